Context: an optimization exercise on an open-source flow, tuned for small area. The choices shown serve that exercise and are no tape-out recipe. Where RTL was checked, it was by simulation tests only, not by an equivalence proof against the original. Order is by start time. A run may have started before the one above it ended, and the first run may already hold edits. Not every run is shown, and edits may drop behaviour that the tests do not exercise. For run 2, only the layout was checked, not whether the RTL still works. The clock port is modelled as an ideal driver, which makes a skipped or thinned clock tree look cheaper than it is; a real chip needs a root buffer or a tree.

==> flow/design.v <==
module mux    #(
		parameter IN1 = 14'h800
	      )
	      (
		  input sel,  
                  output [13:0] out   
               );
assign out = (sel) ? IN1 : sel;
endmodule
module mult #(parameter weight = 0)
	      (
                  input [13:0] input2,
                  output [13:0] out   
               );
wire [27:0] temp_mult;
assign temp_mult = weight * input2;
assign out = temp_mult[21:8];
endmodule
module spike_sum (
                 input reset,
                 input clk,
                 input [111:0] i_weighted_spikes,
                 input [13:0] i_cond_decay,
                 output reg [13:0] o_sum_voltage_ff,
                 output reg [13:0] o_sum_voltage
                 );
genvar i;
assign o_sum_voltage = i_weighted_spikes[111:98] +  i_weighted_spikes[97:84] + i_weighted_spikes[83:70] 
                       +  i_weighted_spikes[69:56] +  i_weighted_spikes[55:42] +  i_weighted_spikes[41:28] 
                       +  i_weighted_spikes[27:14] +  i_weighted_spikes[13:0] + i_cond_decay;
always @(posedge clk or negedge reset) begin
    if (!reset) begin
        o_sum_voltage_ff <= 0;
    end
    else begin
        o_sum_voltage_ff <= o_sum_voltage;
    end
end
endmodule
module spike_sum3 (
                 input reset,
                 input clk,
                 input [13:0] i_sum_excit,
                 input [13:0] i_sum_inhibit,
                 input [13:0] i_cond_decay,
                 output reg [13:0] o_final_voltage,
                 output reg o_spike
                 );
wire [13:0] sum;
wire [13:0] sum_excit_decay;
genvar i;
reg spike_f;
reg spike_ff;
wire comp;
parameter threshold = 14'h1300;
assign sum = i_sum_excit - i_sum_inhibit + i_cond_decay;  
assign sum_excit_decay = i_sum_excit + i_cond_decay;
always_ff @(posedge clk or negedge reset) begin
    if (!reset) begin
        o_final_voltage <= 0;
    end
    else begin
       if (o_spike == 1) begin
          o_final_voltage <= 0;
       end
       else begin
	  if (sum_excit_decay > i_sum_inhibit) begin
	      o_final_voltage <= sum;
	  end
	  else begin
              o_final_voltage <= 0;
	  end
       end
    end
end
assign comp = (o_final_voltage >= threshold);
always_ff @(posedge clk or negedge reset) begin
    if (!reset) begin
        spike_f <= 1'b0;
    end
    else begin
        if (comp) begin
           spike_f <= 1'b1;
        end
        else
           spike_f <= 1'b0;
        end
    end
always_ff @(posedge clk or negedge reset) begin
    if (!reset) begin
        spike_ff <= 1'b0;
    end
    else begin
        spike_ff <= spike_f;
    end
end
assign o_spike = spike_f && ~spike_ff;
endmodule
module neuron (
              input reset,
              input clk,
              input [7:0] i_excitatory,
              input [7:0] i_inhibitory,
	      output o_spike 
              );
localparam weight = 14'h800;  
localparam weight1 = 14'h9A;  
localparam weight2 = 14'hCD;  
localparam weight3 = 14'hE6;  
genvar i;
wire [111:0] excit_weighted;
wire [111:0] inhibit_weighted;
wire [13:0] excit_weight;
wire [13:0] inhibit_weight;
wire [13:0] final_decay;
wire [13:0] final_vt;
wire [13:0] vt_e;
wire [13:0] sum_vt_e;
wire [13:0] vt_i;
wire [13:0] sum_vt_i;
spike_sum element1 (
                   .reset (reset),
		   .clk (clk),
                   .i_weighted_spikes (excit_weighted),
                   .i_cond_decay (excit_weight),
                   .o_sum_voltage(sum_vt_e),
                   .o_sum_voltage_ff(vt_e)
                   );
spike_sum element2 (
                   .reset (reset),
                   .clk (clk),
                   .i_weighted_spikes (inhibit_weighted),
                   .i_cond_decay (inhibit_weight),
		   .o_sum_voltage(sum_vt_i),
                   .o_sum_voltage_ff(vt_i)
                   );
generate 
   for (i = 0; i < 8; i = i+1) begin
       mux #(.IN1(weight)) mux_e (
                 .sel (i_excitatory[i]),
                 .out (excit_weighted[14*i +: 14])
                  );
       mux #(.IN1(weight)) mux_i (
                 .sel (i_inhibitory[i]),
                 .out (inhibit_weighted[14*i +: 14])
                  );
   end
endgenerate         
mult #(weight1) mul3 (
          .input2 (vt_e),
          .out (excit_weight)
          );
mult #(weight2) mul4 (
          .input2 (vt_i),
          .out (inhibit_weight)
          );
mult #(weight3) mul5 (
          .input2 (final_vt),
          .out (final_decay)
          );
spike_sum3 element3 (
                    .reset (reset),
                    .clk (clk),
                    .i_sum_excit (sum_vt_e),
                    .i_sum_inhibit (sum_vt_i),
                    .i_cond_decay (final_decay),
                    .o_final_voltage (final_vt),
                    .o_spike (o_spike)
                    );
endmodule
==> flow/run.sh <==
#!/bin/bash
# synth_recipe.tcl (not shown) runs the flow's synth.tcl, then flattens the netlist and writes it again
# the make line also repeats each setting of config.mk as NAME=value (left out here)
make -C /OpenROAD-flow-scripts/flow DESIGN_CONFIG=/design/flow/config.mk WORK_HOME=/design/flow/orfs CLKGATE_MAP_FILE= SYNTH_SCRIPT=/design/flow/synth_recipe.tcl finish
==> flow/config.mk <==
export PLATFORM = sky130hd
export DESIGN_NAME = neuron
export DESIGN_NICKNAME = neuron
export VERILOG_FILES = /design/flow/design.v
export SDC_FILE = /design/flow/constraint.sdc
export NUM_CORES = 4
export LEC_CHECK = 0
export CAP_MARGIN = 20
export CORE_MARGIN = 2
export CORE_UTILIZATION = 40
export SLEW_MARGIN = 20
==> flow/constraint.sdc <==
create_clock -name core_clock -period 12.0 [get_ports {clk}]
set_input_delay 2.4000 -clock core_clock [delete_from_list [all_inputs] [get_ports {clk}]]
set_output_delay 2.4000 -clock core_clock [all_outputs]
set_load 0.01 [all_outputs]
==> notes.md, run 1 <==
----------------------------------------------------
[Outcome]
  Run status ... timing/DRC/antenna clean

[Route]
  Via count of the routed design ... 6,126
  Post-DRT Antenna Nets ... 0
  DR iter-0 viols ... 184
  DRT Pass-1 Iters ... 4
  Average routed wire per standard cell ... 13.29 um
  Detailed-route vias per instance ... 4.775
  Total detailed-routing wirelength ... 17.05 mm
  Remaining design rule violation count ... 0

[Global route]
  Global-route wire length before repair ... 30.25 mm
  Initial antenna violation count ... 0
  Total routing usage reported by global routing ... 15.52%
  Pin count of the biggest net entering global routing ... 45
  Vias in the first global route ... 6,283
  Overflow left after global routing ... 0

[Clock tree]
  Number of buffers on the longest clock path ... 2
  Worst skew pair latency ... 0.29 ns
  Post-CTS sizing ... 0
  Sink Count ... 44
  Buffer count from post-CTS setup fixing ... 0
  Post-cts hold buffer count ... 0
  Number of buffers created by CTS ... 5
  TritonCTS clock tree ... built
  CTS Root Buffer Type ... sky130_fd_sc_hd__clkbuf_16
  Clock transition at the registers of the reported paths ... 0.07 ns
  H-tree depth ... 2

[Setup path]
  Worst Setup End Kind ... register
  Max stage delay on crit path ... 0.56 ns
  Highest-delay cell along the critical path ... sky130_fd_sc_hd__fa_1
  Length in cells of the worst reg-to-reg path ... 34
  Reg2Reg Setup Slack ... 3.85 ns
  Endpoint of the most critical register-to-register path ... element3.o_final_voltage[11]
  Data required time at the worst endpoint ... 12.21 ns
  Kind of start point of the critical path ... register
  Reg-to-Reg Start ... element2.o_sum_voltage_ff[5]
  Data arrival time of the worst path ... 8.36 ns
  Start-to-end type of the worst setup path ... register to register
  Launching instance or port of the critical path ... element2.o_sum_voltage_ff[5]
  Maximum fanout encountered on the critical timing path ... 11

[Cells and area]
  Post-route cell area ... 9732 um2
  Commonest cells after routing, fill and taps aside ... sky130_fd_sc_hd__inv_1 (272), sky130_fd_sc_hd__ha_1 (219), sky130_fd_sc_hd__fa_1 (100), sky130_fd_sc_hd__dfrtp_1 (44), sky130_fd_sc_hd__nor2_1 (43)
  Fin nets ... 1,334
  Commonest non-fill, non-tap cell in the layout ... sky130_fd_sc_hd__inv_1
  Share of cells above drive strength 1 ... 2.505%
  Util after Layout ... 43.38%
  Synthesis-to-finish area growth ... 7.475%
  Count of inserted antenna diode cells ... 0

[Synth]
  Post-synthesis async set-or-reset flop share ... 100.0%
  Number of distinct library cell variants in the gate-level netlist after synthesis ... 51
  Number of warnings printed during yosys synthesis ... 4
  Syn avg cell area ... 9.297 um2
  Net Count, Synth ... 1,311
  Number of synthesized register bits ... 44
  Number of cells produced by synthesis ... 974
  Syn Std Cell Area ... 9055 um2
  Number of flops mapped to enable cells by yosys ... 0
  Synth Flop Type ... sky130_fd_sc_hd__dfrtp_1
  Sequential cell area fraction in the yosys report ... 12.16%

[Floorplanning]
  Area enclosed by the die boundary ... 23,860 um2
  Placement Rows ... 55
  Initial core utilization ... 40.36%
  I/O pins ... 19
  Die Y ... 154.5 um
  Area of the core region ... 22,430 um2
  Width of the die ... 154.5 um

[Place]
  Dpl cell area ... 9579 um2
  DPL Wire Length ... 15.27 mm
  Last weighted congestion value of the routability-driven placer ... 0.8347
  Port Buffers ... 18

[STA]
  Sum of negative setup slack ... 0 ns
  Worst-margin pin slew ... 0.7700 ns
  Final worst clock skew ... 0.005601 ns
  Max-slew violation count ... 0
  Peak Freq ... 122.7 MHz
  Worst-case headroom to the max-slew limit ... 48.35%
  RSZ-0062 raised after global routing ... false
  Ratio of final minimum period to clock period ... 67.92%
  Shortest period the worst path allows ... 8.151 ns
  Worst Hold Slack ... 0.3943 ns
  Final Hold Vio Count ... 0
  Final setup viols ... 0

[Hold path]
  Min-Delay Path Class ... register to register
  Worst hold endpoint ... element3.spike_ff
  Number of stages on the worst hold path ... 0
  Hold path startpoint ... element3.spike_f

[Flow run]
  Number of max-capacitance violations reported ... 0

----------------------------------------------------
## worst max path at each step
stage	end	slack [ns]	cells past startpoint
detailed placement	element3.o_final_voltage[12]	3.92	34
finish	element3.o_final_voltage[11]	3.85	34
CTS	element3.o_final_voltage[12]	3.89	34
floorplan	element3.o_final_voltage[12]	4.24	35
global placement	element3.o_final_voltage[11]	4.01	34
global route	element3.o_final_voltage[11]	3.29	34
## registers in the layout (all words and copies together), names as in the netlist
| register | count |
|---|---|
| element1.o_sum_voltage_ff | 14 |
| element2.o_sum_voltage_ff | 14 |
| element3.o_final_voltage | 14 |
| element3.spike_f | 1 |
| element3.spike_ff | 1 |
## per-stage QoR
| stage | setup WS, ns | instances |
|---|---|---|
| finish | 3.849 | 1283 |
| global route | 3.292 | 1283 |
| CTS | 3.887 | 1283 |
| detailed placement | 3.921 | 1275 |
| global placement | 4.006 | 1275 |
| floorplan | 4.244 | 974 |
## cell type report
cell class,instances,area (um2)
sequential,44,1101
timing repair buffer,18,177.7
fill,2201,12700
tap,285,356.6
clock buffer,7,142.6
multi-input combinational,655,6917
clock inverter,1,7.507
inverter,273,1030
## synthesized netlist by cell type (3+ instances only)
cell                       count  area [um2]
sky130_fd_sc_hd__a211oi_1      8       60.06
sky130_fd_sc_hd__a21o_1       13       97.59
sky130_fd_sc_hd__a21oi_1      31       155.2
sky130_fd_sc_hd__a31o_2        4       35.03
sky130_fd_sc_hd__a31oi_1       3       18.77
sky130_fd_sc_hd__and2_1        7       43.79
sky130_fd_sc_hd__and3_1        7       43.79
sky130_fd_sc_hd__dfrtp_1      44        1101
sky130_fd_sc_hd__fa_1        100        2002
sky130_fd_sc_hd__ha_1        219        2740
sky130_fd_sc_hd__inv_1       272        1021
sky130_fd_sc_hd__nand2_1      21       78.83
sky130_fd_sc_hd__nand2b_1      5       31.28
sky130_fd_sc_hd__nand3_1      14       70.07
sky130_fd_sc_hd__nand4_1       5       31.28
sky130_fd_sc_hd__nor2_1       43       161.4
sky130_fd_sc_hd__nor2b_1      12       75.07
sky130_fd_sc_hd__nor3_1       15       75.07
sky130_fd_sc_hd__o211ai_1      4       30.03
sky130_fd_sc_hd__o21a_1       11       82.58
sky130_fd_sc_hd__o21ai_0      19       95.09
sky130_fd_sc_hd__o21ba_2       3       30.03
sky130_fd_sc_hd__o21bai_1      6       45.04
sky130_fd_sc_hd__or2_2         4       25.02
sky130_fd_sc_hd__or3_1         3       18.77
sky130_fd_sc_hd__xnor2_1      42       367.9
sky130_fd_sc_hd__xor2_1       25       219.0
## kinds of logic (layout without fill, tap and decap cells)
logic type                 Yosys count  count (layout)  synth area share, %
buffers and inverters              275             299                11.46
adders and majority gates          319             319                52.37
and+or+nand+nor                    141             141                7.614
DFF                                 44              44                12.16
muxes                                1               1               0.1105
xor gates and xnor gates            68              68                6.729
AOI/OAI and AO/OA                  126             126                9.562
## critical path, delay by kind of cell, from the launching register on
| family | cells | cell delay (ns) |
|---|---|---|
| AO/OA/AOI/OAI | 8 | 1.79 |
| XOR/XNOR | 4 | 0.58 |
| adder cells (fa/ha/maj) | 10 | 3.91 |
| buffers and inverters | 4 | 0.18 |
| flip-flops | 1 | 0.42 |
| AND/OR/NAND/NOR | 8 | 1.18 |
## routing by layer
layer / GRT usage [%] / up-vias / wire [um]
met4: 2.646 / 0 / 167
li1: - / 3156 / -
met1: 22.32 / 2898 / 8627
met5: 0 / - / 0
met3: 1.289 / 9 / 389
met2: 25.91 / 63 / 7865
Power of run 1 is not shown: default switching activity piles up to over one toggle a cycle in this logic, so the estimate is an artifact.
==> run 2, diff against run 1 <==
==> flow/design.v (replaced) <==
module fa (
    input  a,
    input  b,
    input  c,
    output s,
    output co
);
assign s  = a ^ b ^ c;
assign co = (a & b) | (a & c) | (b & c);
endmodule
module ha (
    input  a,
    input  b,
    output s,
    output co
);
assign s  = a ^ b;
assign co = a & b;
endmodule
module x2 (
    input  a,
    input  b,
    output y
);
assign y = a ^ b;
endmodule
module neuron (
    input        reset,
    input        clk,
    input  [7:0] i_excitatory,
    input  [7:0] i_inhibitory,
    output       o_spike
);
reg  [13:0] vte;    
reg  [13:0] vti;    
reg  [13:0] v;      
reg         f;      
reg         g;      
wire [13:0] se;     
wire [13:0] si;     
wire [13:0] d;      
wire        ge;     
assign o_spike = f & ~g;
wire g1;
wire s2;
wire c3;
wire g4;
wire s5;
wire c6;
wire m7;
wire s8;
wire c9;
wire m10;
wire s11;
wire c12;
wire s13;
wire c14;
wire g15;
wire s16;
wire c17;
wire s18;
wire c19;
wire s20;
wire c21;
wire s22;
wire c23;
wire s24;
wire c25;
wire s26;
wire c27;
wire s28;
wire c29;
wire s30;
wire c31;
wire s32;
wire c33;
wire s34;
wire c35;
wire s36;
wire c37;
wire s38;
wire c39;
wire s40;
wire c41;
wire s42;
wire c43;
wire s44;
wire c45;
wire s46;
wire c47;
wire s48;
wire c49;
wire s50;
wire c51;
wire s52;
wire c53;
wire s54;
wire c55;
wire s56;
wire c57;
wire s58;
wire c59;
wire s60;
wire c61;
wire s62;
wire c63;
wire s64;
wire c65;
wire s66;
wire c67;
wire s68;
wire c69;
wire s70;
wire c71;
wire s72;
wire c73;
wire s74;
wire c75;
wire s76;
wire c77;
wire s78;
wire c79;
wire s80;
wire c81;
wire s82;
wire c83;
wire s84;
wire c85;
wire s86;
wire c87;
wire s88;
wire c89;
wire s90;
wire c91;
wire x92;
wire x93;
wire s94;
wire c95;
wire s96;
wire c97;
wire s98;
wire c99;
wire s100;
wire c101;
wire s102;
wire c103;
wire s104;
wire c105;
wire s106;
wire c107;
wire s108;
wire c109;
wire s110;
wire c111;
wire s112;
wire c113;
wire s114;
wire c115;
wire s116;
wire c117;
wire s118;
wire c119;
wire s120;
wire c121;
wire g122;
wire m123;
wire s124;
wire c125;
wire g126;
wire s127;
wire c128;
wire m129;
wire s130;
wire c131;
wire m132;
wire s133;
wire c134;
wire s135;
wire c136;
wire s137;
wire c138;
wire s139;
wire c140;
wire s141;
wire c142;
wire s143;
wire c144;
wire s145;
wire c146;
wire s147;
wire c148;
wire s149;
wire c150;
wire s151;
wire c152;
wire s153;
wire c154;
wire s155;
wire c156;
wire s157;
wire c158;
wire s159;
wire c160;
wire s161;
wire c162;
wire s163;
wire c164;
wire s165;
wire c166;
wire s167;
wire c168;
wire s169;
wire c170;
wire s171;
wire c172;
wire s173;
wire c174;
wire s175;
wire c176;
wire s177;
wire c178;
wire s179;
wire c180;
wire s181;
wire c182;
wire s183;
wire c184;
wire s185;
wire c186;
wire s187;
wire c188;
wire s189;
wire c190;
wire s191;
wire c192;
wire s193;
wire c194;
wire x195;
wire x196;
wire x197;
wire g198;
wire m199;
wire m200;
wire x201;
wire g202;
wire m203;
wire s204;
wire c205;
wire ni206;
wire m207;
wire s208;
wire c209;
wire ni210;
wire m211;
wire s212;
wire c213;
wire ni214;
wire s215;
wire c216;
wire s217;
wire c218;
wire s219;
wire c220;
wire ni221;
wire s222;
wire c223;
wire s224;
wire c225;
wire s226;
wire c227;
wire s228;
wire c229;
wire ni230;
wire s231;
wire c232;
wire s233;
wire c234;
wire s235;
wire c236;
wire s237;
wire c238;
wire ni239;
wire s240;
wire c241;
wire s242;
wire c243;
wire s244;
wire c245;
wire s246;
wire c247;
wire ni248;
wire s249;
wire c250;
wire s251;
wire c252;
wire s253;
wire c254;
wire s255;
wire c256;
wire ni257;
wire s258;
wire c259;
wire s260;
wire c261;
wire s262;
wire c263;
wire s264;
wire c265;
wire ni266;
wire s267;
wire c268;
wire s269;
wire c270;
wire s271;
wire c272;
wire s273;
wire c274;
wire ni275;
wire s276;
wire c277;
wire s278;
wire c279;
wire s280;
wire c281;
wire s282;
wire c283;
wire ni284;
wire s285;
wire c286;
wire s287;
wire c288;
wire s289;
wire c290;
wire ni291;
wire s292;
wire c293;
wire s294;
wire c295;
wire s296;
wire c297;
wire ni298;
wire s299;
wire c300;
wire s301;
wire c302;
wire x303;
wire g304;
wire s305;
wire c306;
wire ni307;
wire s308;
wire c309;
wire x310;
wire g311;
wire s312;
wire c313;
wire ni314;
wire s315;
wire c316;
wire x317;
wire x318;
wire x319;
wire x320;
wire x321;
wire g322;
wire s323;
wire c324;
wire ni325;
wire s326;
wire c327;
wire ni328;
wire s329;
wire c330;
wire ni331;
wire s332;
wire c333;
wire ni334;
wire s335;
wire c336;
wire ni337;
wire s338;
wire c339;
wire ni340;
wire s341;
wire c342;
wire ni343;
wire s344;
wire c345;
wire ni346;
wire s347;
wire c348;
wire ni349;
wire s350;
wire c351;
wire ni352;
wire s353;
wire c354;
wire ni355;
wire s356;
wire c357;
wire ni358;
wire s359;
wire c360;
wire ni361;
assign g1 = vte[2] & vte[0];
fa u_s2 (.a(vte[3]), .b(vte[1]), .c(vte[0]), .s(s2), .co(c3));
assign g4 = g1 & s2;
fa u_s5 (.a(vte[4]), .b(vte[2]), .c(vte[1]), .s(s5), .co(c6));
assign m7 = (c3 & s5) | (c3 & g4) | (s5 & g4);
fa u_s8 (.a(vte[5]), .b(vte[3]), .c(vte[2]), .s(s8), .co(c9));
assign m10 = (c6 & s8) | (c6 & m7) | (s8 & m7);
fa u_s11 (.a(vte[6]), .b(vte[4]), .c(vte[3]), .s(s11), .co(c12));
fa u_s13 (.a(vte[0]), .b(c9), .c(s11), .s(s13), .co(c14));
assign g15 = s13 & m10;
fa u_s16 (.a(vte[7]), .b(vte[5]), .c(vte[4]), .s(s16), .co(c17));
fa u_s18 (.a(vte[1]), .b(c12), .c(s16), .s(s18), .co(c19));
fa u_s20 (.a(c14), .b(s18), .c(g15), .s(s20), .co(c21));
fa u_s22 (.a(vte[8]), .b(vte[6]), .c(vte[5]), .s(s22), .co(c23));
fa u_s24 (.a(vte[2]), .b(c17), .c(s22), .s(s24), .co(c25));
fa u_s26 (.a(c19), .b(s24), .c(c21), .s(s26), .co(c27));
fa u_s28 (.a(vte[9]), .b(vte[7]), .c(vte[6]), .s(s28), .co(c29));
fa u_s30 (.a(vte[3]), .b(c23), .c(s28), .s(s30), .co(c31));
fa u_s32 (.a(c25), .b(s30), .c(c27), .s(s32), .co(c33));
fa u_s34 (.a(vte[10]), .b(vte[8]), .c(vte[7]), .s(s34), .co(c35));
fa u_s36 (.a(vte[4]), .b(c29), .c(s34), .s(s36), .co(c37));
fa u_s38 (.a(c31), .b(s36), .c(c33), .s(s38), .co(c39));
fa u_s40 (.a(vte[11]), .b(vte[9]), .c(vte[8]), .s(s40), .co(c41));
fa u_s42 (.a(vte[5]), .b(c35), .c(s40), .s(s42), .co(c43));
fa u_s44 (.a(c37), .b(s42), .c(c39), .s(s44), .co(c45));
fa u_s46 (.a(vte[12]), .b(vte[10]), .c(vte[9]), .s(s46), .co(c47));
fa u_s48 (.a(vte[6]), .b(c41), .c(s46), .s(s48), .co(c49));
fa u_s50 (.a(c43), .b(s48), .c(c45), .s(s50), .co(c51));
fa u_s52 (.a(vte[13]), .b(vte[11]), .c(vte[10]), .s(s52), .co(c53));
fa u_s54 (.a(vte[7]), .b(c47), .c(s52), .s(s54), .co(c55));
fa u_s56 (.a(c49), .b(s54), .c(c51), .s(s56), .co(c57));
fa u_s58 (.a(vte[12]), .b(vte[11]), .c(vte[8]), .s(s58), .co(c59));
fa u_s60 (.a(c53), .b(s58), .c(c55), .s(s60), .co(c61));
ha u_s62 (.a(s60), .b(c57), .s(s62), .co(c63));
fa u_s64 (.a(vte[13]), .b(vte[12]), .c(vte[9]), .s(s64), .co(c65));
fa u_s66 (.a(c59), .b(s64), .c(c61), .s(s66), .co(c67));
ha u_s68 (.a(s66), .b(c63), .s(s68), .co(c69));
fa u_s70 (.a(vte[13]), .b(vte[10]), .c(c65), .s(s70), .co(c71));
fa u_s72 (.a(s70), .b(c67), .c(c69), .s(s72), .co(c73));
fa u_s74 (.a(vte[11]), .b(c71), .c(c73), .s(s74), .co(c75));
fa u_s76 (.a(vte[12]), .b(i_excitatory[0]), .c(i_excitatory[1]), .s(s76), .co(c77));
fa u_s78 (.a(i_excitatory[2]), .b(i_excitatory[3]), .c(i_excitatory[4]), .s(s78), .co(c79));
fa u_s80 (.a(i_excitatory[5]), .b(i_excitatory[6]), .c(i_excitatory[7]), .s(s80), .co(c81));
fa u_s82 (.a(s76), .b(s78), .c(s80), .s(s82), .co(c83));
ha u_s84 (.a(s82), .b(c75), .s(s84), .co(c85));
fa u_s86 (.a(vte[13]), .b(c77), .c(c79), .s(s86), .co(c87));
fa u_s88 (.a(c81), .b(c83), .c(s86), .s(s88), .co(c89));
ha u_s90 (.a(s88), .b(c85), .s(s90), .co(c91));
x2 u_x92 (.a(c87), .b(c89), .y(x92));
x2 u_x93 (.a(x92), .b(c91), .y(x93));
ha u_s94 (.a(vti[2]), .b(vti[0]), .s(s94), .co(c95));
fa u_s96 (.a(vti[3]), .b(vti[1]), .c(c95), .s(s96), .co(c97));
fa u_s98 (.a(vti[4]), .b(vti[2]), .c(c97), .s(s98), .co(c99));
fa u_s100 (.a(vti[5]), .b(vti[3]), .c(c99), .s(s100), .co(c101));
fa u_s102 (.a(vti[6]), .b(vti[4]), .c(c101), .s(s102), .co(c103));
fa u_s104 (.a(vti[7]), .b(vti[5]), .c(c103), .s(s104), .co(c105));
fa u_s106 (.a(vti[8]), .b(vti[6]), .c(c105), .s(s106), .co(c107));
fa u_s108 (.a(vti[9]), .b(vti[7]), .c(c107), .s(s108), .co(c109));
fa u_s110 (.a(vti[10]), .b(vti[8]), .c(c109), .s(s110), .co(c111));
fa u_s112 (.a(vti[11]), .b(vti[9]), .c(c111), .s(s112), .co(c113));
fa u_s114 (.a(vti[12]), .b(vti[10]), .c(c113), .s(s114), .co(c115));
fa u_s116 (.a(vti[13]), .b(vti[11]), .c(c115), .s(s116), .co(c117));
ha u_s118 (.a(vti[12]), .b(c117), .s(s118), .co(c119));
ha u_s120 (.a(vti[13]), .b(c119), .s(s120), .co(c121));
assign g122 = vti[0] & s96;
assign m123 = (vti[1] & g122) | (vti[1] & s98) | (g122 & s98);
fa u_s124 (.a(vti[0]), .b(s94), .c(s100), .s(s124), .co(c125));
assign g126 = m123 & s124;
fa u_s127 (.a(vti[1]), .b(s96), .c(s102), .s(s127), .co(c128));
assign m129 = (c125 & g126) | (c125 & s127) | (g126 & s127);
fa u_s130 (.a(s94), .b(s98), .c(s104), .s(s130), .co(c131));
assign m132 = (c128 & m129) | (c128 & s130) | (m129 & s130);
fa u_s133 (.a(s96), .b(s100), .c(s106), .s(s133), .co(c134));
fa u_s135 (.a(c131), .b(m132), .c(s133), .s(s135), .co(c136));
fa u_s137 (.a(s98), .b(s102), .c(s108), .s(s137), .co(c138));
fa u_s139 (.a(c134), .b(c136), .c(s137), .s(s139), .co(c140));
fa u_s141 (.a(s100), .b(s104), .c(s110), .s(s141), .co(c142));
fa u_s143 (.a(c138), .b(c140), .c(s141), .s(s143), .co(c144));
fa u_s145 (.a(s102), .b(s106), .c(s112), .s(s145), .co(c146));
fa u_s147 (.a(c142), .b(c144), .c(s145), .s(s147), .co(c148));
fa u_s149 (.a(s104), .b(s108), .c(s114), .s(s149), .co(c150));
fa u_s151 (.a(c146), .b(c148), .c(s149), .s(s151), .co(c152));
fa u_s153 (.a(s106), .b(s110), .c(s116), .s(s153), .co(c154));
fa u_s155 (.a(c150), .b(c152), .c(s153), .s(s155), .co(c156));
fa u_s157 (.a(s108), .b(s112), .c(s118), .s(s157), .co(c158));
fa u_s159 (.a(c154), .b(s157), .c(c156), .s(s159), .co(c160));
fa u_s161 (.a(s110), .b(s114), .c(s120), .s(s161), .co(c162));
fa u_s163 (.a(c158), .b(s161), .c(c160), .s(s163), .co(c164));
fa u_s165 (.a(s112), .b(s116), .c(c121), .s(s165), .co(c166));
fa u_s167 (.a(c162), .b(s165), .c(c164), .s(s167), .co(c168));
fa u_s169 (.a(s114), .b(s118), .c(c166), .s(s169), .co(c170));
ha u_s171 (.a(s169), .b(c168), .s(s171), .co(c172));
fa u_s173 (.a(s116), .b(s120), .c(c170), .s(s173), .co(c174));
ha u_s175 (.a(s173), .b(c172), .s(s175), .co(c176));
fa u_s177 (.a(i_inhibitory[0]), .b(i_inhibitory[1]), .c(i_inhibitory[2]), .s(s177), .co(c178));
fa u_s179 (.a(i_inhibitory[3]), .b(i_inhibitory[4]), .c(i_inhibitory[5]), .s(s179), .co(c180));
fa u_s181 (.a(i_inhibitory[6]), .b(i_inhibitory[7]), .c(s177), .s(s181), .co(c182));
fa u_s183 (.a(s179), .b(s181), .c(s118), .s(s183), .co(c184));
fa u_s185 (.a(c121), .b(s183), .c(c174), .s(s185), .co(c186));
ha u_s187 (.a(s185), .b(c176), .s(s187), .co(c188));
fa u_s189 (.a(c178), .b(c180), .c(c182), .s(s189), .co(c190));
fa u_s191 (.a(s189), .b(s120), .c(c184), .s(s191), .co(c192));
fa u_s193 (.a(s191), .b(c186), .c(c188), .s(s193), .co(c194));
x2 u_x195 (.a(c190), .b(c121), .y(x195));
x2 u_x196 (.a(x195), .b(c192), .y(x196));
x2 u_x197 (.a(x196), .b(c194), .y(x197));
assign g198 = v[1] & v[0];
assign m199 = (v[2] & v[1]) | (v[2] & g198) | (v[1] & g198);
assign m200 = (v[3] & v[2]) | (v[3] & m199) | (v[2] & m199);
x2 u_x201 (.a(v[4]), .b(v[3]), .y(x201));
assign g202 = v[4] | v[3];
assign m203 = (v[0] & x201) | (v[0] & ~m200) | (x201 & ~m200);
assign ni206 = ~v[1];
fa u_s204 (.a(v[5]), .b(v[4]), .c(ni206), .s(s204), .co(c205));
assign m207 = (g202 & s204) | (g202 & ~m203) | (s204 & ~m203);
assign ni210 = ~v[2];
fa u_s208 (.a(v[6]), .b(v[5]), .c(ni210), .s(s208), .co(c209));
assign m211 = (c205 & s208) | (c205 & m207) | (s208 & m207);
assign ni214 = ~v[3];
fa u_s212 (.a(v[7]), .b(v[6]), .c(ni214), .s(s212), .co(c213));
fa u_s215 (.a(v[0]), .b(c209), .c(s212), .s(s215), .co(c216));
fa u_s217 (.a(s215), .b(s20), .c(m211), .s(s217), .co(c218));
assign ni221 = ~v[4];
fa u_s219 (.a(v[8]), .b(v[7]), .c(ni221), .s(s219), .co(c220));
fa u_s222 (.a(v[1]), .b(c213), .c(s219), .s(s222), .co(c223));
fa u_s224 (.a(c216), .b(s222), .c(s26), .s(s224), .co(c225));
ha u_s226 (.a(c218), .b(s224), .s(s226), .co(c227));
assign ni230 = ~v[5];
fa u_s228 (.a(v[9]), .b(v[8]), .c(ni230), .s(s228), .co(c229));
fa u_s231 (.a(v[2]), .b(c220), .c(s228), .s(s231), .co(c232));
fa u_s233 (.a(c223), .b(s231), .c(s32), .s(s233), .co(c234));
fa u_s235 (.a(c225), .b(c227), .c(s233), .s(s235), .co(c236));
assign ni239 = ~v[6];
fa u_s237 (.a(v[10]), .b(v[9]), .c(ni239), .s(s237), .co(c238));
fa u_s240 (.a(v[3]), .b(c229), .c(s237), .s(s240), .co(c241));
fa u_s242 (.a(c232), .b(s240), .c(s38), .s(s242), .co(c243));
fa u_s244 (.a(c234), .b(c236), .c(s242), .s(s244), .co(c245));
assign ni248 = ~v[7];
fa u_s246 (.a(v[11]), .b(v[10]), .c(ni248), .s(s246), .co(c247));
fa u_s249 (.a(v[4]), .b(c238), .c(s246), .s(s249), .co(c250));
fa u_s251 (.a(c241), .b(s249), .c(s44), .s(s251), .co(c252));
fa u_s253 (.a(c243), .b(c245), .c(s251), .s(s253), .co(c254));
assign ni257 = ~v[8];
fa u_s255 (.a(v[12]), .b(v[11]), .c(ni257), .s(s255), .co(c256));
fa u_s258 (.a(v[5]), .b(c247), .c(s255), .s(s258), .co(c259));
fa u_s260 (.a(c250), .b(s258), .c(s50), .s(s260), .co(c261));
fa u_s262 (.a(c252), .b(c254), .c(s260), .s(s262), .co(c263));
assign ni266 = ~v[9];
fa u_s264 (.a(v[13]), .b(v[12]), .c(ni266), .s(s264), .co(c265));
fa u_s267 (.a(v[6]), .b(c256), .c(s264), .s(s267), .co(c268));
fa u_s269 (.a(c259), .b(s267), .c(s56), .s(s269), .co(c270));
fa u_s271 (.a(c261), .b(c263), .c(s269), .s(s271), .co(c272));
assign ni275 = ~v[10];
fa u_s273 (.a(v[13]), .b(ni275), .c(v[7]), .s(s273), .co(c274));
fa u_s276 (.a(c265), .b(s273), .c(c268), .s(s276), .co(c277));
fa u_s278 (.a(s276), .b(s62), .c(c270), .s(s278), .co(c279));
ha u_s280 (.a(c272), .b(s278), .s(s280), .co(c281));
assign ni284 = ~v[11];
fa u_s282 (.a(ni284), .b(v[8]), .c(c274), .s(s282), .co(c283));
fa u_s285 (.a(s282), .b(c277), .c(s68), .s(s285), .co(c286));
fa u_s287 (.a(c279), .b(s285), .c(c281), .s(s287), .co(c288));
assign ni291 = ~v[12];
fa u_s289 (.a(ni291), .b(v[9]), .c(c283), .s(s289), .co(c290));
fa u_s292 (.a(s289), .b(s72), .c(c286), .s(s292), .co(c293));
ha u_s294 (.a(s292), .b(c288), .s(s294), .co(c295));
assign ni298 = ~v[13];
fa u_s296 (.a(ni298), .b(v[10]), .c(c290), .s(s296), .co(c297));
fa u_s299 (.a(s296), .b(s74), .c(c293), .s(s299), .co(c300));
ha u_s301 (.a(c295), .b(s299), .s(s301), .co(c302));
x2 u_x303 (.a(v[11]), .b(c297), .y(x303));
assign g304 = v[11] | c297;
assign ni307 = ~x303;
fa u_s305 (.a(ni307), .b(s84), .c(c300), .s(s305), .co(c306));
ha u_s308 (.a(c302), .b(s305), .s(s308), .co(c309));
x2 u_x310 (.a(v[12]), .b(g304), .y(x310));
assign g311 = v[12] | g304;
assign ni314 = ~x310;
fa u_s312 (.a(ni314), .b(s90), .c(c306), .s(s312), .co(c313));
ha u_s315 (.a(c309), .b(s312), .s(s315), .co(c316));
x2 u_x317 (.a(v[13]), .b(g311), .y(x317));
x2 u_x318 (.a(x317), .b(x93), .y(x318));
x2 u_x319 (.a(x318), .b(c313), .y(x319));
x2 u_x320 (.a(c316), .b(x319), .y(x320));
x2 u_x321 (.a(s217), .b(s135), .y(x321));
assign g322 = s217 | ~s135;
assign ni325 = ~s139;
fa u_s323 (.a(s226), .b(g322), .c(ni325), .s(s323), .co(c324));
assign ni328 = ~s143;
fa u_s326 (.a(s235), .b(ni328), .c(c324), .s(s326), .co(c327));
assign ni331 = ~s147;
fa u_s329 (.a(s244), .b(ni331), .c(c327), .s(s329), .co(c330));
assign ni334 = ~s151;
fa u_s332 (.a(s253), .b(ni334), .c(c330), .s(s332), .co(c333));
assign ni337 = ~s155;
fa u_s335 (.a(s262), .b(ni337), .c(c333), .s(s335), .co(c336));
assign ni340 = ~s159;
fa u_s338 (.a(s271), .b(ni340), .c(c336), .s(s338), .co(c339));
assign ni343 = ~s163;
fa u_s341 (.a(s280), .b(ni343), .c(c339), .s(s341), .co(c342));
assign ni346 = ~s167;
fa u_s344 (.a(s287), .b(ni346), .c(c342), .s(s344), .co(c345));
assign ni349 = ~s171;
fa u_s347 (.a(s294), .b(ni349), .c(c345), .s(s347), .co(c348));
assign ni352 = ~s175;
fa u_s350 (.a(s301), .b(ni352), .c(c348), .s(s350), .co(c351));
assign ni355 = ~s187;
fa u_s353 (.a(s308), .b(ni355), .c(c351), .s(s353), .co(c354));
assign ni358 = ~s193;
fa u_s356 (.a(s315), .b(ni358), .c(c354), .s(s356), .co(c357));
assign ni361 = ~c357;
fa u_s359 (.a(x320), .b(x197), .c(ni361), .s(s359), .co(c360));
assign se[0] = s20;
assign si[0] = s135;
assign d[0] = x321;
assign se[1] = s26;
assign si[1] = s139;
assign d[1] = s323;
assign se[2] = s32;
assign si[2] = s143;
assign d[2] = s326;
assign se[3] = s38;
assign si[3] = s147;
assign d[3] = s329;
assign se[4] = s44;
assign si[4] = s151;
assign d[4] = s332;
assign se[5] = s50;
assign si[5] = s155;
assign d[5] = s335;
assign se[6] = s56;
assign si[6] = s159;
assign d[6] = s338;
assign se[7] = s62;
assign si[7] = s163;
assign d[7] = s341;
assign se[8] = s68;
assign si[8] = s167;
assign d[8] = s344;
assign se[9] = s72;
assign si[9] = s171;
assign d[9] = s347;
assign se[10] = s74;
assign si[10] = s175;
assign d[10] = s350;
assign se[11] = s84;
assign si[11] = s187;
assign d[11] = s353;
assign se[12] = s90;
assign si[12] = s193;
assign d[12] = s356;
assign se[13] = x93;
assign si[13] = x197;
assign d[13] = ~s359;
assign ge = ~c360;
always @(posedge clk or negedge reset) begin
    if (!reset) begin
        vte <= 14'd0;
        vti <= 14'd0;
        v   <= 14'd0;
        f   <= 1'b0;
        g   <= 1'b0;
    end else begin
        vte <= se;
        vti <= si;
        v   <= (ge & ~o_spike) ? d : 14'd0;
        f   <= (v >= 14'h1300);
        g   <= f;
    end
end
endmodule
--- a/flow/config.mk
+++ b/flow/config.mk
@@ -8,4 +8,7 @@
 export CAP_MARGIN = 20
 export CORE_MARGIN = 2
 export CORE_UTILIZATION = 40
+export CTS_BUF_LIST = sky130_fd_sc_hd__clkbuf_4 sky130_fd_sc_hd__clkbuf_8
 export SLEW_MARGIN = 20
+export SYNTH_HIERARCHICAL = 1
+export SYNTH_MINIMUM_KEEP_SIZE = 0
==> run 2 against run 1 <==
Effect of this change: maximum frequency down 20%; sequential share of layout area up 11 points; non-clock buffer count unchanged; clock-buffer cell count down 1; utilization up 2.0 points; worst hold slack worse by 0.0012 ns; die area down 50%.
==> notes.md, run 2 <==
----------------------------------------------------
[Outcome]
  Run status ... timing/DRC/antenna clean

[STA]
  Worst-case headroom to the max-slew limit ... 58.46% (+10 points)
  Sum of negative setup slack ... 0 ns (unchanged)
  Worst path setup slack after routing ... 1.806 ns (-2.043 ns)
  Final setup viols ... 0 (unchanged)
  Shortest period the worst path allows ... 10.19 ns (+2.043 ns)
  Peak Freq ... 98.10 MHz (-20%)
  Ratio of final minimum period to clock period ... 84.95% (+17 points)
  Final Hold Vio Count ... 0 (unchanged)
  Worst Hold Slack ... 0.3931 ns (-0.001176 ns)
  RSZ-0062 raised after global routing ... false
  Max-slew violation count ... 0 (unchanged)
  Worst-margin pin slew ... 0.6208 ns (-0.1493 ns)
  Final worst clock skew ... 0.005491 ns (-0.0001097 ns)

[Flow run]
  Number of max-capacitance violations reported ... 0 (unchanged)

[Floorplanning]
  I/O pins ... 19 (unchanged)
  Initial core utilization ... 41.16% (+0.80 points)
  Area enclosed by the die boundary ... 12,020 um2 (-50%)
  Placement Rows ... 38 (-31%)
  Die Y ... 109.6 um (-29%)
  Width of the die ... 109.6 um (-29%)
  Area of the core region ... 10,840 um2 (-52%)

[Synth]
  Syn avg cell area ... 16.17 um2 (+74%)
  Cell with the most instances after synthesis ... sky130_fd_sc_hd__fa_1
  Number of synthesized register bits ... 44 (unchanged)
  Synth Flop Type ... sky130_fd_sc_hd__dfrtp_1
  Dominant cell type by area after synthesis ... sky130_fd_sc_hd__fa_1
  Number of cells produced by synthesis ... 276 (-72%)
  Sequential cell area fraction in the yosys report ... 24.68% (+13 points)
  Syn Std Cell Area ... 4462 um2 (-51%)
  Number of flops mapped to enable cells by yosys ... 0 (unchanged)
  Number of distinct library cell variants in the gate-level netlist after synthesis ... 24 (-53%)
  Number of warnings printed during yosys synthesis ... 7 (+3)
  Top cells by count, synth ... sky130_fd_sc_hd__fa_1 (134), sky130_fd_sc_hd__dfrtp_1 (44), sky130_fd_sc_hd__inv_1 (28)
  Net Count, Synth ... 444 (-66%)
  Ranking of synthesized cells by area ... sky130_fd_sc_hd__fa_1 (60%), sky130_fd_sc_hd__dfrtp_1 (25%), sky130_fd_sc_hd__ha_1 (4.5%), sky130_fd_sc_hd__xor2_1 (2.6%), sky130_fd_sc_hd__inv_1 (2.4%)
  Post-synthesis async set-or-reset flop share ... 100.0% (unchanged)
  Portion of synthesized cell area occupied by the leading cell type ... 60.12% (+30 points)

[Clock tree]
  Post-CTS sizing ... 0 (unchanged)
  Number of buffers on the longest clock path ... 2 (unchanged)
  Number of buffers created by CTS ... 5 (unchanged)
  Sink Count ... 44 (unchanged)
  TritonCTS clock tree ... built
  Post-cts hold buffer count ... 0 (unchanged)
  Clock transition at the registers of the reported paths ... 0.09 ns (+0.02 ns)
  CTS Root Buffer Type ... sky130_fd_sc_hd__clkbuf_8
  Buffer count from post-CTS setup fixing ... 0 (unchanged)
  Worst skew pair latency ... 0.30 ns (about the same)
  H-tree depth ... 2 (unchanged)

[Setup path]
  Cell class contributing the biggest share of worst-path delay ... adder cells
  Reg2Reg Setup Slack ... 1.81 ns (-2.04 ns)
  Reg-to-Reg Start ... vti[0]
  Worst Path Buf+Inv ... 2 (-2)
  Endpoint of the most critical register-to-register path ... v[4]
  Cell type with the highest occurrence count on the critical path ... sky130_fd_sc_hd__fa_1
  Data arrival time of the worst path ... 10.39 ns (+2.03 ns)
  Max stage delay on crit path ... 0.62 ns (+0.06 ns)
  Length in cells of the worst reg-to-reg path ... 27 (-21%)
  Highest-delay cell along the critical path ... sky130_fd_sc_hd__fa_1
  Kind of start point of the critical path ... register
  Data required time at the worst endpoint ... 12.19 ns (-0.02 ns)
  Maximum fanout encountered on the critical timing path ... 13 (+2)
  Start-to-end type of the worst setup path ... register to register
  Worst Setup End Kind ... register

[Global route]
  Pin count of the biggest net entering global routing ... 45 (unchanged)
  Vias in the first global route ... 2,636 (-58%)
  Global-route wire length before repair ... 12.61 mm (-58%)
  Total routing usage reported by global routing ... 13.94% (-1.6 points)
  Overflow left after global routing ... 0 (unchanged)
  Initial antenna violation count ... 0 (unchanged)

[Cells and area]
  Area of the multi-input gates ... 3252 um2 (-53%)
  Area of all sequential standard cells ... 1101 um2 (unchanged)
  Post-route cell area ... 4922 um2 (-49%)
  Layout filler cell count ... 992 (-55%)
  Count of inserted antenna diode cells ... 0 (unchanged)
  Largest regs ... v: 14 flops, vte: 14 flops, vti: 14 flops
  Synthesis-to-finish area growth ... 10.32%
  Share of cells above drive strength 1 ... 4.319% (+1.8 points)
  Fin nets ... 468 (-65%)
  Commonest non-fill, non-tap cell in the layout ... sky130_fd_sc_hd__fa_1
  Commonest cells after routing, fill and taps aside ... sky130_fd_sc_hd__fa_1 (134), sky130_fd_sc_hd__dfrtp_1 (44), sky130_fd_sc_hd__inv_1 (28), sky130_fd_sc_hd__clkdlybuf4s50_1 (17), sky130_fd_sc_hd__ha_1 (16)

[Route]
  Average routed wire per standard cell ... 14.89 um (+12%)
  Remaining design rule violation count ... 0 (unchanged)
  Via count of the routed design ... 2,101 (-66%)
  Detailed-route vias per instance ... 4.764 (-0.22%)
  Total detailed-routing wirelength ... 6.568 mm (-61%)
  DRT Pass-1 Iters ... 4 (unchanged)
  Post-DRT Antenna Nets ... 0 (unchanged)
  DR iter-0 viols ... 86 (-53%)

[Place]
  Last weighted congestion value of the routability-driven placer ... 0.7342 (-12%)
  Dpl cell area ... 4808 um2 (-50%)
  Port Buffers ... 18 (unchanged)
  Worst slack at placement ... 1.748 ns (-2.173 ns)
  DPL Wire Length ... 6.030 mm (-61%)

[Hold path]
  Number of stages on the worst hold path ... 0 (unchanged)
  Hold path startpoint ... f
  Worst hold endpoint ... g
  Min-Delay Path Class ... register to register

----------------------------------------------------
## run 2: cell families after synthesis
| family | share of synthesized area (%) |
|---|---|
| AOI/OAI and AO/OA | 1.963 |
| xor gates and xnor gates | 2.552 |
| and+or+nand+nor | 3.253 |
| DFF | 24.68 |
| adders and majority gates | 65.11 |
| buffers and inverters | 2.440 |
## run 2: through the flow
stage / instances / util, %
after floorplan: 276 / -
after global placement: 433 / 44.36
after detailed placement: 433 / 44.36
after CTS: 441 / 45.38
after global routing: 441 / 45.41
final: 441 / 45.41
## run 2: Yosys stat by module, one instance, submodules excluded
module,flip-flops and latches,times used,cells
fa,0,134,1
ha,0,16,1
neuron,44,1,113
x2,0,13,1
## run 2: how the worst max path moves through the flow
stage,depth (start not counted),to,startpoint
2_1_floorplan,28,v[10],vti[0]
3_3_place_gp,26,v[13],vti[0]
3_5_place_dp,26,v[13],vti[0]
4_1_cts,27,v[4],vti[0]
5_1_grt,27,v[5],vti[0]
6_report,27,v[4],vti[0]
## run 2: per-layer routing
layer	vias to the layer above	GRT usage, %	share of wire (%)
li1	897	-	-
met1	1171	19.77	44
met2	23	22.75	52
met3	10	2.134	1.9
met4	0	3.617	1.4
met5	-	0	0
## run 2: cell type report
class / instances / share of cell area, %
flip-flops and latches: 44 / 22.37
repair buffers: 18 / 3.610
clock inverters: 2 / 0.7117
clock buffers: 6 / 1.551
well taps: 140 / 3.559
inverters: 28 / 2.135
multi-input cells: 203 / 66.07
Power of run 2 is left out for the same reason.
==> run 3, diff against run 2 <==
--- a/flow/design.v
+++ b/flow/design.v
@@ -354,54 +354,53 @@
 wire g311;
 wire s312;
 wire c313;
-wire ni314;
-wire s315;
-wire c316;
+wire s314;
+wire c315;
+wire x316;
 wire x317;
 wire x318;
 wire x319;
 wire x320;
-wire x321;
-wire g322;
-wire s323;
-wire c324;
-wire ni325;
-wire s326;
-wire c327;
-wire ni328;
-wire s329;
-wire c330;
-wire ni331;
-wire s332;
-wire c333;
-wire ni334;
-wire s335;
-wire c336;
-wire ni337;
-wire s338;
-wire c339;
-wire ni340;
-wire s341;
-wire c342;
-wire ni343;
-wire s344;
-wire c345;
-wire ni346;
-wire s347;
-wire c348;
-wire ni349;
-wire s350;
-wire c351;
-wire ni352;
-wire s353;
-wire c354;
-wire ni355;
-wire s356;
-wire c357;
-wire ni358;
-wire s359;
-wire c360;
-wire ni361;
+wire g321;
+wire s322;
+wire c323;
+wire ni324;
+wire s325;
+wire c326;
+wire ni327;
+wire s328;
+wire c329;
+wire ni330;
+wire s331;
+wire c332;
+wire ni333;
+wire s334;
+wire c335;
+wire ni336;
+wire s337;
+wire c338;
+wire ni339;
+wire s340;
+wire c341;
+wire ni342;
+wire s343;
+wire c344;
+wire ni345;
+wire s346;
+wire c347;
+wire ni348;
+wire s349;
+wire c350;
+wire ni351;
+wire s352;
+wire c353;
+wire ni354;
+wire s355;
+wire c356;
+wire ni357;
+wire s358;
+wire c359;
+wire ni360;
 assign g1 = vte[2] & vte[0];
 fa u_s2 (.a(vte[3]), .b(vte[1]), .c(vte[0]), .s(s2), .co(c3));
 assign g4 = g1 & s2;
@@ -512,14 +511,14 @@
 assign m199 = (v[2] & v[1]) | (v[2] & g198) | (v[1] & g198);
 assign m200 = (v[3] & v[2]) | (v[3] & m199) | (v[2] & m199);
 x2 u_x201 (.a(v[4]), .b(v[3]), .y(x201));
-assign g202 = v[4] | v[3];
+assign g202 = ~(v[4] | v[3]);
 assign m203 = (v[0] & x201) | (v[0] & ~m200) | (x201 & ~m200);
 assign ni206 = ~v[1];
 fa u_s204 (.a(v[5]), .b(v[4]), .c(ni206), .s(s204), .co(c205));
-assign m207 = (g202 & s204) | (g202 & ~m203) | (s204 & ~m203);
+assign m207 = (g202 & ~s204) | (g202 & m203) | (~s204 & m203);
 assign ni210 = ~v[2];
 fa u_s208 (.a(v[6]), .b(v[5]), .c(ni210), .s(s208), .co(c209));
-assign m211 = (c205 & s208) | (c205 & m207) | (s208 & m207);
+assign m211 = (c205 & s208) | (c205 & ~m207) | (s208 & ~m207);
 assign ni214 = ~v[3];
 fa u_s212 (.a(v[7]), .b(v[6]), .c(ni214), .s(s212), .co(c213));
 fa u_s215 (.a(v[0]), .b(c209), .c(s212), .s(s215), .co(c216));
@@ -572,90 +571,89 @@
 fa u_s299 (.a(s296), .b(s74), .c(c293), .s(s299), .co(c300));
 ha u_s301 (.a(c295), .b(s299), .s(s301), .co(c302));
 x2 u_x303 (.a(v[11]), .b(c297), .y(x303));
-assign g304 = v[11] | c297;
+assign g304 = ~(v[11] | c297);
 assign ni307 = ~x303;
 fa u_s305 (.a(ni307), .b(s84), .c(c300), .s(s305), .co(c306));
 ha u_s308 (.a(c302), .b(s305), .s(s308), .co(c309));
 x2 u_x310 (.a(v[12]), .b(g304), .y(x310));
-assign g311 = v[12] | g304;
-assign ni314 = ~x310;
-fa u_s312 (.a(ni314), .b(s90), .c(c306), .s(s312), .co(c313));
-ha u_s315 (.a(c309), .b(s312), .s(s315), .co(c316));
-x2 u_x317 (.a(v[13]), .b(g311), .y(x317));
-x2 u_x318 (.a(x317), .b(x93), .y(x318));
-x2 u_x319 (.a(x318), .b(c313), .y(x319));
-x2 u_x320 (.a(c316), .b(x319), .y(x320));
-x2 u_x321 (.a(s217), .b(s135), .y(x321));
-assign g322 = s217 | ~s135;
-assign ni325 = ~s139;
-fa u_s323 (.a(s226), .b(g322), .c(ni325), .s(s323), .co(c324));
-assign ni328 = ~s143;
-fa u_s326 (.a(s235), .b(ni328), .c(c324), .s(s326), .co(c327));
-assign ni331 = ~s147;
-fa u_s329 (.a(s244), .b(ni331), .c(c327), .s(s329), .co(c330));
-assign ni334 = ~s151;
-fa u_s332 (.a(s253), .b(ni334), .c(c330), .s(s332), .co(c333));
-assign ni337 = ~s155;
-fa u_s335 (.a(s262), .b(ni337), .c(c333), .s(s335), .co(c336));
-assign ni340 = ~s159;
-fa u_s338 (.a(s271), .b(ni340), .c(c336), .s(s338), .co(c339));
-assign ni343 = ~s163;
-fa u_s341 (.a(s280), .b(ni343), .c(c339), .s(s341), .co(c342));
-assign ni346 = ~s167;
-fa u_s344 (.a(s287), .b(ni346), .c(c342), .s(s344), .co(c345));
-assign ni349 = ~s171;
-fa u_s347 (.a(s294), .b(ni349), .c(c345), .s(s347), .co(c348));
-assign ni352 = ~s175;
-fa u_s350 (.a(s301), .b(ni352), .c(c348), .s(s350), .co(c351));
-assign ni355 = ~s187;
-fa u_s353 (.a(s308), .b(ni355), .c(c351), .s(s353), .co(c354));
-assign ni358 = ~s193;
-fa u_s356 (.a(s315), .b(ni358), .c(c354), .s(s356), .co(c357));
-assign ni361 = ~c357;
-fa u_s359 (.a(x320), .b(x197), .c(ni361), .s(s359), .co(c360));
+assign g311 = ~(v[12] | ~g304);
+fa u_s312 (.a(x310), .b(s90), .c(c306), .s(s312), .co(c313));
+ha u_s314 (.a(c309), .b(s312), .s(s314), .co(c315));
+x2 u_x316 (.a(v[13]), .b(g311), .y(x316));
+x2 u_x317 (.a(x316), .b(x93), .y(x317));
+x2 u_x318 (.a(x317), .b(c313), .y(x318));
+x2 u_x319 (.a(c315), .b(x318), .y(x319));
+x2 u_x320 (.a(s217), .b(s135), .y(x320));
+assign g321 = ~(s217 | ~s135);
+assign ni324 = ~s226;
+fa u_s322 (.a(ni324), .b(g321), .c(s139), .s(s322), .co(c323));
+assign ni327 = ~s235;
+fa u_s325 (.a(ni327), .b(s143), .c(c323), .s(s325), .co(c326));
+assign ni330 = ~s244;
+fa u_s328 (.a(ni330), .b(s147), .c(c326), .s(s328), .co(c329));
+assign ni333 = ~s253;
+fa u_s331 (.a(ni333), .b(s151), .c(c329), .s(s331), .co(c332));
+assign ni336 = ~s262;
+fa u_s334 (.a(ni336), .b(s155), .c(c332), .s(s334), .co(c335));
+assign ni339 = ~s271;
+fa u_s337 (.a(ni339), .b(s159), .c(c335), .s(s337), .co(c338));
+assign ni342 = ~s280;
+fa u_s340 (.a(ni342), .b(s163), .c(c338), .s(s340), .co(c341));
+assign ni345 = ~s287;
+fa u_s343 (.a(ni345), .b(s167), .c(c341), .s(s343), .co(c344));
+assign ni348 = ~s294;
+fa u_s346 (.a(ni348), .b(s171), .c(c344), .s(s346), .co(c347));
+assign ni351 = ~s301;
+fa u_s349 (.a(ni351), .b(s175), .c(c347), .s(s349), .co(c350));
+assign ni354 = ~s308;
+fa u_s352 (.a(ni354), .b(s187), .c(c350), .s(s352), .co(c353));
+assign ni357 = ~s314;
+fa u_s355 (.a(ni357), .b(s193), .c(c353), .s(s355), .co(c356));
+assign ni360 = ~x319;
+fa u_s358 (.a(ni360), .b(x197), .c(c356), .s(s358), .co(c359));
 assign se[0] = s20;
 assign si[0] = s135;
-assign d[0] = x321;
+assign d[0] = x320;
 assign se[1] = s26;
 assign si[1] = s139;
-assign d[1] = s323;
+assign d[1] = ~s322;
 assign se[2] = s32;
 assign si[2] = s143;
-assign d[2] = s326;
+assign d[2] = ~s325;
 assign se[3] = s38;
 assign si[3] = s147;
-assign d[3] = s329;
+assign d[3] = ~s328;
 assign se[4] = s44;
 assign si[4] = s151;
-assign d[4] = s332;
+assign d[4] = ~s331;
 assign se[5] = s50;
 assign si[5] = s155;
-assign d[5] = s335;
+assign d[5] = ~s334;
 assign se[6] = s56;
 assign si[6] = s159;
-assign d[6] = s338;
+assign d[6] = ~s337;
 assign se[7] = s62;
 assign si[7] = s163;
-assign d[7] = s341;
+assign d[7] = ~s340;
 assign se[8] = s68;
 assign si[8] = s167;
-assign d[8] = s344;
+assign d[8] = ~s343;
 assign se[9] = s72;
 assign si[9] = s171;
-assign d[9] = s347;
+assign d[9] = ~s346;
 assign se[10] = s74;
 assign si[10] = s175;
-assign d[10] = s350;
+assign d[10] = ~s349;
 assign se[11] = s84;
 assign si[11] = s187;
-assign d[11] = s353;
+assign d[11] = ~s352;
 assign se[12] = s90;
 assign si[12] = s193;
-assign d[12] = s356;
+assign d[12] = ~s355;
 assign se[13] = x93;
 assign si[13] = x197;
-assign d[13] = ~s359;
-assign ge = ~c360;
+assign d[13] = ~s358;
+assign ge = ~c359;
 always @(posedge clk or negedge reset) begin
     if (!reset) begin
         vte <= 14'd0;
--- a/flow/config.mk
+++ b/flow/config.mk
@@ -8,7 +8,9 @@
 export CAP_MARGIN = 20
 export CORE_MARGIN = 2
 export CORE_UTILIZATION = 40
-export CTS_BUF_LIST = sky130_fd_sc_hd__clkbuf_4 sky130_fd_sc_hd__clkbuf_8
+export CTS_BUF_LIST = sky130_fd_sc_hd__clkbuf_8 sky130_fd_sc_hd__clkbuf_16
+export CTS_CLUSTER_DIAMETER = 500
+export CTS_CLUSTER_SIZE = 50
 export SLEW_MARGIN = 20
 export SYNTH_HIERARCHICAL = 1
 export SYNTH_MINIMUM_KEEP_SIZE = 0
==> run 3 against run 2 <==
Effect of this change: highest routed layer unchanged; still clean on timing, DRC and antenna; critical path type unchanged; routed wire length down 0.21%; critical endpoint is now v[5]; sequential cell count unchanged; maximum frequency down 2.6%; utilization down 0.16 points.
==> notes.md, run 3 <==
----------------------------------------------------
[Global route]
  Overflow left after global routing ... 0 (unchanged)
  Global-route wire length before repair ... 12.68 mm (+0.60%)
  Total routing usage reported by global routing ... 13.92% (-0.021 points)
  Initial antenna violation count ... 0 (unchanged)
  Pin count of the biggest net entering global routing ... 45 (unchanged)
  Vias in the first global route ... 2,694 (+2.2%)

[Synth]
  Syn avg cell area ... 16.00 um2 (-1.0%)
  Number of flops mapped to enable cells by yosys ... 0 (unchanged)
  Number of cells produced by synthesis ... 277 (+0.36%)
  Dominant cell type by area after synthesis ... sky130_fd_sc_hd__fa_1
  Ranking of synthesized cells by area ... sky130_fd_sc_hd__fa_1 (61%), sky130_fd_sc_hd__dfrtp_1 (25%), sky130_fd_sc_hd__ha_1 (4.5%), sky130_fd_sc_hd__xor2_1 (2.6%), sky130_fd_sc_hd__inv_1 (2.4%)
  Portion of synthesized cell area occupied by the leading cell type ... 60.53% (+0.41 points)
  Top cells by count, synth ... sky130_fd_sc_hd__fa_1 (134), sky130_fd_sc_hd__dfrtp_1 (44), sky130_fd_sc_hd__inv_1 (28)
  Number of warnings printed during yosys synthesis ... 7 (unchanged)
  Number of synthesized register bits ... 44 (unchanged)
  Number of distinct library cell variants in the gate-level netlist after synthesis ... 23 (-4.2%)
  Synth Flop Type ... sky130_fd_sc_hd__dfrtp_1
  Post-synthesis async set-or-reset flop share ... 100.0% (unchanged)
  Sequential cell area fraction in the yosys report ... 24.84% (+0.17 points)
  Cell with the most instances after synthesis ... sky130_fd_sc_hd__fa_1
  Syn Std Cell Area ... 4432 um2 (-0.67%)
  Net Count, Synth ... 445 (+0.23%)

[Clock tree]
  CTS Root Buffer Type ... sky130_fd_sc_hd__clkbuf_8
  Number of buffers created by CTS ... 5 (unchanged)
  Post-CTS sizing ... 0 (unchanged)
  Number of buffers on the longest clock path ... 2 (unchanged)
  Sink Count ... 44 (unchanged)
  H-tree depth ... 2 (unchanged)
  Buffer count from post-CTS setup fixing ... 0 (unchanged)
  Post-cts hold buffer count ... 0 (unchanged)
  Clock transition at the registers of the reported paths ... 0.09 ns (about the same)
  TritonCTS clock tree ... built
  Worst skew pair latency ... 0.30 ns (about the same)

[Route]
  DR iter-0 viols ... 54 (-37%)
  Post-DRT Antenna Nets ... 0 (unchanged)
  Average routed wire per standard cell ... 14.90 um (about the same)
  Via count of the routed design ... 2,107 (+0.29%)
  Detailed-route vias per instance ... 4.789 (+0.51%)
  Remaining design rule violation count ... 0 (unchanged)
  Total detailed-routing wirelength ... 6.554 mm (-0.21%)
  DRT Pass-1 Iters ... 4 (unchanged)

[Cells and area]
  Area of all sequential standard cells ... 1101 um2 (unchanged)
  Commonest non-fill, non-tap cell in the layout ... sky130_fd_sc_hd__fa_1
  Share of cells above drive strength 1 ... 4.000% (-0.32 points)
  Fin nets ... 468 (unchanged)
  Area of the multi-input gates ... 3217 um2 (-1.1%)
  Filler-free cell count of the finished design ... 440 (-0.23%)
  Layout filler cell count ... 984 (-0.81%)
  Largest regs ... v: 14 flops, vte: 14 flops, vti: 14 flops
  Commonest cells after routing, fill and taps aside ... sky130_fd_sc_hd__fa_1 (134), sky130_fd_sc_hd__dfrtp_1 (44), sky130_fd_sc_hd__inv_1 (28), sky130_fd_sc_hd__nor2_1 (17), sky130_fd_sc_hd__clkdlybuf4s50_1 (17)
  Synthesis-to-finish area growth ... 10.67%
  Post-route cell area ... 4905 um2 (-0.36%)
  Count of inserted antenna diode cells ... 0 (unchanged)

[Setup path]
  Kind of start point of the critical path ... register
  Highest-delay cell along the critical path ... sky130_fd_sc_hd__fa_1
  Cell type with the highest occurrence count on the critical path ... sky130_fd_sc_hd__fa_1
  Max stage delay on crit path ... 0.64 ns (+0.02 ns)
  Maximum fanout encountered on the critical timing path ... 14 (+1)
  Start-to-end type of the worst setup path ... register to register
  Worst Setup End Kind ... register
  Data arrival time of the worst path ... 10.69 ns (+0.30 ns)
  Data required time at the worst endpoint ... 12.22 ns (+0.03 ns)

[STA]
  Shortest period the worst path allows ... 10.46 ns (+0.2688 ns)
  Max-slew violation count ... 0 (unchanged)
  Worst Hold Slack ... 0.3885 ns (-0.004622 ns)
  Final setup viols ... 0 (unchanged)
  Worst-case headroom to the max-slew limit ... 63.51% (+5.0 points)
  Peak Freq ... 95.58 MHz (-2.6%)
  Final Hold Vio Count ... 0 (unchanged)
  Worst-margin pin slew ... 0.5474 ns (-0.07340 ns)
  Final worst clock skew ... 0.009319 ns (+0.003828 ns)
  Ratio of final minimum period to clock period ... 87.19% (+2.2 points)
  Sum of negative setup slack ... 0 ns (unchanged)
  RSZ-0062 raised after global routing ... false

[Floorplanning]
  Die Y ... 109.3 um (-0.32%)
  Area enclosed by the die boundary ... 11,940 um2 (-0.65%)
  Initial core utilization ... 40.88% (-0.28 points)
  Width of the die ... 109.3 um (-0.32%)
  Area of the core region ... 10,840 um2 (unchanged)
  I/O pins ... 19 (unchanged)
  Placement Rows ... 38 (unchanged)

[Place]
  DPL Wire Length ... 6.097 mm (+1.1%)
  Placed cell count ... 433 (unchanged)
  Port Buffers ... 18 (unchanged)
  Last weighted congestion value of the routability-driven placer ... 0.7570 (+3.1%)
  Dpl cell area ... 4773 um2 (-0.73%)

[Flow run]
  Number of max-capacitance violations reported ... 0 (unchanged)

[Hold path]
  Min-Delay Path Class ... register to register

[Outcome]
  Run status ... timing/DRC/antenna clean

----------------------------------------------------
==> run 3: cells by family (layout without fill, tap and decap cells) <==
logic type,count (synthesis),in the layout,synth area share (%)
xor gates and xnor gates,13,13,2.569
adders and majority gates,152,152,65.56
AOI/OAI and AO/OA,12,12,1.976
and+or+nand+nor,26,26,2.485
DFF,44,44,24.84
buffers and inverters,30,53,2.569
==> run 3: area by class of cell <==
class                      instances  share of cell area (%)
multi-input combinational        203                   65.59
sequential                        44                   22.45
timing repair buffer              18                   3.622
tap                              140                   3.571
inverter                          28                   2.143
clock buffer                       5                   1.403
clock inverter                     2                   1.224
==> run 3: path summary, 6_finish.rpt <==
kind | start | endpoint | slack [ns] | depth (start not counted)
max in group asynchronous | reset | v[3] | 9.54 | 1
hold reg to reg | f | g | 0.39 | 0
setup reg to reg | vti[0] | v[5] | 1.54 | 25
setup / recovery | vti[0] | v[5] | 1.54 | 25
min in group asynchronous | reset | vti[13] | 2.09 | 1
hold / removal | f | g | 0.39 | 0
==> run 3: critical path, delay by kind of cell, from the launching register on <==
family | cells | cell delay (ns)
adders and majority gates | 23 | 9.41
DFF | 1 | 0.43
and+or+nand+nor | 2 | 0.55
==> run 3: Yosys stat by module, one instance, submodules excluded <==
module,times used,cell area (um2),cells inside,flip-flops and latches
neuron,1,1435,114,44
x2,13,8.758,1,0
fa,134,20.02,1,0
ha,16,12.51,1,0
==> run 3: metal layers <==
layer / global-route usage, % / wire, um / vias up
met2: 24.13 / 3636 / 15
met1: 19.01 / 2742 / 1192
met3: 2.391 / 125 / 5
met4: 2.080 / 49 / 0
met5: 0 / 0 / -
li1: - / - / 895
==> run 3: stage by stage <==
step / worst slack, ns / utilization (%)
floorplan: 1.754 / -
global placement: 1.711 / 44.03
detailed placement: 1.437 / 44.03
CTS: 1.418 / 45.22
global route: 1.040 / 45.24
finish: 1.537 / 45.24
Power of run 3 is left out for the same reason.
==> run 4, diff against run 3 <==
==> flow/flow/run.sh (new file) <==
#!/bin/bash
# Layout: the standard flow, with the port buffers made of the smallest buffer cell.
bash standard.sh "BUFFER_PORTS_ARGS=-buffer_cell sky130_fd_sc_hd__buf_1" finish > standard.log 2>&1
==> flow/standard.sh (new file) <==
#!/bin/bash
# synth_recipe.tcl (not shown) runs the flow's synth.tcl, then flattens the netlist and writes it again
# the make line also repeats each setting of config.mk as NAME=value (left out here)
make -C /OpenROAD-flow-scripts/flow DESIGN_CONFIG=/design/flow/config.mk WORK_HOME=/design/flow/orfs CLKGATE_MAP_FILE= SYNTH_SCRIPT=/design/flow/synth_recipe.tcl "${@:-finish}"
--- a/flow/config.mk
+++ b/flow/config.mk
@@ -8,9 +8,7 @@
 export CAP_MARGIN = 20
 export CORE_MARGIN = 2
 export CORE_UTILIZATION = 40
-export CTS_BUF_LIST = sky130_fd_sc_hd__clkbuf_8 sky130_fd_sc_hd__clkbuf_16
-export CTS_CLUSTER_DIAMETER = 500
-export CTS_CLUSTER_SIZE = 50
+export CTS_BUF_LIST = sky130_fd_sc_hd__clkbuf_4 sky130_fd_sc_hd__clkbuf_8
 export SLEW_MARGIN = 20
 export SYNTH_HIERARCHICAL = 1
 export SYNTH_MINIMUM_KEEP_SIZE = 0
removed: flow/run.sh
==> run 4 against run 3 <==
Effect of this change: still clean; clock skew shrank 0.0022 ns; cell count grew 0.23%; register-to-register slack gained 0.12 ns; sequential cell count is the same; critical path depth is the same; global-route usage shrank 0.60 points; die area is the same; utilization shrank 1.1 points.
==> notes.md, run 4 <==
----------------------------------------------------
[Global route]
  Initial antenna violation count ... 0 (unchanged)
  Vias in the first global route ... 2,623 (-2.6%)
  Global-route wire length before repair ... 12.21 mm (-3.7%)
  Overflow left after global routing ... 0 (unchanged)
  Pin count of the biggest net entering global routing ... 45 (unchanged)
  Total routing usage reported by global routing ... 13.32% (-0.60 points)

[Setup path]
  Cell type with the highest occurrence count on the critical path ... sky130_fd_sc_hd__fa_1
  Highest-delay cell along the critical path ... sky130_fd_sc_hd__fa_1
  Worst Setup End Kind ... register
  Maximum fanout encountered on the critical timing path ... 14 (unchanged)
  Reg2Reg Setup Slack ... 1.65 ns (+0.12 ns)
  Start-to-end type of the worst setup path ... register to register
  Max stage delay on crit path ... 0.63 ns (about the same)
  Kind of start point of the critical path ... register
  Data required time at the worst endpoint ... 12.22 ns (about the same)
  Launching instance or port of the critical path ... vti[0]
  Reg-to-Reg Start ... vti[0]
  Data arrival time of the worst path ... 10.57 ns (-0.12 ns)

[STA]
  Final worst clock skew ... 0.007124 ns (-0.002196 ns)
  Shortest period the worst path allows ... 10.35 ns (-0.1155 ns)
  RSZ-0062 raised after global routing ... false
  Worst Hold Slack ... 0.3885 ns (+0.00002300 ns)
  Ratio of final minimum period to clock period ... 86.23% (-0.96 points)
  Worst-case headroom to the max-slew limit ... 62.98% (-0.53 points)
  Max-slew violation count ... 0 (unchanged)
  Sum of negative setup slack ... 0 ns (unchanged)
  Final setup viols ... 0 (unchanged)
  Final Hold Vio Count ... 0 (unchanged)
  Peak Freq ... 96.65 MHz (+1.1%)
  Worst-margin pin slew ... 0.5553 ns (+0.007907 ns)
  Worst path setup slack after routing ... 1.653 ns (+0.1155 ns)

[Synth]
  Dominant cell type by area after synthesis ... sky130_fd_sc_hd__fa_1
  Syn Std Cell Area ... 4432 um2 (unchanged)
  Portion of synthesized cell area occupied by the leading cell type ... 60.53% (unchanged)
  Sequential cell area fraction in the yosys report ... 24.84% (unchanged)
  Number of synthesized register bits ... 44 (unchanged)
  Number of cells produced by synthesis ... 277 (unchanged)
  Net Count, Synth ... 445 (unchanged)
  Post-synthesis async set-or-reset flop share ... 100.0% (unchanged)
  Top cells by count, synth ... sky130_fd_sc_hd__fa_1 (134), sky130_fd_sc_hd__dfrtp_1 (44), sky130_fd_sc_hd__inv_1 (28)
  Synth Flop Type ... sky130_fd_sc_hd__dfrtp_1
  Ranking of synthesized cells by area ... sky130_fd_sc_hd__fa_1 (61%), sky130_fd_sc_hd__dfrtp_1 (25%), sky130_fd_sc_hd__ha_1 (4.5%), sky130_fd_sc_hd__xor2_1 (2.6%), sky130_fd_sc_hd__inv_1 (2.4%)
  Number of warnings printed during yosys synthesis ... 7 (unchanged)
  Number of distinct library cell variants in the gate-level netlist after synthesis ... 23 (unchanged)
  Syn avg cell area ... 16.00 um2 (unchanged)
  Cell with the most instances after synthesis ... sky130_fd_sc_hd__fa_1
  Number of flops mapped to enable cells by yosys ... 0 (unchanged)

[Cells and area]
  Fin nets ... 468 (unchanged)
  Count of inserted antenna diode cells ... 0 (unchanged)
  Area of all sequential standard cells ... 1101 um2 (unchanged)
  Share of cells above drive strength 1 ... 4.319% (+0.32 points)
  Commonest cells after routing, fill and taps aside ... sky130_fd_sc_hd__fa_1 (134), sky130_fd_sc_hd__dfrtp_1 (44), sky130_fd_sc_hd__inv_1 (28), sky130_fd_sc_hd__nor2_1 (17), sky130_fd_sc_hd__buf_1 (17)
  Commonest non-fill, non-tap cell in the layout ... sky130_fd_sc_hd__fa_1
  Area of the multi-input gates ... 3217 um2 (unchanged)
  Layout filler cell count ... 994 (+1.0%)
  Post-route cell area ... 4781 um2 (-2.5%)
  Synthesis-to-finish area growth ... 7.877%
  Largest regs ... v: 14 flops, vte: 14 flops, vti: 14 flops

[Hold path]
  Hold path startpoint ... f
  Min-Delay Path Class ... register to register

[Floorplanning]
  Placement Rows ... 38 (unchanged)
  Width of the die ... 109.3 um (unchanged)
  I/O pins ... 19 (unchanged)
  Initial core utilization ... 40.88% (unchanged)
  Area enclosed by the die boundary ... 11,940 um2 (unchanged)
  Area of the core region ... 10,840 um2 (unchanged)
  Die Y ... 109.3 um (unchanged)

[Route]
  Metal-1 WL ... 2.679 mm (-2.3%)
  Amount of wire on met2 after detailed routing ... 3.446 mm (-5.2%)
  Total detailed-routing wirelength ... 6.291 mm (-4.0%)
  Top routing layer in use ... met4
  DRT Pass-1 Iters ... 4 (unchanged)
  DR iter-0 viols ... 45 (-17%)
  Via count of the routed design ... 2,087 (-0.95%)
  Total length of routed met3 wires ... 125 um (unchanged)
  Average routed wire per standard cell ... 14.27 um (-4.2%)
  Detailed-route vias per instance ... 4.732 (-1.2%)
  Post-DRT Antenna Nets ... 0 (unchanged)
  Remaining design rule violation count ... 0 (unchanged)

[Flow run]
  Number of max-capacitance violations reported ... 0 (unchanged)

[Place]
  Dpl cell area ... 4667 um2 (-2.2%)
  Last weighted congestion value of the routability-driven placer ... 0.7476 (-1.2%)
  DPL Wire Length ... 5.805 mm (-4.8%)
  Worst slack at placement ... 1.589 ns (+0.1519 ns)
  Port Buffers ... 18 (unchanged)

[Clock tree]
  Number of buffers created by CTS ... 5 (unchanged)
  H-tree depth ... 2 (unchanged)
  CTS Root Buffer Type ... sky130_fd_sc_hd__clkbuf_8
  Number of buffers on the longest clock path ... 2 (unchanged)
  TritonCTS clock tree ... built
  Sink Count ... 44 (unchanged)
  Buffer count from post-CTS setup fixing ... 0 (unchanged)
  Post-cts hold buffer count ... 0 (unchanged)
  Clock transition at the registers of the reported paths ... 0.09 ns (about the same)
  Worst skew pair latency ... 0.29 ns (about the same)
  Post-CTS sizing ... 0 (unchanged)

[Outcome]
  Run status ... timing/DRC/antenna clean

----------------------------------------------------
run 4: cell counts after synthesis:
No cell type changed its count.
run 4: through the flow:
stage / util (%) / std cells
after floorplan: - / 277
after global placement: 43.05 / 433
after detailed placement: 43.05 / 433
after CTS: 44.08 / 441
after global routing: 44.10 / 441
final: 44.10 / 441
run 4: final timing paths:
check,endpoint,cells after the start
setup / recovery,v[8],25
max in group asynchronous,v[10],1
setup reg to reg,v[8],25
hold reg to reg,g,0
hold / removal,g,0
min in group asynchronous,vti[13],1
run 4: layout make-up:
class,count,share of cell area (%)
repair buffers,18,1.492
clock inverters,2,0.7328
clock buffers,6,1.596
inverters,28,2.198
multi-input cells,203,67.29
well taps,140,3.664
flip-flops and latches,44,23.03
run 4: critical path: cells and delay by family (launching register included):
family / cells / cell delay, ns
adder cells (fa/ha/maj): 23 / 9.29
AND/OR/NAND/NOR: 2 / 0.55
flip-flops: 1 / 0.43
run 4: routing by layer:
metal / GRT usage (%) / vias up
li1: - / 896
met1: 18.87 / 1165
met2: 22.36 / 20
met3: 1.973 / 6
met4: 2.441 / 0
met5: 0 / -
run 4: Yosys stat by module, one instance, submodules excluded:
module | flip-flops and latches | cells inside
neuron | 44 | 114
x2 | 0 | 1
ha | 0 | 1
fa | 0 | 1
run 4: logic make-up (layout without fill, tap and decap cells):
group,after synthesis,count (layout),synth area share (%)
AOI/OAI and AO/OA,12,12,1.976
xor gates and xnor gates,13,13,2.569
adders and majority gates,152,152,65.56
buffers and inverters,30,54,2.569
DFF,44,44,24.84
and+or+nand+nor,26,26,2.485
Power of run 4 is left out for the same reason.
==> run 5, diff against run 4 <==
==> flow/flow/run.sh (replaced) <==
#!/bin/bash
# Layout: the standard flow, with the port buffers made of the smallest
# buffer cell and a clock tree without dummy loads.
bash standard.sh "BUFFER_PORTS_ARGS=-buffer_cell sky130_fd_sc_hd__buf_1" \
  "CTS_ARGS=-sink_clustering_enable -repair_clock_nets -dont_use_dummy_load -buf_list sky130_fd_sc_hd__clkbuf_16 -root_buf sky130_fd_sc_hd__clkbuf_16 -sink_clustering_size 50 -sink_clustering_max_diameter 500" \
  finish > standard.log 2>&1
--- a/flow/config.mk
+++ b/flow/config.mk
@@ -8,7 +8,6 @@
 export CAP_MARGIN = 20
 export CORE_MARGIN = 2
 export CORE_UTILIZATION = 40
-export CTS_BUF_LIST = sky130_fd_sc_hd__clkbuf_4 sky130_fd_sc_hd__clkbuf_8
 export SLEW_MARGIN = 20
 export SYNTH_HIERARCHICAL = 1
 export SYNTH_MINIMUM_KEEP_SIZE = 0
==> run 5 against run 4 <==
Effect of this change: sequential cell count did not move; utilization rose by 0.13 points; synthesized cell count did not move; first-iteration DRC count fell by 53%; via count fell by 0.62%; die area did not move; critical path depth did not move; worst setup slack barely moved; synthesized area did not move; global-route usage barely moved; register-to-register slack barely moved; maximum frequency barely moved.
==> notes.md, run 5 <==
----------------------------------------------------
[Floorplanning]
  Die Y ... 109.3 um (unchanged)
  Area enclosed by the die boundary ... 11,940 um2 (unchanged)
  I/O pins ... 19 (unchanged)
  Width of the die ... 109.3 um (unchanged)
  Area of the core region ... 10,840 um2 (unchanged)
  Placement Rows ... 38 (unchanged)
  Initial core utilization ... 40.88% (unchanged)

[Synth]
  Number of cells produced by synthesis ... 277 (unchanged)
  Number of synthesized register bits ... 44 (unchanged)
  Post-synthesis async set-or-reset flop share ... 100.0% (unchanged)
  Sequential cell area fraction in the yosys report ... 24.84% (unchanged)
  Portion of synthesized cell area occupied by the leading cell type ... 60.53% (unchanged)
  Syn avg cell area ... 16.00 um2 (unchanged)
  Number of flops mapped to enable cells by yosys ... 0 (unchanged)
  Net Count, Synth ... 445 (unchanged)
  Dominant cell type by area after synthesis ... sky130_fd_sc_hd__fa_1
  Number of distinct library cell variants in the gate-level netlist after synthesis ... 23 (unchanged)
  Top cells by count, synth ... sky130_fd_sc_hd__fa_1 (134), sky130_fd_sc_hd__dfrtp_1 (44), sky130_fd_sc_hd__inv_1 (28)
  Number of warnings printed during yosys synthesis ... 7 (unchanged)
  Syn Std Cell Area ... 4432 um2 (unchanged)
  Cell with the most instances after synthesis ... sky130_fd_sc_hd__fa_1
  Synth Flop Type ... sky130_fd_sc_hd__dfrtp_1
  Ranking of synthesized cells by area ... sky130_fd_sc_hd__fa_1 (61%), sky130_fd_sc_hd__dfrtp_1 (25%), sky130_fd_sc_hd__ha_1 (4.5%), sky130_fd_sc_hd__xor2_1 (2.6%), sky130_fd_sc_hd__inv_1 (2.4%)

[Cells and area]
  Commonest cells after routing, fill and taps aside ... sky130_fd_sc_hd__fa_1 (134), sky130_fd_sc_hd__dfrtp_1 (44), sky130_fd_sc_hd__inv_1 (28), sky130_fd_sc_hd__nor2_1 (17), sky130_fd_sc_hd__buf_1 (17)
  Largest regs ... v: 14 flops, vte: 14 flops, vti: 14 flops
  Post-route cell area ... 4795 um2 (+0.29%)
  Commonest non-fill, non-tap cell in the layout ... sky130_fd_sc_hd__fa_1
  Synthesis-to-finish area growth ... 8.188%
  Share of cells above drive strength 1 ... 3.356% (-0.96 points)
  Count of inserted antenna diode cells ... 0 (unchanged)
  Fin nets ... 468 (unchanged)

[STA]
  Ratio of final minimum period to clock period ... 86.22% (about the same)
  Final worst clock skew ... 0.01051 ns (+0.003388 ns)
  Final setup viols ... 0 (unchanged)
  Max-slew violation count ... 0 (unchanged)
  Worst-margin pin slew ... 0.5577 ns (+0.002458 ns)
  Worst-case headroom to the max-slew limit ... 62.82% (-0.16 points)
  RSZ-0062 raised after global routing ... false
  Final Hold Vio Count ... 0 (unchanged)
  Sum of negative setup slack ... 0 ns (unchanged)
  Shortest period the worst path allows ... 10.35 ns (-0.0002900 ns)
  Peak Freq ... 96.65 MHz (about the same)

[Setup path]
  Cell class contributing the biggest share of worst-path delay ... adder cells
  Max stage delay on crit path ... 0.63 ns (about the same)
  Worst Setup End Kind ... register
  Maximum fanout encountered on the critical timing path ... 14 (unchanged)
  Data arrival time of the worst path ... 10.54 ns (-0.03 ns)
  Start-to-end type of the worst setup path ... register to register
  Kind of start point of the critical path ... register
  Highest-delay cell along the critical path ... sky130_fd_sc_hd__fa_1
  Cell type with the highest occurrence count on the critical path ... sky130_fd_sc_hd__fa_1
  Worst Path Buf+Inv ... 0 (unchanged)
  Data required time at the worst endpoint ... 12.20 ns (-0.02 ns)

[Clock tree]
  Number of buffers created by CTS ... 5 (unchanged)
  Worst skew pair latency ... 0.28 ns (about the same)
  Post-CTS sizing ... 0 (unchanged)
  Post-cts hold buffer count ... 0 (unchanged)
  TritonCTS clock tree ... built
  Sink Count ... 44 (unchanged)
  H-tree depth ... 2 (unchanged)
  Number of buffers on the longest clock path ... 2 (unchanged)
  Buffer count from post-CTS setup fixing ... 0 (unchanged)
  CTS Root Buffer Type ... sky130_fd_sc_hd__clkbuf_16
  Clock transition at the registers of the reported paths ... 0.06 ns (-0.03 ns)

[Global route]
  Vias in the first global route ... 2,608 (-0.57%)
  Busiest layer in global routing ... met2
  Global-route track usage on met1 ... 18.88% (about the same)
  Met3 capacity usage during global routing ... 1.973% (unchanged)
  Total routing usage reported by global routing ... 13.34% (+0.015 points)
  Initial antenna violation count ... 0 (unchanged)
  Pin count of the biggest net entering global routing ... 45 (unchanged)
  Global-route wire length before repair ... 12.19 mm (-0.23%)
  Met2 GRT Util ... 22.67% (+0.31 points)
  Overflow left after global routing ... 0 (unchanged)

[Route]
  Detailed-route vias per instance ... 4.735 (about the same)
  Total detailed-routing wirelength ... 6.258 mm (-0.52%)
  Remaining design rule violation count ... 0 (unchanged)
  Via count of the routed design ... 2,074 (-0.62%)
  DR iter-0 viols ... 21 (-53%)
  DRT Pass-1 Iters ... 4 (unchanged)
  Post-DRT Antenna Nets ... 0 (unchanged)
  Average routed wire per standard cell ... 14.29 um (+0.16%)

[Place]
  Last weighted congestion value of the routability-driven placer ... 0.7476 (unchanged)
  Port Buffers ... 18 (unchanged)
  Dpl cell area ... 4667 um2 (unchanged)
  DPL Wire Length ... 5.805 mm (unchanged)

[Hold path]
  Min-Delay Path Class ... register to register

[Outcome]
  Run status ... timing/DRC/antenna clean

[Flow run]
  Number of max-capacitance violations reported ... 0 (unchanged)

----------------------------------------------------
-- run 5: cell count changes in the layout (fill, tap and decap cells not counted), sizes merged --
cell	previous run	this run
clkinv	1	0
bufinv	1	0
clkbuf	6	5
-- run 5: Yosys stat by module (local to each module, per instance) --
| module | cell area [um2] | times used | flip-flops and latches | cells |
|---|---|---|---|---|
| neuron | 1435 | 1 | 44 | 114 |
| fa | 20.02 | 134 | 0 | 1 |
| ha | 12.51 | 16 | 0 | 1 |
| x2 | 8.758 | 13 | 0 | 1 |
-- run 5: metal layers --
| layer | up-vias | part of all wire [%] |
|---|---|---|
| li1 | 894 | - |
| met1 | 1161 | 42 |
| met2 | 17 | 56 |
| met3 | 2 | 1.9 |
| met4 | 0 | 0.34 |
| met5 | - | 0 |
-- run 5: cell families after synthesis --
| family | count (synthesis) | synth area share (%) |
|---|---|---|
| AO/OA/AOI/OAI | 12 | 1.976 |
| XOR/XNOR | 13 | 2.569 |
| adder cells (fa/ha/maj) | 152 | 65.56 |
| buffers and inverters | 30 | 2.569 |
| flip-flops | 44 | 24.84 |
| AND/OR/NAND/NOR | 26 | 2.485 |
-- run 5: metrics by stage --
| step | setup WS, ns | hold slack, ns | util [%] | cells |
|---|---|---|---|---|
| 5_1_grt | 1.224 | 0.4138 | 44.23 | 438 |
| 3_5_place_dp | 1.589 | 0.3680 | 43.05 | 433 |
| 4_1_cts | 1.563 | 0.3926 | 44.21 | 438 |
| 2_1_floorplan | 1.754 | 0.3465 | - | 277 |
| 6_report | 1.653 | 0.3884 | 44.23 | 438 |
| 3_3_place_gp | 1.713 | 0.3718 | 43.05 | 433 |
-- run 5: final timing paths --
kind	slack, ns	end	startpoint	cells past startpoint
max reg2reg	1.65	v[8]	vti[0]	25
min reg2reg	0.39	g	f	0
min	0.39	g	f	0
min in group asynchronous	2.12	vti[7]	reset	1
max	1.65	v[8]	vti[0]	25
max in group asynchronous	9.50	v[8]	reset	1
-- run 5: area by class of cell --
| class | instances | area [um2] |
|---|---|---|
| clock buffers | 5 | 125.1 |
| fillers | 991 | 6046 |
| inverters | 28 | 105.1 |
| multi-input cells | 203 | 3217 |
| flip-flops and latches | 44 | 1101 |
| well taps | 140 | 175.2 |
| repair buffers | 18 | 71.32 |
Power of run 5 is left out for the same reason.
==> run 6, diff against run 5 <==
==> flow/flow/run.sh (replaced) <==
#!/bin/bash
# Layout: the standard flow, with the port buffers made of the smallest
# buffer cell and a clock tree without dummy loads.
bash standard.sh "BUFFER_PORTS_ARGS=-buffer_cell sky130_fd_sc_hd__buf_1" \
  "CTS_ARGS=-sink_clustering_enable -repair_clock_nets -dont_use_dummy_load -buf_list sky130_fd_sc_hd__clkbuf_8" \
  finish > standard.log 2>&1
==> run 6 against run 5 <==
Effect of this change: still clean; synthesized area unchanged; first-iteration DRC count up 110%; die area stayed put; final area shrank 1.2%; clock-buffer cell count unchanged; synthesized cell count did not move; register-to-register slack hardly changed; utilization is 0.52 points lower; critical path type unchanged.
==> notes.md, run 6 <==
----------------------------------------------------
[Outcome]
  Run status ... timing/DRC/antenna clean

[Floorplanning]
  Initial core utilization ... 40.88% (unchanged)
  Die Y ... 109.3 um (unchanged)
  I/O pins ... 19 (unchanged)
  Placement Rows ... 38 (unchanged)
  Area of the core region ... 10,840 um2 (unchanged)
  Area enclosed by the die boundary ... 11,940 um2 (unchanged)
  Width of the die ... 109.3 um (unchanged)

[Synth]
  Ranking of synthesized cells by area ... sky130_fd_sc_hd__fa_1 (61%), sky130_fd_sc_hd__dfrtp_1 (25%), sky130_fd_sc_hd__ha_1 (4.5%), sky130_fd_sc_hd__xor2_1 (2.6%), sky130_fd_sc_hd__inv_1 (2.4%)
  Syn avg cell area ... 16.00 um2 (unchanged)
  Cell with the most instances after synthesis ... sky130_fd_sc_hd__fa_1
  Net Count, Synth ... 445 (unchanged)
  Portion of synthesized cell area occupied by the leading cell type ... 60.53% (unchanged)
  Top cells by count, synth ... sky130_fd_sc_hd__fa_1 (134), sky130_fd_sc_hd__dfrtp_1 (44), sky130_fd_sc_hd__inv_1 (28)
  Number of warnings printed during yosys synthesis ... 7 (unchanged)
  Post-synthesis async set-or-reset flop share ... 100.0% (unchanged)
  Number of distinct library cell variants in the gate-level netlist after synthesis ... 23 (unchanged)
  Number of cells produced by synthesis ... 277 (unchanged)
  Dominant cell type by area after synthesis ... sky130_fd_sc_hd__fa_1
  Synth Flop Type ... sky130_fd_sc_hd__dfrtp_1
  Sequential cell area fraction in the yosys report ... 24.84% (unchanged)
  Number of flops mapped to enable cells by yosys ... 0 (unchanged)
  Syn Std Cell Area ... 4432 um2 (unchanged)
  Number of synthesized register bits ... 44 (unchanged)

[Hold path]
  Worst hold endpoint ... g
  Number of stages on the worst hold path ... 0 (unchanged)
  Min-Delay Path Class ... register to register
  Hold path startpoint ... f

[Route]
  Remaining design rule violation count ... 0 (unchanged)
  DR iter-0 viols ... 45 (+110%)
  Total detailed-routing wirelength ... 6.207 mm (-0.81%)
  DRT Pass-1 Iters ... 4 (unchanged)
  Post-DRT Antenna Nets ... 0 (unchanged)
  Average routed wire per standard cell ... 14.17 um (-0.81%)
  Detailed-route vias per instance ... 4.721 (-0.29%)
  Via count of the routed design ... 2,068 (-0.29%)

[STA]
  Worst-case headroom to the max-slew limit ... 63.04% (+0.22 points)
  Peak Freq ... 96.58 MHz (about the same)
  Max-slew violation count ... 0 (unchanged)
  Sum of negative setup slack ... 0 ns (unchanged)
  RSZ-0062 raised after global routing ... false
  Shortest period the worst path allows ... 10.35 ns (+0.007760 ns)
  Final worst clock skew ... 0.01477 ns (+0.004262 ns)
  Final setup viols ... 0 (unchanged)
  Worst-margin pin slew ... 0.5544 ns (-0.003351 ns)
  Ratio of final minimum period to clock period ... 86.29% (about the same)
  Final Hold Vio Count ... 0 (unchanged)

[Cells and area]
  Commonest cells after routing, fill and taps aside ... sky130_fd_sc_hd__fa_1 (134), sky130_fd_sc_hd__dfrtp_1 (44), sky130_fd_sc_hd__inv_1 (28), sky130_fd_sc_hd__nor2_1 (17), sky130_fd_sc_hd__buf_1 (17)
  Largest regs ... v: 14 flops, vte: 14 flops, vti: 14 flops
  Fin nets ... 468 (unchanged)
  Commonest non-fill, non-tap cell in the layout ... sky130_fd_sc_hd__fa_1
  Layout filler cell count ... 998 (+0.71%)
  Area of the multi-input gates ... 3217 um2 (unchanged)
  Area of all sequential standard cells ... 1101 um2 (unchanged)
  Synthesis-to-finish area growth ... 6.917%
  Share of cells above drive strength 1 ... 3.356% (unchanged)
  Count of inserted antenna diode cells ... 0 (unchanged)

[Clock tree]
  Number of buffers created by CTS ... 5 (unchanged)
  Buffer count from post-CTS setup fixing ... 0 (unchanged)
  Post-CTS sizing ... 0 (unchanged)
  Sink Count ... 44 (unchanged)
  TritonCTS clock tree ... built
  CTS Root Buffer Type ... sky130_fd_sc_hd__clkbuf_8
  Post-cts hold buffer count ... 0 (unchanged)
  Clock transition at the registers of the reported paths ... 0.08 ns (+0.02 ns)
  Worst skew pair latency ... 0.29 ns (about the same)
  Number of buffers on the longest clock path ... 2 (unchanged)
  H-tree depth ... 2 (unchanged)

[Setup path]
  Endpoint of the most critical register-to-register path ... v[8]
  Length in cells of the worst reg-to-reg path ... 25 (unchanged)
  Maximum fanout encountered on the critical timing path ... 14 (unchanged)
  Worst Setup End Kind ... register
  Kind of start point of the critical path ... register
  Reg2Reg Setup Slack ... 1.65 ns (about the same)
  Data arrival time of the worst path ... 10.56 ns (+0.02 ns)
  Reg-to-Reg Start ... vti[0]
  Data required time at the worst endpoint ... 12.20 ns (about the same)
  Start-to-end type of the worst setup path ... register to register

[Global route]
  Pin count of the biggest net entering global routing ... 45 (unchanged)
  Overflow left after global routing ... 0 (unchanged)
  Initial antenna violation count ... 0 (unchanged)
  Global-route wire length before repair ... 12.08 mm (-0.90%)
  Vias in the first global route ... 2,604 (-0.15%)
  Total routing usage reported by global routing ... 13.13% (-0.21 points)

[Place]
  DPL Wire Length ... 5.805 mm (unchanged)
  Port Buffers ... 18 (unchanged)
  Last weighted congestion value of the routability-driven placer ... 0.7476 (unchanged)

[Flow run]
  Number of max-capacitance violations reported ... 0 (unchanged)

----------------------------------------------------
-- run 6: changes by cell type in the layout (fill, tap and decap cells not counted) --
cell / delta
sky130_fd_sc_hd__clkbuf_8: +5
sky130_fd_sc_hd__clkbuf_16: -5
-- run 6: worst max-delay path by stage --
stage	start	end	slack, ns	cells past startpoint
floorplan	vti[0]	v[10]	1.75	27
global placement	vti[0]	v[0]	1.71	25
detailed placement	vti[0]	v[8]	1.59	25
CTS	vti[0]	v[8]	1.55	25
global route	vti[0]	v[10]	1.22	25
finish	vti[0]	v[8]	1.65	25
-- run 6: logic make-up (layout without fill, tap and decap cells) --
kind of cell | Yosys count | after routing | share of synthesized area [%]
xor+xnor | 13 | 13 | 2.569
simple gates | 26 | 26 | 2.485
buf+inv | 30 | 51 | 2.569
flops | 44 | 44 | 24.84
fa+ha+maj | 152 | 152 | 65.56
compound gates | 12 | 12 | 1.976
-- run 6: final cells by class --
cell class	instances	share of cell area (%)
flip-flops and latches	44	23.24
multi-input cells	203	67.89
well taps	140	3.697
clock buffers	5	1.452
repair buffers	18	1.505
inverters	28	2.218
-- run 6: stage by stage --
stage / util (%) / area (um2) / cells / hold WS (ns) / setup slack, ns
2_1_floorplan: - / 4432 / 277 / 0.3465 / 1.754
6_report: 43.71 / 4738 / 438 / 0.3943 / 1.645
5_1_grt: 43.71 / 4738 / 438 / 0.4208 / 1.219
3_3_place_gp: 43.05 / 4667 / 433 / 0.3718 / 1.713
4_1_cts: 43.69 / 4736 / 438 / 0.3979 / 1.548
3_5_place_dp: 43.05 / 4667 / 433 / 0.3680 / 1.589
-- run 6: Yosys stat by module, one instance, submodules excluded --
module	area (um2)	copies in the design
fa	20.02	134
x2	8.758	13
ha	12.51	16
neuron	1435	1
-- run 6: routing by layer --
layer	GRT usage (%)	routed length, um
met1	18.76	2623
met3	1.973	135
met2	22.09	3430
met4	1.899	19
met5	0	0
-- run 6: worst max-delay path, stage by stage, from the launching register on --
cell	delay [ns]
sky130_fd_sc_hd__dfrtp_1	0.43
sky130_fd_sc_hd__ha_1	0.21
sky130_fd_sc_hd__fa_1	0.37
sky130_fd_sc_hd__fa_1	0.38
sky130_fd_sc_hd__fa_1	0.38
sky130_fd_sc_hd__fa_1	0.38
sky130_fd_sc_hd__fa_1	0.38
sky130_fd_sc_hd__fa_1	0.63
sky130_fd_sc_hd__fa_1	0.48
sky130_fd_sc_hd__fa_1	0.40
sky130_fd_sc_hd__fa_1	0.42
sky130_fd_sc_hd__fa_1	0.42
sky130_fd_sc_hd__fa_1	0.42
sky130_fd_sc_hd__fa_1	0.43
sky130_fd_sc_hd__fa_1	0.42
sky130_fd_sc_hd__fa_1	0.38
sky130_fd_sc_hd__fa_1	0.49
sky130_fd_sc_hd__fa_1	0.42
sky130_fd_sc_hd__fa_1	0.38
sky130_fd_sc_hd__fa_1	0.38
sky130_fd_sc_hd__fa_1	0.38
sky130_fd_sc_hd__fa_1	0.39
sky130_fd_sc_hd__fa_1	0.39
sky130_fd_sc_hd__fa_1	0.36
sky130_fd_sc_hd__or2_2	0.42
sky130_fd_sc_hd__nor2_1	0.13
Power of run 6 is left out for the same reason.
==> run 7, diff against run 6 <==
==> flow/flow/run.sh (replaced) <==
#!/bin/bash
bash standard.sh "BUFFER_PORTS_ARGS=-buffer_cell sky130_fd_sc_hd__buf_1" \
  "CTS_ARGS=-sink_clustering_enable -repair_clock_nets -dont_use_dummy_load -buf_list sky130_fd_sc_hd__clkbuf_4" \
  finish > standard.log 2>&1
--- a/flow/config.mk
+++ b/flow/config.mk
@@ -7,7 +7,7 @@
 export LEC_CHECK = 0
 export CAP_MARGIN = 20
 export CORE_MARGIN = 2
-export CORE_UTILIZATION = 40
+export CORE_UTILIZATION = 60
 export SLEW_MARGIN = 20
 export SYNTH_HIERARCHICAL = 1
 export SYNTH_MINIMUM_KEEP_SIZE = 0
==> run 7 against run 6 <==
Effect of this change: non-clock buffer count is the same; register-to-register slack worse by 0.11 ns; first-iteration DRC count up 33%; maximum frequency shrank 1.1%; clock skew increased by 0.0070 ns; utilization up 21 points; routed wire length is 0.29% lower; sequential cell count unchanged; sequential share of layout area increased by 0.41 points; global-route usage rose by 5.6 points; die area decreased by 32%; clock-buffer cell count unchanged; critical endpoint unchanged; largest cell class unchanged; highest routed layer unchanged.
==> notes.md, run 7 <==
----------------------------------------------------
[Outcome]
  Run status ... timing/DRC/antenna clean

[Cells and area]
  Commonest non-fill, non-tap cell in the layout ... sky130_fd_sc_hd__fa_1
  Fin nets ... 468 (unchanged)
  Synthesis-to-finish area growth ... 5.054%
  Count of inserted antenna diode cells ... 0 (unchanged)
  Share of cells above drive strength 1 ... 3.356% (unchanged)
  Commonest cells after routing, fill and taps aside ... sky130_fd_sc_hd__fa_1 (134), sky130_fd_sc_hd__dfrtp_1 (44), sky130_fd_sc_hd__inv_1 (28), sky130_fd_sc_hd__nor2_1 (17), sky130_fd_sc_hd__buf_1 (17)
  Largest regs ... v: 14 flops, vte: 14 flops, vti: 14 flops

[Synth]
  Top cells by count, synth ... sky130_fd_sc_hd__fa_1 (134), sky130_fd_sc_hd__dfrtp_1 (44), sky130_fd_sc_hd__inv_1 (28)
  Syn Std Cell Area ... 4432 um2 (unchanged)
  Net Count, Synth ... 445 (unchanged)
  Cell with the most instances after synthesis ... sky130_fd_sc_hd__fa_1
  Syn avg cell area ... 16.00 um2 (unchanged)
  Number of cells produced by synthesis ... 277 (unchanged)
  Number of flops mapped to enable cells by yosys ... 0 (unchanged)
  Number of distinct library cell variants in the gate-level netlist after synthesis ... 23 (unchanged)
  Sequential cell area fraction in the yosys report ... 24.84% (unchanged)
  Ranking of synthesized cells by area ... sky130_fd_sc_hd__fa_1 (61%), sky130_fd_sc_hd__dfrtp_1 (25%), sky130_fd_sc_hd__ha_1 (4.5%), sky130_fd_sc_hd__xor2_1 (2.6%), sky130_fd_sc_hd__inv_1 (2.4%)
  Dominant cell type by area after synthesis ... sky130_fd_sc_hd__fa_1
  Synth Flop Type ... sky130_fd_sc_hd__dfrtp_1
  Number of warnings printed during yosys synthesis ... 7 (unchanged)
  Post-synthesis async set-or-reset flop share ... 100.0% (unchanged)
  Portion of synthesized cell area occupied by the leading cell type ... 60.53% (unchanged)
  Number of synthesized register bits ... 44 (unchanged)

[Floorplanning]
  Area enclosed by the die boundary ... 8090 um2 (-32%)
  Initial core utilization ... 61.43% (+21 points)
  Placement Rows ... 31 (-18%)
  Width of the die ... 89.95 um (-18%)
  Area of the core region ... 7214 um2 (-33%)
  Die Y ... 89.95 um (-18%)
  I/O pins ... 19 (unchanged)

[Setup path]
  Endpoint of the most critical register-to-register path ... v[8]
  Data arrival time of the worst path ... 10.72 ns (+0.16 ns)
  Reg2Reg Setup Slack ... 1.53 ns (-0.11 ns)
  Reg-to-Reg Start ... vti[0]
  Maximum fanout encountered on the critical timing path ... 14 (unchanged)
  Kind of start point of the critical path ... register
  Worst Setup End Kind ... register
  Length in cells of the worst reg-to-reg path ... 25 (unchanged)
  Data required time at the worst endpoint ... 12.25 ns (+0.05 ns)
  Start-to-end type of the worst setup path ... register to register

[Place]
  Last weighted congestion value of the routability-driven placer ... 0.7578 (+1.4%)
  DPL Wire Length ... 5.776 mm (-0.52%)
  Port Buffers ... 18 (unchanged)

[Clock tree]
  CTS Root Buffer Type ... sky130_fd_sc_hd__clkbuf_4
  Post-cts hold buffer count ... 0 (unchanged)
  Buffer count from post-CTS setup fixing ... 0 (unchanged)
  Post-CTS sizing ... 0 (unchanged)
  Sink Count ... 44 (unchanged)
  Number of buffers on the longest clock path ... 2 (unchanged)
  Number of buffers created by CTS ... 5 (unchanged)
  Worst skew pair latency ... 0.33 ns (+0.04 ns)
  H-tree depth ... 2 (unchanged)
  Clock transition at the registers of the reported paths ... 0.12 ns (+0.04 ns)
  TritonCTS clock tree ... built

[Route]
  Detailed-route vias per instance ... 5.252 (+11%)
  Average routed wire per standard cell ... 15.59 um (+10%)
  Total length of routed met3 wires ... 87 um (-36%)
  Remaining design rule violation count ... 0 (unchanged)
  Metal-1 WL ... 2.533 mm (-3.4%)
  DR iter-0 viols ... 60 (+33%)
  Post-DRT Antenna Nets ... 0 (unchanged)
  Via count of the routed design ... 2,085 (+0.82%)
  Total detailed-routing wirelength ... 6.189 mm (-0.29%)
  Top routing layer in use ... met4
  Amount of wire on met2 after detailed routing ... 3.529 mm (+2.9%)
  DRT Pass-1 Iters ... 4 (unchanged)

[Hold path]
  Worst hold endpoint ... g
  Min-Delay Path Class ... register to register
  Hold path startpoint ... f
  Number of stages on the worst hold path ... 0 (unchanged)

[Global route]
  Initial antenna violation count ... 0 (unchanged)
  Total routing usage reported by global routing ... 18.76% (+5.6 points)
  Overflow left after global routing ... 0 (unchanged)
  Vias in the first global route ... 2,621 (+0.65%)
  Pin count of the biggest net entering global routing ... 45 (unchanged)
  Global-route wire length before repair ... 11.99 mm (-0.69%)

[Flow run]
  Number of max-capacitance violations reported ... 0 (unchanged)

[STA]
  Ratio of final minimum period to clock period ... 87.24% (+0.95 points)
  Sum of negative setup slack ... 0 ns (unchanged)
  Peak Freq ... 95.53 MHz (-1.1%)
  RSZ-0062 raised after global routing ... false
  Worst-case headroom to the max-slew limit ... 63.40% (+0.36 points)
  Worst-margin pin slew ... 0.5490 ns (-0.005363 ns)
  Shortest period the worst path allows ... 10.47 ns (+0.1137 ns)
  Final worst clock skew ... 0.02173 ns (+0.006953 ns)
  Final Hold Vio Count ... 0 (unchanged)
  Final setup viols ... 0 (unchanged)
  Max-slew violation count ... 0 (unchanged)

----------------------------------------------------
[run 7: cell counts after synthesis]
Identical to the previous run, type by type.
[run 7: per-module statistics from Yosys (local to each module, per instance)]
module / flip-flops and latches / area, um2 / times used
ha: 0 / 12.51 / 16
fa: 0 / 20.02 / 134
x2: 0 / 8.758 / 13
neuron: 44 / 1435 / 1
[run 7: layer usage]
metal / GRT usage [%] / vias up
met5: 0 / -
met4: 2.949 / 0
met3: 2.682 / 4
met2: 32.77 / 13
met1: 26.33 / 1177
li1: - / 891
[run 7: cell type report]
| cell class | instances | area, um2 |
|---|---|---|
| multi-input cells | 203 | 3217 |
| flip-flops and latches | 44 | 1101 |
| repair buffers | 18 | 71.32 |
| well taps | 99 | 123.9 |
| inverters | 28 | 105.1 |
| clock buffers | 5 | 37.54 |
| fillers | 563 | 2559 |
[run 7: worst max path at each step]
stage	startpoint	to	cells after the start
2_1_floorplan	vti[0]	v[10]	27
4_1_cts	vti[0]	v[8]	25
6_report	vti[0]	v[8]	25
3_5_place_dp	vti[0]	v[3]	25
5_1_grt	vti[0]	v[8]	25
3_3_place_gp	vti[0]	v[13]	25
[run 7: critical path, stage by stage, from the launching register on]
cell	delay, ns
sky130_fd_sc_hd__dfrtp_1	0.44
sky130_fd_sc_hd__ha_1	0.21
sky130_fd_sc_hd__fa_1	0.38
sky130_fd_sc_hd__fa_1	0.40
sky130_fd_sc_hd__fa_1	0.39
sky130_fd_sc_hd__fa_1	0.39
sky130_fd_sc_hd__fa_1	0.39
sky130_fd_sc_hd__fa_1	0.63
sky130_fd_sc_hd__fa_1	0.48
sky130_fd_sc_hd__fa_1	0.41
sky130_fd_sc_hd__fa_1	0.43
sky130_fd_sc_hd__fa_1	0.44
sky130_fd_sc_hd__fa_1	0.43
sky130_fd_sc_hd__fa_1	0.43
sky130_fd_sc_hd__fa_1	0.41
sky130_fd_sc_hd__fa_1	0.49
sky130_fd_sc_hd__fa_1	0.42
sky130_fd_sc_hd__fa_1	0.38
sky130_fd_sc_hd__fa_1	0.38
sky130_fd_sc_hd__fa_1	0.39
sky130_fd_sc_hd__fa_1	0.39
sky130_fd_sc_hd__fa_1	0.39
sky130_fd_sc_hd__fa_1	0.38
sky130_fd_sc_hd__fa_1	0.35
sky130_fd_sc_hd__or2_2	0.43
sky130_fd_sc_hd__nor2_1	0.13
[run 7: metrics by stage]
step / utilization [%] / instances / setup WS, ns / hold slack, ns / area, um2
floorplan: - / 277 / 1.754 / 0.3465 / 4432
global placement: 63.98 / 392 / 1.732 / 0.3728 / 4616
detailed placement: 63.98 / 392 / 1.488 / 0.3633 / 4616
global route: 64.53 / 397 / 1.102 / 0.4091 / 4656
finish: 64.53 / 397 / 1.532 / 0.3959 / 4656
CTS: 64.50 / 397 / 1.440 / 0.4022 / 4653
[run 7: kinds of logic after synthesis]
logic type      count (synthesis)  synth area share [%]
simple gates                   26                 2.485
xor+xnor                       13                 2.569
buf+inv                        30                 2.569
compound gates                 12                 1.976
fa+ha+maj                     152                 65.56
flops                          44                 24.84
Power of run 7 is left out for the same reason.
==> run 8, diff against run 7 <==
==> flow/flow/run.sh (replaced) <==
#!/bin/bash
# Layout: the standard flow, with the port buffers made of the smallest
# buffer cell and a clock tree without dummy loads.
bash standard.sh "BUFFER_PORTS_ARGS=-buffer_cell sky130_fd_sc_hd__buf_1" \
  "CTS_ARGS=-sink_clustering_enable -repair_clock_nets -dont_use_dummy_load -buf_list sky130_fd_sc_hd__clkbuf_8" \
  finish > standard.log 2>&1
--- a/flow/config.mk
+++ b/flow/config.mk
@@ -5,6 +5,7 @@
 export SDC_FILE = /design/flow/constraint.sdc
 export NUM_CORES = 4
 export LEC_CHECK = 0
+export ABC_AREA = 1
 export CAP_MARGIN = 20
 export CORE_MARGIN = 2
 export CORE_UTILIZATION = 60
==> run 8 against run 7 <==
Effect of this change: still clean on timing, DRC and antenna; critical path depth stayed put; final area up 5.7%; clock-buffer cell count stayed put; sequential cell count did not move; utilization is 0.20 points lower; non-clock buffer count is the same; via count increased by 12%; critical path type unchanged; critical endpoint is now v[2]; largest cell class unchanged.
==> notes.md, run 8 <==
----------------------------------------------------
[Outcome]
  Run status ... timing/DRC/antenna clean

[Synth]
  Ranking of synthesized cells by area ... sky130_fd_sc_hd__fa_1 (57%), sky130_fd_sc_hd__dfrtp_1 (24%), sky130_fd_sc_hd__nand2_1 (4.9%), sky130_fd_sc_hd__inv_1 (4.6%), sky130_fd_sc_hd__ha_1 (4.3%)
  Post-synthesis async set-or-reset flop share ... 100.0% (unchanged)
  Syn avg cell area ... 13.54 um2 (-15%)
  Number of synthesized register bits ... 44 (unchanged)
  Portion of synthesized cell area occupied by the leading cell type ... 57.28% (-3.3 points)
  Main combinational cell family by area after synthesis ... adder cells
  Net Count, Synth ... 514 (+16%)
  Dominant cell type by area after synthesis ... sky130_fd_sc_hd__fa_1
  Number of warnings printed during yosys synthesis ... 7 (unchanged)
  Synth Area in XOR/XNOR ... 0% (-2.6 points)
  Number of flops mapped to enable cells by yosys ... 0 (unchanged)
  Complex-gate fraction of the synthesized area ... 0.9351% (-1.0 points)
  Synthesized-area fraction occupied by and/or/nand/nor cells ... 8.763% (+6.3 points)
  Number of cells produced by synthesis ... 346 (+25%)
  Arithmetic-cell share of the synthesized area counting full adders, half adders and majority gates ... 61.55% (-4.0 points)
  Cell with the most instances after synthesis ... sky130_fd_sc_hd__fa_1
  Top cells by count, synth ... sky130_fd_sc_hd__fa_1 (134), sky130_fd_sc_hd__nand2_1 (61), sky130_fd_sc_hd__inv_1 (57)
  Multiplexer share of the synthesized area ... 0% (unchanged)
  Syn Std Cell Area ... 4683 um2 (+5.7%)
  Synth Flop Type ... sky130_fd_sc_hd__dfrtp_1
  Sequential cell area fraction in the yosys report ... 23.51% (-1.3 points)
  Number of distinct library cell variants in the gate-level netlist after synthesis ... 18 (-22%)

[Place]
  Worst slack at placement ... 1.206 ns (-0.2825 ns)
  Port Buffers ... 18 (unchanged)
  DPL Wire Length ... 6.166 mm (+6.8%)
  Placed cell count ... 464 (+18%)
  Last weighted congestion value of the routability-driven placer ... 0.7365 (-2.8%)

[Route]
  Via count of the routed design ... 2,338 (+12%)
  DR iter-0 viols ... 67 (+12%)
  DRT Pass-1 Iters ... 6 (+2)
  Remaining design rule violation count ... 0 (unchanged)
  Total detailed-routing wirelength ... 6.686 mm (+8.0%)
  Average routed wire per standard cell ... 14.26 um (-8.6%)
  Detailed-route vias per instance ... 4.985 (-5.1%)
  Post-DRT Antenna Nets ... 0 (unchanged)

[Clock tree]
  Sink Count ... 44 (unchanged)
  Number of buffers created by CTS ... 5 (unchanged)
  Number of buffers on the longest clock path ... 2 (unchanged)
  H-tree depth ... 2 (unchanged)
  Post-CTS sizing ... 0 (unchanged)
  TritonCTS clock tree ... built
  Clock transition at the registers of the reported paths ... 0.09 ns (-0.03 ns)
  Post-cts hold buffer count ... 0 (unchanged)
  Buffer count from post-CTS setup fixing ... 0 (unchanged)
  CTS Root Buffer Type ... sky130_fd_sc_hd__clkbuf_8
  Worst skew pair latency ... 0.30 ns (-0.03 ns)

[Hold path]
  Min-Delay Path Class ... register to register

[Setup path]
  Worst Path Buf+Inv ... 0 (unchanged)
  Highest-delay cell along the critical path ... sky130_fd_sc_hd__fa_1
  Worst Setup End Kind ... register
  Data required time at the worst endpoint ... 12.21 ns (-0.04 ns)
  Max stage delay on crit path ... 0.62 ns (about the same)
  Data arrival time of the worst path ... 10.91 ns (+0.19 ns)
  Cell type with the highest occurrence count on the critical path ... sky130_fd_sc_hd__fa_1
  Start-to-end type of the worst setup path ... register to register
  Kind of start point of the critical path ... register
  Cell class contributing the biggest share of worst-path delay ... adder cells
  Maximum fanout encountered on the critical timing path ... 14 (unchanged)

[STA]
  RSZ-0062 raised after global routing ... false
  Max-slew violation count ... 0 (unchanged)
  Sum of negative setup slack ... 0 ns (unchanged)
  Final Hold Vio Count ... 0 (unchanged)
  Worst-case headroom to the max-slew limit ... 30.39% (-33 points)
  Worst-margin pin slew ... 1.044 ns (+0.4951 ns)
  Shortest period the worst path allows ... 10.70 ns (+0.2296 ns)
  Final worst clock skew ... 0.02373 ns (+0.002004 ns)
  Ratio of final minimum period to clock period ... 89.15% (+1.9 points)
  Worst path setup slack after routing ... 1.302 ns (-0.2296 ns)
  Final setup viols ... 0 (unchanged)
  Peak Freq ... 93.48 MHz (-2.1%)

[Cells and area]
  Share of cells above drive strength 1 ... 4.632% (+1.3 points)
  Area of all sequential standard cells ... 1101 um2 (unchanged)
  Synthesis-to-finish area growth ... 5.049% (about the same)
  Filler-free cell count of the finished design ... 469 (+18%)
  Fin nets ... 537 (+15%)
  Commonest cells after routing, fill and taps aside ... sky130_fd_sc_hd__fa_1 (134), sky130_fd_sc_hd__nand2_1 (61), sky130_fd_sc_hd__inv_1 (57), sky130_fd_sc_hd__dfrtp_1 (44), sky130_fd_sc_hd__buf_1 (17)
  Count of inserted antenna diode cells ... 0 (unchanged)
  Largest regs ... v: 14 flops, vte: 14 flops, vti: 14 flops
  Layout filler cell count ... 606 (+7.6%)
  Area of the multi-input gates ... 3337 um2 (+3.7%)
  Commonest non-fill, non-tap cell in the layout ... sky130_fd_sc_hd__fa_1
  Util after Layout ... 64.33% (-0.20 points)

[Floorplanning]
  Initial core utilization ... 61.24% (-0.19 points)
  Width of the die ... 92.35 um (+2.7%)
  Area of the core region ... 7647 um2 (+6.0%)
  Area enclosed by the die boundary ... 8529 um2 (+5.4%)
  Placement Rows ... 32 (+3.2%)
  I/O pins ... 19 (unchanged)
  Die Y ... 92.35 um (+2.7%)

[Global route]
  Total routing usage reported by global routing ... 19.60% (+0.84 points)
  Global-route wire length before repair ... 12.83 mm (+7.0%)
  Pin count of the biggest net entering global routing ... 45 (unchanged)
  Initial antenna violation count ... 0 (unchanged)
  Vias in the first global route ... 2,763 (+5.4%)
  Overflow left after global routing ... 0 (unchanged)

[Flow run]
  Number of max-capacitance violations reported ... 0 (unchanged)

----------------------------------------------------
## run 8: cell count changes in the layout (fill, tap and decap cells not counted), sizes merged, moves of 2 or more
cell    before  now
nand3        0    2
maj3         2    0
a211oi       2    0
o21ai        3    0
nand2        3   61
nor2b        2    0
xor2        13    0
inv         28   57
nor2        17   21
## run 8: logic make-up (layout without fill, tap and decap cells)
group / after synthesis / count (layout)
adders and majority gates: 150 / 150
DFF: 44 / 44
AOI/OAI and AO/OA: 6 / 6
and+or+nand+nor: 87 / 87
buffers and inverters: 59 / 80
## run 8: area by class of cell
cell class | instances | share of cell area, %
timing repair buffer | 18 | 1.450
multi-input combinational | 243 | 67.83
clock buffer | 5 | 1.399
sequential | 44 | 22.38
tap | 102 | 2.594
inverter | 57 | 4.349
## run 8: through the flow
step | instance area [um2] | hold slack [ns]
2_1_floorplan | 4683 | 0.3537
3_3_place_gp | 4848 | 0.3750
3_5_place_dp | 4848 | 0.3713
4_1_cts | 4917 | 0.4028
5_1_grt | 4920 | 0.4130
6_report | 4920 | 0.4016
## run 8: per-layer routing
layer	share of wire (%)	GRT usage [%]
met5	0	0
met3	1.6	2.441
met2	55	33.15
met1	43	28.35
met4	0.78	3.731
## run 8: final timing paths
path,startpoint,to,slack (ns),depth (start not counted)
worst max-delay path,vti[0],v[2],1.30,25
worst min-delay path,f,g,0.40,0
worst max register to register,vti[0],v[2],1.30,25
worst min register to register,f,g,0.40,0
max in group asynchronous,reset,v[12],9.50,1
min in group asynchronous,reset,v[3],2.09,1
## run 8: worst reg2reg max path, stage by stage (launching register included)
cell,delay (ns)
sky130_fd_sc_hd__dfrtp_1,0.43
sky130_fd_sc_hd__ha_1,0.20
sky130_fd_sc_hd__fa_1,0.37
sky130_fd_sc_hd__fa_1,0.39
sky130_fd_sc_hd__fa_1,0.38
sky130_fd_sc_hd__fa_1,0.40
sky130_fd_sc_hd__fa_1,0.41
sky130_fd_sc_hd__fa_1,0.62
sky130_fd_sc_hd__fa_1,0.47
sky130_fd_sc_hd__fa_1,0.40
sky130_fd_sc_hd__fa_1,0.42
sky130_fd_sc_hd__fa_1,0.42
sky130_fd_sc_hd__fa_1,0.42
sky130_fd_sc_hd__fa_1,0.43
sky130_fd_sc_hd__fa_1,0.42
sky130_fd_sc_hd__fa_1,0.49
sky130_fd_sc_hd__fa_1,0.43
sky130_fd_sc_hd__fa_1,0.39
sky130_fd_sc_hd__fa_1,0.39
sky130_fd_sc_hd__fa_1,0.39
sky130_fd_sc_hd__fa_1,0.39
sky130_fd_sc_hd__fa_1,0.40
sky130_fd_sc_hd__fa_1,0.40
sky130_fd_sc_hd__fa_1,0.36
sky130_fd_sc_hd__or2_1,0.59
sky130_fd_sc_hd__nor2_1,0.22
## run 8: Yosys stat by module, one instance, submodules excluded
module / area [um2] / copies in the design
ha: 12.51 / 16
x2: 18.77 / 13
neuron: 1556 / 1
fa: 20.02 / 134
Power of run 8 is left out for the same reason.
==> run 9, diff against run 8 <==
==> flow/flow/run.sh (replaced) <==
#!/bin/bash
bash standard.sh "BUFFER_PORTS_ARGS=-buffer_cell sky130_fd_sc_hd__buf_1" \
  "CTS_ARGS=-sink_clustering_enable -repair_clock_nets -dont_use_dummy_load -buf_list sky130_fd_sc_hd__clkbuf_4 -sink_clustering_size 10" \
  finish > standard.log 2>&1
--- a/flow/config.mk
+++ b/flow/config.mk
@@ -5,7 +5,6 @@
 export SDC_FILE = /design/flow/constraint.sdc
 export NUM_CORES = 4
 export LEC_CHECK = 0
-export ABC_AREA = 1
 export CAP_MARGIN = 20
 export CORE_MARGIN = 2
 export CORE_UTILIZATION = 60
==> run 9 against run 8 <==
Effect of this change: sequential share of layout area up 1.3 points; worst hold slack worse by 0.0058 ns; maximum frequency up 2.2%; via count down 11%; highest routed layer unchanged; largest cell class unchanged; global-route usage down 0.84 points; still clean on timing, DRC and antenna.
==> notes.md, run 9 <==
----------------------------------------------------
[Outcome]
  Run status ... timing/DRC/antenna clean

[Setup path]
  Reg-to-Reg Start ... vti[0]
  Kind of start point of the critical path ... register
  Maximum fanout encountered on the critical timing path ... 14 (unchanged)
  Start-to-end type of the worst setup path ... register to register
  Data arrival time of the worst path ... 10.72 ns (-0.19 ns)
  Worst Setup End Kind ... register
  Launching instance or port of the critical path ... vti[0]
  Data required time at the worst endpoint ... 12.25 ns (+0.04 ns)

[Synth]
  Dominant cell type by area after synthesis ... sky130_fd_sc_hd__fa_1
  Cell with the most instances after synthesis ... sky130_fd_sc_hd__fa_1
  Number of cells produced by synthesis ... 277 (-20%)
  Syn Std Cell Area ... 4432 um2 (-5.4%)
  Net Count, Synth ... 445 (-13%)
  Portion of synthesized cell area occupied by the leading cell type ... 60.53% (+3.3 points)
  Number of warnings printed during yosys synthesis ... 7 (unchanged)
  Synth Flop Type ... sky130_fd_sc_hd__dfrtp_1
  Post-synthesis async set-or-reset flop share ... 100.0% (unchanged)
  Ranking of synthesized cells by area ... sky130_fd_sc_hd__fa_1 (61%), sky130_fd_sc_hd__dfrtp_1 (25%), sky130_fd_sc_hd__ha_1 (4.5%), sky130_fd_sc_hd__xor2_1 (2.6%), sky130_fd_sc_hd__inv_1 (2.4%)
  Number of distinct library cell variants in the gate-level netlist after synthesis ... 23 (+5)
  Top cells by count, synth ... sky130_fd_sc_hd__fa_1 (134), sky130_fd_sc_hd__dfrtp_1 (44), sky130_fd_sc_hd__inv_1 (28)
  Sequential cell area fraction in the yosys report ... 24.84% (+1.3 points)
  Number of flops mapped to enable cells by yosys ... 0 (unchanged)
  Number of synthesized register bits ... 44 (unchanged)
  Syn avg cell area ... 16.00 um2 (+18%)

[Cells and area]
  Largest regs ... v: 14 flops, vte: 14 flops, vti: 14 flops
  Commonest non-fill, non-tap cell in the layout ... sky130_fd_sc_hd__fa_1
  Commonest cells after routing, fill and taps aside ... sky130_fd_sc_hd__fa_1 (134), sky130_fd_sc_hd__dfrtp_1 (44), sky130_fd_sc_hd__inv_1 (28), sky130_fd_sc_hd__nor2_1 (17), sky130_fd_sc_hd__buf_1 (17)
  Share of cells above drive strength 1 ... 3.356% (-1.3 points)
  Synthesis-to-finish area growth ... 5.054% (about the same)
  Fin nets ... 468 (-13%)
  Count of inserted antenna diode cells ... 0 (unchanged)

[Clock tree]
  Buffer count from post-CTS setup fixing ... 0 (unchanged)
  CTS Root Buffer Type ... sky130_fd_sc_hd__clkbuf_4
  Clock transition at the registers of the reported paths ... 0.12 ns (+0.03 ns)
  TritonCTS clock tree ... built
  Post-cts hold buffer count ... 0 (unchanged)
  Number of buffers created by CTS ... 5 (unchanged)
  Sink Count ... 44 (unchanged)
  Number of buffers on the longest clock path ... 2 (unchanged)
  Worst skew pair latency ... 0.33 ns (+0.03 ns)
  H-tree depth ... 2 (unchanged)
  Post-CTS sizing ... 0 (unchanged)

[Place]
  Last weighted congestion value of the routability-driven placer ... 0.7578 (+2.9%)
  Port Buffers ... 18 (unchanged)
  DPL Wire Length ... 5.776 mm (-6.3%)

[Global route]
  Vias in the first global route ... 2,621 (-5.1%)
  Global-route wire length before repair ... 11.99 mm (-6.6%)
  Total routing usage reported by global routing ... 18.76% (-0.84 points)
  Overflow left after global routing ... 0 (unchanged)
  Initial antenna violation count ... 0 (unchanged)
  Pin count of the biggest net entering global routing ... 45 (unchanged)

[Floorplanning]
  Area enclosed by the die boundary ... 8090 um2 (-5.1%)
  Width of the die ... 89.95 um (-2.6%)
  Die Y ... 89.95 um (-2.6%)
  Initial core utilization ... 61.43% (+0.19 points)
  Placement Rows ... 31 (-3.1%)
  I/O pins ... 19 (unchanged)
  Area of the core region ... 7214 um2 (-5.7%)

[Route]
  Via count of the routed design ... 2,085 (-11%)
  Post-DRT Antenna Nets ... 0 (unchanged)
  Detailed-route vias per instance ... 5.252 (+5.4%)
  DR iter-0 viols ... 60 (-10%)
  Average routed wire per standard cell ... 15.59 um (+9.4%)
  Total detailed-routing wirelength ... 6.189 mm (-7.4%)
  DRT Pass-1 Iters ... 4 (-2)
  Remaining design rule violation count ... 0 (unchanged)

[STA]
  Worst-margin pin slew ... 0.5490 ns (-0.4951 ns)
  RSZ-0062 raised after global routing ... false
  Final setup viols ... 0 (unchanged)
  Ratio of final minimum period to clock period ... 87.24% (-1.9 points)
  Peak Freq ... 95.53 MHz (+2.2%)
  Final Hold Vio Count ... 0 (unchanged)
  Shortest period the worst path allows ... 10.47 ns (-0.2296 ns)
  Worst-case headroom to the max-slew limit ... 63.40% (+33 points)
  Final worst clock skew ... 0.02173 ns (-0.002004 ns)
  Max-slew violation count ... 0 (unchanged)
  Sum of negative setup slack ... 0 ns (unchanged)

[Hold path]
  Min-Delay Path Class ... register to register
  Hold path startpoint ... f

[Flow run]
  Number of max-capacitance violations reported ... 0 (unchanged)

----------------------------------------------------
-- run 9: cell types whose count changed after synthesis, sizes merged, moves of 3 or more --
| cell | delta |
|---|---|
| nand2 | -58 |
| inv | -29 |
| xor2 | +13 |
| nor2 | -4 |
| o21ai | +3 |
-- run 9: final cells by class --
type / instances / area (um2)
Sequential cell: 44 / 1101
Multi-Input combinational cell: 203 / 3217
Fill cell: 563 / 2559
Tap cell: 99 / 123.9
Timing Repair Buffer: 18 / 71.32
Inverter: 28 / 105.1
Clock buffer: 5 / 37.54
-- run 9: critical path, stage by stage (launching register included) --
cell and delay [ns]:
sky130_fd_sc_hd__dfrtp_1 0.44, sky130_fd_sc_hd__ha_1 0.21, sky130_fd_sc_hd__fa_1 0.38, sky130_fd_sc_hd__fa_1 0.40, sky130_fd_sc_hd__fa_1 0.39, sky130_fd_sc_hd__fa_1 0.39, sky130_fd_sc_hd__fa_1 0.39, sky130_fd_sc_hd__fa_1 0.63
sky130_fd_sc_hd__fa_1 0.48, sky130_fd_sc_hd__fa_1 0.41, sky130_fd_sc_hd__fa_1 0.43, sky130_fd_sc_hd__fa_1 0.44, sky130_fd_sc_hd__fa_1 0.43, sky130_fd_sc_hd__fa_1 0.43, sky130_fd_sc_hd__fa_1 0.41, sky130_fd_sc_hd__fa_1 0.49
sky130_fd_sc_hd__fa_1 0.42, sky130_fd_sc_hd__fa_1 0.38, sky130_fd_sc_hd__fa_1 0.38, sky130_fd_sc_hd__fa_1 0.39, sky130_fd_sc_hd__fa_1 0.39, sky130_fd_sc_hd__fa_1 0.39, sky130_fd_sc_hd__fa_1 0.38, sky130_fd_sc_hd__fa_1 0.35
sky130_fd_sc_hd__or2_2 0.43, sky130_fd_sc_hd__nor2_1 0.13
-- run 9: stage by stage --
stage | utilization [%] | cells | hold slack, ns | setup WS, ns | cell area, um2
global placement | 63.98 | 392 | 0.3728 | 1.732 | 4616
floorplan | - | 277 | 0.3465 | 1.754 | 4432
detailed placement | 63.98 | 392 | 0.3633 | 1.488 | 4616
CTS | 64.50 | 397 | 0.4022 | 1.440 | 4653
finish | 64.53 | 397 | 0.3959 | 1.532 | 4656
global route | 64.53 | 397 | 0.4091 | 1.102 | 4656
-- run 9: path summary, 6_finish.rpt --
kind                        end  slack [ns]  cells after the start
max                        v[8]        1.53                     25
min                           g        0.40                      0
max reg2reg                v[8]        1.53                     25
min reg2reg                   g        0.40                      0
max in group asynchronous  v[8]        9.57                      1
min in group asynchronous  v[1]        2.05                      1
-- run 9: cell families (layout without fill, tap and decap cells) --
family | after synthesis | in the layout | share of synthesized area (%)
fa+ha+maj | 152 | 152 | 65.56
flops | 44 | 44 | 24.84
xor+xnor | 13 | 13 | 2.569
compound gates | 12 | 12 | 1.976
simple gates | 26 | 26 | 2.485
buf+inv | 30 | 51 | 2.569
-- run 9: layer usage --
metal / part of all wire (%) / up-vias / wire (um) / global-route usage (%)
met2: 57 / 13 / 3529 / 32.77
met1: 41 / 1177 / 2533 / 26.33
met4: 0.61 / 0 / 38 / 2.949
li1: - / 891 / - / -
met5: 0 / - / 0 / 0
met3: 1.4 / 4 / 87 / 2.682
-- run 9: modules after synthesis (local to each module, per instance) --
module	area, um2	times used	cells	flops+latches
ha	12.51	16	1	0
neuron	1435	1	114	44
fa	20.02	134	1	0
x2	8.758	13	1	0
Power of run 9 is left out for the same reason.
==> run 10, diff against run 9 <==
--- a/flow/design.v
+++ b/flow/design.v
@@ -254,61 +254,61 @@
 wire m211;
 wire s212;
 wire c213;
-wire ni214;
-wire s215;
-wire c216;
+wire s214;
+wire c215;
+wire ni216;
 wire s217;
 wire c218;
 wire s219;
 wire c220;
-wire ni221;
-wire s222;
-wire c223;
+wire s221;
+wire c222;
+wire ni223;
 wire s224;
 wire c225;
 wire s226;
 wire c227;
 wire s228;
 wire c229;
-wire ni230;
-wire s231;
-wire c232;
+wire s230;
+wire c231;
+wire ni232;
 wire s233;
 wire c234;
 wire s235;
 wire c236;
 wire s237;
 wire c238;
-wire ni239;
-wire s240;
-wire c241;
+wire s239;
+wire c240;
+wire ni241;
 wire s242;
 wire c243;
 wire s244;
 wire c245;
 wire s246;
 wire c247;
-wire ni248;
-wire s249;
-wire c250;
+wire s248;
+wire c249;
+wire ni250;
 wire s251;
 wire c252;
 wire s253;
 wire c254;
 wire s255;
 wire c256;
-wire ni257;
-wire s258;
-wire c259;
+wire s257;
+wire c258;
+wire ni259;
 wire s260;
 wire c261;
 wire s262;
 wire c263;
 wire s264;
 wire c265;
-wire ni266;
-wire s267;
-wire c268;
+wire s266;
+wire c267;
+wire ni268;
 wire s269;
 wire c270;
 wire s271;
@@ -347,60 +347,58 @@
 wire g304;
 wire s305;
 wire c306;
-wire ni307;
-wire s308;
-wire c309;
-wire x310;
-wire g311;
-wire s312;
-wire c313;
-wire s314;
-wire c315;
+wire x307;
+wire g308;
+wire x309;
+wire g310;
+wire s311;
+wire c312;
+wire s313;
+wire c314;
+wire x315;
 wire x316;
 wire x317;
 wire x318;
 wire x319;
-wire x320;
-wire g321;
-wire s322;
-wire c323;
-wire ni324;
-wire s325;
-wire c326;
-wire ni327;
-wire s328;
-wire c329;
-wire ni330;
-wire s331;
-wire c332;
-wire ni333;
-wire s334;
-wire c335;
-wire ni336;
-wire s337;
-wire c338;
-wire ni339;
-wire s340;
-wire c341;
-wire ni342;
-wire s343;
-wire c344;
-wire ni345;
-wire s346;
-wire c347;
-wire ni348;
-wire s349;
-wire c350;
-wire ni351;
-wire s352;
-wire c353;
-wire ni354;
-wire s355;
-wire c356;
-wire ni357;
-wire s358;
-wire c359;
-wire ni360;
+wire g320;
+wire s321;
+wire c322;
+wire ni323;
+wire s324;
+wire c325;
+wire ni326;
+wire s327;
+wire c328;
+wire ni329;
+wire s330;
+wire c331;
+wire ni332;
+wire s333;
+wire c334;
+wire ni335;
+wire s336;
+wire c337;
+wire ni338;
+wire s339;
+wire c340;
+wire ni341;
+wire s342;
+wire c343;
+wire ni344;
+wire s345;
+wire c346;
+wire ni347;
+wire s348;
+wire c349;
+wire ni350;
+wire s351;
+wire c352;
+wire s353;
+wire c354;
+wire ni355;
+wire s356;
+wire c357;
+wire ni358;
 assign g1 = vte[2] & vte[0];
 fa u_s2 (.a(vte[3]), .b(vte[1]), .c(vte[0]), .s(s2), .co(c3));
 assign g4 = g1 & s2;
@@ -519,43 +517,43 @@
 assign ni210 = ~v[2];
 fa u_s208 (.a(v[6]), .b(v[5]), .c(ni210), .s(s208), .co(c209));
 assign m211 = (c205 & s208) | (c205 & ~m207) | (s208 & ~m207);
-assign ni214 = ~v[3];
-fa u_s212 (.a(v[7]), .b(v[6]), .c(ni214), .s(s212), .co(c213));
-fa u_s215 (.a(v[0]), .b(c209), .c(s212), .s(s215), .co(c216));
-fa u_s217 (.a(s215), .b(s20), .c(m211), .s(s217), .co(c218));
-assign ni221 = ~v[4];
-fa u_s219 (.a(v[8]), .b(v[7]), .c(ni221), .s(s219), .co(c220));
-fa u_s222 (.a(v[1]), .b(c213), .c(s219), .s(s222), .co(c223));
-fa u_s224 (.a(c216), .b(s222), .c(s26), .s(s224), .co(c225));
+fa u_s212 (.a(v[7]), .b(v[6]), .c(v[0]), .s(s212), .co(c213));
+assign ni216 = ~v[3];
+fa u_s214 (.a(ni216), .b(c209), .c(s212), .s(s214), .co(c215));
+fa u_s217 (.a(s214), .b(s20), .c(m211), .s(s217), .co(c218));
+fa u_s219 (.a(v[8]), .b(v[7]), .c(v[1]), .s(s219), .co(c220));
+assign ni223 = ~v[4];
+fa u_s221 (.a(ni223), .b(c213), .c(s219), .s(s221), .co(c222));
+fa u_s224 (.a(c215), .b(s221), .c(s26), .s(s224), .co(c225));
 ha u_s226 (.a(c218), .b(s224), .s(s226), .co(c227));
-assign ni230 = ~v[5];
-fa u_s228 (.a(v[9]), .b(v[8]), .c(ni230), .s(s228), .co(c229));
-fa u_s231 (.a(v[2]), .b(c220), .c(s228), .s(s231), .co(c232));
-fa u_s233 (.a(c223), .b(s231), .c(s32), .s(s233), .co(c234));
+fa u_s228 (.a(v[9]), .b(v[8]), .c(v[2]), .s(s228), .co(c229));
+assign ni232 = ~v[5];
+fa u_s230 (.a(ni232), .b(c220), .c(s228), .s(s230), .co(c231));
+fa u_s233 (.a(c222), .b(s230), .c(s32), .s(s233), .co(c234));
 fa u_s235 (.a(c225), .b(c227), .c(s233), .s(s235), .co(c236));
-assign ni239 = ~v[6];
-fa u_s237 (.a(v[10]), .b(v[9]), .c(ni239), .s(s237), .co(c238));
-fa u_s240 (.a(v[3]), .b(c229), .c(s237), .s(s240), .co(c241));
-fa u_s242 (.a(c232), .b(s240), .c(s38), .s(s242), .co(c243));
+fa u_s237 (.a(v[10]), .b(v[9]), .c(v[3]), .s(s237), .co(c238));
+assign ni241 = ~v[6];
+fa u_s239 (.a(ni241), .b(c229), .c(s237), .s(s239), .co(c240));
+fa u_s242 (.a(c231), .b(s239), .c(s38), .s(s242), .co(c243));
 fa u_s244 (.a(c234), .b(c236), .c(s242), .s(s244), .co(c245));
-assign ni248 = ~v[7];
-fa u_s246 (.a(v[11]), .b(v[10]), .c(ni248), .s(s246), .co(c247));
-fa u_s249 (.a(v[4]), .b(c238), .c(s246), .s(s249), .co(c250));
-fa u_s251 (.a(c241), .b(s249), .c(s44), .s(s251), .co(c252));
+fa u_s246 (.a(v[11]), .b(v[10]), .c(v[4]), .s(s246), .co(c247));
+assign ni250 = ~v[7];
+fa u_s248 (.a(ni250), .b(c238), .c(s246), .s(s248), .co(c249));
+fa u_s251 (.a(c240), .b(s248), .c(s44), .s(s251), .co(c252));
 fa u_s253 (.a(c243), .b(c245), .c(s251), .s(s253), .co(c254));
-assign ni257 = ~v[8];
-fa u_s255 (.a(v[12]), .b(v[11]), .c(ni257), .s(s255), .co(c256));
-fa u_s258 (.a(v[5]), .b(c247), .c(s255), .s(s258), .co(c259));
-fa u_s260 (.a(c250), .b(s258), .c(s50), .s(s260), .co(c261));
+fa u_s255 (.a(v[12]), .b(v[11]), .c(v[5]), .s(s255), .co(c256));
+assign ni259 = ~v[8];
+fa u_s257 (.a(ni259), .b(c247), .c(s255), .s(s257), .co(c258));
+fa u_s260 (.a(c249), .b(s257), .c(s50), .s(s260), .co(c261));
 fa u_s262 (.a(c252), .b(c254), .c(s260), .s(s262), .co(c263));
-assign ni266 = ~v[9];
-fa u_s264 (.a(v[13]), .b(v[12]), .c(ni266), .s(s264), .co(c265));
-fa u_s267 (.a(v[6]), .b(c256), .c(s264), .s(s267), .co(c268));
-fa u_s269 (.a(c259), .b(s267), .c(s56), .s(s269), .co(c270));
+fa u_s264 (.a(v[13]), .b(v[12]), .c(v[6]), .s(s264), .co(c265));
+assign ni268 = ~v[9];
+fa u_s266 (.a(ni268), .b(c256), .c(s264), .s(s266), .co(c267));
+fa u_s269 (.a(c258), .b(s266), .c(s56), .s(s269), .co(c270));
 fa u_s271 (.a(c261), .b(c263), .c(s269), .s(s271), .co(c272));
 assign ni275 = ~v[10];
 fa u_s273 (.a(v[13]), .b(ni275), .c(v[7]), .s(s273), .co(c274));
-fa u_s276 (.a(c265), .b(s273), .c(c268), .s(s276), .co(c277));
+fa u_s276 (.a(c265), .b(s273), .c(c267), .s(s276), .co(c277));
 fa u_s278 (.a(s276), .b(s62), .c(c270), .s(s278), .co(c279));
 ha u_s280 (.a(c272), .b(s278), .s(s280), .co(c281));
 assign ni284 = ~v[11];
@@ -572,88 +570,87 @@
 ha u_s301 (.a(c295), .b(s299), .s(s301), .co(c302));
 x2 u_x303 (.a(v[11]), .b(c297), .y(x303));
 assign g304 = ~(v[11] | c297);
-assign ni307 = ~x303;
-fa u_s305 (.a(ni307), .b(s84), .c(c300), .s(s305), .co(c306));
-ha u_s308 (.a(c302), .b(s305), .s(s308), .co(c309));
-x2 u_x310 (.a(v[12]), .b(g304), .y(x310));
-assign g311 = ~(v[12] | ~g304);
-fa u_s312 (.a(x310), .b(s90), .c(c306), .s(s312), .co(c313));
-ha u_s314 (.a(c309), .b(s312), .s(s314), .co(c315));
-x2 u_x316 (.a(v[13]), .b(g311), .y(x316));
-x2 u_x317 (.a(x316), .b(x93), .y(x317));
-x2 u_x318 (.a(x317), .b(c313), .y(x318));
-x2 u_x319 (.a(c315), .b(x318), .y(x319));
-x2 u_x320 (.a(s217), .b(s135), .y(x320));
-assign g321 = ~(s217 | ~s135);
-assign ni324 = ~s226;
-fa u_s322 (.a(ni324), .b(g321), .c(s139), .s(s322), .co(c323));
-assign ni327 = ~s235;
-fa u_s325 (.a(ni327), .b(s143), .c(c323), .s(s325), .co(c326));
-assign ni330 = ~s244;
-fa u_s328 (.a(ni330), .b(s147), .c(c326), .s(s328), .co(c329));
-assign ni333 = ~s253;
-fa u_s331 (.a(ni333), .b(s151), .c(c329), .s(s331), .co(c332));
-assign ni336 = ~s262;
-fa u_s334 (.a(ni336), .b(s155), .c(c332), .s(s334), .co(c335));
-assign ni339 = ~s271;
-fa u_s337 (.a(ni339), .b(s159), .c(c335), .s(s337), .co(c338));
-assign ni342 = ~s280;
-fa u_s340 (.a(ni342), .b(s163), .c(c338), .s(s340), .co(c341));
-assign ni345 = ~s287;
-fa u_s343 (.a(ni345), .b(s167), .c(c341), .s(s343), .co(c344));
-assign ni348 = ~s294;
-fa u_s346 (.a(ni348), .b(s171), .c(c344), .s(s346), .co(c347));
-assign ni351 = ~s301;
-fa u_s349 (.a(ni351), .b(s175), .c(c347), .s(s349), .co(c350));
-assign ni354 = ~s308;
-fa u_s352 (.a(ni354), .b(s187), .c(c350), .s(s352), .co(c353));
-assign ni357 = ~s314;
-fa u_s355 (.a(ni357), .b(s193), .c(c353), .s(s355), .co(c356));
-assign ni360 = ~x319;
-fa u_s358 (.a(ni360), .b(x197), .c(c356), .s(s358), .co(c359));
+fa u_s305 (.a(s84), .b(c300), .c(c302), .s(s305), .co(c306));
+x2 u_x307 (.a(x303), .b(s305), .y(x307));
+assign g308 = ~x303 & s305;
+x2 u_x309 (.a(v[12]), .b(g304), .y(x309));
+assign g310 = ~(v[12] | ~g304);
+fa u_s311 (.a(x309), .b(s90), .c(c306), .s(s311), .co(c312));
+ha u_s313 (.a(g308), .b(s311), .s(s313), .co(c314));
+x2 u_x315 (.a(v[13]), .b(g310), .y(x315));
+x2 u_x316 (.a(x315), .b(x93), .y(x316));
+x2 u_x317 (.a(x316), .b(c312), .y(x317));
+x2 u_x318 (.a(c314), .b(x317), .y(x318));
+x2 u_x319 (.a(s217), .b(s135), .y(x319));
+assign g320 = ~(s217 | ~s135);
+assign ni323 = ~s226;
+fa u_s321 (.a(ni323), .b(g320), .c(s139), .s(s321), .co(c322));
+assign ni326 = ~s235;
+fa u_s324 (.a(ni326), .b(s143), .c(c322), .s(s324), .co(c325));
+assign ni329 = ~s244;
+fa u_s327 (.a(ni329), .b(s147), .c(c325), .s(s327), .co(c328));
+assign ni332 = ~s253;
+fa u_s330 (.a(ni332), .b(s151), .c(c328), .s(s330), .co(c331));
+assign ni335 = ~s262;
+fa u_s333 (.a(ni335), .b(s155), .c(c331), .s(s333), .co(c334));
+assign ni338 = ~s271;
+fa u_s336 (.a(ni338), .b(s159), .c(c334), .s(s336), .co(c337));
+assign ni341 = ~s280;
+fa u_s339 (.a(ni341), .b(s163), .c(c337), .s(s339), .co(c340));
+assign ni344 = ~s287;
+fa u_s342 (.a(ni344), .b(s167), .c(c340), .s(s342), .co(c343));
+assign ni347 = ~s294;
+fa u_s345 (.a(ni347), .b(s171), .c(c343), .s(s345), .co(c346));
+assign ni350 = ~s301;
+fa u_s348 (.a(ni350), .b(s175), .c(c346), .s(s348), .co(c349));
+fa u_s351 (.a(x307), .b(s187), .c(c349), .s(s351), .co(c352));
+assign ni355 = ~s313;
+fa u_s353 (.a(ni355), .b(s193), .c(c352), .s(s353), .co(c354));
+assign ni358 = ~x318;
+fa u_s356 (.a(ni358), .b(x197), .c(c354), .s(s356), .co(c357));
 assign se[0] = s20;
 assign si[0] = s135;
-assign d[0] = x320;
+assign d[0] = x319;
 assign se[1] = s26;
 assign si[1] = s139;
-assign d[1] = ~s322;
+assign d[1] = ~s321;
 assign se[2] = s32;
 assign si[2] = s143;
-assign d[2] = ~s325;
+assign d[2] = ~s324;
 assign se[3] = s38;
 assign si[3] = s147;
-assign d[3] = ~s328;
+assign d[3] = ~s327;
 assign se[4] = s44;
 assign si[4] = s151;
-assign d[4] = ~s331;
+assign d[4] = ~s330;
 assign se[5] = s50;
 assign si[5] = s155;
-assign d[5] = ~s334;
+assign d[5] = ~s333;
 assign se[6] = s56;
 assign si[6] = s159;
-assign d[6] = ~s337;
+assign d[6] = ~s336;
 assign se[7] = s62;
 assign si[7] = s163;
-assign d[7] = ~s340;
+assign d[7] = ~s339;
 assign se[8] = s68;
 assign si[8] = s167;
-assign d[8] = ~s343;
+assign d[8] = ~s342;
 assign se[9] = s72;
 assign si[9] = s171;
-assign d[9] = ~s346;
+assign d[9] = ~s345;
 assign se[10] = s74;
 assign si[10] = s175;
-assign d[10] = ~s349;
+assign d[10] = ~s348;
 assign se[11] = s84;
 assign si[11] = s187;
-assign d[11] = ~s352;
+assign d[11] = ~s351;
 assign se[12] = s90;
 assign si[12] = s193;
-assign d[12] = ~s355;
+assign d[12] = ~s353;
 assign se[13] = x93;
 assign si[13] = x197;
-assign d[13] = ~s358;
-assign ge = ~c359;
+assign d[13] = ~s356;
+assign ge = ~c357;
 always @(posedge clk or negedge reset) begin
     if (!reset) begin
         vte <= 14'd0;
==> flow/flow/run.sh (replaced) <==
#!/bin/bash
# Layout: the standard flow, with the port buffers made of the smallest
# buffer cell and a clock tree without dummy loads.
bash standard.sh "BUFFER_PORTS_ARGS=-buffer_cell sky130_fd_sc_hd__buf_1" \
  "CTS_ARGS=-sink_clustering_enable -repair_clock_nets -dont_use_dummy_load -buf_list sky130_fd_sc_hd__clkbuf_8" \
  finish > standard.log 2>&1
==> run 10 against run 9 <==
Effect of this change: still clean; clock skew down 0.0079 ns; routed wire length decreased by 0.65%; final area up 0.56%; cell count is 0.25% lower; utilization grew 0.36 points; critical path depth is the same; sequential cell count stayed put; synthesized cell count fell by 0.36%; global-route usage hardly changed; worst hold slack got worse by 0.0072 ns; via count fell by 0.82%; critical endpoint is now v[5]; largest cell class unchanged.
==> notes.md, run 10 <==
----------------------------------------------------
[Synth]
  Ranking of synthesized cells by area ... sky130_fd_sc_hd__fa_1 (61%), sky130_fd_sc_hd__dfrtp_1 (25%), sky130_fd_sc_hd__ha_1 (4.2%), sky130_fd_sc_hd__xor2_1 (2.8%), sky130_fd_sc_hd__inv_1 (2.2%)
  Main combinational cell family by area after synthesis ... adder cells
  Arithmetic-cell share of the synthesized area counting full adders, half adders and majority gates ... 65.35% (-0.21 points)
  Syn avg cell area ... 16.04 um2 (+0.25%)
  Sequential cell area fraction in the yosys report ... 24.87% (+0.028 points)
  Net Count, Synth ... 443 (-0.45%)
  Synthesized-area fraction occupied by and/or/nand/nor cells ... 2.629% (+0.14 points)
  Number of flops mapped to enable cells by yosys ... 0 (unchanged)
  Syn Std Cell Area ... 4427 um2 (-0.11%)
  Synth Flop Type ... sky130_fd_sc_hd__dfrtp_1
  Top cells by count, synth ... sky130_fd_sc_hd__fa_1 (134), sky130_fd_sc_hd__dfrtp_1 (44), sky130_fd_sc_hd__inv_1 (26)
  Complex-gate fraction of the synthesized area ... 1.979% (+0.0022 points)
  Cell with the most instances after synthesis ... sky130_fd_sc_hd__fa_1
  Number of cells produced by synthesis ... 276 (-0.36%)
  Dominant cell type by area after synthesis ... sky130_fd_sc_hd__fa_1
  Portion of synthesized cell area occupied by the leading cell type ... 60.60% (+0.068 points)
  Synth Area in XOR/XNOR ... 2.770% (+0.20 points)
  Post-synthesis async set-or-reset flop share ... 100.0% (unchanged)
  Multiplexer share of the synthesized area ... 0% (unchanged)
  Number of warnings printed during yosys synthesis ... 7 (unchanged)
  Number of synthesized register bits ... 44 (unchanged)
  Number of distinct library cell variants in the gate-level netlist after synthesis ... 23 (unchanged)

[Route]
  Average routed wire per standard cell ... 15.53 um (-0.40%)
  DR iter-0 viols ... 78 (+30%)
  Detailed-route vias per instance ... 5.222 (-0.56%)
  Post-DRT Antenna Nets ... 0 (unchanged)
  DRT Pass-1 Iters ... 4 (unchanged)
  Total detailed-routing wirelength ... 6.149 mm (-0.65%)
  Remaining design rule violation count ... 0 (unchanged)
  Via count of the routed design ... 2,068 (-0.82%)

[Cells and area]
  Commonest non-fill, non-tap cell in the layout ... sky130_fd_sc_hd__fa_1
  Commonest cells after routing, fill and taps aside ... sky130_fd_sc_hd__fa_1 (134), sky130_fd_sc_hd__dfrtp_1 (44), sky130_fd_sc_hd__inv_1 (26), sky130_fd_sc_hd__nor2_1 (17), sky130_fd_sc_hd__buf_1 (17)
  Post-route cell area ... 4682 um2 (+0.56%)
  Count of inserted antenna diode cells ... 0 (unchanged)
  Fin nets ... 466 (-0.43%)
  Share of cells above drive strength 1 ... 3.367% (+0.011 points)
  Layout filler cell count ... 560 (-0.53%)
  Synthesis-to-finish area growth ... 5.766%
  Largest regs ... v: 14 flops, vte: 14 flops, vti: 14 flops

[Setup path]
  Start-to-end type of the worst setup path ... register to register
  Kind of start point of the critical path ... register
  Data required time at the worst endpoint ... 12.21 ns (-0.04 ns)
  Maximum fanout encountered on the critical timing path ... 14 (unchanged)
  Data arrival time of the worst path ... 10.57 ns (-0.15 ns)
  Endpoint of the most critical register-to-register path ... v[5]
  Length in cells of the worst reg-to-reg path ... 25 (unchanged)
  Reg2Reg Setup Slack ... 1.64 ns (+0.11 ns)
  Worst Setup End Kind ... register
  Reg-to-Reg Start ... vti[0]

[Clock tree]
  Post-CTS sizing ... 0 (unchanged)
  Worst skew pair latency ... 0.30 ns (-0.03 ns)
  H-tree depth ... 2 (unchanged)
  CTS Root Buffer Type ... sky130_fd_sc_hd__clkbuf_8
  Clock transition at the registers of the reported paths ... 0.08 ns (-0.04 ns)
  Post-cts hold buffer count ... 0 (unchanged)
  Number of buffers on the longest clock path ... 2 (unchanged)
  Buffer count from post-CTS setup fixing ... 0 (unchanged)
  TritonCTS clock tree ... built
  Sink Count ... 44 (unchanged)
  Number of buffers created by CTS ... 5 (unchanged)

[Floorplanning]
  I/O pins ... 19 (unchanged)
  Initial core utilization ... 61.36% (-0.069 points)
  Width of the die ... 89.90 um (about the same)
  Placement Rows ... 31 (unchanged)
  Area of the core region ... 7214 um2 (unchanged)
  Area enclosed by the die boundary ... 8081 um2 (-0.11%)
  Die Y ... 89.90 um (about the same)

[STA]
  Final Hold Vio Count ... 0 (unchanged)
  Max-slew violation count ... 0 (unchanged)
  Worst Hold Slack ... 0.3887 ns (-0.007156 ns)
  Sum of negative setup slack ... 0 ns (unchanged)
  Worst-margin pin slew ... 0.5538 ns (+0.004778 ns)
  Worst-case headroom to the max-slew limit ... 63.08% (-0.32 points)
  Final setup viols ... 0 (unchanged)
  Final worst clock skew ... 0.01381 ns (-0.007915 ns)
  Shortest period the worst path allows ... 10.36 ns (-0.1111 ns)
  RSZ-0062 raised after global routing ... false
  Peak Freq ... 96.55 MHz (+1.1%)
  Ratio of final minimum period to clock period ... 86.31% (-0.93 points)

[Global route]
  Total routing usage reported by global routing ... 18.78% (about the same)
  Pin count of the biggest net entering global routing ... 45 (unchanged)
  Initial antenna violation count ... 0 (unchanged)
  Vias in the first global route ... 2,503 (-4.5%)
  Global-route wire length before repair ... 11.85 mm (-1.2%)
  Overflow left after global routing ... 0 (unchanged)

[Hold path]
  Number of stages on the worst hold path ... 0 (unchanged)
  Worst hold endpoint ... g
  Min-Delay Path Class ... register to register
  Hold path startpoint ... f

[Flow run]
  Number of max-capacitance violations reported ... 0 (unchanged)

[Place]
  Dpl cell area ... 4611 um2 (-0.11%)
  Last weighted congestion value of the routability-driven placer ... 0.7619 (+0.54%)
  Port Buffers ... 18 (unchanged)
  DPL Wire Length ... 5.694 mm (-1.4%)

[Outcome]
  Run status ... timing/DRC/antenna clean

----------------------------------------------------
[run 10: cell count changes after synthesis]
| cell | before | now |
|---|---|---|
| sky130_fd_sc_hd__inv_1 | 28 | 26 |
| sky130_fd_sc_hd__xor2_1 | 13 | 14 |
| sky130_fd_sc_hd__ha_1 | 16 | 15 |
| sky130_fd_sc_hd__nor2b_1 | 2 | 3 |
[run 10: cell families (layout without fill, tap and decap cells)]
logic type | after synthesis | count (layout)
xor+xnor | 14 | 14
fa+ha+maj | 151 | 151
simple gates | 27 | 27
buf+inv | 28 | 49
compound gates | 12 | 12
flops | 44 | 44
[run 10: per-stage QoR]
step	setup WS, ns	utilization [%]	std cells
after global routing	1.221	64.90	396
after CTS	1.580	64.86	396
after detailed placement	1.611	63.91	391
final	1.643	64.90	396
after global placement	1.747	63.91	391
after floorplan	1.754	-	276
[run 10: layout make-up]
cell class	instances	area (um2)	share of cell area, %
Multi-Input combinational cell	204	3219	68.76
Sequential cell	44	1101	23.52
Tap cell	99	123.9	2.646
Inverter	26	97.59	2.084
Timing Repair Buffer	18	71.32	1.523
Clock buffer	5	68.82	1.470
[run 10: modules after synthesis (local to each module, per instance)]
module  copies in the design  cells  flops+latches
fa                       134      1              0
neuron                     1    113             44
ha                        15      1              0
x2                        14      1              0
[run 10: worst max path at each step]
stage,end,from,cells past startpoint
4_1_cts,v[5],vti[0],25
5_1_grt,v[7],vti[2],25
6_report,v[5],vti[0],25
2_1_floorplan,v[10],vti[0],27
3_3_place_gp,v[0],vti[0],25
3_5_place_dp,v[5],vti[0],25
[run 10: critical path: stages, from the launching register on]
cell,delay (ns)
sky130_fd_sc_hd__dfrtp_1,0.43
sky130_fd_sc_hd__ha_1,0.21
sky130_fd_sc_hd__fa_1,0.38
sky130_fd_sc_hd__fa_1,0.39
sky130_fd_sc_hd__fa_1,0.38
sky130_fd_sc_hd__fa_1,0.38
sky130_fd_sc_hd__fa_1,0.39
sky130_fd_sc_hd__fa_1,0.62
sky130_fd_sc_hd__fa_1,0.47
sky130_fd_sc_hd__fa_1,0.40
sky130_fd_sc_hd__fa_1,0.42
sky130_fd_sc_hd__fa_1,0.42
sky130_fd_sc_hd__fa_1,0.42
sky130_fd_sc_hd__fa_1,0.42
sky130_fd_sc_hd__fa_1,0.42
sky130_fd_sc_hd__fa_1,0.39
sky130_fd_sc_hd__fa_1,0.49
sky130_fd_sc_hd__fa_1,0.42
sky130_fd_sc_hd__fa_1,0.38
sky130_fd_sc_hd__fa_1,0.38
sky130_fd_sc_hd__fa_1,0.38
sky130_fd_sc_hd__fa_1,0.38
sky130_fd_sc_hd__fa_1,0.39
sky130_fd_sc_hd__fa_1,0.35
sky130_fd_sc_hd__or2_2,0.42
sky130_fd_sc_hd__nor2_1,0.13
[run 10: metal layers]
layer	up-vias	wire length, um	track usage [%]
met3	6	135	3.604
met5	-	0	0
met2	16	3406	31.57
met1	1157	2539	26.59
li1	889	-	-
met4	0	68	3.590
Power of run 10 is left out for the same reason.
==> run 11, diff against run 10 <==
==> flow/flow/run.sh (replaced) <==
#!/bin/bash
# Layout: the standard flow, with the port buffers made of the smallest
# buffer cell, a clock tree without dummy loads and without a root buffer
# (the clock port drives the four leaf buffers).
bash standard.sh "BUFFER_PORTS_ARGS=-buffer_cell sky130_fd_sc_hd__buf_1" \
  "CTS_ARGS=-sink_clustering_enable -repair_clock_nets -dont_use_dummy_load -buf_list sky130_fd_sc_hd__clkbuf_8" \
  "POST_CTS_TCL=$(pwd)/flow/post_cts.tcl" \
  finish > standard.log 2>&1
==> flow/flow/post_cts.tcl (new file) <==
set block [ord::get_db_block]
set root [$block findInst clkbuf_0_clk]
if { $root != "NULL" } {
  set clk_net [[$root findITerm A] getNet]
  set mid_net [[$root findITerm X] getNet]
  set loads {}
  foreach it [$mid_net getITerms] {
    if { [$it getInst] != $root } { lappend loads $it }
  }
  if { [llength $loads] <= 4 } {
    foreach it $loads {
      $it disconnect
      $it connect $clk_net
    }
    odb::dbInst_destroy $root
    odb::dbNet_destroy $mid_net
    puts "post_cts: removed root buffer, clock port drives [llength $loads] buffers"
  }
}
==> run 11 against run 10 <==
Effect of this change: synthesized cell count did not move; sequential share of layout area rose by 0.069 points; routed wire length fell by 0.88%; critical endpoint unchanged; clock skew fell by 0.00090 ns; first-iteration DRC count fell by 22%; critical path type unchanged; via count fell by 0.34%.
==> notes.md, run 11 <==
----------------------------------------------------
[Synth]
  Number of synthesized register bits ... 44 (unchanged)
  Sequential cell area fraction in the yosys report ... 24.87% (unchanged)
  Dominant cell type by area after synthesis ... sky130_fd_sc_hd__fa_1
  Ranking of synthesized cells by area ... sky130_fd_sc_hd__fa_1 (61%), sky130_fd_sc_hd__dfrtp_1 (25%), sky130_fd_sc_hd__ha_1 (4.2%), sky130_fd_sc_hd__xor2_1 (2.8%), sky130_fd_sc_hd__inv_1 (2.2%)
  Top cells by count, synth ... sky130_fd_sc_hd__fa_1 (134), sky130_fd_sc_hd__dfrtp_1 (44), sky130_fd_sc_hd__inv_1 (26)
  Syn avg cell area ... 16.04 um2 (unchanged)
  Post-synthesis async set-or-reset flop share ... 100.0% (unchanged)
  Cell with the most instances after synthesis ... sky130_fd_sc_hd__fa_1
  Net Count, Synth ... 443 (unchanged)
  Number of flops mapped to enable cells by yosys ... 0 (unchanged)
  Number of warnings printed during yosys synthesis ... 7 (unchanged)
  Portion of synthesized cell area occupied by the leading cell type ... 60.60% (unchanged)
  Syn Std Cell Area ... 4427 um2 (unchanged)
  Number of cells produced by synthesis ... 276 (unchanged)
  Synth Flop Type ... sky130_fd_sc_hd__dfrtp_1
  Number of distinct library cell variants in the gate-level netlist after synthesis ... 23 (unchanged)

[STA]
  Peak Freq ... 96.55 MHz (about the same)
  Final setup viols ... 0 (unchanged)
  Shortest period the worst path allows ... 10.36 ns (+0.0006900 ns)
  Ratio of final minimum period to clock period ... 86.32% (about the same)
  Final Hold Vio Count ... 0 (unchanged)
  Sum of negative setup slack ... 0 ns (unchanged)
  RSZ-0062 raised after global routing ... false
  Worst path setup slack after routing ... 1.642 ns (-0.0006900 ns)
  Max-slew violation count ... 0 (unchanged)
  Final worst clock skew ... 0.01291 ns (-0.0009001 ns)
  Worst-margin pin slew ... 0.5584 ns (+0.004564 ns)
  Worst-case headroom to the max-slew limit ... 62.78% (-0.30 points)

[Outcome]
  Run status ... timing/DRC/antenna clean

[Cells and area]
  Count of inserted antenna diode cells ... 0 (unchanged)
  Commonest non-fill, non-tap cell in the layout ... sky130_fd_sc_hd__fa_1
  Synthesis-to-finish area growth ... 5.455%
  Largest regs ... v: 14 flops, vte: 14 flops, vti: 14 flops
  Share of cells above drive strength 1 ... 3.041% (-0.33 points)
  Fin nets ... 465 (-0.21%)
  Commonest cells after routing, fill and taps aside ... sky130_fd_sc_hd__fa_1 (134), sky130_fd_sc_hd__dfrtp_1 (44), sky130_fd_sc_hd__inv_1 (26), sky130_fd_sc_hd__nor2_1 (17), sky130_fd_sc_hd__buf_1 (17)

[Setup path]
  Endpoint of the most critical register-to-register path ... v[5]
  Worst Setup End Kind ... register
  Worst Path Buf+Inv ... 0 (unchanged)
  Max stage delay on crit path ... 0.62 ns (about the same)
  Maximum fanout encountered on the critical timing path ... 14 (unchanged)
  Cell class contributing the biggest share of worst-path delay ... adder cells
  Reg-to-Reg Start ... vti[0]
  Kind of start point of the critical path ... register
  Data arrival time of the worst path ... 10.42 ns (-0.15 ns)
  Start-to-end type of the worst setup path ... register to register
  Reg2Reg Setup Slack ... 1.64 ns (about the same)
  Count of cell instances traversed by the critical path ... 25 (unchanged)
  Highest-delay cell along the critical path ... sky130_fd_sc_hd__fa_1
  Cell type with the highest occurrence count on the critical path ... sky130_fd_sc_hd__fa_1
  Length in cells of the worst reg-to-reg path ... 25 (unchanged)
  Data required time at the worst endpoint ... 12.06 ns (-0.15 ns)

[Clock tree]
  Clock transition at the registers of the reported paths ... 0.08 ns (about the same)
  Worst skew pair latency ... 0.14 ns (-0.16 ns)
  Sink Count ... 44 (unchanged)

[Route]
  DRT Pass-1 Iters ... 4 (unchanged)
  Detailed-route vias per instance ... 5.218 (about the same)
  Post-DRT Antenna Nets ... 0 (unchanged)
  DR iter-0 viols ... 61 (-22%)
  Remaining design rule violation count ... 0 (unchanged)
  Top routing layer in use ... met4
  Amount of wire on met2 after detailed routing ... 3.424 mm (+0.53%)
  Total length of routed met3 wires ... 85 um (-37%)
  Total detailed-routing wirelength ... 6.095 mm (-0.88%)
  Metal-1 WL ... 2.541 mm (about the same)
  Average routed wire per standard cell ... 15.43 um (-0.63%)
  Via count of the routed design ... 2,061 (-0.34%)

[Global route]
  Overflow left after global routing ... 0 (unchanged)
  Global-route wire length before repair ... 11.80 mm (-0.46%)
  Total routing usage reported by global routing ... 18.50% (-0.28 points)
  Vias in the first global route ... 2,493 (-0.40%)
  Initial antenna violation count ... 0 (unchanged)
  Pin count of the biggest net entering global routing ... 45 (unchanged)

[Place]
  DPL Wire Length ... 5.694 mm (unchanged)
  Port Buffers ... 18 (unchanged)
  Worst slack at placement ... 1.611 ns (unchanged)
  Last weighted congestion value of the routability-driven placer ... 0.7619 (unchanged)

[Hold path]
  Min-Delay Path Class ... register to register
  Number of stages on the worst hold path ... 0 (unchanged)
  Worst hold endpoint ... g
  Hold path startpoint ... f

[Floorplanning]
  Area enclosed by the die boundary ... 8081 um2 (unchanged)
  I/O pins ... 19 (unchanged)
  Area of the core region ... 7214 um2 (unchanged)
  Die Y ... 89.90 um (unchanged)
  Placement Rows ... 31 (unchanged)
  Initial core utilization ... 61.36% (unchanged)
  Width of the die ... 89.90 um (unchanged)

[Flow run]
  Number of max-capacitance violations reported ... 0 (unchanged)

----------------------------------------------------
[run 11: cell counts after synthesis]
Identical to the previous run, type by type.
[run 11: layout make-up]
| class | instances | area (um2) |
|---|---|---|
| inverter | 26 | 97.59 |
| fill | 559 | 2546 |
| timing repair buffer | 18 | 71.32 |
| multi-input combinational | 204 | 3219 |
| tap | 99 | 123.9 |
| sequential | 44 | 1101 |
| clock buffer | 4 | 55.05 |
[run 11: Yosys stat by module, one instance, submodules excluded]
module	flops+latches	cells inside
fa	0	1
x2	0	1
ha	0	1
neuron	44	113
[run 11: metrics by stage]
step                cell area (um2)  util [%]  hold slack, ns  std cells
floorplan                      4427         -          0.3465        276
global placement               4611     63.91          0.3685        391
detailed placement             4611     63.91          0.3619        391
global route                   4668     64.71          0.4020        395
finish                         4668     64.71          0.3887        395
[run 11: metal layers]
| layer | vias to the layer above | global-route usage, % |
|---|---|---|
| met5 | - | 0 |
| met4 | 0 | 2.436 |
| met3 | 4 | 3.101 |
| met2 | 13 | 31.57 |
| met1 | 1156 | 26.59 |
| li1 | 888 | - |
[run 11: how the worst max path moves through the flow]
stage / startpoint / to / slack (ns)
floorplan: vti[0] / v[10] / 1.75
global placement: vti[0] / v[0] / 1.75
detailed placement: vti[0] / v[5] / 1.61
global route: vti[2] / v[7] / 1.22
finish: vti[0] / v[5] / 1.64
[run 11: kinds of logic (layout without fill, tap and decap cells)]
group	count (synthesis)	after routing	share of synthesized area (%)
DFF	44	44	24.87
xor gates and xnor gates	14	14	2.770
and+or+nand+nor	27	27	2.629
AOI/OAI and AO/OA	12	12	1.978
adders and majority gates	151	151	65.35
buffers and inverters	28	48	2.402
Power of run 11 is left out for the same reason.
==> run 12, diff against run 11 <==
--- a/flow/design.v
+++ b/flow/design.v
@@ -246,12 +246,12 @@
 wire m203;
 wire s204;
 wire c205;
-wire ni206;
-wire m207;
-wire s208;
-wire c209;
-wire ni210;
-wire m211;
+wire m206;
+wire s207;
+wire c208;
+wire m209;
+wire s210;
+wire c211;
 wire s212;
 wire c213;
 wire s214;
@@ -264,97 +264,97 @@
 wire s221;
 wire c222;
 wire ni223;
-wire s224;
-wire c225;
+wire x224;
+wire g225;
 wire s226;
 wire c227;
 wire s228;
 wire c229;
 wire s230;
 wire c231;
-wire ni232;
-wire s233;
-wire c234;
+wire s232;
+wire c233;
+wire ni234;
 wire s235;
 wire c236;
 wire s237;
 wire c238;
 wire s239;
 wire c240;
-wire ni241;
-wire s242;
-wire c243;
+wire s241;
+wire c242;
+wire ni243;
 wire s244;
 wire c245;
 wire s246;
 wire c247;
 wire s248;
 wire c249;
-wire ni250;
-wire s251;
-wire c252;
+wire s250;
+wire c251;
+wire ni252;
 wire s253;
 wire c254;
 wire s255;
 wire c256;
 wire s257;
 wire c258;
-wire ni259;
-wire s260;
-wire c261;
+wire s259;
+wire c260;
+wire ni261;
 wire s262;
 wire c263;
 wire s264;
 wire c265;
 wire s266;
 wire c267;
-wire ni268;
-wire s269;
-wire c270;
+wire s268;
+wire c269;
+wire ni270;
 wire s271;
 wire c272;
 wire s273;
 wire c274;
-wire ni275;
-wire s276;
-wire c277;
-wire s278;
-wire c279;
+wire s275;
+wire c276;
+wire ni277;
+wire x278;
+wire g279;
 wire s280;
 wire c281;
 wire s282;
 wire c283;
-wire ni284;
-wire s285;
-wire c286;
+wire s284;
+wire c285;
+wire ni286;
 wire s287;
 wire c288;
 wire s289;
 wire c290;
 wire ni291;
-wire s292;
-wire c293;
+wire x292;
+wire g293;
 wire s294;
 wire c295;
 wire s296;
 wire c297;
 wire ni298;
-wire s299;
-wire c300;
-wire s301;
-wire c302;
-wire x303;
-wire g304;
-wire s305;
-wire c306;
-wire x307;
-wire g308;
-wire x309;
-wire g310;
-wire s311;
-wire c312;
-wire s313;
-wire c314;
+wire x299;
+wire g300;
+wire x301;
+wire g302;
+wire s303;
+wire c304;
+wire ni305;
+wire x306;
+wire g307;
+wire x308;
+wire g309;
+wire s310;
+wire c311;
+wire ni312;
+wire x313;
+wire g314;
 wire x315;
 wire x316;
 wire x317;
@@ -366,39 +366,29 @@
 wire ni323;
 wire s324;
 wire c325;
-wire ni326;
-wire s327;
-wire c328;
-wire ni329;
+wire s326;
+wire c327;
+wire s328;
+wire c329;
 wire s330;
 wire c331;
-wire ni332;
-wire s333;
-wire c334;
-wire ni335;
+wire s332;
+wire c333;
+wire s334;
+wire c335;
 wire s336;
 wire c337;
-wire ni338;
-wire s339;
-wire c340;
-wire ni341;
+wire s338;
+wire c339;
+wire s340;
+wire c341;
 wire s342;
 wire c343;
-wire ni344;
-wire s345;
-wire c346;
-wire ni347;
-wire s348;
-wire c349;
-wire ni350;
-wire s351;
-wire c352;
-wire s353;
-wire c354;
-wire ni355;
-wire s356;
-wire c357;
-wire ni358;
+wire s344;
+wire c345;
+wire s346;
+wire c347;
+wire ni348;
 assign g1 = vte[2] & vte[0];
 fa u_s2 (.a(vte[3]), .b(vte[1]), .c(vte[0]), .s(s2), .co(c3));
 assign g4 = g1 & s2;
@@ -509,108 +499,103 @@
 assign m199 = (v[2] & v[1]) | (v[2] & g198) | (v[1] & g198);
 assign m200 = (v[3] & v[2]) | (v[3] & m199) | (v[2] & m199);
 x2 u_x201 (.a(v[4]), .b(v[3]), .y(x201));
-assign g202 = ~(v[4] | v[3]);
+assign g202 = v[4] | v[3];
 assign m203 = (v[0] & x201) | (v[0] & ~m200) | (x201 & ~m200);
-assign ni206 = ~v[1];
-fa u_s204 (.a(v[5]), .b(v[4]), .c(ni206), .s(s204), .co(c205));
-assign m207 = (g202 & ~s204) | (g202 & m203) | (~s204 & m203);
-assign ni210 = ~v[2];
-fa u_s208 (.a(v[6]), .b(v[5]), .c(ni210), .s(s208), .co(c209));
-assign m211 = (c205 & s208) | (c205 & ~m207) | (s208 & ~m207);
-fa u_s212 (.a(v[7]), .b(v[6]), .c(v[0]), .s(s212), .co(c213));
-assign ni216 = ~v[3];
-fa u_s214 (.a(ni216), .b(c209), .c(s212), .s(s214), .co(c215));
-fa u_s217 (.a(s214), .b(s20), .c(m211), .s(s217), .co(c218));
-fa u_s219 (.a(v[8]), .b(v[7]), .c(v[1]), .s(s219), .co(c220));
-assign ni223 = ~v[4];
-fa u_s221 (.a(ni223), .b(c213), .c(s219), .s(s221), .co(c222));
-fa u_s224 (.a(c215), .b(s221), .c(s26), .s(s224), .co(c225));
-ha u_s226 (.a(c218), .b(s224), .s(s226), .co(c227));
-fa u_s228 (.a(v[9]), .b(v[8]), .c(v[2]), .s(s228), .co(c229));
-assign ni232 = ~v[5];
-fa u_s230 (.a(ni232), .b(c220), .c(s228), .s(s230), .co(c231));
-fa u_s233 (.a(c222), .b(s230), .c(s32), .s(s233), .co(c234));
-fa u_s235 (.a(c225), .b(c227), .c(s233), .s(s235), .co(c236));
-fa u_s237 (.a(v[10]), .b(v[9]), .c(v[3]), .s(s237), .co(c238));
-assign ni241 = ~v[6];
-fa u_s239 (.a(ni241), .b(c229), .c(s237), .s(s239), .co(c240));
-fa u_s242 (.a(c231), .b(s239), .c(s38), .s(s242), .co(c243));
-fa u_s244 (.a(c234), .b(c236), .c(s242), .s(s244), .co(c245));
-fa u_s246 (.a(v[11]), .b(v[10]), .c(v[4]), .s(s246), .co(c247));
-assign ni250 = ~v[7];
-fa u_s248 (.a(ni250), .b(c238), .c(s246), .s(s248), .co(c249));
-fa u_s251 (.a(c240), .b(s248), .c(s44), .s(s251), .co(c252));
-fa u_s253 (.a(c243), .b(c245), .c(s251), .s(s253), .co(c254));
-fa u_s255 (.a(v[12]), .b(v[11]), .c(v[5]), .s(s255), .co(c256));
-assign ni259 = ~v[8];
-fa u_s257 (.a(ni259), .b(c247), .c(s255), .s(s257), .co(c258));
-fa u_s260 (.a(c249), .b(s257), .c(s50), .s(s260), .co(c261));
-fa u_s262 (.a(c252), .b(c254), .c(s260), .s(s262), .co(c263));
-fa u_s264 (.a(v[13]), .b(v[12]), .c(v[6]), .s(s264), .co(c265));
-assign ni268 = ~v[9];
-fa u_s266 (.a(ni268), .b(c256), .c(s264), .s(s266), .co(c267));
-fa u_s269 (.a(c258), .b(s266), .c(s56), .s(s269), .co(c270));
-fa u_s271 (.a(c261), .b(c263), .c(s269), .s(s271), .co(c272));
-assign ni275 = ~v[10];
-fa u_s273 (.a(v[13]), .b(ni275), .c(v[7]), .s(s273), .co(c274));
-fa u_s276 (.a(c265), .b(s273), .c(c267), .s(s276), .co(c277));
-fa u_s278 (.a(s276), .b(s62), .c(c270), .s(s278), .co(c279));
-ha u_s280 (.a(c272), .b(s278), .s(s280), .co(c281));
-assign ni284 = ~v[11];
-fa u_s282 (.a(ni284), .b(v[8]), .c(c274), .s(s282), .co(c283));
-fa u_s285 (.a(s282), .b(c277), .c(s68), .s(s285), .co(c286));
-fa u_s287 (.a(c279), .b(s285), .c(c281), .s(s287), .co(c288));
-assign ni291 = ~v[12];
-fa u_s289 (.a(ni291), .b(v[9]), .c(c283), .s(s289), .co(c290));
-fa u_s292 (.a(s289), .b(s72), .c(c286), .s(s292), .co(c293));
-ha u_s294 (.a(s292), .b(c288), .s(s294), .co(c295));
-assign ni298 = ~v[13];
-fa u_s296 (.a(ni298), .b(v[10]), .c(c290), .s(s296), .co(c297));
-fa u_s299 (.a(s296), .b(s74), .c(c293), .s(s299), .co(c300));
-ha u_s301 (.a(c295), .b(s299), .s(s301), .co(c302));
-x2 u_x303 (.a(v[11]), .b(c297), .y(x303));
-assign g304 = ~(v[11] | c297);
-fa u_s305 (.a(s84), .b(c300), .c(c302), .s(s305), .co(c306));
-x2 u_x307 (.a(x303), .b(s305), .y(x307));
-assign g308 = ~x303 & s305;
-x2 u_x309 (.a(v[12]), .b(g304), .y(x309));
-assign g310 = ~(v[12] | ~g304);
-fa u_s311 (.a(x309), .b(s90), .c(c306), .s(s311), .co(c312));
-ha u_s313 (.a(g308), .b(s311), .s(s313), .co(c314));
-x2 u_x315 (.a(v[13]), .b(g310), .y(x315));
-x2 u_x316 (.a(x315), .b(x93), .y(x316));
-x2 u_x317 (.a(x316), .b(c312), .y(x317));
-x2 u_x318 (.a(c314), .b(x317), .y(x318));
-x2 u_x319 (.a(s217), .b(s135), .y(x319));
-assign g320 = ~(s217 | ~s135);
-assign ni323 = ~s226;
-fa u_s321 (.a(ni323), .b(g320), .c(s139), .s(s321), .co(c322));
-assign ni326 = ~s235;
-fa u_s324 (.a(ni326), .b(s143), .c(c322), .s(s324), .co(c325));
-assign ni329 = ~s244;
-fa u_s327 (.a(ni329), .b(s147), .c(c325), .s(s327), .co(c328));
-assign ni332 = ~s253;
-fa u_s330 (.a(ni332), .b(s151), .c(c328), .s(s330), .co(c331));
-assign ni335 = ~s262;
-fa u_s333 (.a(ni335), .b(s155), .c(c331), .s(s333), .co(c334));
-assign ni338 = ~s271;
-fa u_s336 (.a(ni338), .b(s159), .c(c334), .s(s336), .co(c337));
-assign ni341 = ~s280;
-fa u_s339 (.a(ni341), .b(s163), .c(c337), .s(s339), .co(c340));
-assign ni344 = ~s287;
-fa u_s342 (.a(ni344), .b(s167), .c(c340), .s(s342), .co(c343));
-assign ni347 = ~s294;
-fa u_s345 (.a(ni347), .b(s171), .c(c343), .s(s345), .co(c346));
-assign ni350 = ~s301;
-fa u_s348 (.a(ni350), .b(s175), .c(c346), .s(s348), .co(c349));
-fa u_s351 (.a(x307), .b(s187), .c(c349), .s(s351), .co(c352));
-assign ni355 = ~s313;
-fa u_s353 (.a(ni355), .b(s193), .c(c352), .s(s353), .co(c354));
-assign ni358 = ~x318;
-fa u_s356 (.a(ni358), .b(x197), .c(c354), .s(s356), .co(c357));
+fa u_s204 (.a(v[5]), .b(v[4]), .c(g202), .s(s204), .co(c205));
+assign m206 = (v[1] & m203) | (v[1] & ~s204) | (m203 & ~s204);
+fa u_s207 (.a(v[6]), .b(v[5]), .c(c205), .s(s207), .co(c208));
+assign m209 = (v[2] & m206) | (v[2] & ~s207) | (m206 & ~s207);
+fa u_s210 (.a(v[7]), .b(v[6]), .c(v[0]), .s(s210), .co(c211));
+fa u_s212 (.a(s210), .b(c208), .c(s20), .s(s212), .co(c213));
+assign ni216 = ~s212;
+fa u_s214 (.a(v[3]), .b(m209), .c(ni216), .s(s214), .co(c215));
+fa u_s217 (.a(v[8]), .b(v[7]), .c(v[1]), .s(s217), .co(c218));
+fa u_s219 (.a(c211), .b(s217), .c(s26), .s(s219), .co(c220));
+assign ni223 = ~c213;
+fa u_s221 (.a(v[4]), .b(c215), .c(ni223), .s(s221), .co(c222));
+x2 u_x224 (.a(s219), .b(s221), .y(x224));
+assign g225 = s219 & ~s221;
+fa u_s226 (.a(v[9]), .b(v[8]), .c(v[2]), .s(s226), .co(c227));
+fa u_s228 (.a(c218), .b(s226), .c(s32), .s(s228), .co(c229));
+fa u_s230 (.a(c220), .b(s228), .c(g225), .s(s230), .co(c231));
+assign ni234 = ~s230;
+fa u_s232 (.a(v[5]), .b(c222), .c(ni234), .s(s232), .co(c233));
+fa u_s235 (.a(v[10]), .b(v[9]), .c(v[3]), .s(s235), .co(c236));
+fa u_s237 (.a(c227), .b(s235), .c(s38), .s(s237), .co(c238));
+fa u_s239 (.a(c229), .b(s237), .c(c231), .s(s239), .co(c240));
+assign ni243 = ~s239;
+fa u_s241 (.a(v[6]), .b(c233), .c(ni243), .s(s241), .co(c242));
+fa u_s244 (.a(v[11]), .b(v[10]), .c(v[4]), .s(s244), .co(c245));
+fa u_s246 (.a(c236), .b(s244), .c(s44), .s(s246), .co(c247));
+fa u_s248 (.a(c238), .b(s246), .c(c240), .s(s248), .co(c249));
+assign ni252 = ~s248;
+fa u_s250 (.a(v[7]), .b(c242), .c(ni252), .s(s250), .co(c251));
+fa u_s253 (.a(v[12]), .b(v[11]), .c(v[5]), .s(s253), .co(c254));
+fa u_s255 (.a(c245), .b(s253), .c(s50), .s(s255), .co(c256));
+fa u_s257 (.a(c247), .b(s255), .c(c249), .s(s257), .co(c258));
+assign ni261 = ~s257;
+fa u_s259 (.a(v[8]), .b(c251), .c(ni261), .s(s259), .co(c260));
+fa u_s262 (.a(v[13]), .b(v[12]), .c(v[6]), .s(s262), .co(c263));
+fa u_s264 (.a(c254), .b(s262), .c(s56), .s(s264), .co(c265));
+fa u_s266 (.a(c256), .b(s264), .c(c258), .s(s266), .co(c267));
+assign ni270 = ~s266;
+fa u_s268 (.a(v[9]), .b(c260), .c(ni270), .s(s268), .co(c269));
+fa u_s271 (.a(v[13]), .b(v[7]), .c(c263), .s(s271), .co(c272));
+fa u_s273 (.a(s271), .b(s62), .c(c265), .s(s273), .co(c274));
+assign ni277 = ~s273;
+fa u_s275 (.a(v[10]), .b(c269), .c(ni277), .s(s275), .co(c276));
+x2 u_x278 (.a(c267), .b(s275), .y(x278));
+assign g279 = c267 & ~s275;
+fa u_s280 (.a(v[8]), .b(c272), .c(s68), .s(s280), .co(c281));
+fa u_s282 (.a(c274), .b(s280), .c(g279), .s(s282), .co(c283));
+assign ni286 = ~s282;
+fa u_s284 (.a(v[11]), .b(c276), .c(ni286), .s(s284), .co(c285));
+fa u_s287 (.a(v[9]), .b(s72), .c(c281), .s(s287), .co(c288));
+assign ni291 = ~s287;
+fa u_s289 (.a(v[12]), .b(c285), .c(ni291), .s(s289), .co(c290));
+x2 u_x292 (.a(c283), .b(s289), .y(x292));
+assign g293 = c283 & ~s289;
+fa u_s294 (.a(v[10]), .b(s74), .c(c288), .s(s294), .co(c295));
+assign ni298 = ~s294;
+fa u_s296 (.a(v[13]), .b(c290), .c(ni298), .s(s296), .co(c297));
+x2 u_x299 (.a(g293), .b(s296), .y(x299));
+assign g300 = g293 & ~s296;
+x2 u_x301 (.a(v[11]), .b(s84), .y(x301));
+assign g302 = v[11] | s84;
+assign ni305 = ~c295;
+fa u_s303 (.a(x301), .b(c297), .c(ni305), .s(s303), .co(c304));
+x2 u_x306 (.a(g300), .b(s303), .y(x306));
+assign g307 = g300 & ~s303;
+x2 u_x308 (.a(v[12]), .b(s90), .y(x308));
+assign g309 = v[12] | s90;
+assign ni312 = ~g302;
+fa u_s310 (.a(x308), .b(c304), .c(ni312), .s(s310), .co(c311));
+x2 u_x313 (.a(g307), .b(s310), .y(x313));
+assign g314 = g307 & ~s310;
+x2 u_x315 (.a(v[13]), .b(g309), .y(x315));
+x2 u_x316 (.a(x315), .b(c311), .y(x316));
+x2 u_x317 (.a(x316), .b(x93), .y(x317));
+x2 u_x318 (.a(g314), .b(x317), .y(x318));
+x2 u_x319 (.a(s214), .b(s135), .y(x319));
+assign g320 = ~s214 | ~s135;
+assign ni323 = ~g320;
+fa u_s321 (.a(x224), .b(s139), .c(ni323), .s(s321), .co(c322));
+fa u_s324 (.a(s143), .b(c322), .c(s232), .s(s324), .co(c325));
+fa u_s326 (.a(s147), .b(s241), .c(c325), .s(s326), .co(c327));
+fa u_s328 (.a(s151), .b(s250), .c(c327), .s(s328), .co(c329));
+fa u_s330 (.a(s155), .b(s259), .c(c329), .s(s330), .co(c331));
+fa u_s332 (.a(s159), .b(s268), .c(c331), .s(s332), .co(c333));
+fa u_s334 (.a(s163), .b(c333), .c(x278), .s(s334), .co(c335));
+fa u_s336 (.a(s167), .b(c335), .c(s284), .s(s336), .co(c337));
+fa u_s338 (.a(s171), .b(c337), .c(x292), .s(s338), .co(c339));
+fa u_s340 (.a(s175), .b(x299), .c(c339), .s(s340), .co(c341));
+fa u_s342 (.a(s187), .b(x306), .c(c341), .s(s342), .co(c343));
+fa u_s344 (.a(s193), .b(x313), .c(c343), .s(s344), .co(c345));
+assign ni348 = ~x318;
+fa u_s346 (.a(x197), .b(c345), .c(ni348), .s(s346), .co(c347));
 assign se[0] = s20;
 assign si[0] = s135;
-assign d[0] = x319;
+assign d[0] = ~x319;
 assign se[1] = s26;
 assign si[1] = s139;
 assign d[1] = ~s321;
@@ -619,38 +604,38 @@
 assign d[2] = ~s324;
 assign se[3] = s38;
 assign si[3] = s147;
-assign d[3] = ~s327;
+assign d[3] = ~s326;
 assign se[4] = s44;
 assign si[4] = s151;
-assign d[4] = ~s330;
+assign d[4] = ~s328;
 assign se[5] = s50;
 assign si[5] = s155;
-assign d[5] = ~s333;
+assign d[5] = ~s330;
 assign se[6] = s56;
 assign si[6] = s159;
-assign d[6] = ~s336;
+assign d[6] = ~s332;
 assign se[7] = s62;
 assign si[7] = s163;
-assign d[7] = ~s339;
+assign d[7] = ~s334;
 assign se[8] = s68;
 assign si[8] = s167;
-assign d[8] = ~s342;
+assign d[8] = ~s336;
 assign se[9] = s72;
 assign si[9] = s171;
-assign d[9] = ~s345;
+assign d[9] = ~s338;
 assign se[10] = s74;
 assign si[10] = s175;
-assign d[10] = ~s348;
+assign d[10] = ~s340;
 assign se[11] = s84;
 assign si[11] = s187;
-assign d[11] = ~s351;
+assign d[11] = ~s342;
 assign se[12] = s90;
 assign si[12] = s193;
-assign d[12] = ~s353;
+assign d[12] = ~s344;
 assign se[13] = x93;
 assign si[13] = x197;
-assign d[13] = ~s356;
-assign ge = ~c357;
+assign d[13] = ~s346;
+assign ge = ~c347;
 always @(posedge clk or negedge reset) begin
     if (!reset) begin
         vte <= 14'd0;
==> run 12 against run 11 <==
Effect of this change: global-route usage grew 0.81 points; utilization increased by 0.053 points; sequential cell count stayed put; worst setup slack worse by 0.90 ns; first-iteration DRC count down 15%; highest routed layer unchanged; maximum frequency down 8.0%; routed wire length grew 2.7%; clock skew grew 0.0098 ns; largest cell class unchanged; final area down 0.46%; critical path type unchanged.
==> notes.md, run 12 <==
----------------------------------------------------
[Route]
  Average routed wire per standard cell ... 16.01 um (+3.7%)
  Total detailed-routing wirelength ... 6.259 mm (+2.7%)
  Post-DRT Antenna Nets ... 0 (unchanged)
  DR iter-0 viols ... 52 (-15%)
  DRT Pass-1 Iters ... 4 (unchanged)
  Detailed-route vias per instance ... 5.240 (+0.43%)
  Remaining design rule violation count ... 0 (unchanged)
  Via count of the routed design ... 2,049 (-0.58%)

[Cells and area]
  Commonest non-fill, non-tap cell in the layout ... sky130_fd_sc_hd__fa_1
  Synthesis-to-finish area growth ... 5.481% (about the same)
  Count of inserted antenna diode cells ... 0 (unchanged)
  Share of cells above drive strength 1 ... 3.425% (+0.38 points)
  Util after Layout ... 64.76% (about the same)
  Commonest cells after routing, fill and taps aside ... sky130_fd_sc_hd__fa_1 (134), sky130_fd_sc_hd__dfrtp_1 (44), sky130_fd_sc_hd__xor2_1 (19), sky130_fd_sc_hd__nor2_1 (18), sky130_fd_sc_hd__buf_1 (17)
  Largest regs ... v: 14 flops, vte: 14 flops, vti: 14 flops
  Fin nets ... 456 (-1.9%)

[Floorplanning]
  Width of the die ... 89.69 um (-0.23%)
  Initial core utilization ... 61.39% (about the same)
  I/O pins ... 19 (unchanged)
  Die Y ... 89.69 um (-0.23%)
  Placement Rows ... 31 (unchanged)
  Area of the core region ... 7176 um2 (-0.54%)
  Area enclosed by the die boundary ... 8044 um2 (-0.46%)

[Synth]
  Number of cells produced by synthesis ... 272 (-1.4%)
  Cell with the most instances after synthesis ... sky130_fd_sc_hd__fa_1
  Number of flops mapped to enable cells by yosys ... 0 (unchanged)
  Synth Flop Type ... sky130_fd_sc_hd__dfrtp_1
  Number of distinct library cell variants in the gate-level netlist after synthesis ... 26 (+13%)
  Sequential cell area fraction in the yosys report ... 24.99% (+0.12 points)
  Ranking of synthesized cells by area ... sky130_fd_sc_hd__fa_1 (61%), sky130_fd_sc_hd__dfrtp_1 (25%), sky130_fd_sc_hd__xor2_1 (3.8%), sky130_fd_sc_hd__ha_1 (2.8%), sky130_fd_sc_hd__nor2_1 (1.5%)
  Syn Std Cell Area ... 4405 um2 (-0.48%)
  Post-synthesis async set-or-reset flop share ... 100.0% (unchanged)
  Dominant cell type by area after synthesis ... sky130_fd_sc_hd__fa_1
  Number of synthesized register bits ... 44 (unchanged)
  Top cells by count, synth ... sky130_fd_sc_hd__fa_1 (134), sky130_fd_sc_hd__dfrtp_1 (44), sky130_fd_sc_hd__xor2_1 (19)
  Portion of synthesized cell area occupied by the leading cell type ... 60.89% (+0.29 points)
  Net Count, Synth ... 434 (-2.0%)
  Number of warnings printed during yosys synthesis ... 7 (unchanged)
  Syn avg cell area ... 16.20 um2 (+0.98%)

[Setup path]
  Cell type with the highest occurrence count on the critical path ... sky130_fd_sc_hd__fa_1
  Data required time at the worst endpoint ... 12.06 ns (about the same)
  Start-to-end type of the worst setup path ... register to register
  Maximum fanout encountered on the critical timing path ... 14 (unchanged)
  Data arrival time of the worst path ... 11.33 ns (+0.91 ns)
  Worst Setup End Kind ... register
  Max stage delay on crit path ... 0.56 ns (-0.06 ns)
  Kind of start point of the critical path ... register
  Highest-delay cell along the critical path ... sky130_fd_sc_hd__fa_1

[Hold path]
  Min-Delay Path Class ... register to register

[STA]
  Worst-margin pin slew ... 0.5500 ns (-0.008346 ns)
  Sum of negative setup slack ... 0 ns (unchanged)
  RSZ-0062 raised after global routing ... false
  Final worst clock skew ... 0.02268 ns (+0.009769 ns)
  Worst-case headroom to the max-slew limit ... 63.33% (+0.56 points)
  Max-slew violation count ... 0 (unchanged)
  Ratio of final minimum period to clock period ... 93.85% (+7.5 points)
  Final setup viols ... 0 (unchanged)
  Final Hold Vio Count ... 0 (unchanged)
  Shortest period the worst path allows ... 11.26 ns (+0.9044 ns)
  Peak Freq ... 88.79 MHz (-8.0%)

[Place]
  Last weighted congestion value of the routability-driven placer ... 0.7631 (+0.16%)
  DPL Wire Length ... 5.880 mm (+3.3%)
  Port Buffers ... 18 (unchanged)

[Global route]
  Global-route wire length before repair ... 11.36 mm (-3.7%)
  Total routing usage reported by global routing ... 19.31% (+0.81 points)
  Initial antenna violation count ... 0 (unchanged)
  Vias in the first global route ... 2,445 (-1.9%)
  Pin count of the biggest net entering global routing ... 45 (unchanged)
  Overflow left after global routing ... 0 (unchanged)

[Clock tree]
  Clock transition at the registers of the reported paths ... 0.08 ns (about the same)
  Worst skew pair latency ... 0.14 ns (about the same)
  Sink Count ... 44 (unchanged)

[Flow run]
  Number of max-capacitance violations reported ... 0 (unchanged)

[Outcome]
  Run status ... timing/DRC/antenna clean

----------------------------------------------------
run 12: path summary, 6_finish.rpt:
check,from,end,slack [ns],depth (start not counted)
max,vte[6],v[2],0.74,31
max reg2reg,vte[6],v[2],0.74,31
min in group asynchronous,reset,vti[1],2.23,1
min,f,g,0.38,0
min reg2reg,f,g,0.38,0
max in group asynchronous,reset,vte[6],9.36,1
run 12: area by class of cell:
type | instances | area, um2
sequential | 44 | 1101
timing repair buffer | 18 | 71.32
clock buffer | 4 | 55.05
fill | 559 | 2529
multi-input combinational | 212 | 3243
inverter | 14 | 52.55
tap | 99 | 123.9
run 12: per-layer routing:
metal | global-route usage, % | part of all wire [%] | wire length [um] | vias up
met4 | 4.342 | 0.96 | 60 | 0
li1 | - | - | - | 880
met3 | 2.377 | 1.4 | 86 | 6
met1 | 26.94 | 40 | 2527 | 1151
met5 | 0 | 0 | 0 | -
met2 | 33.36 | 57 | 3584 | 12
run 12: modules after synthesis (local to each module, per instance):
module | cells inside | area [um2] | flip-flops and latches
fa | 1 | 20.02 | 0
ha | 1 | 12.51 | 0
neuron | 109 | 1431 | 44
x2 | 1 | 8.758 | 0
run 12: logic make-up (layout without fill, tap and decap cells):
logic type,count (synthesis),count (layout),share of synthesized area [%]
fa+ha+maj,146,146,64.24
compound gates,11,11,1.619
simple gates,36,36,3.976
buf+inv,16,36,1.391
xor+xnor,19,19,3.777
flops,44,44,24.99
run 12: critical path: cells and delay by family (launching register included):
| family | cells | cell delay, ns |
|---|---|---|
| and+or+nand+nor | 4 | 0.69 |
| xor gates and xnor gates | 1 | 0.21 |
| DFF | 1 | 0.47 |
| AOI/OAI and AO/OA | 2 | 0.22 |
| adders and majority gates | 21 | 9.45 |
| buffers and inverters | 3 | 0.15 |
run 12: through the flow:
step | instances | hold WS (ns) | setup slack (ns) | instance area, um2
3_5_place_dp | 387 | 0.3596 | 0.6777 | 4589
3_3_place_gp | 387 | 0.3582 | 0.8244 | 4589
2_1_floorplan | 272 | 0.3465 | 0.9116 | 4405
6_report | 391 | 0.3770 | 0.7378 | 4647
5_1_grt | 391 | 0.3888 | 0.1021 | 4647
Power of run 12 is left out for the same reason.
==> run 13, diff against run 12 <==
==> flow/flow/run.sh (replaced) <==
#!/bin/bash
# Layout: the standard flow, with the port buffers made of the smallest
# buffer cell, a clock tree without dummy loads and without a root buffer
# (the clock port drives the four leaf buffers).
export LEAF_SMALL_MAX=10
bash standard.sh "BUFFER_PORTS_ARGS=-buffer_cell sky130_fd_sc_hd__buf_1" \
  "CTS_ARGS=-sink_clustering_enable -repair_clock_nets -dont_use_dummy_load -buf_list sky130_fd_sc_hd__clkbuf_8" \
  "POST_CTS_TCL=$(pwd)/flow/post_cts.tcl" \
  finish > standard.log 2>&1
--- a/flow/flow/post_cts.tcl
+++ b/flow/flow/post_cts.tcl
@@ -17,3 +17,13 @@
     puts "post_cts: removed root buffer, clock port drives [llength $loads] buffers"
   }
 }
+set small [[ord::get_db] findMaster sky130_fd_sc_hd__clkbuf_4]
+foreach inst [$block getInsts] {
+  if { [[$inst getMaster] getName] != "sky130_fd_sc_hd__clkbuf_8" } { continue }
+  set out [[$inst findITerm X] getNet]
+  set n [expr {[llength [$out getITerms]] - 1}]
+  if { $n <= $::env(LEAF_SMALL_MAX) } {
+    $inst swapMaster $small
+    puts "post_cts: [$inst getName] drives $n sinks, now clkbuf_4"
+  }
+}
==> run 13 against run 12 <==
Effect of this change: first-iteration DRC count grew 1.9%; non-clock buffer count stayed put; worst hold slack unchanged; clock-buffer cell count unchanged; final area fell by 0.27%.
==> notes.md, run 13 <==
----------------------------------------------------
[Synth]
  Syn Std Cell Area ... 4405 um2 (unchanged)
  Syn avg cell area ... 16.20 um2 (unchanged)
  Synth Flop Type ... sky130_fd_sc_hd__dfrtp_1
  Ranking of synthesized cells by area ... sky130_fd_sc_hd__fa_1 (61%), sky130_fd_sc_hd__dfrtp_1 (25%), sky130_fd_sc_hd__xor2_1 (3.8%), sky130_fd_sc_hd__ha_1 (2.8%), sky130_fd_sc_hd__nor2_1 (1.5%)
  Number of flops mapped to enable cells by yosys ... 0 (unchanged)
  Sequential cell area fraction in the yosys report ... 24.99% (unchanged)
  Number of cells produced by synthesis ... 272 (unchanged)
  Net Count, Synth ... 434 (unchanged)
  Number of distinct library cell variants in the gate-level netlist after synthesis ... 26 (unchanged)
  Number of warnings printed during yosys synthesis ... 7 (unchanged)
  Portion of synthesized cell area occupied by the leading cell type ... 60.89% (unchanged)
  Dominant cell type by area after synthesis ... sky130_fd_sc_hd__fa_1
  Post-synthesis async set-or-reset flop share ... 100.0% (unchanged)
  Top cells by count, synth ... sky130_fd_sc_hd__fa_1 (134), sky130_fd_sc_hd__dfrtp_1 (44), sky130_fd_sc_hd__xor2_1 (19)
  Cell with the most instances after synthesis ... sky130_fd_sc_hd__fa_1
  Number of synthesized register bits ... 44 (unchanged)

[Clock tree]
  Worst skew pair latency ... 0.17 ns (+0.03 ns)
  Sink Count ... 44 (unchanged)
  Clock transition at the registers of the reported paths ... 0.11 ns (+0.03 ns)

[Setup path]
  Kind of start point of the critical path ... register
  Reg2Reg Setup Slack ... 0.71 ns (-0.02 ns)
  Data arrival time of the worst path ... 11.36 ns (+0.03 ns)
  Highest-delay cell along the critical path ... sky130_fd_sc_hd__fa_1
  Data required time at the worst endpoint ... 12.07 ns (about the same)
  Maximum fanout encountered on the critical timing path ... 14 (unchanged)
  Length in cells of the worst reg-to-reg path ... 31 (unchanged)
  Worst Setup End Kind ... register
  Cell type with the highest occurrence count on the critical path ... sky130_fd_sc_hd__fa_1
  Start-to-end type of the worst setup path ... register to register
  Reg-to-Reg Start ... vte[5]
  Max stage delay on crit path ... 0.56 ns (about the same)
  Endpoint of the most critical register-to-register path ... v[11]

[Route]
  Via count of the routed design ... 2,044 (-0.24%)
  Post-DRT Antenna Nets ... 0 (unchanged)
  DRT Pass-1 Iters ... 4 (unchanged)
  Detailed-route vias per instance ... 5.228 (-0.24%)
  DR iter-0 viols ... 53 (+1.9%)
  Average routed wire per standard cell ... 15.98 um (-0.14%)
  Remaining design rule violation count ... 0 (unchanged)
  Total detailed-routing wirelength ... 6.250 mm (-0.14%)

[Cells and area]
  Largest regs ... v: 14 flops, vte: 14 flops, vti: 14 flops
  Share of cells above drive strength 1 ... 3.425% (unchanged)
  Layout filler cell count ... 562 (+0.54%)
  Commonest non-fill, non-tap cell in the layout ... sky130_fd_sc_hd__fa_1
  Filler-free cell count of the finished design ... 391 (unchanged)
  Count of inserted antenna diode cells ... 0 (unchanged)
  Util after Layout ... 64.59% (-0.17 points)
  Commonest cells after routing, fill and taps aside ... sky130_fd_sc_hd__fa_1 (134), sky130_fd_sc_hd__dfrtp_1 (44), sky130_fd_sc_hd__xor2_1 (19), sky130_fd_sc_hd__nor2_1 (18), sky130_fd_sc_hd__buf_1 (17)
  Synthesis-to-finish area growth ... 5.197%
  Fin nets ... 456 (unchanged)

[Floorplanning]
  Initial core utilization ... 61.39% (unchanged)
  I/O pins ... 19 (unchanged)
  Area enclosed by the die boundary ... 8044 um2 (unchanged)
  Area of the core region ... 7176 um2 (unchanged)
  Width of the die ... 89.69 um (unchanged)
  Placement Rows ... 31 (unchanged)
  Die Y ... 89.69 um (unchanged)

[STA]
  Final worst clock skew ... 0.02651 ns (+0.003831 ns)
  Ratio of final minimum period to clock period ... 94.05% (+0.19 points)
  Shortest period the worst path allows ... 11.29 ns (+0.02337 ns)
  Max-slew violation count ... 0 (unchanged)
  Final Hold Vio Count ... 0 (unchanged)
  Worst-margin pin slew ... 0.5514 ns (+0.001406 ns)
  Final setup viols ... 0 (unchanged)
  Sum of negative setup slack ... 0 ns (unchanged)
  Worst Hold Slack ... 0.3770 ns (unchanged)
  Worst-case headroom to the max-slew limit ... 63.24% (-0.094 points)
  Peak Freq ... 88.61 MHz (-0.21%)
  RSZ-0062 raised after global routing ... false

[Place]
  Placed cell count ... 387 (unchanged)
  Last weighted congestion value of the routability-driven placer ... 0.7631 (unchanged)
  DPL Wire Length ... 5.880 mm (unchanged)
  Port Buffers ... 18 (unchanged)

[Hold path]
  Hold path startpoint ... f
  Number of stages on the worst hold path ... 0 (unchanged)
  Worst hold endpoint ... g
  Min-Delay Path Class ... register to register

[Global route]
  Initial antenna violation count ... 0 (unchanged)
  Global-route wire length before repair ... 11.36 mm (about the same)
  Vias in the first global route ... 2,445 (unchanged)
  Pin count of the biggest net entering global routing ... 45 (unchanged)
  Overflow left after global routing ... 0 (unchanged)
  Total routing usage reported by global routing ... 19.31% (unchanged)

[Flow run]
  Number of max-capacitance violations reported ... 0 (unchanged)

[Outcome]
  Run status ... timing/DRC/antenna clean

----------------------------------------------------
## run 13: kinds of logic after synthesis
group	count (synthesis)	share of synthesized area (%)
flops	44	24.99
fa+ha+maj	146	64.24
compound gates	11	1.619
simple gates	36	3.976
xor+xnor	19	3.777
buf+inv	16	1.391
## run 13: worst max-delay path by stage
stage / cells after the start / slack, ns / from / endpoint
after detailed placement: 31 / 0.68 / vte[5] / v[3]
after floorplan: 33 / 0.91 / vte[6] / v[10]
after global placement: 31 / 0.82 / vte[6] / v[13]
final: 31 / 0.71 / vte[5] / v[11]
after global routing: 31 / 0.08 / vte[5] / v[3]
## run 13: layer usage
layer,global-route usage (%),part of all wire (%),vias up
li1,-,-,881
met1,26.94,40,1145
met2,33.36,57,12
met3,2.377,1.4,6
met4,4.342,0.96,0
met5,0,0,-
## run 13: per-stage QoR
| step | setup slack [ns] | cell area [um2] |
|---|---|---|
| after floorplan | 0.9116 | 4405 |
| after global placement | 0.8244 | 4589 |
| after detailed placement | 0.6777 | 4589 |
| final | 0.7144 | 4634 |
| after global routing | 0.07860 | 4634 |
## run 13: layout make-up
cell class	count	area [um2]	area share, %
clock buffer	4	42.54	0.9179
inverter	14	52.55	1.134
multi-input combinational	212	3243	69.98
sequential	44	1101	23.76
tap	99	123.9	2.673
timing repair buffer	18	71.32	1.539
## run 13: modules after synthesis, one instance, submodules excluded
module	cell area [um2]	cells inside	flops+latches
neuron	1431	109	44
fa	20.02	1	0
ha	12.51	1	0
x2	8.758	1	0
## run 13: critical path, delay by kind of cell, from the launching register on
family / cells / cell delay [ns]
adder cells (fa/ha/maj): 21 / 9.43
AND/OR/NAND/NOR: 4 / 0.68
flip-flops: 1 / 0.49
AO/OA/AOI/OAI: 2 / 0.22
XOR/XNOR: 1 / 0.21
buffers and inverters: 3 / 0.15
Power of run 13 is left out for the same reason.

==> what the ideal ports hide <==
No port has a modelled driver above. Below, the same layouts with a new extraction and two added sets of constraints. Step 1 assumes that a clkbuf_16 drives the clock port and a buf_2 every other input. Step 2 times the ports against the registers' clock, not the clock port: input delays grow and output delays shrink by t, the midpoint of the rising clock arrivals with the driver on. a / b / c = no drivers / after step 1 / after step 2; a / b = the first two.
run	t (ns)	setup slack, ns	worst setup path at the end	latest minus earliest clock arrival (ns)	slew at the worst register clock pin (ns)
run 1	0.325	3.849 / 3.849 / 3.849	register to register	0.007 / 0.006	0.07 / 0.07
run 2	0.326	1.806 / 1.806 / 1.806	register to register	0.006 / 0.005	0.09 / 0.09
run 3	0.321	1.537 / 1.537 / 1.537	register to register	0.009 / 0.009	0.09 / 0.09
run 4	0.319	1.653 / 1.653 / 1.653	register to register	0.007 / 0.007	0.09 / 0.09
run 5	0.304	1.653 / 1.653 / 1.653	register to register	0.010 / 0.010	0.06 / 0.06
run 6	0.305	1.645 / 1.645 / 1.645	register to register	0.015 / 0.015	0.08 / 0.08
run 7	0.348	1.532 / 1.532 / 1.532	register to register	0.021 / 0.021	0.12 / 0.12
run 8	0.314	1.302 / 1.302 / 1.302	register to register	0.024 / 0.024	0.09 / 0.09
run 9	0.348	1.532 / 1.532 / 1.532	register to register	0.021 / 0.021	0.12 / 0.12
run 10	0.319	1.643 / 1.643 / 1.643	register to register	0.013 / 0.014	0.08 / 0.08
run 11	0.186	1.642 / 1.642 / 1.642	register to register	0.013 / 0.013	0.08 / 0.08
run 12	0.185	0.738 / 0.738 / 0.738	register to register	0.023 / 0.023	0.08 / 0.08
run 13	0.202	0.714 / 0.714 / 0.714	register to register	0.027 / 0.027	0.11 / 0.11
After both steps setup and hold are still met in every run listed.
